Source: an optimization exercise on an open RTL-to-GDS flow (aim: small area). Production flows keep margins and buffers that such runs may drop.
RTL that was checked went through simulation tests only; none was proved equivalent to the original.
Order is by start time. A run may have started before the one above it ended, and the first run may already hold edits.
Not every run is shown, and edits may drop behaviour that the tests do not exercise.
No functional check of the RTL was part of runs 6 to 8.
No activity file was given, so power comes from the tool's default toggle rates.

## flow/design.v

```verilog
`timescale 1ns / 1ps
module clock_div  #(
	parameter int COUNT_VAL = 1)(
    input logic clock,
    input logic reset,
    output logic div_clock,
    output logic tick
    );
logic [$clog2(COUNT_VAL):0] count;
localparam COUNT_VAL_n = COUNT_VAL / 2;
assign tick = (count == COUNT_VAL_n - 1) && (div_clock == 1'b0);
always_ff @(posedge clock or posedge reset)
    begin
        if(reset) begin
           count <= 'b0;
           div_clock <= 'b0;
         end
         else if (count == COUNT_VAL_n -1) begin
           count <= 'b0;
           div_clock <= ~div_clock;
         end
         else begin
           count <= count +1;
           div_clock <= div_clock; 
         end
    end
endmodule
`timescale 1ns / 1ps
module vga_controller #( 
    parameter h_actv_pixel = 640,
    parameter h_sync_pulse = 96,
    parameter h_back_porch = 48,
    parameter h_front_porch = 16,
    parameter h_sync_pol = 0,
    parameter v_actv_pixel = 480,
    parameter v_sync_pulse = 2,
    parameter v_back_porch = 33,
    parameter v_front_porch = 10,
    parameter v_sync_pol = 0    
)(
    input logic clk,    
    input logic ce,     
    input logic reset,  
    output logic h_sync,  
    output logic v_sync,  
    output logic [11:0] h_counter_out,  
    output logic [11:0] v_counter_out,  
    output logic disp_enable   
    );
    localparam v_tot_pixel = v_sync_pulse + v_back_porch + v_actv_pixel + v_front_porch;
    localparam h_tot_pixel = h_sync_pulse + h_back_porch + h_actv_pixel + h_front_porch;
    localparam beg_of_v_sync = v_actv_pixel + v_front_porch ;
    localparam end_of_v_sync = v_sync_pulse + v_actv_pixel + v_front_porch -1 ;
    localparam beg_of_h_sync = h_actv_pixel + h_front_porch ;
    localparam end_of_h_sync = h_sync_pulse + h_actv_pixel + h_front_porch -1 ;
    logic [11:0]  v_counter;
    logic [11:0]  h_counter;
    always_ff @(posedge clk or  posedge reset )begin
        if (reset)begin     
            v_counter <= 0;  
            h_counter <= 0;
            h_sync <= ~h_sync_pol;
            v_sync <= ~v_sync_pol;
            h_counter_out <= 0;
            v_counter_out <= 0;
        end
        else if (ce) begin
            h_counter_out <= h_counter;
            v_counter_out <= v_counter;
            if (h_counter < (h_tot_pixel-1))begin
                h_counter <= h_counter + 1 ;
            end
            else begin
                h_counter <= 0;
                if (v_counter < (v_tot_pixel -1))
                    v_counter <= v_counter + 1 ;
                else 
                    v_counter <= 0;
            end
            if(h_counter >= beg_of_h_sync && h_counter <= end_of_h_sync)begin
                h_sync <= h_sync_pol; 
            end           
            else begin
                h_sync <= ~h_sync_pol;
            end
            if (v_counter >= beg_of_v_sync && v_counter <= end_of_v_sync)
                v_sync <= v_sync_pol;
            else
                v_sync <= ~v_sync_pol;
        end
    end 
    always_ff @(posedge clk or  posedge reset)begin
        if(reset)begin
            disp_enable <= 0;
        end
        else if (ce) begin
            if ((v_counter <= v_actv_pixel-1) & (h_counter <= h_actv_pixel-1) )
                disp_enable <= 1;
            else 
                disp_enable <= 0; 
            end
    end
endmodule
`timescale 1ns / 1ps
module line_drawer(
    input logic [11:0] nx0,ny0,nx1,ny1,
    input logic  disp_en,
    input logic [11:0] v_cntr,
    input logic [11:0] h_cntr,
    input logic clk,
    input logic ce,
    input logic rst, 
    input logic Vsync,
    output logic [11:0] y, x
    );
    logic [11:0] x0;
    logic [11:0] y0;
    logic [11:0] x1;
    logic [11:0] y1;
    logic [11:0] n,w;
    logic [11:0] w0,n0,w1,n1;
    localparam logic [1:0] set_drawer = 2'd0;
    localparam logic [1:0] loop_drawer = 2'd1;
    localparam logic [1:0] low_high = 2'd2;
    localparam logic [1:0] reset_state = 2'd3;
    logic [1:0] drw_s;  
    logic [11:0] dw,dn;
    int  D;
    localparam int offset_D = 32'hffff;
    logic [11:0] w_cntr;
    logic low_or_high;   
    logic n_dir ; 
    always_ff @(posedge clk or posedge rst)begin
            if(rst)begin
                x0 <= 12'd2;
                y0 <= 12'd7;
                x1 <= 12'd9;
                y1 <= 12'd2;
                w0 <= 'd0;
                n0 <= 'd0;
                w1 <= 'd0;
                n1 <= 'd0;
                n <= 'd0;
                w <= 'd0;
                dw <= 'd0;
                dn <= 'd0;
                D <= 0;
                n_dir <= 1'b0;
                low_or_high <= 1'b0;
                x <= 12'hfff;
                y <= 12'hfff;
                w_cntr <= 'd0;
                drw_s <= low_high;
            end 
            else if (ce) begin
                case(drw_s) 
                    low_high:begin
                                if(x0 >  x1 && y0 > y1 )begin
                                    if((x0 - x1) > (y0 - y1))begin
                                        low_or_high <= 1'b1 ;
                                    end
                                    else begin
                                        low_or_high <= 1'b0 ;
                                    end
                                end
                                else if(x0 >  x1 && y0 < y1 )begin
                                    if((x0 - x1) > (y1 - y0))begin
                                        low_or_high <= 1'b1 ;
                                    end
                                    else begin
                                        low_or_high <= 1'b0 ;
                                    end
                                end
                                else if(x0 <  x1 && y0 > y1 )begin
                                    if((x1 - x0) > (y0 - y1))begin
                                        low_or_high <= 1'b1 ;
                                    end
                                    else begin
                                        low_or_high <= 1'b0 ;
                                    end
                                end
                                else if(x0 <  x1 && y0 < y1 )begin
                                    if((x1 - x0) > (y1 - y0))begin
                                        low_or_high <= 1'b1 ;
                                    end
                                    else begin
                                        low_or_high <= 1'b0 ;
                                    end
                                end 
                                drw_s <= set_drawer;                                                                                            
                            end
                    set_drawer:begin
                                    if(low_or_high == 1'b1)begin  
                                        if(x0 > x1)begin 
                                            {w0, n0, w1, n1} <= {x1,y1,x0,y0}; 
                                            dw <= x0 - x1;
                                            if(y0 > y1) begin
                                                dn <= y0 - y1;
                                                D <= 2*(y0 - y1) - (x0 - x1) + offset_D; 
                                                n_dir <= 1'b0;  
                                            end
                                            else begin
                                                dn <= y1 - y0;
                                                D <= 2*(y1 - y0) - (x0 - x1) + offset_D; 
                                                n_dir <= 1'b0;  
                                            end
                                            n <= y1;
                                            w <= x1; 
                                            w_cntr <= 'd0;
                                            drw_s <= loop_drawer;
                                        end
                                        else begin
                                            {w0, n0, w1, n1} <= {x0,y0,x1,y1}; 
                                            dw <= x1 - x0;
                                            if(y1 > y0) begin
                                                dn <= y1 - y0;
                                                D <= 2*(y1 - y0) - (x1 - x0) + offset_D;
                                                n_dir <= 1'b1;  
                                            end
                                            else begin
                                                dn <= y0 - y1;
                                                D <= 2*(y0 - y1) - (x1 - x0) + offset_D;
                                                n_dir <= 1'b0;  
                                            end
                                            n <= y0;
                                            w <= x0; 
                                            w_cntr <= 'd0;
                                            drw_s <= loop_drawer;
                                        end
                                    end
                                    else begin     
                                        if(y0 > y1)begin 
                                           {w0, n0, w1, n1} <= {y1,x1,y0,x0}; 
                                           dw <= y0 - y1; 
                                           if(x0 > x1) begin
                                               dn <= x0 - x1;
                                               n_dir <= 1'b0;  
                                               D <= 2*(x0 - x1) - (y0 - y1) + offset_D;
                                           end
                                           else begin
                                               dn <= x1 - x0;
                                               n_dir <= 1'b1;  
                                               D <= 2*(x1 - x0) - (y0 - y1) + offset_D;
                                           end
                                           n <= x0;
                                           w <= y1; 
                                           w_cntr <= 'd0;
                                           drw_s <= loop_drawer;
                                        end
                                        else begin  
                                            {w0, n0, w1, n1} <= {y0,x0,y1,x1}; 
                                            dw <= y1 - y0;
                                            if(x0 > x1) begin
                                              dn <= x0 - x1;
                                              n_dir <= 1'b0;  
                                              D <= 2*(x0 - x1) - (y1 - y0) + offset_D;
                                            end
                                            else begin
                                              dn <= x1 - x0;
                                              n_dir <= 1'b1;  
                                              D <= 2*(x1 - x0) - (y1 - y0) + offset_D;
                                            end
                                            n <= x0;
                                            w <= y0; 
                                            w_cntr <= 'd0;
                                            drw_s <= loop_drawer;
                                        end
                                    end
                                end
                    loop_drawer:begin
                                    if(low_or_high == 1'b1)
                                        {x,y} <= {w,n};
                                    else
                                        {x,y} <= {n,w};
                                    if(  (low_or_high == 1'b1) && (h_cntr +1 == w0 + w_cntr) ||    ((low_or_high == 1'b0) && (v_cntr == w0 + w_cntr && h_cntr > n ) ))begin  
                                        w_cntr <= w_cntr + 1;  
                                        w <= w + 1;
                                        if( D > (12'd0 + offset_D) )begin   
                                            if(n_dir == 1'b0)begin 
                                                n <= n - 1;
                                            end
                                            if(n_dir == 1'b1)begin 
                                                n <= n + 1; 
                                            end
                                            D <= D - 2*dw  + 2*dn;
                                        end
                                        else begin
                                        D <= D + 2*dn;
                                        end
                                    end 
                                    if(((low_or_high == 1'b1) && (w_cntr + w0 == w1)) ||    ((low_or_high == 1'b0) && (w_cntr + w0 == w1+1))) begin  
                                        w_cntr <= 'd0; 
                                        n <= n0;
                                        w <= w0;
                                        drw_s <= set_drawer;   
                                    end
                                end
                endcase        
                if(x0 != nx0 || y0 != ny0 || x1 != nx1 || y1 != ny1)begin
                    {x0, y0, x1, y1} <= {nx0, ny0, nx1, ny1};
                    drw_s <= low_high;
                end
            end
        end
endmodule
`timescale 1ns / 1ps
module drawing_line_top(
    input logic clk,
    input logic rst,
    output logic Hsync,
    output logic Vsync,
    output logic [3:0] vgaRed,
    output logic [3:0] vgaGreen,
    output logic [3:0] vgaBlue,
    input logic [11:0] x0,y0,x1,y1,
    output logic disp_en,
    output logic vga_clk,
    output logic [11:0] v_cntr, h_cntr
    );
    logic  vga_clk_buff;
    logic  vga_ce;
    clock_div#(4) vga_clk_mod(.clock(clk), .reset(rst), .div_clock(vga_clk_buff), .tick(vga_ce) ); 
    logic [11:0] v_cntr_buff, h_cntr_buff;
    logic Hsync_buff, Vsync_buff, disp_en_buff;   
    vga_controller#(
         .h_actv_pixel(50), 
         .h_sync_pulse(2),
         .h_back_porch(1),
         .h_front_porch(3),
         .h_sync_pol(0),
         .v_actv_pixel(60),
         .v_sync_pulse(1),
         .v_back_porch(1),
         .v_front_porch(1),
         .v_sync_pol(0)
    ) vgatxt(.clk(clk), .ce(vga_ce), .reset(rst), .h_sync(Hsync_buff), .v_sync(Vsync_buff), .h_counter_out(h_cntr_buff), .v_counter_out(v_cntr_buff), .disp_enable(disp_en_buff));
    logic [11:0] pix_y,pix_x;  
    line_drawer drw1(.nx0(x0), .nx1(x1),.disp_en(disp_en_buff), .rst(rst), .Vsync(Vsync_buff), .ny0(y0), .ny1(y1), .v_cntr(v_cntr_buff), .h_cntr(h_cntr_buff), .clk(clk), .ce(vga_ce), .y(pix_y), .x(pix_x)); 
    logic [3:0] red_r, green_r, blue_r;  
    assign {vgaRed, vgaGreen, vgaBlue} = {red_r, green_r, blue_r}; 
    always_ff @(posedge clk or posedge rst)begin
        if (rst) begin
            {red_r, green_r, blue_r} <= {4'b0 ,4'b0 , 4'b0};
        end
        else if (vga_ce) begin
            if (( (h_cntr_buff == pix_x && v_cntr_buff == pix_y ))&& disp_en_buff == 1'b1 )begin
                {red_r, green_r, blue_r} <= {4'hf,4'b0,4'b0};
            end  
            else if (disp_en_buff == 1'b1) begin
                {red_r, green_r, blue_r} <= {4'b1111,4'b1111,4'b1111};
            end
            else begin
                {red_r, green_r, blue_r} <= {4'b0 ,4'b0 , 4'b0}; 
            end
        end
    end
    assign vga_clk = vga_clk_buff;
    always_ff @(posedge clk or posedge rst)begin
        if (rst) begin
            v_cntr <= 12'd0;
            h_cntr <= 12'd0;
            Vsync <= 1'b1;
            Hsync <= 1'b1;
            disp_en <= 1'b0;
        end
        else if (vga_ce) begin
            v_cntr <= v_cntr_buff;
            h_cntr <= h_cntr_buff;
            Vsync <= Vsync_buff;
            Hsync <= Hsync_buff;
            disp_en <= disp_en_buff;
        end
    end
endmodule
```

## flow/run.sh

```bash
#!/bin/bash
# synth_recipe.tcl (not shown) runs the flow's synth.tcl, then flattens the netlist and writes it again
# the make line also repeats each setting of config.mk as NAME=value (left out here)
make -C /OpenROAD-flow-scripts/flow DESIGN_CONFIG=/design/flow/config.mk WORK_HOME=/design/flow/orfs CLKGATE_MAP_FILE= SYNTH_SCRIPT=/design/flow/synth_recipe.tcl finish
```

## flow/config.mk

```make
export PLATFORM = sky130hd
export DESIGN_NAME = drawing_line_top
export DESIGN_NICKNAME = drawing_line_top
export VERILOG_FILES = /design/flow/design.v
export SDC_FILE = /design/flow/constraint.sdc
export NUM_CORES = 4
export LEC_CHECK = 0
export CAP_MARGIN = 20
export CORE_MARGIN = 2
export CORE_UTILIZATION = 40
export SLEW_MARGIN = 20
```

## flow/constraint.sdc

```tcl
create_clock -name core_clock -period 10.0 [get_ports {clk}]
set_input_delay 2.0000 -clock core_clock [delete_from_list [all_inputs] [get_ports {clk}]]
set_output_delay 2.0000 -clock core_clock [all_outputs]
set_load 0.01 [all_outputs]
```

==> impl_metrics.tcl, run 1 <==
set metrics [dict create \
    grt_max_degree 144 \
    gp_congestion 0.9568 \
    synth_area_per_cell_um2 7.865 \
    drv_slew 0 \
    route.detailed.drc 0 \
    synth_warnings 4 \
    powerDensity_nw_per_um2 172.8 \
    synth_cell_type_count 92 \
    io_pins 90 \
    cts_tree "done" \
    nets 4233 \
    synth_edf_count 0 \
    area_growth_pct 10.52 \
    sw_frac_of_total_pct 42.72 \
    finalSetupViolations 0 \
    outcome "finished clean" \
    grt-ovfl-total 0 \
    root_buffer "clkbuf_16" \
    fmaxAchievable_mhz 167.8 \
    synth_top_area_cell "dfrtp_1" \
    clock_sink_count 288 \
    cts_setup_buffers 0 \
    vias 27220 \
    p_leak_nw 15.31 \
    ys.flop_type "dfrtp_1" \
    dp_slack_ps 3940 \
    tightest_slew_ps 1095 \
    rows 100 \
    ir_drop_v 0.0001098 \
    drtIter0Drc 2173 \
    use_met3_pct 3.032 \
    synth_area_um2 29910 \
    wirelength_mm 98.34 \
    finalSetupTns_ps 0 \
    grt.busiest_layer "met2" \
    worst_slack_ps 4040 \
    placed_cell_area_um2 31660 \
    hold-worst-slack_ps 458.8 \
    die_x_um 277.5 \
    grt_pass1_wl_mm 152.1 \
    yosys-top-cells-area "dfrtp_1 21%, ha_1 15%, nand2_1 6.7%" \
    path_class "flip-flop to flip-flop" \
    netlist_instances 3803 \
    rsz0062_at_grt "false" \
    switchingPower_mw 2.440 \
    cp.required_ps 10420 \
    yosysTopAreaCellShare_pct 21.08 \
    layout_common_cells "528 x nand2_1, 363 x ha_1, 351 x o21ai_0, 321 x nor2_1, 264 x a21oi_1" \
    yosysSeqAreaShare_pct 24.24 \
    async_flop_share_pct 100.0 \
    initial_core_util_pct 40.32 \
    port_buffers 89 \
    cts_made_buffers 38 \
    cts.clk_slew.worst_paths_ps 50 \
    hp-class "flip-flop to flip-flop" \
    cts_resized 0 \
    finalCritPeriodShare_pct 59.60 \
    htree_levels 2 \
    hold_violations 0 \
    ys_ff_latch 288 \
    antenna_found_initial 3 \
    die-area_um2 76980 \
    grt_use_met2_pct 39.54 \
    finalCriticalPeriod_ps 5960 \
    crit_arrival_ps 6380 \
    drive_gt1_share_pct 5.390 \
    gr-usage-met1_pct 35.21 \
    drv_cap 0 \
    clockPowerShare_pct 26.4 \
    internal-power_mw 3.271 \
    slew_headroom_pct 26.46 \
    cts_buffer_depth 3 \
    clk_latency_ps 580 \
    fin_area_um2 33060 \
    vias_per_cell 5.679 \
    dr.pass1.iters 6 \
    crit_path_max_fanout 5 \
    pwr-share-seq_pct 21.5 \
    fp.coreArea_um2 74200 \
    wl_per_cell_um 20.52 \
    finalClockSkew_ps 12.70 \
    comb_power_share_pct 52.0 \
    crit_path_start_kind "flip-flop" \
    grtUsageTotal_pct 25.04 \
    cts.hold.buffers_added 0 \
    drtAntennaViolNets 0 \
    die_h_um 277.5 \
    grt_pass1_vias 25480 \
    cp-end-kind "flip-flop" \
    final_common_cell "nand2_1" \
    hpwl_mm 75.12 \
]
-- layer usage --
layer / wire length, µm / share of wire (%)
met4: 3526 / 3.6
met5: 13 / 0.013
met3: 5971 / 6.1
met2: 43350 / 44
met1: 45470 / 46
-- stage by stage --
stage | utilization (%) | std cells | total power, mW
after floorplan | - | 3803 | 3.373
after global placement | 42.67 | 4721 | 4.156
after detailed placement | 42.67 | 4721 | 4.165
after CTS | 44.54 | 4791 | 5.711
after global routing | 44.55 | 4793 | 6.082
final | 44.55 | 4793 | 5.711
-- registers in the layout (all words and copies together) (netlist names), 3 cells and up --
name and count:
drw1.D 32, drw1.n 12, vgatxt.h_counter_out 12, drw1.x1 12
drw1.w_cntr 12, drw1.w1 12, vgatxt.h_counter 12, drw1.y1 12
drw1.dw 12, drw1.x0 12, drw1.y0 12, drw1.y 12
vgatxt.v_counter_out 12, v_cntr 12, vgatxt.v_counter 12, drw1.dn 12
vga_clk_mod.count 3, h_cntr 12, drw1.x 12, drw1.w 12
drw1.w0 12, drw1.n0 12
-- cell families after synthesis --
family	Yosys count	synth area share, %
XOR/XNOR	336	9.888
AO/OA/AOI/OAI	1072	22.19
flip-flops	288	24.24
buffers and inverters	416	5.542
AND/OR/NAND/NOR	1223	18.35
adder cells (fa/ha/maj)	400	17.37
multiplexers	68	2.422
-- final timing paths --
kind / cells after the start / slack [ps] / from / end
min in group asynchronous: 2 / 1890 / rst / drw1.D[21]
max in group asynchronous: 3 / 6740 / rst / h_cntr[6]
max: 22 / 4040 / drw1.x1[1] / drw1.D[16]
min reg2reg: 2 / 460 / Vsync / Vsync
max reg2reg: 22 / 4040 / drw1.x1[1] / drw1.D[16]
min: 2 / 460 / Vsync / Vsync
-- worst max-delay path, cell delays in order, from the launching register on --
cell	delay, ps
dfrtp_1	440
inv_1	150
ha_1	370
nor2b_1	150
o21ai_0	100
a21boi_0	310
o21ai_0	120
nand2b_1	130
a21oi_1	80
o21bai_1	250
xor2_1	470
inv_1	240
ha_1	350
ha_1	330
o21a_1	140
o41ai_1	810
o21ai_0	310
a22oi_1	260
xor2_1	180
mux2i_1	80
and3_1	210
nor4_1	230
a211oi_1	90
-- synthesized netlist by cell type (14+ instances only) --
cell type  number
o21ai_0       352
buf_2          19
a311oi_1       14
o21a_1         43
inv_1         230
a21o_1         75
nand4_1        57
a21oi_1       264
o21ai_1        21
and3_1         33
o211ai_1       39
a221oi_1       15
nand2_1       530
buf_1          21
a211oi_1       47
nor2b_1        39
xor2_1        151
ha_1          363
nor4_1         36
o31ai_1        14
a31oi_1        39
clkbuf_1      130
mux2_2         15
fa_1           28
and2_1         16
dfrtp_1       252
nor3_1         53
mux2i_1        51
nand2b_1       26
dfstp_2        36
xnor2_1       183
nor2_1        324
nand3_1        54
o21bai_1       27
-- layout make-up --
| class | instances | area (µm²) |
|---|---|---|
| antenna | 2 | 5.005 |
| multi-input combinational | 3099 | 21080 |
| inverter | 230 | 870.8 |
| timing repair buffer | 135 | 1249 |
| sequential | 288 | 7256 |
| fill | 7521 | 41140 |
| tap | 969 | 1212 |
| clock buffer | 52 | 1084 |
| clock inverter | 18 | 302.8 |
-- power groups by stage --
stage	registers [mW]	logic [mW]	clock network, mW
2_1_floorplan	1.21	2.16	0
3_3_place_gp	1.25	2.91	0
3_5_place_dp	1.25	2.91	0
4_1_cts	1.23	2.93	1.55
5_1_grt	1.23	3.26	1.59
6_report	1.23	2.97	1.51
==> inputs of run 2 (changes only) <==
==> flow/design.v (replaced) <==
`timescale 1ns / 1ps
module clock_div (
    input  logic clock,
    input  logic reset,
    output logic div_clock,
    output logic tick
    );
logic half;
assign tick = half & ~div_clock;
always_ff @(posedge clock or posedge reset)
    if (reset) begin
        half      <= 1'b0;
        div_clock <= 1'b0;
    end
    else begin
        half      <= ~half;
        div_clock <= div_clock ^ half;
    end
endmodule
`timescale 1ns / 1ps
module vga_controller (
    input  logic       clk,
    input  logic       ce,
    input  logic       reset,
    output logic [5:0] h2, v2,    
    output logic [5:0] h1, v1,    
    output logic       h_sync, v_sync, disp_en
    );
    logic f1, f2;    
    logic hw;
    assign hw = (h2 == 6'd55);
    assign h1 = f2 ? (hw ? 6'd0 : h2 + 6'd1) : 6'd0;
    assign v1 = f2 ? (hw ? ((v2 == 6'd62) ? 6'd0 : v2 + 6'd1) : v2) : 6'd0;
    always_ff @(posedge clk or posedge reset)
        if (reset) begin
            h2 <= 6'd0;
            v2 <= 6'd0;
            f1 <= 1'b0;
            f2 <= 1'b0;
        end
        else if (ce) begin
            h2 <= h1;
            v2 <= v1;
            f1 <= 1'b1;
            f2 <= f1;
        end
    assign h_sync  = ~(h2 == 6'd53 || h2 == 6'd54);
    assign v_sync  = ~(v2 == 6'd61);
    assign disp_en = f2 & (h2 < 6'd50) & (v2 < 6'd60);
endmodule
`timescale 1ns / 1ps
module line_drawer (
    input  logic [11:0] nx0, ny0, nx1, ny1,
    input  logic [5:0]  h,       
    input  logic [5:0]  v,       
    input  logic        clk,
    input  logic        ce,
    input  logic        rst,
    output logic [5:0]  px, py
    );
    logic [11:0] x0, y0, x1, y1;
    logic        st_set, st_loop;    
    logic        loh;                
    logic [5:0]  w;
    logic [11:0] n;
    logic [12:0] hd;
    logic        pend;               
    logic [12:0] ddx, ddy;
    logic        sx, sy, ex, ey;
    logic [11:0] adx, ady;
    assign ddx = {1'b0, x1} - {1'b0, x0};
    assign ddy = {1'b0, y1} - {1'b0, y0};
    assign sx  = ddx[12];            
    assign sy  = ddy[12];            
    assign ex  = (x0 == x1);
    assign ey  = (y0 == y1);
    assign adx = sx ? -ddx[11:0] : ddx[11:0];
    assign ady = sy ? -ddy[11:0] : ddy[11:0];
    logic [12:0] u;                  
    assign u = {1'b0, ady} - {1'b0, adx};
    logic [11:0] dw, dn, w0, w1, nst;
    logic        ndir, big, ew;
    assign dw   = loh ? adx : ady;
    assign dn   = loh ? ady : adx;
    assign w0   = loh ? (sx ? x1 : x0) : (sy ? y1 : y0);
    assign w1   = loh ? (sx ? x0 : x1) : (sy ? y0 : y1);
    assign ew   = loh ? ex : ey;
    assign nst  = loh ? (sx ? y1 : y0) : x0;
    assign ndir = loh ? (~sx & ~sy & ~ey) : ~sx;
    assign big  = |w0[11:6];
    logic        at_w1, adv, fin, pos;
    assign at_w1 = big ? ew : (w1[11:6] == 6'd0 && w1[5:0] == w);
    assign adv   = ~big & (loh ? ({1'b0, h} + 7'd1 == {1'b0, w})
                               : (v == w && n[11:6] == 6'd0 && h > n[5:0]));
    assign fin   = loh ? at_w1 : pend;
    assign pos   = ~hd[12];
    logic [12:0] opa, opb, hsum;
    logic        cin;
    always_comb begin
        if (st_set) begin
            opa = {1'b0, dn};
            opb = ~{2'b0, dw[11:1]};
            cin = 1'b0;
        end
        else begin
            opa = hd;
            if (pos) begin
                opb = loh ? u : ~u;    
                cin = ~loh;
            end
            else begin
                opb = {1'b0, dn};
                cin = 1'b0;
            end
        end
    end
    assign hsum = opa + opb + {12'd0, cin};
    logic [5:0] wenc, nenc;
    assign wenc = big ? 6'h3f : w;
    assign nenc = (n[11:6] != 6'd0) ? 6'h3f : n[5:0];
    always_ff @(posedge clk or posedge rst)
        if (rst) begin
            x0      <= 12'd2;
            y0      <= 12'd7;
            x1      <= 12'd9;
            y1      <= 12'd2;
            st_set  <= 1'b0;
            st_loop <= 1'b0;
            loh     <= 1'b0;
            px      <= 6'h3f;
            py      <= 6'h3f;
        end
        else if (ce) begin
            {x0, y0, x1, y1} <= {nx0, ny0, nx1, ny1};
            if (~st_set & ~st_loop) begin
                if (~ex & ~ey)
                    loh <= u[12];
                st_set <= 1'b1;
            end
            if (st_set) begin
                st_set  <= 1'b0;
                st_loop <= 1'b1;
            end
            if (st_loop) begin
                px <= loh ? wenc : nenc;
                py <= loh ? nenc : wenc;
                if (fin) begin
                    st_set  <= 1'b1;
                    st_loop <= 1'b0;
                end
            end
            if (x0 != nx0 || y0 != ny0 || x1 != nx1 || y1 != ny1) begin
                st_set  <= 1'b0;
                st_loop <= 1'b0;
            end
        end
    always_ff @(posedge clk)
        if (ce) begin
            if (st_set) begin
                w    <= w0[5:0];
                n    <= nst;
                hd   <= hsum;
                pend <= 1'b0;
            end
            else if (st_loop & adv) begin
                w    <= w + 6'd1;
                pend <= at_w1;
                hd   <= hsum;
                if (pos)
                    n <= ndir ? n + 12'd1 : n - 12'd1;
            end
        end
endmodule
`timescale 1ns / 1ps
module drawing_line_top(
    input logic clk,
    input logic rst,
    output logic Hsync,
    output logic Vsync,
    output logic [3:0] vgaRed,
    output logic [3:0] vgaGreen,
    output logic [3:0] vgaBlue,
    input logic [11:0] x0,y0,x1,y1,
    output logic disp_en,
    output logic vga_clk,
    output logic [11:0] v_cntr, h_cntr
    );
    logic vga_ce;
    clock_div vga_clk_mod(.clock(clk), .reset(rst), .div_clock(vga_clk), .tick(vga_ce));
    logic [5:0] h2, v2, h1, v1;
    vga_controller vgatxt(.clk(clk), .ce(vga_ce), .reset(rst), .h2(h2), .v2(v2), .h1(h1), .v1(v1),
                          .h_sync(Hsync), .v_sync(Vsync), .disp_en(disp_en));
    assign h_cntr = {6'd0, h2};
    assign v_cntr = {6'd0, v2};
    logic [5:0] px, py;
    line_drawer drw1(.nx0(x0), .ny0(y0), .nx1(x1), .ny1(y1), .h(h1), .v(v1),
                     .clk(clk), .ce(vga_ce), .rst(rst), .px(px), .py(py));
    logic hit;
    always_ff @(posedge clk)
        if (vga_ce)
            hit <= (h1 == px) && (v1 == py);
    assign vgaRed   = {4{disp_en}};
    assign vgaGreen = {4{disp_en & ~hit}};
    assign vgaBlue  = {4{disp_en & ~hit}};
endmodule
==> impl_metrics.tcl, run 2 <==
set metrics [dict create \
    initial_core_util_pct 40.64 \
    grt_max_degree 66 \
    die_x_um 166.5 \
    cts_setup_buffers 0 \
    finalCritPeriodShare_pct 64.56 \
    n_fill_cell 2544 \
    cp_slowest_stage_delay_ps 600 \
    n_antenna_cell 0 \
    synth_warnings 4 \
    grt_pass1_vias 8456 \
    synth_edf_count 33 \
    final_common_cell "nand2_1" \
    drv_slew 0 \
    yosysTopAreaCellShare_pct 14.22 \
    wirelength_mm 29.70 \
    cts.hold.buffers_added 0 \
    vias 8831 \
    rows 59 \
    cts_tree "done" \
    critPathSlowestCell "dfstp_2" \
    synthTopCellsByCount "131 x nand2_1, 95 x o21ai_0, 84 x xor2_1" \
    clk_latency_ps 380 \
    hold-worst-slack_ps 472.8 \
    wl_per_cell_um 18.74 \
    synth_cell_type_count 80 \
    largest_reg_flops 13 \
    tightest_slew_ps 802.2 \
    synth_top_area_cell "dfrtp_1" \
    yosys-top-cells-area "dfrtp_1 14%, edfxtp_1 9.4%, ha_1 8.8%" \
    grt_pass1_wl_mm 47.09 \
    port_buffers 77 \
    cts_buffer_depth 2 \
    async_flop_share_pct 70.54 \
    seq_area_um2 2994 \
    powerDensity_nw_per_um2 175.5 \
    hp-class "flip-flop to flip-flop" \
    gp_congestion 0.9101 \
    hold_violations 0 \
    drv_cap 0 \
    cts_resized 0 \
    rsz0062_at_grt "false" \
    finalCriticalPeriod_ps 6456 \
    ys.flop_type "dfrtp_1" \
    htree_levels 3 \
    critical_path_buf_inv_count 3 \
    cp-end-kind "flip-flop" \
    die_h_um 166.5 \
    finalSetupViolations 0 \
    ys_ff_latch 112 \
    outcome "finished clean" \
    fp.coreArea_um2 25980 \
    drive_gt1_share_pct 10.24 \
    finalClockSkew_ps 16.41 \
    crit_arrival_ps 6580 \
    antenna_found_initial 0 \
    crit_path_max_fanout 25 \
    totalPowerFinal_mw 2.072 \
    synth.most_common_cell "nand2_1" \
    p_leak_nw 4.960 \
    area_growth_pct 11.79 \
    top_register "drw1.hd" \
    drtAntennaViolNets 0 \
    grt-ovfl-total 0 \
    slew_headroom_pct 46.06 \
    dr.pass1.iters 6 \
    multi_input_area_um2 6965 \
    fmaxAchievable_mhz 154.9 \
    path_class "flip-flop to flip-flop" \
    die-area_um2 27720 \
    hpwl_mm 23.22 \
    ir_drop_v 0.0001404 \
    nets 1375 \
    crit_top_cell "a21oi_1" \
    cts_made_buffers 9 \
    netlist_instances 1214 \
    crit_path_start_kind "flip-flop" \
    synth_area_per_cell_um2 8.700 \
    layout_common_cells "131 x nand2_1, 95 x o21ai_0, 84 x xor2_1, 77 x nor2_1, 77 x clkdlybuf4s50_1" \
    yosysSeqAreaShare_pct 28.33 \
    synth_area_um2 10560 \
    finalSetupTns_ps 0 \
    drtIter0Drc 601 \
    vias_per_cell 5.572 \
    root_buffer "clkbuf_16" \
    route.detailed.drc 0 \
    cp.required_ps 10130 \
    clock_sink_count 112 \
    cts.clk_slew.worst_paths_ps 90 \
    grtUsageTotal_pct 21.33 \
    dp_slack_ps 3546 \
    worst_slack_ps 3544 \
    path_delay_family "compound AO/OA/AOI/OAI gates" \
    io_pins 90 \
]
run 2: cell count changes after synthesis, sizes merged, moves of 153 or more:
cell,previous run,this run
a21oi,265,64
dfrtp,252,60
ha,363,74
inv,230,77
nand2,531,131
nor2,325,77
o21ai,374,97
run 2: worst paths after layout:
check	slack, ps	from	endpoint	cells past startpoint
min in group asynchronous	2050	rst	drw1.y0[7]	2
max in group asynchronous	6890	rst	drw1.loh	3
min reg2reg	470	vga_clk_mod.half	vga_clk_mod.half	1
min	470	vga_clk_mod.half	vga_clk_mod.half	1
max reg2reg	3540	drw1.y0[0]	drw1.hd[12]	28
max	3540	drw1.y0[0]	drw1.hd[12]	28
run 2: area by class of cell:
class | count | share of cell area (%)
sequential | 112 | 25.36
multi-input combinational | 959 | 59.00
clock buffer | 9 | 1.908
tap | 335 | 3.550
inverter | 77 | 2.459
timing repair buffer | 86 | 7.100
clock inverter | 7 | 0.6253
run 2: power by group:
part | internal [mW] | switching [mW]
logic | 0.502 | 0.626
registers | 0.519 | 0.0398
clock network | 0.178 | 0.208
total | 1.20 | 0.873
run 2: layer usage:
| layer | global-route usage (%) | vias to the layer above | part of all wire [%] |
|---|---|---|---|
| met3 | 3.137 | 43 | 5.5 |
| met4 | 6.522 | 0 | 2.5 |
| met2 | 35.48 | 240 | 48 |
| li1 | - | 4345 | - |
| met1 | 28.76 | 4203 | 45 |
| met5 | 0 | - | 0 |
run 2: logic make-up (layout without fill, tap and decap cells):
group	after synthesis	count (layout)	share of synthesized area, %
adders and majority gates	80	80	9.904
other	1	12	0.03551
xor gates and xnor gates	158	158	14.09
and+or+nand+nor	333	333	14.70
muxes	67	67	6.871
DFF	112	112	28.33
AOI/OAI and AO/OA	309	309	19.69
buffers and inverters	154	179	6.386
run 2: stage by stage:
step / cells / utilization (%) / area [µm²]
2_1_floorplan: 1225 / - / 10600
3_3_place_gp: 1569 / 44.24 / 11490
3_5_place_dp: 1569 / 44.24 / 11490
4_1_cts: 1585 / 45.39 / 11790
5_1_grt: 1585 / 45.44 / 11810
6_report: 1585 / 45.44 / 11810
run 2: worst register-to-register path, delay by kind of cell, from the launching register on:
kind,cells,cell delay (ps)
xor+xnor,2,320
flops,1,600
buf+inv,3,480
simple gates,8,850
fa+ha+maj,4,1700
compound gates,11,2240
==> inputs of run 3 (changes only) <==
==> flow/design.v (replaced) <==
`timescale 1ns / 1ps
module clock_div (
    input  logic clock,
    input  logic reset,
    output logic div_clock,
    output logic tick,
    output logic ph1, ph2, ph3
    );
logic half;
assign tick = half & ~div_clock;
assign ph1  = ~half & div_clock;
assign ph2  = half & div_clock;
assign ph3  = ~half & ~div_clock;
always_ff @(posedge clock or posedge reset)
    if (reset) begin
        half      <= 1'b0;
        div_clock <= 1'b0;
    end
    else begin
        half      <= ~half;
        div_clock <= div_clock ^ half;
    end
endmodule
`timescale 1ns / 1ps
module vga_controller (
    input  logic       clk,
    input  logic       ce,
    input  logic       reset,
    output logic [5:0] h2, v2,    
    output logic [5:0] h1, v1,    
    output logic       h_sync, v_sync, disp_en,
    output logic       started   
    );
    logic [5:0] hc;
    logic       hw, hs;
    assign hw = (hc == 6'd55);
    assign hs = (hc[5:1] == 5'b11111);           
    assign h1 = (hw | (hc == 6'd62)) ? 6'd0 : hc + 6'd1;
    assign v1 = hw ? ((v2 == 6'd62) ? 6'd0 : v2 + 6'd1) : v2;
    assign h2 = hs ? 6'd0 : hc;
    always_ff @(posedge clk or posedge reset)
        if (reset) begin
            hc <= 6'd62;
            v2 <= 6'd0;
        end
        else if (ce) begin
            hc <= (hw | (hc == 6'd63)) ? 6'd0 : hc + 6'd1;
            v2 <= v1;
        end
    assign started = hc != 6'd62;
    assign h_sync  = ~(hc == 6'd53 || hc == 6'd54);
    assign v_sync  = ~(v2 == 6'd61);
    assign disp_en = (hc < 6'd50) & (v2 < 6'd60);
endmodule
`timescale 1ns / 1ps
module line_drawer (
    input  logic [11:0] nx0, ny0, nx1, ny1,
    input  logic [5:0]  h,       
    input  logic [5:0]  v,       
    input  logic        clk,
    input  logic        ce,      
    input  logic        ph1, ph2, ph3,
    input  logic        rst,
    input  logic        started,  
    output logic [5:0]  px, py
    );
    logic [11:0] x0, y0, x1, y1;
    logic        st_set, st_loop;    
    logic        loh;                
    logic [5:0]  w;
    logic [7:0]  n;                  
    logic [13:0] acc;                
    logic [1:0]  mode;               
    logic        pend;               
    logic        chg;
    logic        in_lh;
    assign in_lh = ~st_set & ~st_loop;
    logic        sx, sy, ex, ey;
    assign sx = x0 > x1;
    assign sy = y0 > y1;
    assign ex = x0 == x1;
    assign ey = y0 == y1;
    logic        big;                
    logic        near;               
    logic        lwz;                
    logic [5:0]  lwl;                
    logic        ndir, nlg;
    assign ndir = loh ? (~sx & ~sy) : ~sx;
    assign nlg  = loh ? (sx ^ sy) : sx;
    logic        at_w1, adv, fin, pos;
    assign at_w1 = lwz && lwl == w;
    assign adv   = ~big & (loh ? ({1'b0, h} + 7'd1 == {1'b0, w})
                               : (v == w && near && n[7:6] == 2'd0 && h > n[5:0]));
    assign fin   = loh ? at_w1 : pend;
    assign pos   = ~acc[13];
    logic        aen, bon, axy, lg, sh, inv, cin;
    always_comb begin
        aen = 1'b1; bon = 1'b0; axy = 1'b0; lg = 1'b0; sh = 1'b0; inv = 1'b0; cin = 1'b0;
        if (ce) begin
            if (in_lh) begin                     
                bon = 1'b1; axy = 1'b1;
            end
            else if (st_set) begin               
                aen = 1'b0; bon = 1'b1; axy = ~loh; lg = 1'b1; inv = 1'b1;
            end
            else if (adv & pos) begin            
                bon = 1'b1; axy = ~loh; lg = 1'b1; sh = 1'b1; inv = 1'b1; cin = 1'b1;
            end
        end
        else if (ph1) begin
            if (in_lh) begin                     
                aen = 1'b0; bon = 1'b1; lg = 1'b1;
            end
            else if (mode[1]) begin              
                bon = 1'b1; axy = ~loh; sh = ~mode[0];
            end
        end
        else if (ph2) begin
            if (in_lh) begin                     
                bon = 1'b1; inv = 1'b1; cin = 1'b1;
            end
            else if (mode != 2'd0) begin         
                bon = 1'b1; axy = loh; lg = 1'b1; sh = 1'b1;
            end
        end
        else begin  
            if (in_lh) begin                     
                bon = 1'b1; axy = 1'b1; lg = 1'b1; inv = 1'b1;
            end
            else if (mode != 2'd0) begin         
                bon = 1'b1; axy = loh; sh = 1'b1; inv = 1'b1; cin = 1'b1;
            end
        end
    end
    logic [11:0] pc;
    logic [13:0] opb, sum;
    assign pc  = axy ? ((lg ~^ sy) ? y0 : y1) : ((lg ~^ sx) ? x0 : x1);
    assign opb = (bon ? (sh ? {1'b0, pc, 1'b0} : {2'b0, pc}) : 14'd0) ^ {14{inv}};
    assign sum = (aen ? acc : 14'd0) + opb + {13'd0, cin};
    always_ff @(posedge clk)
        acc <= sum;
    logic [5:0] wenc, nenc;
    assign wenc = big ? 6'h3f : w;
    assign nenc = (near && n[7:6] == 2'd0) ? n[5:0] : 6'h3f;
    always_ff @(posedge clk or posedge rst)
        if (rst) begin
            st_set  <= 1'b0;
            st_loop <= 1'b0;
            loh     <= 1'b0;
            px      <= 6'h3f;
            py      <= 6'h3f;
        end
        else if (ce) begin
            if (in_lh) begin
                if (~started)
                    loh <= 1'b1;
                else if (~ex & ~ey)
                    loh <= ~sum[13];
                st_set <= 1'b1;
            end
            if (st_set) begin
                st_set  <= 1'b0;
                st_loop <= 1'b1;
            end
            if (st_loop) begin
                px <= loh ? wenc : nenc;
                py <= loh ? nenc : wenc;
                if (fin) begin
                    st_set  <= 1'b1;
                    st_loop <= 1'b0;
                end
            end
            if (chg) begin
                st_set  <= 1'b0;
                st_loop <= 1'b0;
            end
        end
    always_ff @(posedge clk)
        if (ce)
            {x0, y0, x1, y1} <= {nx0, ny0, nx1, ny1};
    assign chg = started ? ({x0, y0, x1, y1} != {nx0, ny0, nx1, ny1})
                         : ({nx0, ny0, nx1, ny1} != {12'd2, 12'd7, 12'd9, 12'd2});
    always_ff @(posedge clk)
        if (ce) begin
            mode <= st_set ? 2'd3 : (st_loop & adv) ? (pos ? 2'd2 : 2'd1) : 2'd0;
            if (st_set) begin
                lwz  <= pc[11:6] == 6'd0;
                lwl  <= pc[5:0];
                pend <= 1'b0;
            end
            else if (st_loop & adv) begin
                w    <= w + 6'd1;
                pend <= at_w1;
                if (pos)
                    n <= ndir ? n + 8'd1 : n - 8'd1;
            end
        end
        else if (mode == 2'd3) begin
            if (ph1) begin
                w    <= pc[5:0];
                big  <= pc[11:6] != 6'd0;
            end
            if ((ph2 & nlg) | (ph3 & ~nlg)) begin
                n    <= pc[7:0];
                near <= (pc[11:7] == 5'd0) || (pc[11:6] == 6'h3f);
            end
        end
endmodule
`timescale 1ns / 1ps
module drawing_line_top(
    input logic clk,
    input logic rst,
    output logic Hsync,
    output logic Vsync,
    output logic [3:0] vgaRed,
    output logic [3:0] vgaGreen,
    output logic [3:0] vgaBlue,
    input logic [11:0] x0,y0,x1,y1,
    output logic disp_en,
    output logic vga_clk,
    output logic [11:0] v_cntr, h_cntr
    );
    logic vga_ce, ph1, ph2, ph3;
    clock_div vga_clk_mod(.clock(clk), .reset(rst), .div_clock(vga_clk), .tick(vga_ce),
                          .ph1(ph1), .ph2(ph2), .ph3(ph3));
    logic [5:0] h2, v2, h1, v1;
    logic started;
    vga_controller vgatxt(.clk(clk), .ce(vga_ce), .reset(rst), .h2(h2), .v2(v2), .h1(h1), .v1(v1),
                          .h_sync(Hsync), .v_sync(Vsync), .disp_en(disp_en), .started(started));
    assign h_cntr = {6'd0, h2};
    assign v_cntr = {6'd0, v2};
    logic [5:0] px, py;
    line_drawer drw1(.nx0(x0), .ny0(y0), .nx1(x1), .ny1(y1), .h(h1), .v(v1),
                     .clk(clk), .ce(vga_ce), .ph1(ph1), .ph2(ph2), .ph3(ph3), .rst(rst), .started(started), .px(px), .py(py));
    logic hit;
    always_ff @(posedge clk)
        if (vga_ce)
            hit <= (h1 == px) && (v1 == py);
    assign vgaRed   = {4{disp_en}};
    assign vgaGreen = {4{disp_en & ~hit}};
    assign vgaBlue  = {4{disp_en & ~hit}};
endmodule
==> impl_metrics.tcl, run 3 <==
set metrics [dict create \
    die_x_um 154.7 \
    switchingPower_mw 0.4279 \
    sw_frac_of_total_pct 27.13 \
    drtIter0Drc 490 \
    n_fill_cell 2160 \
    antenna_found_initial 0 \
    cts_tree "done" \
    cts.hold.buffers_added 0 \
    wl_per_cell_um 18.58 \
    vias 7578 \
    crit_path_start_kind "flip-flop" \
    synth_edf_count 75 \
    outcome "finished clean" \
    grt_max_degree 55 \
    synth_area_um2 9080 \
    yosysTopAreaCellShare_pct 24.80 \
    ys_ff_latch 118 \
    cp.required_ps 10350 \
    clk_latency_ps 430 \
    synth.most_common_cell "nor2_1" \
    yosysSeqAreaShare_pct 36.12 \
    ir_drop_v 0.00009171 \
    rows 55 \
    die-area_um2 23920 \
    clockPowerShare_pct 40.6 \
    pwr-share-seq_pct 36.9 \
    grt-ovfl-total 0 \
    cts_made_buffers 17 \
    vias_per_cell 5.698 \
    drtAntennaViolNets 0 \
    drv_cap 0 \
    wirelength_mm 24.71 \
    layout_common_cells "79 x nor2_1, 77 x clkdlybuf4s50_1, 75 x edfxtp_1, 66 x inv_1, 65 x xnor2_1" \
    crit_arrival_ps 8240 \
    final_common_cell "nor2_1" \
    place_inst 1298 \
    gp_congestion 0.9174 \
    initial_core_util_pct 40.47 \
    crit_top_cell "a21oi_1" \
    tightest_slew_ps 1040 \
    cts_setup_buffers 0 \
    io_pins 90 \
    route.detailed.drc 0 \
    cts_buffer_depth 2 \
    rsz0062_at_grt "false" \
    synth_warnings 4 \
    hp-class "flip-flop to flip-flop" \
    largest_reg_flops 14 \
    port_buffers 77 \
    dr.pass1.iters 5 \
    top_register "drw1.acc" \
    hpwl_mm 18.32 \
    grt_pass1_vias 7217 \
    grtUsageTotal_pct 20.95 \
    fp.coreArea_um2 22430 \
    comb_power_share_pct 22.6 \
    synth_top_area_cell "edfxtp_1" \
    path_class "flip-flop to flip-flop" \
    ys.flop_type "edfxtp_1" \
    n_antenna_cell 0 \
    cts_resized 0 \
    synth_area_per_cell_um2 9.218 \
    clock_sink_count 118 \
    instances_no_fill 1330 \
    finalClockSkew_ps 11.67 \
    grt_pass1_wl_mm 39.05 \
    die_h_um 154.7 \
    root_buffer "clkbuf_16" \
    hold-worst-slack_ps 492.9 \
    worst_slack_ps 2105 \
    path_delay_family "compound AO/OA/AOI/OAI gates" \
    slew_headroom_pct 30.43 \
    internal-power_mw 1.149 \
    totalPowerFinal_mw 1.577 \
    finalCritPeriodShare_pct 78.95 \
    critPathSlowestCell "mux2i_1" \
    netlist_instances 985 \
    drv_slew 0 \
    nets 1142 \
    critical_path_buf_inv_count 1 \
    yosys-top-cells-area "edfxtp_1 25%, ha_1 7.9%, xnor2_1 6.3%" \
    synthTopCellsByCount "79 x nor2_1, 75 x edfxtp_1, 66 x inv_1" \
    dp_slack_ps 2321 \
    hold_violations 0 \
    async_flop_share_pct 24.58 \
    htree_levels 4 \
    crit_path_max_fanout 12 \
    finalCriticalPeriod_ps 7895 \
    area_growth_pct 16.26 \
    fmaxAchievable_mhz 126.7 \
    cp_slowest_stage_delay_ps 710 \
    placed_cell_area_um2 9942 \
    final_util_pct 47.06 \
    fin_area_um2 10560 \
    drive_gt1_share_pct 8.038 \
    finalSetupTns_ps 0 \
    cts.clk_slew.worst_paths_ps 60 \
    finalSetupViolations 0 \
    p_leak_nw 4.269 \
    cp-end-kind "flip-flop" \
    synth_cell_type_count 83 \
    powerDensity_nw_per_um2 149.4 \
]
run 3: worst paths after layout:
path	from	to	slack, ps	cells past startpoint
worst min register to register	drw1.py[4]	drw1.py[4]	490	2
worst min-delay path	drw1.py[4]	drw1.py[4]	490	2
max in group asynchronous	rst	drw1.px[5]	7670	3
min in group asynchronous	rst	vgatxt.v2[2]	1980	3
worst max-delay path	vgatxt.hc[1]	drw1.acc[12]	2100	30
worst max register to register	vgatxt.hc[1]	drw1.acc[12]	2100	30
run 3: layout make-up:
class,count,area (µm²),area share [%]
multi-input combinational,745,5261,49.84
sequential,118,3279,31.07
timing repair buffer,82,808.3,7.657
clock buffer,20,436.7,4.137
tap,285,356.6,3.378
inverter,68,255.2,2.418
clock inverter,12,158.9,1.505
run 3: cell families (layout without fill, tap and decap cells):
logic type / after synthesis / in the layout / synth area share (%)
AOI/OAI and AO/OA: 264 / 264 / 19.31
adders and majority gates: 60 / 60 / 8.516
buffers and inverters: 133 / 182 / 6.807
xor gates and xnor gates: 91 / 91 / 8.985
DFF: 118 / 118 / 36.12
and+or+nand+nor: 289 / 289 / 16.80
other: 1 / 12 / 0.04130
muxes: 29 / 29 / 3.431
run 3: worst register-to-register path: cells and delay by family (launching register included):
| family | cells | cell delay, ps |
|---|---|---|
| AO/OA/AOI/OAI | 11 | 2520 |
| AND/OR/NAND/NOR | 11 | 2440 |
| adder cells (fa/ha/maj) | 3 | 1070 |
| multiplexers | 1 | 710 |
| flip-flops | 1 | 630 |
| XOR/XNOR | 3 | 380 |
| buffers and inverters | 1 | 60 |
run 3: metal layers:
metal  up-vias  part of all wire, %  track usage (%)
met2       222                   47            34.40
met1      3630                   45            27.23
met4         0                  3.4            9.127
li1       3675                    -                -
met5         -                    0                0
met3        51                  4.5            3.614
run 3: power by group through the flow:
stage                     clock [mW]  sequential, mW  combinational, mW
after floorplan                    0           0.582              0.275
after global routing           0.671           0.586              0.399
final                          0.640           0.582              0.356
after CTS                      0.651           0.581              0.357
after detailed placement           0           0.591              0.353
after global placement             0           0.590              0.347
==> inputs of run 4 (changes only) <==
==> flow/flow/run.sh (new file) <==
#!/bin/bash
# Standard layout, with the smallest buffer on the ports.
export BUFFER_PORTS_ARGS="-buffer_cell sky130_fd_sc_hd__buf_1"
cat standard.sh > standard_copy.log
bash standard.sh > standard.log 2>&1
==> flow/standard.sh (new file) <==
#!/bin/bash
# synth_recipe.tcl (not shown) runs the flow's synth.tcl, then flattens the netlist and writes it again
# the make line also repeats each setting of config.mk as NAME=value (left out here)
make -C /OpenROAD-flow-scripts/flow DESIGN_CONFIG=/design/flow/config.mk WORK_HOME=/design/flow/orfs CLKGATE_MAP_FILE= SYNTH_SCRIPT=/design/flow/synth_recipe.tcl "${@:-finish}"
removed: flow/run.sh
==> impl_metrics.tcl, run 4 <==
set metrics [dict create \
    ir_drop_v 0.0001092 \
    r2r_cells 30 \
    crit_path_start_kind "flip-flop" \
    min_to "drw1.py[5]" \
    p_leak_nw 4.072 \
    finalSetupViolations 0 \
    n_antenna_cell 0 \
    grt_pass1_wl_mm 38.21 \
    drive_gt1_share_pct 8.206 \
    synth_top_area_cell "edfxtp_1" \
    grtUsageTotal_pct 20.44 \
    wirelength_mm 24.05 \
    synth.most_common_cell "nor2_1" \
    clock_sink_count 118 \
    drtIter0Drc 468 \
    hold-worst-slack_ps 488.5 \
    slew_headroom_pct 30.93 \
    yosysSeqAreaShare_pct 36.12 \
    dp_slack_ps 2436 \
    synth_edf_count 75 \
    netlist_instances 985 \
    antenna_found_initial 0 \
    pwr-share-seq_pct 37.2 \
    hpwl_mm 18.02 \
    yosysTopAreaCellShare_pct 24.80 \
    synth_cell_type_count 83 \
    clk_latency_ps 430 \
    root_buffer "clkbuf_16" \
    path_class "flip-flop to flip-flop" \
    synth_area_per_cell_um2 9.218 \
    largest_reg_flops 14 \
    top_register "drw1.acc" \
    cts_made_buffers 17 \
    final_util_pct 44.96 \
    synthTopCellsByCount "79 x nor2_1, 75 x edfxtp_1, 66 x inv_1" \
    cts_buffer_depth 2 \
    cts.clk_slew.worst_paths_ps 60 \
    port_buffers 77 \
    tightest_slew_ps 1034 \
    initial_core_util_pct 40.47 \
    synth_area_um2 9080 \
    cts_tree "done" \
    htree_levels 4 \
    internal-power_mw 1.133 \
    io_pins 90 \
    crit_top_cell "a21oi_1" \
    worst_slack_ps 2275 \
    crit_arrival_ps 8080 \
    powerDensity_nw_per_um2 154.5 \
    reg2reg_slack_ps 2280 \
    finalSetupTns_ps 0 \
    comb_power_share_pct 21.8 \
    vias_per_cell 5.563 \
    drtAntennaViolNets 0 \
    die_x_um 154.7 \
    final_common_cell "nor2_1" \
    outcome "finished clean" \
    die_h_um 154.7 \
    hp-class "flip-flop to flip-flop" \
    hold_violations 0 \
    cp.required_ps 10350 \
    sw_frac_of_total_pct 27.25 \
    finalCriticalPeriod_ps 7725 \
    gp_congestion 0.8912 \
    fp.coreArea_um2 22430 \
    grt_max_degree 57 \
    hp-start "drw1.py[5]" \
    async_flop_share_pct 24.58 \
    cp-startpoint "vgatxt.hc[1]" \
    hold_depth 2 \
    die-area_um2 23920 \
    cts_setup_buffers 0 \
    route.detailed.drc 0 \
    finalClockSkew_ps 8.366 \
    yosys-top-cells-area "edfxtp_1 25%, ha_1 7.9%, xnor2_1 6.3%" \
    cp-end-kind "flip-flop" \
    cts.hold.buffers_added 0 \
    drv_slew 0 \
    ys_ff_latch 118 \
    finalCritPeriodShare_pct 77.25 \
    rows 55 \
    n_fill_cell 2203 \
    crit_path_max_fanout 12 \
    dr.pass1.iters 5 \
    synth_warnings 4 \
    fmaxAchievable_mhz 129.5 \
    grt-ovfl-total 0 \
    grt_pass1_vias 6901 \
    cp_slowest_stage_delay_ps 740 \
    area_growth_pct 11.08 \
    worstReg2RegEnd "drw1.acc[12]" \
    rsz0062_at_grt "false" \
    totalPowerFinal_mw 1.558 \
    vias 7416 \
    ys.flop_type "edfxtp_1" \
    nets 1145 \
    reg2reg_from "vgatxt.hc[1]" \
    wl_per_cell_um 18.04 \
    cts_resized 0 \
    layout_common_cells "79 x nor2_1, 77 x buf_1, 75 x edfxtp_1, 66 x inv_1, 65 x xnor2_1" \
    clockPowerShare_pct 41.0 \
    drv_cap 0 \
    switchingPower_mw 0.4245 \
    critPathSlowestCell "mux2i_1" \
]
## run 4: cell count changes in the layout (fill, tap and decap cells not counted), moves of 3 or more
cell,previous run,this run
clkdlybuf4s50_1,77,0
buf_1,0,77
clkinv_2,7,3
clkbuf_8,0,3
buf_4,5,8
## run 4: how the worst max path moves through the flow
stage | to | slack (ps)
3_5_place_dp | drw1.acc[12] | 2440
3_3_place_gp | drw1.acc[12] | 2650
2_1_floorplan | drw1.acc[12] | 3520
6_report | drw1.acc[12] | 2280
5_1_grt | drw1.acc[12] | 1620
4_1_cts | drw1.acc[12] | 2380
## run 4: layer usage
layer	global-route usage, %	vias to the layer above	wire length, µm
met5	0	-	0
met4	6.658	0	514
met3	3.642	36	1101
met2	33.61	199	11420
met1	27.33	3501	11010
li1	-	3680	-
## run 4: through the flow
step	cell area, µm²	std cells
after floorplan	9121	996
after global placement	9483	1301
after detailed placement	9483	1301
after CTS	10090	1333
after global routing	10090	1333
final	10090	1333
## run 4: final cells by class
class                      instances  area, µm²  area share [%]
sequential                       118       3279           32.51
clock inverter                     9      125.1           1.241
inverter                          68      255.2           2.531
timing repair buffer              85      349.1           3.461
multi-input combinational        745       5243           51.98
clock buffer                      23      478.0           4.739
tap                              285      356.6           3.536
## run 4: cell families after synthesis
group | Yosys count | share of synthesized area, %
and+or+nand+nor | 289 | 16.80
AOI/OAI and AO/OA | 264 | 19.31
buffers and inverters | 133 | 6.807
DFF | 118 | 36.12
xor gates and xnor gates | 91 | 8.985
adders and majority gates | 60 | 8.516
muxes | 29 | 3.431
other | 1 | 0.04130
## run 4: power groups by stage
stage,Clock [mW],Sequential [mW],Combinational (mW)
after global placement,0,0.590,0.334
final,0.638,0.580,0.340
after global routing,0.670,0.583,0.386
after CTS,0.648,0.581,0.341
after detailed placement,0,0.590,0.337
after floorplan,0,0.582,0.275
## run 4: critical path: cells and delay by family, from the launching register on
family	cells	cell delay, ps
AOI/OAI and AO/OA	11	2490
xor gates and xnor gates	3	390
adders and majority gates	3	1020
buffers and inverters	1	60
DFF	1	620
muxes	1	740
and+or+nand+nor	11	2340
==> inputs of run 5 (changes only) <==
==> flow/run.sh (new file) <==
#!/bin/bash
# synth_recipe.tcl (not shown) runs the flow's synth.tcl, then flattens the netlist and writes it again
# the make line also repeats each setting of config.mk as NAME=value (left out here)
make -C /OpenROAD-flow-scripts/flow DESIGN_CONFIG=/design/flow/config.mk WORK_HOME=/design/flow/orfs CLKGATE_MAP_FILE= SYNTH_SCRIPT=/design/flow/synth_recipe.tcl finish
--- a/flow/config.mk
+++ b/flow/config.mk
@@ -9,3 +9,4 @@
 export CORE_MARGIN = 2
-export CORE_UTILIZATION = 40
+export CORE_UTILIZATION = 60
+export CTS_BUF_LIST = sky130_fd_sc_hd__clkbuf_4
 export SLEW_MARGIN = 20
removed: flow/flow/run.sh
removed: flow/standard.sh
==> impl_metrics.tcl, run 5 <==
set metrics [dict create \
    port_buffers 77 \
    final_util_pct 68.92 \
    cts.hold.buffers_added 0 \
    layout_common_cells "79 x nor2_1, 77 x clkdlybuf4s50_1, 75 x edfxtp_1, 66 x inv_1, 65 x xnor2_1" \
    fin_area_um2 10090 \
    ys.flop_type "edfxtp_1" \
    grt-ovfl-total 0 \
    clk_latency_ps 550 \
    nets 1142 \
    synth_area_um2 9080 \
    synth_edf_count 75 \
    final_common_cell "nor2_1" \
    n_antenna_cell 0 \
    met1_length_mm 9.881 \
    crit_top_cell "a21o_1" \
    reg2reg_slack_ps 2260 \
    reg2reg_from "vgatxt.hc[1]" \
    crit_arrival_ps 8150 \
    grt_pass1_vias 7044 \
    async_flop_share_pct 24.58 \
    r2r_cells 28 \
    vias 7590 \
    drtIter0Drc 573 \
    finalCritPeriodShare_pct 77.41 \
    instances_no_fill 1228 \
    synthTopCellsByCount "79 x nor2_1, 75 x edfxtp_1, 66 x inv_1" \
    powerDensity_nw_per_um2 126.1 \
    hold_violations 0 \
    yosys-top-cells-area "edfxtp_1 25%, ha_1 7.9%, xnor2_1 6.3%" \
    drive_gt1_share_pct 8.238 \
    ys_ff_latch 118 \
    rows 44 \
    sw_frac_of_total_pct 30.66 \
    path_class "flip-flop to flip-flop" \
    cp.required_ps 10410 \
    wl_per_cell_um 18.45 \
    p_leak_nw 4.107 \
    synth_area_per_cell_um2 9.218 \
    rsz0062_at_grt "false" \
    clock_sink_count 118 \
    wirelength_mm 22.66 \
    io_pins 90 \
    synth_cell_type_count 83 \
    netlist_instances 985 \
    cts.clk_slew.worst_paths_ps 110 \
    slew_headroom_pct 29.50 \
    finalCriticalPeriod_ps 7741 \
    fmaxAchievable_mhz 129.2 \
    route.detailed.drc 0 \
    drv_slew 0 \
    die_x_um 127.0 \
    hp-start "drw1.py[3]" \
    hold-worst-slack_ps 498.9 \
    multi_input_area_um2 5249 \
    vias_per_cell 6.181 \
    area_growth_pct 11.15 \
    grt_max_degree 82 \
    finalClockSkew_ps 24.73 \
    largest_reg_flops 14 \
    crit_path_max_fanout 12 \
    cts_buffer_depth 2 \
    cts_made_buffers 17 \
    placed_cell_area_um2 9816 \
    drv_cap 0 \
    finalSetupViolations 0 \
    dr_wl_met3_mm 1.119 \
    antenna_found_initial 0 \
    switchingPower_mw 0.3903 \
    place_inst 1197 \
    cp-end-kind "flip-flop" \
    wl_met2_mm 10.87 \
    cts_resized 0 \
    outcome "finished clean" \
    die_h_um 127.0 \
    min_to "drw1.py[3]" \
    cts_setup_buffers 0 \
    initial_core_util_pct 62.00 \
    critPathSlowestCell "mux2i_1" \
    clockPowerShare_pct 26.9 \
    die-area_um2 16130 \
    pwr-share-seq_pct 45.6 \
    comb_power_share_pct 27.5 \
    top_register "drw1.acc" \
    finalSetupTns_ps 0 \
    yosysSeqAreaShare_pct 36.12 \
    dr.pass1.iters 8 \
    synth_warnings 4 \
    htree_levels 4 \
    synth.most_common_cell "nor2_1" \
    hpwl_mm 17.11 \
    worstReg2RegEnd "drw1.loh" \
    drtAntennaViolNets 0 \
    hold_depth 2 \
    topRoutingLayerUsed "met4" \
    root_buffer "clkbuf_4" \
    internal-power_mw 0.8828 \
    gp_congestion 0.9509 \
    hp-class "flip-flop to flip-flop" \
    grt_pass1_wl_mm 36.60 \
    tightest_slew_ps 1055 \
    crit_path_start_kind "flip-flop" \
    ir_drop_v 0.0001481 \
    grtUsageTotal_pct 28.57 \
    n_fill_cell 1161 \
    yosysTopAreaCellShare_pct 24.80 \
    cp_slowest_stage_delay_ps 750 \
    synth_top_area_cell "edfxtp_1" \
    cts_tree "done" \
    seq_area_um2 3279 \
    fp.coreArea_um2 14640 \
]
==> run 5: cell counts after synthesis <==
Identical to the previous run, type by type.
==> run 5: metal layers <==
| layer | track usage, % | vias to the layer above |
|---|---|---|
| met1 | 37.60 | 3574 |
| li1 | - | 3688 |
| met5 | 0 | - |
| met3 | 4.941 | 59 |
| met4 | 12.54 | 0 |
| met2 | 46.65 | 269 |
==> run 5: logic make-up after synthesis <==
kind of cell | synth area share [%]
multiplexers | 3.431
other | 0.04130
buffers and inverters | 6.807
flip-flops | 36.12
XOR/XNOR | 8.985
adder cells (fa/ha/maj) | 8.516
AND/OR/NAND/NOR | 16.80
AO/OA/AOI/OAI | 19.31
==> run 5: worst max-delay path by stage <==
stage               slack, ps            to                   from  depth (start not counted)
floorplan                3520  drw1.acc[12]  vga_clk_mod.div_clock                         28
global placement         2650  drw1.acc[12]           vgatxt.hc[1]                         30
detailed placement       2450  drw1.acc[12]           vgatxt.hc[1]                         30
CTS                      2390      drw1.loh           vgatxt.hc[1]                         28
global route             1510      drw1.loh           vgatxt.hc[1]                         28
finish                   2260      drw1.loh           vgatxt.hc[1]                         28
==> run 5: area by class of cell <==
cell class                      instances  area share, %
Timing Repair Buffer                   82          8.009
Inverter                               68          2.529
Clock inverter                         13          1.339
Sequential cell                       118          32.49
Tap cell                              184          2.281
Multi-Input combinational cell        745          52.01
Clock buffer                           18          1.339
==> run 5: power groups by stage <==
stage	Sequential (mW)	Combinational (mW)	Clock (mW)
after floorplan	0.582	0.275	0
after global placement	0.589	0.341	0
after detailed placement	0.591	0.347	0
after CTS	0.580	0.350	0.350
after global routing	0.583	0.400	0.371
final	0.580	0.350	0.343
==> run 5: worst max-delay path, delay by kind of cell, from the launching register on <==
| family | cells | cell delay (ps) |
|---|---|---|
| fa+ha+maj | 2 | 680 |
| xor+xnor | 3 | 550 |
| simple gates | 9 | 2240 |
| flops | 1 | 630 |
| mux | 1 | 750 |
| compound gates | 13 | 2770 |
==> run 5: metrics by stage <==
| step | total power [mW] | setup WS (ps) |
|---|---|---|
| 2_1_floorplan | 0.8565 | 3520 |
| 3_3_place_gp | 0.9306 | 2652 |
| 3_5_place_dp | 0.9380 | 2447 |
| 4_1_cts | 1.281 | 2389 |
| 5_1_grt | 1.354 | 1512 |
| 6_report | 1.273 | 2259 |
==> inputs of run 6 (changes only) <==
--- a/flow/design.v
+++ b/flow/design.v
@@ -82,5 +82,2 @@
     assign ey = y0 == y1;
-    logic        big;                
-    logic        near;               
-    logic        lwz;                
     logic [5:0]  lwl;                
@@ -90,5 +87,5 @@
     logic        at_w1, adv, fin, pos;
-    assign at_w1 = lwz && lwl == w;
-    assign adv   = ~big & (loh ? ({1'b0, h} + 7'd1 == {1'b0, w})
-                               : (v == w && near && n[7:6] == 2'd0 && h > n[5:0]));
+    assign at_w1 = lwl == w;
+    assign adv   = loh ? ({1'b0, h} + 7'd1 == {1'b0, w})
+                       : (v == w && n[7:6] == 2'd0 && h > n[5:0]);
     assign fin   = loh ? at_w1 : pend;
@@ -142,4 +139,4 @@
     logic [5:0] wenc, nenc;
-    assign wenc = big ? 6'h3f : w;
-    assign nenc = (near && n[7:6] == 2'd0) ? n[5:0] : 6'h3f;
+    assign wenc = w;
+    assign nenc = (n[7:6] == 2'd0) ? n[5:0] : 6'h3f;
     always_ff @(posedge clk or posedge rst)
@@ -186,4 +183,3 @@
             if (st_set) begin
-                lwz  <= pc[11:6] == 6'd0;
-                lwl  <= pc[5:0];
+                lwl  <= (pc[11:6] == 6'd0) ? pc[5:0] : 6'h3f;
                 pend <= 1'b0;
@@ -199,8 +195,6 @@
             if (ph1) begin
-                w    <= pc[5:0];
-                big  <= pc[11:6] != 6'd0;
+                w    <= (pc[11:6] == 6'd0) ? pc[5:0] : 6'h3f;
             end
             if ((ph2 & nlg) | (ph3 & ~nlg)) begin
-                n    <= pc[7:0];
-                near <= (pc[11:7] == 5'd0) || (pc[11:6] == 6'h3f);
+                n    <= ((pc[11:7] == 5'd0) || (pc[11:6] == 6'h3f)) ? pc[7:0] : 8'd128;
             end
==> flow/flow/run.sh (new file) <==
#!/bin/bash
# Standard layout, with the smallest buffer on the ports.
export BUFFER_PORTS_ARGS="-buffer_cell sky130_fd_sc_hd__buf_1"
bash standard.sh > standard.log 2>&1
==> flow/standard.sh (new file) <==
#!/bin/bash
# synth_recipe.tcl (not shown) runs the flow's synth.tcl, then flattens the netlist and writes it again
# the make line also repeats each setting of config.mk as NAME=value (left out here)
make -C /OpenROAD-flow-scripts/flow DESIGN_CONFIG=/design/flow/config.mk WORK_HOME=/design/flow/orfs CLKGATE_MAP_FILE= SYNTH_SCRIPT=/design/flow/synth_recipe.tcl "${@:-finish}"
--- a/flow/config.mk
+++ b/flow/config.mk
@@ -10,3 +10,3 @@
 export CORE_UTILIZATION = 60
-export CTS_BUF_LIST = sky130_fd_sc_hd__clkbuf_4
+export CTS_BUF_LIST = sky130_fd_sc_hd__clkbuf_8
 export SLEW_MARGIN = 20
removed: flow/run.sh
==> impl_metrics.tcl, run 6 <==
set metrics [dict create \
    outcome "finished clean" \
    clockPowerShare_pct 30.6 \
    dr.pass1.iters 6 \
    fmaxAchievable_mhz 127.4 \
    final_common_cell "nor2_1" \
    hold_violations 0 \
    path_class "flip-flop to flip-flop" \
    slew_headroom_pct 30.92 \
    ys_ff_latch 115 \
    grt-ovfl-total 0 \
    root_buffer "clkbuf_8" \
    critPathSlowestCell "o41a_1" \
    critical_path_buf_inv_count 0 \
    internal-power_mw 0.9123 \
    cp_slowest_stage_delay_ps 650 \
    cts_made_buffers 17 \
    sw_frac_of_total_pct 32.63 \
    wirelength_mm 24.00 \
    crit_top_cell "o21ai_0" \
    initial_core_util_pct 61.10 \
    cts.hold.buffers_added 0 \
    top_register "drw1.acc" \
    reg2reg_slack_ps 2150 \
    wl_per_cell_um 18.75 \
    synth_cell_type_count 95 \
    drv_cap 0 \
    synth_warnings 4 \
    async_flop_share_pct 25.22 \
    nets 1188 \
    vias_per_cell 6.174 \
    n_antenna_cell 0 \
    drv_slew 0 \
    io_pins 90 \
    die-area_um2 16430 \
    cp-startpoint "vgatxt.hc[1]" \
    netlist_instances 1034 \
    ys.flop_type "edfxtp_1" \
    yosys-top-cells-area "edfxtp_1 23%, ha_1 7.6%, xnor2_1 5.7%" \
    cp-end-kind "flip-flop" \
    synth_area_um2 9254 \
    yosysSeqAreaShare_pct 34.46 \
    crit_cells 29 \
    clk_latency_ps 460 \
    drive_gt1_share_pct 8.150 \
    r2r_cells 29 \
    cts.clk_slew.worst_paths_ps 80 \
    clock_sink_count 115 \
    synth_edf_count 72 \
    crit_end "drw1.loh" \
    comb_power_share_pct 26.9 \
    pwr-share-seq_pct 42.5 \
    crit_path_max_fanout 18 \
    layout_common_cells "82 x nor2_1, 77 x buf_1, 73 x inv_1, 72 x edfxtp_1, 71 x a21oi_1" \
    htree_levels 4 \
    rsz0062_at_grt "false" \
    place_inst 1248 \
    cts_buffer_depth 2 \
    switchingPower_mw 0.4420 \
    finalClockSkew_ps 12.56 \
    instances_no_fill 1280 \
    crit_path_start_kind "flip-flop" \
    n_fill_cell 1317 \
    grtUsageTotal_pct 29.64 \
    grt_pass1_wl_mm 37.75 \
    antenna_found_initial 0 \
    yosysTopAreaCellShare_pct 23.36 \
    synth_top_area_cell "edfxtp_1" \
    port_buffers 77 \
    powerDensity_nw_per_um2 137.0 \
    rows 45 \
    finalCritPeriodShare_pct 78.47 \
    die_h_um 128.2 \
    grt_max_degree 46 \
    largest_reg_flops 14 \
    synth_area_per_cell_um2 8.950 \
    ir_drop_v 0.0001363 \
    finalCriticalPeriod_ps 7847 \
    hp-class "flip-flop to flip-flop" \
    p_leak_nw 3.832 \
    reg2reg_from "vgatxt.hc[1]" \
    worstReg2RegEnd "drw1.loh" \
    gp_congestion 0.9579 \
    finalSetupViolations 0 \
    cp.required_ps 10340 \
    cts_tree "done" \
    drtIter0Drc 782 \
    finalSetupTns_ps 0 \
    path_delay_family "compound AO/OA/AOI/OAI gates" \
    area_growth_pct 6.801 \
    vias 7903 \
    cts_setup_buffers 0 \
    drtAntennaViolNets 0 \
    synthTopCellsByCount "82 x nor2_1, 73 x inv_1, 72 x edfxtp_1" \
    tightest_slew_ps 1029 \
    cts_resized 0 \
    route.detailed.drc 0 \
    crit_arrival_ps 8190 \
    fp.coreArea_um2 15150 \
    grt_pass1_vias 7166 \
    die_x_um 128.2 \
    hpwl_mm 18.05 \
    synth.most_common_cell "nor2_1" \
]
## run 6: cell types whose count changed after synthesis, sizes merged, moves of 7 or more
cell   before  now
a21oi      50   72
nand4      16   35
a21o       32   14
o22ai      24   12
nand3      21   31
mux2i      22   15
nand2      57   64
## run 6: logic make-up (layout without fill, tap and decap cells)
group           count (synthesis)  count (layout)  share of synthesized area [%]
compound gates                280             280                          20.13
buf+inv                       144             191                          7.139
simple gates                  330             330                          19.46
mux                            23              23                          2.772
flops                         115             115                          34.46
xor+xnor                       81              81                          7.666
fa+ha+maj                      60              60                          8.329
other cells                     1              12                        0.04052
## run 6: final cells by class
| type | instances | area (µm²) | area share, % |
|---|---|---|---|
| repair buffers | 85 | 349.1 | 3.532 |
| flip-flops and latches | 115 | 3189 | 32.27 |
| clock buffers | 17 | 234.0 | 2.367 |
| multi-input cells | 786 | 5464 | 55.29 |
| inverters | 74 | 277.8 | 2.810 |
| clock inverters | 15 | 133.9 | 1.355 |
| well taps | 188 | 235.2 | 2.380 |
## run 6: worst min path at each step
stage | slack (ps) | end | depth (start not counted) | startpoint
2_1_floorplan | 460 | drw1.py[0] | 2 | drw1.py[0]
3_3_place_gp | 480 | drw1.py[0] | 2 | drw1.py[0]
3_5_place_dp | 480 | drw1.py[0] | 2 | drw1.py[0]
4_1_cts | 490 | drw1.py[0] | 2 | drw1.py[0]
5_1_grt | 510 | drw1.py[0] | 2 | drw1.py[0]
6_report | 490 | drw1.py[0] | 2 | drw1.py[0]
## run 6: metal layers
metal | track usage (%) | vias up | part of all wire, %
met2 | 48.62 | 252 | 47
met5 | 0 | - | 0
met4 | 9.632 | 0 | 2.1
li1 | - | 3890 | -
met1 | 39.96 | 3726 | 46
met3 | 5.050 | 35 | 5.1
## run 6: worst min-delay path: cells and delay by family (launching register included)
family / cells / cell delay, ps
AOI/OAI and AO/OA: 1 / 60
DFF: 1 / 380
and+or+nand+nor: 1 / 40
## run 6: through the flow
stage	hold slack, ps	instance area (µm²)	total power, mW	utilization [%]	setup WS [ps]
after floorplan	463.7	9295	0.8637	-	3277
after global placement	476.5	9509	0.9395	62.78	2551
after detailed placement	477.7	9509	0.9447	62.78	2293
after CTS	488.3	9877	1.360	65.21	2268
after global routing	511.4	9883	1.429	65.25	1317
final	487.1	9883	1.354	65.25	2153
## run 6: power by group through the flow
| stage | Sequential, mW | Clock [mW] | Combinational (mW) |
|---|---|---|---|
| finish | 0.576 | 0.414 | 0.365 |
| global route | 0.578 | 0.439 | 0.412 |
| CTS | 0.575 | 0.421 | 0.363 |
| detailed placement | 0.585 | 0 | 0.360 |
| global placement | 0.584 | 0 | 0.355 |
| floorplan | 0.569 | 0 | 0.294 |
==> inputs of run 7 (changes only) <==
--- a/flow/config.mk
+++ b/flow/config.mk
@@ -10,3 +10,3 @@
 export CORE_UTILIZATION = 60
-export CTS_BUF_LIST = sky130_fd_sc_hd__clkbuf_8
+export CTS_BUF_LIST = sky130_fd_sc_hd__clkbuf_4
 export SLEW_MARGIN = 20
==> impl_metrics.tcl, run 7 <==
set metrics [dict create \
    vias_per_cell 6.166 \
    layout_common_cells "82 x nor2_1, 77 x buf_1, 73 x inv_1, 72 x edfxtp_1, 71 x a21oi_1" \
    reg2reg_from "vgatxt.hc[1]" \
    hold_violations 0 \
    grt_pass1_vias 7160 \
    wl_per_cell_um 18.64 \
    port_buffers 77 \
    initial_core_util_pct 61.10 \
    crit_top_cell "o21ai_0" \
    synth_area_per_cell_um2 8.950 \
    drv_cap 0 \
    grt-ovfl-total 0 \
    hold-worst-slack_ps 492.7 \
    synth_edf_count 72 \
    cp_slowest_stage_delay_ps 650 \
    async_flop_share_pct 25.22 \
    hp-start "drw1.py[0]" \
    cts_buffer_depth 2 \
    route.detailed.drc 0 \
    gp_congestion 0.9579 \
    grt_max_degree 46 \
    io_pins 90 \
    drtIter0Drc 873 \
    fmaxAchievable_mhz 127.3 \
    reg2reg_slack_ps 2140 \
    top_register "drw1.acc" \
    die_x_um 128.2 \
    finalSetupViolations 0 \
    slew_headroom_pct 30.20 \
    synth_area_um2 9254 \
    path_delay_family "compound AO/OA/AOI/OAI gates" \
    wirelength_mm 23.86 \
    path_class "flip-flop to flip-flop" \
    crit_path_start_kind "flip-flop" \
    tightest_slew_ps 1040 \
    die-area_um2 16430 \
    crit_arrival_ps 8300 \
    drv_slew 0 \
    cts.clk_slew.worst_paths_ps 120 \
    rows 45 \
    rsz0062_at_grt "false" \
    n_antenna_cell 0 \
    p_leak_nw 3.788 \
    finalCriticalPeriod_ps 7857 \
    synth_top_area_cell "edfxtp_1" \
    drive_gt1_share_pct 8.150 \
    dr.pass1.iters 5 \
    critPathSlowestCell "o41a_1" \
    area_growth_pct 5.652 \
    powerDensity_nw_per_um2 129.7 \
    ir_drop_v 0.0001396 \
    cp.required_ps 10440 \
    root_buffer "clkbuf_4" \
    ys_ff_latch 115 \
    finalCritPeriodShare_pct 78.57 \
    largest_reg_flops 14 \
    cts_tree "done" \
    netlist_instances 1034 \
    cts.hold.buffers_added 0 \
    cts_resized 0 \
    grtUsageTotal_pct 29.58 \
    vias 7893 \
    yosys-top-cells-area "edfxtp_1 23%, ha_1 7.6%, xnor2_1 5.7%" \
    synth_warnings 4 \
    clock_sink_count 115 \
    finalClockSkew_ps 22.45 \
    final_common_cell "nor2_1" \
    finalSetupTns_ps 0 \
    outcome "finished clean" \
    hpwl_mm 18.05 \
    cts_setup_buffers 0 \
    worstReg2RegEnd "drw1.loh" \
    antenna_found_initial 0 \
    synth.most_common_cell "nor2_1" \
    critical_path_buf_inv_count 0 \
    yosysSeqAreaShare_pct 34.46 \
    final_util_pct 64.55 \
    grt_pass1_wl_mm 37.66 \
    yosysTopAreaCellShare_pct 23.36 \
    fp.coreArea_um2 15150 \
    clk_latency_ps 550 \
    nets 1188 \
    hold_depth 2 \
    ys.flop_type "edfxtp_1" \
    synth_cell_type_count 95 \
    hp-class "flip-flop to flip-flop" \
    die_h_um 128.2 \
    drtAntennaViolNets 0 \
    htree_levels 4 \
    min_to "drw1.py[0]" \
    n_fill_cell 1329 \
    r2r_cells 29 \
    synthTopCellsByCount "82 x nor2_1, 73 x inv_1, 72 x edfxtp_1" \
    cp-end-kind "flip-flop" \
    cts_made_buffers 17 \
    crit_path_max_fanout 18 \
]
## run 7: cell counts after synthesis
Identical to the previous run, type by type.
## run 7: cell type report
type,count,area [µm²],area share (%)
multi-input cells,786,5464,55.89
flip-flops and latches,115,3189,32.62
clock inverters,15,133.9,1.369
inverters,74,277.8,2.841
repair buffers,85,349.1,3.571
well taps,188,235.2,2.406
clock buffers,17,127.6,1.305
## run 7: worst max path at each step
stage,start,to,slack (ps),cells after the start
CTS,vgatxt.hc[1],drw1.loh,2260,29
global placement,vgatxt.hc[1],drw1.loh,2550,29
finish,vgatxt.hc[1],drw1.loh,2140,29
global route,vgatxt.hc[1],drw1.loh,1300,29
detailed placement,vgatxt.hc[1],drw1.loh,2290,29
floorplan,vgatxt.hc[0],drw1.loh,3280,32
## run 7: cells by family after synthesis
logic type | after synthesis | synth area share (%)
simple gates | 330 | 19.46
other cells | 1 | 0.04052
fa+ha+maj | 60 | 8.329
compound gates | 280 | 20.13
xor+xnor | 81 | 7.666
buf+inv | 144 | 7.139
flops | 115 | 34.46
mux | 23 | 2.772
## run 7: metrics by stage
| stage | instance area (µm²) | worst slack, ps | cells | power, mW |
|---|---|---|---|---|
| after floorplan | 9295 | 3277 | 1045 | 0.8637 |
| after global placement | 9509 | 2551 | 1248 | 0.9395 |
| after detailed placement | 9509 | 2293 | 1248 | 0.9447 |
| after CTS | 9771 | 2262 | 1280 | 1.271 |
| after global routing | 9777 | 1304 | 1280 | 1.342 |
| final | 9777 | 2143 | 1280 | 1.268 |
## run 7: tightest hold or removal path: cells and delay by family, from the launching register on
kind	cells	cell delay, ps
flip-flops	1	390
AND/OR/NAND/NOR	1	40
AO/OA/AOI/OAI	1	60
## run 7: report_power, final
group | total, mW | switching [mW] | internal (mW)
Clock | 0.328 | 0.203 | 0.125
Sequential | 0.576 | 0.0268 | 0.549
Combinational | 0.365 | 0.199 | 0.166
## run 7: per-layer routing
layer	track usage [%]	share of wire [%]
met1	39.99	46
met2	48.15	47
met3	5.634	5.0
met5	0	0
met4	9.179	2.0
==> inputs of run 8 (changes only) <==
--- a/flow/design.v
+++ b/flow/design.v
@@ -77,11 +77,8 @@
     assign in_lh = ~st_set & ~st_loop;
-    logic        sx, sy, ex, ey;
+    logic        sx, ex, sy, ey;
     assign sx = x0 > x1;
-    assign sy = y0 > y1;
     assign ex = x0 == x1;
-    assign ey = y0 == y1;
     logic [5:0]  lwl;                
-    logic        ndir, nlg;
+    logic        ndir;
     assign ndir = loh ? (~sx & ~sy) : ~sx;
-    assign nlg  = loh ? (sx ^ sy) : sx;
     logic        at_w1, adv, fin, pos;
@@ -92,44 +89,44 @@
     assign pos   = ~acc[13];
-    logic        aen, bon, axy, lg, sh, inv, cin;
+    logic [11:0] pc;
+    logic        isx, lg, syu, wrole;
+    assign pc    = ce ? x0 : ph1 ? y1 : ph2 ? y0 : x1;
+    assign isx   = ce | ph3;
+    assign syu   = (in_lh & ph3) ? acc[13] : sy;    
+    assign lg    = ce ? sx : ph3 ? ~sx : ph2 ? syu : ~syu;   
+    assign wrole = isx == loh;                      
+    logic        aen, bon, sh, inv, cin;
+    logic        ini, stp, sgn;
     always_comb begin
-        aen = 1'b1; bon = 1'b0; axy = 1'b0; lg = 1'b0; sh = 1'b0; inv = 1'b0; cin = 1'b0;
+        ini = 1'b0; stp = 1'b0; sgn = 1'b0;
         if (ce) begin
-            if (in_lh) begin                     
-                bon = 1'b1; axy = 1'b1;
-            end
-            else if (st_set) begin               
-                aen = 1'b0; bon = 1'b1; axy = ~loh; lg = 1'b1; inv = 1'b1;
-            end
-            else if (adv & pos) begin            
-                bon = 1'b1; axy = ~loh; lg = 1'b1; sh = 1'b1; inv = 1'b1; cin = 1'b1;
-            end
-        end
-        else if (ph1) begin
-            if (in_lh) begin                     
-                aen = 1'b0; bon = 1'b1; lg = 1'b1;
-            end
-            else if (mode[1]) begin              
-                bon = 1'b1; axy = ~loh; sh = ~mode[0];
-            end
-        end
-        else if (ph2) begin
-            if (in_lh) begin                     
-                bon = 1'b1; inv = 1'b1; cin = 1'b1;
-            end
-            else if (mode != 2'd0) begin         
-                bon = 1'b1; axy = loh; lg = 1'b1; sh = 1'b1;
-            end
-        end
-        else begin  
-            if (in_lh) begin                     
-                bon = 1'b1; axy = 1'b1; lg = 1'b1; inv = 1'b1;
-            end
-            else if (mode != 2'd0) begin         
-                bon = 1'b1; axy = loh; sh = 1'b1; inv = 1'b1; cin = 1'b1;
-            end
-        end
-    end
-    logic [11:0] pc;
+            ini = st_set;
+            stp = st_loop & adv;
+            sgn = pos;
+        end
+        else begin
+            ini = mode == 2'd3;
+            stp = mode == 2'd2 || mode == 2'd1;
+            sgn = mode == 2'd2;
+        end
+        aen = 1'b1; bon = 1'b0; sh = 1'b0; inv = 1'b0; cin = 1'b0;
+        if (in_lh) begin
+            bon = 1'b1;
+            if (ph1)
+                aen = 1'b0;
+            else if (ph2) begin
+                inv = 1'b1; cin = 1'b1;
+            end
+            else begin
+                inv = lg ^ syu; cin = ~lg & ~syu;
+            end
+        end
+        else if (ini | stp) begin
+            aen = ~(ce & ini);
+            bon = ~(stp & ~sgn & wrole);
+            sh  = stp | ~wrole;
+            inv = wrole ? lg : ~lg;
+            cin = inv & ~(ini & wrole);
+        end
+    end
     logic [13:0] opb, sum;
-    assign pc  = axy ? ((lg ~^ sy) ? y0 : y1) : ((lg ~^ sx) ? x0 : x1);
     assign opb = (bon ? (sh ? {1'b0, pc, 1'b0} : {2'b0, pc}) : 14'd0) ^ {14{inv}};
@@ -138,2 +135,6 @@
         acc <= sum;
+    logic        cap_w, cap_l, cap_n;
+    assign cap_w = ini & wrole & ~lg;
+    assign cap_l = ini & wrole & lg;
+    assign cap_n = ini & (ce ? ~loh : ph1 ? (loh & sx) : ph2 ? (loh & ~sx) : 1'b0);
     logic [5:0] wenc, nenc;
@@ -146,2 +147,3 @@
             loh     <= 1'b0;
+            sy      <= 1'b1;
             px      <= 6'h3f;
@@ -149,3 +151,6 @@
         end
-        else if (ce) begin
+        else begin
+          if (in_lh & ph3 & started)
+            sy <= acc[13];
+          if (ce) begin
             if (in_lh) begin
@@ -154,3 +159,3 @@
                 else if (~ex & ~ey)
-                    loh <= ~sum[13];
+                    loh <= sum[13] ^ sy;
                 st_set <= 1'b1;
@@ -173,2 +178,3 @@
             end
+          end
         end
@@ -179,9 +185,7 @@
                          : ({nx0, ny0, nx1, ny1} != {12'd2, 12'd7, 12'd9, 12'd2});
-    always_ff @(posedge clk)
+    always_ff @(posedge clk) begin
         if (ce) begin
             mode <= st_set ? 2'd3 : (st_loop & adv) ? (pos ? 2'd2 : 2'd1) : 2'd0;
-            if (st_set) begin
-                lwl  <= (pc[11:6] == 6'd0) ? pc[5:0] : 6'h3f;
+            if (st_set)
                 pend <= 1'b0;
-            end
             else if (st_loop & adv) begin
@@ -193,10 +197,11 @@
         end
-        else if (mode == 2'd3) begin
-            if (ph1) begin
-                w    <= (pc[11:6] == 6'd0) ? pc[5:0] : 6'h3f;
-            end
-            if ((ph2 & nlg) | (ph3 & ~nlg)) begin
-                n    <= ((pc[11:7] == 5'd0) || (pc[11:6] == 6'h3f)) ? pc[7:0] : 8'd128;
-            end
-        end
+        if (in_lh & ph3)
+            ey <= acc == 14'd0;
+        if (cap_w)
+            w   <= (pc[11:6] == 6'd0) ? pc[5:0] : 6'h3f;
+        if (cap_l)
+            lwl <= (pc[11:6] == 6'd0) ? pc[5:0] : 6'h3f;
+        if (cap_n)
+            n   <= ((pc[11:7] == 5'd0) || (pc[11:6] == 6'h3f)) ? pc[7:0] : 8'd128;
+    end
 endmodule
--- a/flow/config.mk
+++ b/flow/config.mk
@@ -10,3 +10,3 @@
 export CORE_UTILIZATION = 60
-export CTS_BUF_LIST = sky130_fd_sc_hd__clkbuf_4
+export CTS_BUF_LIST = sky130_fd_sc_hd__clkbuf_8
 export SLEW_MARGIN = 20
==> impl_metrics.tcl, run 8 <==
set metrics [dict create \
    outcome "finished clean" \
    top_register "drw1.acc" \
    synth_edf_count 73 \
    finalClockSkew_ps 8.018 \
    internal-power_mw 0.9028 \
    cts_setup_buffers 0 \
    cp-end-kind "flip-flop" \
    place_inst 1196 \
    hold-worst-slack_ps 490.1 \
    crit_top_cell "ha_1" \
    die_x_um 125.2 \
    root_buffer "clkbuf_8" \
    worst_slack_ps 3445 \
    cts.clk_slew.worst_paths_ps 80 \
    cts_buffer_depth 2 \
    cts_made_buffers 17 \
    fmaxAchievable_mhz 152.6 \
    grtUsageTotal_pct 28.12 \
    cts.hold.buffers_added 0 \
    wl_per_cell_um 17.67 \
    cts_resized 0 \
    ys_ff_latch 117 \
    drtAntennaViolNets 0 \
    io_pins 90 \
    final_util_pct 65.61 \
    crit_path_max_fanout 11 \
    clockPowerShare_pct 34.2 \
    vias 7375 \
    critical_path_buf_inv_count 1 \
    grt_max_degree 69 \
    dr.pass1.iters 6 \
    synth.most_common_cell "nor2_1" \
    netlist_instances 986 \
    hp-class "flip-flop to flip-flop" \
    finalSetupTns_ps 0 \
    nets 1131 \
    p_leak_nw 3.681 \
    tightest_slew_ps 1033 \
    synth_area_um2 8807 \
    crit_path_start_kind "flip-flop" \
    slew_headroom_pct 30.48 \
    final_common_cell "nor2_1" \
    synth_warnings 4 \
    hold_violations 0 \
    area_growth_pct 7.458 \
    drtIter0Drc 606 \
    rows 44 \
    cp_slowest_stage_delay_ps 610 \
    crit_arrival_ps 6900 \
    drv_cap 0 \
    path_class "flip-flop to flip-flop" \
    vias_per_cell 6.006 \
    yosysTopAreaCellShare_pct 24.89 \
    die-area_um2 15660 \
    fp.coreArea_um2 14420 \
    antenna_found_initial 0 \
    clock_sink_count 117 \
    htree_levels 4 \
    initial_core_util_pct 61.06 \
    dp_slack_ps 3502 \
    finalCritPeriodShare_pct 65.55 \
    grt_pass1_vias 6908 \
    comb_power_share_pct 22.5 \
    n_antenna_cell 0 \
    finalCriticalPeriod_ps 6555 \
    pwr-share-seq_pct 43.3 \
    synth_top_area_cell "edfxtp_1" \
    finalSetupViolations 0 \
    rsz0062_at_grt "false" \
    wirelength_mm 21.70 \
    largest_reg_flops 14 \
    cp.required_ps 10340 \
    port_buffers 77 \
    synth_area_per_cell_um2 8.932 \
    switchingPower_mw 0.4035 \
    sw_frac_of_total_pct 30.89 \
    powerDensity_nw_per_um2 138.0 \
    instances_no_fill 1228 \
    drv_slew 0 \
    cts_tree "done" \
    yosys-top-cells-area "edfxtp_1 25%, ha_1 6.7%, xnor2_1 5.7%" \
    critPathSlowestCell "o21ai_1" \
    ir_drop_v 0.0001086 \
    gp_congestion 0.8845 \
    n_fill_cell 1233 \
    synthTopCellsByCount "104 x nor2_1, 80 x nand2_1, 73 x edfxtp_1" \
    drive_gt1_share_pct 7.471 \
    grt_pass1_wl_mm 35.16 \
    clk_latency_ps 460 \
    hpwl_mm 15.91 \
    layout_common_cells "103 x nor2_1, 80 x nand2_1, 77 x buf_1, 73 x edfxtp_1, 65 x a21oi_1" \
    path_delay_family "compound AO/OA/AOI/OAI gates" \
    die_h_um 125.2 \
    grt-ovfl-total 0 \
    yosysSeqAreaShare_pct 36.85 \
    async_flop_share_pct 25.64 \
    ys.flop_type "edfxtp_1" \
    synth_cell_type_count 78 \
    route.detailed.drc 0 \
]
==> run 8: final timing paths <==
| kind | depth (start not counted) | from | to | slack (ps) |
|---|---|---|---|---|
| max in group asynchronous | 3 | rst | drw1.py[2] | 8060 |
| max | 25 | vgatxt.hc[1] | drw1.loh | 3450 |
| min in group asynchronous | 3 | rst | vga_clk_mod.half | 1600 |
| min | 2 | drw1.py[1] | drw1.py[1] | 490 |
| min reg2reg | 2 | drw1.py[1] | drw1.py[1] | 490 |
| max reg2reg | 25 | vgatxt.hc[1] | drw1.loh | 3450 |
==> run 8: area by class of cell <==
class	instances	area, µm²	area share [%]
tap	184	230.2	2.433
timing repair buffer	83	334.1	3.530
inverter	56	210.2	2.221
clock inverter	15	156.4	1.653
sequential	117	3246	34.29
clock buffer	17	234.0	2.472
multi-input combinational	756	5054	53.40
==> run 8: layer usage <==
layer  wire length [µm]  GRT usage, %
met1               9975         37.40
met2              10230         46.07
met3                875         4.878
met4                614         10.98
met5                  0             0
==> run 8: cells by family after synthesis <==
| logic type | count (synthesis) | share of synthesized area, % |
|---|---|---|
| AOI/OAI and AO/OA | 253 | 18.64 |
| other | 1 | 0.04258 |
| muxes | 23 | 2.713 |
| and+or+nand+nor | 323 | 18.24 |
| xor gates and xnor gates | 95 | 9.689 |
| adders and majority gates | 50 | 7.359 |
| DFF | 117 | 36.85 |
| buffers and inverters | 124 | 6.464 |
==> run 8: power by group through the flow <==
stage,Clock [mW],Combinational [mW],Sequential (mW)
after CTS,0.452,0.293,0.565
after floorplan,0,0.248,0.563
after detailed placement,0,0.291,0.575
after global routing,0.471,0.331,0.568
final,0.446,0.294,0.566
after global placement,0,0.289,0.575
==> run 8: tightest hold or removal path, stage by stage, from the launching register on <==
cell,delay (ps)
dfstp_2,380
nand2_1,40
o21ai_0,60
==> run 8: metrics by stage <==
step / power (mW) / cell area, µm²
2_1_floorplan: 0.8103 / 8848
3_3_place_gp: 0.8645 / 9074
3_5_place_dp: 0.8659 / 9074
4_1_cts: 1.310 / 9464
5_1_grt: 1.370 / 9464
6_report: 1.306 / 9464
==> inputs of run 9 (changes only) <==
--- a/flow/design.v
+++ b/flow/design.v
@@ -148,4 +148,3 @@
             sy      <= 1'b1;
-            px      <= 6'h3f;
-            py      <= 6'h3f;
+            py[5:2] <= 4'hf;                 
         end
@@ -167,4 +166,3 @@
             if (st_loop) begin
-                px <= loh ? wenc : nenc;
-                py <= loh ? nenc : wenc;
+                py[5:2] <= loh ? nenc[5:2] : wenc[5:2];
                 if (fin) begin
@@ -186,2 +184,6 @@
     always_ff @(posedge clk) begin
+        if (ce & st_loop) begin
+            px      <= loh ? wenc : nenc;
+            py[1:0] <= loh ? nenc[1:0] : wenc[1:0];
+        end
         if (ce) begin
==> impl_metrics.tcl, run 9 <==
set metrics [dict create \
    drtAntennaViolNets 0 \
    n_fill_cell 1203 \
    cts_resized 0 \
    path_class "flip-flop to flip-flop" \
    grt-ovfl-total 0 \
    finalCriticalPeriod_ps 7466 \
    cp_slowest_stage_delay_ps 630 \
    tightest_slew_ps 875.3 \
    grt_pass1_wl_mm 36.78 \
    hpwl_mm 16.52 \
    htree_levels 4 \
    hp-class "flip-flop to flip-flop" \
    wirelength_mm 22.26 \
    yosys-top-cells-area "edfxtp_1 28%, ha_1 6.7%, xnor2_1 6.7%" \
    placed_cell_area_um2 9035 \
    finalClockSkew_ps 11.35 \
    yosysTopAreaCellShare_pct 27.74 \
    die_h_um 124.9 \
    finalCritPeriodShare_pct 74.66 \
    cts.clk_slew.worst_paths_ps 80 \
    outcome "finished clean" \
    synth.most_common_cell "edfxtp_1" \
    gp_congestion 0.9141 \
    synth_area_per_cell_um2 9.126 \
    synth_cell_type_count 78 \
    ys.flop_type "edfxtp_1" \
    cts_tree "done" \
    cts_setup_buffers 0 \
    fmaxAchievable_mhz 133.9 \
    n_antenna_cell 0 \
    grtUsageTotal_pct 29.26 \
    ys_ff_latch 117 \
    crit_path_start_kind "flip-flop" \
    netlist_instances 961 \
    vias_per_cell 6.106 \
    cp.required_ps 10330 \
    grt_max_degree 80 \
    drtIter0Drc 606 \
    hold_violations 0 \
    antenna_found_initial 0 \
    finalSetupTns_ps 0 \
    grt_pass1_vias 7168 \
    synth_top_area_cell "edfxtp_1" \
    drv_slew 0 \
    initial_core_util_pct 60.80 \
    nets 1108 \
    io_pins 90 \
    rows 44 \
    area_growth_pct 7.690 \
    clk_latency_ps 450 \
    instances_no_fill 1205 \
    port_buffers 77 \
    async_flop_share_pct 18.80 \
    cts.hold.buffers_added 0 \
    ir_drop_v 0.0001288 \
    dp_slack_ps 2702 \
    crit_arrival_ps 7800 \
    layout_common_cells "81 x edfxtp_1, 77 x buf_1, 76 x nand2_1, 73 x nor2_1, 67 x xnor2_1" \
    route.detailed.drc 0 \
    synthTopCellsByCount "81 x edfxtp_1, 76 x nand2_1, 74 x nor2_1" \
    drv_cap 0 \
    die-area_um2 15600 \
    wl_per_cell_um 18.47 \
    synth_edf_count 81 \
    path_delay_family "compound AO/OA/AOI/OAI gates" \
    yosysSeqAreaShare_pct 37.35 \
    fp.coreArea_um2 14420 \
    synth_area_um2 8770 \
    place_inst 1172 \
    powerDensity_nw_per_um2 140.5 \
    final_common_cell "edfxtp_1" \
    crit_path_max_fanout 12 \
    cts_buffer_depth 2 \
    rsz0062_at_grt "false" \
    critPathSlowestCell "a21oi_1" \
    critical_path_buf_inv_count 1 \
    dr.pass1.iters 7 \
    die_x_um 124.9 \
    cts_made_buffers 17 \
    drive_gt1_share_pct 6.758 \
    top_register "drw1.acc" \
    vias 7358 \
    p_leak_nw 3.691 \
    slew_headroom_pct 41.65 \
    root_buffer "clkbuf_8" \
    final_util_pct 65.48 \
    fin_area_um2 9444 \
    clock_sink_count 117 \
    finalSetupViolations 0 \
    largest_reg_flops 14 \
    cp-end-kind "flip-flop" \
    synth_warnings 4 \
    worst_slack_ps 2534 \
]
## run 9: path summary, 6_finish.rpt
check | start | end | slack, ps | depth (start not counted)
setup / recovery | vgatxt.hc[1] | drw1.loh | 2530 | 27
hold / removal | drw1.py[2] | drw1.py[2] | 490 | 2
setup reg to reg | vgatxt.hc[1] | drw1.loh | 2530 | 27
hold reg to reg | drw1.py[2] | drw1.py[2] | 490 | 2
max in group asynchronous | rst | drw1.sy | 8000 | 3
min in group asynchronous | rst | vgatxt.hc[0] | 1500 | 2
## run 9: area by class of cell
cell class,count,area [µm²],area share [%]
multi-input combinational,721,4932,52.23
timing repair buffer,87,384.1,4.067
inverter,64,240.2,2.544
tap,184,230.2,2.438
sequential,117,3276,34.68
clock buffer,17,234.0,2.477
clock inverter,15,147.6,1.563
## run 9: logic make-up (layout without fill, tap and decap cells)
group,Yosys count,count (layout),share of synthesized area (%)
flops,117,117,37.35
simple gates,294,294,17.05
other cells,1,12,0.04276
mux,22,22,2.540
xor+xnor,95,95,9.730
compound gates,248,248,18.85
fa+ha+maj,50,50,7.390
buf+inv,134,183,7.048
## run 9: power by group
part           leakage, nW  switching [mW]  internal, mW
Combinational         2.32           0.166         0.141
Sequential            1.17          0.0267         0.555
Clock                0.201           0.199         0.239
Total                 3.69           0.392         0.935
## run 9: worst reg2reg max path, delay by kind of cell (launching register included)
family                     cells  cell delay [ps]
AOI/OAI and AO/OA             14             3830
buffers and inverters          1               80
DFF                            1              610
and+or+nand+nor                5              930
xor gates and xnor gates       4              930
adders and majority gates      3              950
## run 9: through the flow
stage	total power [mW]	hold WS, ps
floorplan	0.8300	463.7
global placement	0.8825	483.9
detailed placement	0.8934	480.5
CTS	1.331	491.0
global route	1.398	509.0
finish	1.327	490.0
## run 9: metal layers
layer / wire length (µm) / vias up / global-route usage (%)
met2: 10870 / 249 / 49.76
met4: 620 / 0 / 10.33
met1: 9493 / 3507 / 37.30
li1: - / 3555 / -
met3: 1274 / 47 / 5.756
met5: 0 / - / 0
==> inputs of run 10 (changes only) <==
--- a/flow/config.mk
+++ b/flow/config.mk
@@ -11,2 +11,4 @@
 export CTS_BUF_LIST = sky130_fd_sc_hd__clkbuf_8
+export CTS_CLUSTER_DIAMETER = 100
+export CTS_CLUSTER_SIZE = 30
 export SLEW_MARGIN = 20
==> impl_metrics.tcl, run 10 <==
set metrics [dict create \
    cts_setup_buffers 0 \
    cts_made_buffers 17 \
    cts_buffer_depth 2 \
    clk_latency_ps 450 \
    pwr-share-seq_pct 43.9 \
    wl_per_cell_um 18.47 \
    ys_ff_latch 117 \
    cts_resized 0 \
    antenna_found_initial 0 \
    top_register "drw1.acc" \
    grt_pass1_wl_mm 36.78 \
    finalCritPeriodShare_pct 74.66 \
    ir_drop_v 0.0001288 \
    port_buffers 77 \
    initial_core_util_pct 60.80 \
    fmaxAchievable_mhz 133.9 \
    gp_congestion 0.9141 \
    synthTopCellsByCount "81 x edfxtp_1, 76 x nand2_1, 74 x nor2_1" \
    synth_edf_count 81 \
    largest_reg_flops 14 \
    die_x_um 124.9 \
    slew_headroom_pct 41.65 \
    grt_pass1_vias 7168 \
    rows 44 \
    die_h_um 124.9 \
    drive_gt1_share_pct 6.758 \
    crit_path_start_kind "flip-flop" \
    powerDensity_nw_per_um2 140.5 \
    switchingPower_mw 0.3918 \
    cts.hold.buffers_added 0 \
    synth_cell_type_count 78 \
    cts.clk_slew.worst_paths_ps 80 \
    htree_levels 4 \
    grtUsageTotal_pct 29.26 \
    grt-ovfl-total 0 \
    cp.required_ps 10330 \
    drtAntennaViolNets 0 \
    synth_area_um2 8770 \
    dp_slack_ps 2702 \
    finalClockSkew_ps 11.35 \
    synth_top_area_cell "edfxtp_1" \
    comb_power_share_pct 23.1 \
    die-area_um2 15600 \
    final_common_cell "edfxtp_1" \
    layout_common_cells "81 x edfxtp_1, 77 x buf_1, 76 x nand2_1, 73 x nor2_1, 67 x xnor2_1" \
    drv_cap 0 \
    grt_max_degree 80 \
    io_pins 90 \
    crit_arrival_ps 7800 \
    nets 1108 \
    vias 7358 \
    synth_area_per_cell_um2 9.126 \
    path_class "flip-flop to flip-flop" \
    internal-power_mw 0.9350 \
    route.detailed.drc 0 \
    hpwl_mm 16.52 \
    cts_tree "done" \
    root_buffer "clkbuf_8" \
    sw_frac_of_total_pct 29.53 \
    yosysSeqAreaShare_pct 37.35 \
    worst_slack_ps 2534 \
    finalSetupTns_ps 0 \
    vias_per_cell 6.106 \
    yosysTopAreaCellShare_pct 27.74 \
    dr.pass1.iters 7 \
    hp-class "flip-flop to flip-flop" \
    wirelength_mm 22.26 \
    drv_slew 0 \
    hold_violations 0 \
    p_leak_nw 3.691 \
    clock_sink_count 117 \
    area_growth_pct 7.690 \
    async_flop_share_pct 18.80 \
    tightest_slew_ps 875.3 \
    ys.flop_type "edfxtp_1" \
    outcome "finished clean" \
    fp.coreArea_um2 14420 \
    final_util_pct 65.48 \
    drtIter0Drc 606 \
    cp-end-kind "flip-flop" \
    crit_path_max_fanout 12 \
    synth_warnings 4 \
    n_antenna_cell 0 \
    synth.most_common_cell "edfxtp_1" \
    finalCriticalPeriod_ps 7466 \
    rsz0062_at_grt "false" \
    yosys-top-cells-area "edfxtp_1 28%, ha_1 6.7%, xnor2_1 6.7%" \
    clockPowerShare_pct 33.0 \
    finalSetupViolations 0 \
    netlist_instances 961 \
]
## run 10: cell counts after synthesis
No cell type changed its count.
## run 10: cell type report
class                   instances  area (µm²)
clock buffers                  17       234.0
well taps                     184       230.2
inverters                      64       240.2
clock inverters                15       147.6
flip-flops and latches        117        3276
multi-input cells             721        4932
fillers                      1203        4980
repair buffers                 87       384.1
## run 10: cells by family (layout without fill, tap and decap cells)
family	Yosys count	after routing	synth area share [%]
fa+ha+maj	50	50	7.390
simple gates	294	294	17.05
other cells	1	12	0.04276
buf+inv	134	183	7.048
compound gates	248	248	18.85
xor+xnor	95	95	9.730
mux	22	22	2.540
flops	117	117	37.35
## run 10: final timing paths
check / slack (ps) / startpoint / depth (start not counted) / endpoint
max in group asynchronous: 8000 / rst / 3 / drw1.sy
setup / recovery: 2530 / vgatxt.hc[1] / 27 / drw1.loh
hold reg to reg: 490 / drw1.py[2] / 2 / drw1.py[2]
hold / removal: 490 / drw1.py[2] / 2 / drw1.py[2]
setup reg to reg: 2530 / vgatxt.hc[1] / 27 / drw1.loh
min in group asynchronous: 1500 / rst / 2 / vgatxt.hc[0]
## run 10: worst max-delay path, stage by stage (launching register included)
cell	delay (ps)
dfstp_2	610
ha_1	450
nand2b_4	110
a21oi_1	620
or2_1	240
inv_1	80
ha_1	200
xor2_1	160
xnor2_1	150
nor3_1	130
nand4_1	130
o32ai_2	330
o2111ai_2	250
o21a_2	230
a21oi_1	630
a22oi_1	200
xnor2_1	300
ha_1	300
a21o_1	180
a21o_1	200
a21oi_1	140
o21bai_1	100
a21o_1	200
a41o_1	250
nor4_1	320
o41a_1	300
xnor3_1	320
o22a_1	200
## run 10: per-layer routing
layer	global-route usage [%]	vias up	wire length [µm]
li1	-	3555	-
met2	49.76	249	10870
met4	10.33	0	620
met5	0	-	0
met3	5.756	47	1274
met1	37.30	3507	9493
## run 10: power groups by stage
stage | logic [mW] | registers, mW | clock network, mW
floorplan | 0.256 | 0.574 | 0
global route | 0.349 | 0.585 | 0.465
detailed placement | 0.302 | 0.592 | 0
finish | 0.307 | 0.582 | 0.438
CTS | 0.304 | 0.581 | 0.445
global placement | 0.292 | 0.591 | 0
## run 10: per-stage QoR
step                      instance area (µm²)  hold slack [ps]  std cells  power [mW]
after global placement                   9027            483.9       1171      0.8825
after floorplan                          8811            463.7        972      0.8300
after global routing                     9444            509.0       1205       1.398
final                                    9444            490.0       1205       1.327
after CTS                                9417            491.0       1204       1.331
after detailed placement                 9035            480.5       1172      0.8934
==> inputs of run 11 (changes only) <==
--- a/flow/config.mk
+++ b/flow/config.mk
@@ -7,3 +7,3 @@
 export LEC_CHECK = 0
-export CAP_MARGIN = 20
+export CAP_MARGIN = 0
 export CORE_MARGIN = 2
@@ -11,4 +11,2 @@
 export CTS_BUF_LIST = sky130_fd_sc_hd__clkbuf_8
-export CTS_CLUSTER_DIAMETER = 100
-export CTS_CLUSTER_SIZE = 30
-export SLEW_MARGIN = 20
+export SLEW_MARGIN = 0
==> impl_metrics.tcl, run 11 <==
set metrics [dict create \
    outcome "finished clean" \
    grt_use_met2_pct 49.60 \
    synth_top_family_by_area "compound AO/OA/AOI/OAI gates" \
    synthAdderAreaFrac_pct 7.390 \
    port_buffers 77 \
    hold_violations 0 \
    crit_path_start_kind "flip-flop" \
    synth_cell_type_count 78 \
    fmaxAchievable_mhz 133.9 \
    layout_common_cells "81 x edfxtp_1, 77 x buf_1, 76 x nand2_1, 73 x nor2_1" \
    cp_slowest_stage_delay_ps 640 \
    synthTopCellsByCount "81 x edfxtp_1, 76 x nand2_1, 74 x nor2_1" \
    synth_top_area_cell "edfxtp_1" \
    grt_pass1_wl_mm 36.26 \
    finalCritPeriodShare_pct 74.66 \
    cp-end-kind "flip-flop" \
    drv_cap 0 \
    final_common_cell "edfxtp_1" \
    fp.coreArea_um2 14420 \
    route.detailed.drc 0 \
    critPathSlowestCell "a21oi_1" \
    cts_buffer_depth 2 \
    critical_path_buf_inv_count 1 \
    grt-ovfl-total 0 \
    synth_edf_count 81 \
    synth.most_common_cell "edfxtp_1" \
    drtIter0Drc 550 \
    yosys-top-cells-area "edfxtp_1 28%, ha_1 6.7%, xnor2_1 6.7%" \
    path_delay_family "compound AO/OA/AOI/OAI gates" \
    synth_area_um2 8770 \
    synth_warnings 4 \
    ys_ff_latch 117 \
    finalSetupViolations 0 \
    cts_setup_buffers 0 \
    cts_tree "done" \
    synth_area_per_cell_um2 9.126 \
    grtUsageTotal_pct 28.75 \
    gr-usage-met1_pct 36.77 \
    n_fill_cell 1185 \
    yosysTopAreaCellShare_pct 27.74 \
    cp.required_ps 10330 \
    cts_made_buffers 17 \
    dr.pass1.iters 5 \
    p_leak_nw 3.663 \
    drive_gt1_share_pct 6.575 \
    vias 7373 \
    grt_pass1_vias 7175 \
    die_h_um 124.9 \
    async_flop_share_pct 18.80 \
    antenna_found_initial 0 \
    rows 44 \
    wirelength_mm 22.13 \
    sw_frac_of_total_pct 29.97 \
    slew_headroom_pct 21.86 \
    top_register "drw1.acc" \
    initial_core_util_pct 60.80 \
    pwr-share-seq_pct 44.9 \
    finalSetupTns_ps 0 \
    powerDensity_nw_per_um2 138.2 \
    place_inst 1171 \
    cts_resized 0 \
    ys.flop_type "edfxtp_1" \
    finalCriticalPeriod_ps 7466 \
    n_antenna_cell 0 \
    use_met3_pct 4.639 \
    htree_levels 4 \
    wl_per_cell_um 18.40 \
    grt_max_degree 80 \
    synth_compound_gate_area_share_pct 18.85 \
    grt.busiest_layer "met2" \
    largest_reg_flops 14 \
    tightest_slew_ps 1163 \
    cts.clk_slew.worst_paths_ps 70 \
    yosys.area_share.simple_pct 17.05 \
    comb_power_share_pct 23.4 \
    ir_drop_v 0.0001225 \
    area_growth_pct 7.034 \
    synth_mux_area_share_pct 2.540 \
    clk_latency_ps 440 \
    hpwl_mm 16.52 \
    clockPowerShare_pct 31.7 \
    yosysSeqAreaShare_pct 37.35 \
    switchingPower_mw 0.3888 \
    instances_no_fill 1203 \
    nets 1106 \
    die-area_um2 15600 \
    hp-class "flip-flop to flip-flop" \
    clock_sink_count 117 \
    gp_congestion 0.9141 \
    root_buffer "clkbuf_8" \
    rsz0062_at_grt "false" \
    internal-power_mw 0.9087 \
    crit_path_max_fanout 12 \
    finalClockSkew_ps 13.52 \
    drtAntennaViolNets 0 \
    io_pins 90 \
    yosys.area_share.xor_xnor_pct 9.730 \
    netlist_instances 961 \
    crit_arrival_ps 7790 \
    vias_per_cell 6.129 \
    path_class "flip-flop to flip-flop" \
    drv_slew 0 \
    cts.hold.buffers_added 0 \
    die_x_um 124.9 \
]
-- run 11: changes by cell type in the layout (fill, tap and decap cells not counted) --
cell	previous run	this run
buf_16	1	0
buf_4	9	8
bufinv_16	3	2
clkinv_1	3	2
clkinvlp_4	2	3
inv_1	66	67
-- run 11: logic make-up (layout without fill, tap and decap cells) --
family                     count (synthesis)  after routing
AOI/OAI and AO/OA                        248            248
xor gates and xnor gates                  95             95
adders and majority gates                 50             50
buffers and inverters                    134            181
DFF                                      117            117
muxes                                     22             22
other                                      1             12
and+or+nand+nor                          294            294
-- run 11: layout make-up --
| class | instances | area [µm²] | share of cell area [%] |
|---|---|---|---|
| Inverter | 64 | 240.2 | 2.559 |
| Sequential cell | 117 | 3276 | 34.90 |
| Clock inverter | 15 | 125.1 | 1.333 |
| Multi-Input combinational cell | 721 | 4932 | 52.55 |
| Clock buffer | 17 | 234.0 | 2.493 |
| Timing Repair Buffer | 85 | 349.1 | 3.719 |
| Tap cell | 184 | 230.2 | 2.453 |
-- run 11: worst paths after layout --
kind,slack (ps),cells past startpoint,to,startpoint
min reg2reg,490,2,drw1.py[2],drw1.py[2]
max in group asynchronous,7630,2,drw1.st_loop,rst
min,490,2,drw1.py[2],drw1.py[2]
max reg2reg,2530,27,drw1.loh,vgatxt.hc[1]
min in group asynchronous,1760,2,vgatxt.v2[0],rst
max,2530,27,drw1.loh,vgatxt.hc[1]
-- run 11: per-stage QoR --
step                      power (mW)  util, %  setup WS, ps  area, µm²  hold slack, ps
after floorplan               0.8300        -          3511       8811           463.7
after detailed placement      0.8933    62.59          2693       9027           480.3
after global placement        0.8825    62.59          2983       9027           483.9
after global routing           1.371    65.08          2014       9387           506.4
after CTS                      1.304    65.08          2641       9387           490.6
final                          1.298    65.08          2534       9387           491.8
-- run 11: power groups by stage --
| stage | logic (mW) | registers (mW) | clock network [mW] |
|---|---|---|---|
| finish | 0.303 | 0.582 | 0.412 |
| global placement | 0.292 | 0.591 | 0 |
| floorplan | 0.256 | 0.574 | 0 |
| CTS | 0.304 | 0.582 | 0.419 |
| detailed placement | 0.301 | 0.592 | 0 |
| global route | 0.344 | 0.585 | 0.441 |
-- run 11: metal layers --
| metal | vias to the layer above | wire length (µm) |
|---|---|---|
| li1 | 3551 | - |
| met1 | 3523 | 9606 |
| met2 | 261 | 10910 |
| met3 | 38 | 1111 |
| met4 | 0 | 505 |
| met5 | - | 0 |
-- run 11: tightest hold or removal path, stage by stage (launching register included) --
cell and delay (ps):
dfstp_2 380, nand2_1 50, o21ai_0 70
==> inputs of run 12 (changes only) <==
==> flow/flow/run.sh (replaced) <==
#!/bin/bash
# Standard layout, with the smallest buffer on the ports and no dummy clock loads.
export BUFFER_PORTS_ARGS="-buffer_cell sky130_fd_sc_hd__buf_1"
export CTS_ARGS="-sink_clustering_enable -repair_clock_nets -buf_list sky130_fd_sc_hd__clkbuf_8 -dont_use_dummy_load"
bash standard.sh > standard.log 2>&1
--- a/flow/config.mk
+++ b/flow/config.mk
@@ -7,3 +7,3 @@
 export LEC_CHECK = 0
-export CAP_MARGIN = 0
+export CAP_MARGIN = 20
 export CORE_MARGIN = 2
@@ -11,2 +11,2 @@
 export CTS_BUF_LIST = sky130_fd_sc_hd__clkbuf_8
-export SLEW_MARGIN = 0
+export SLEW_MARGIN = 20
==> impl_metrics.tcl, run 12 <==
set metrics [dict create \
    worstReg2RegEnd "drw1.loh" \
    outcome "finished clean" \
    drv_slew 0 \
    cts.hold.buffers_added 0 \
    reg2reg_from "vgatxt.hc[1]" \
    r2r_cells 27 \
    synth_edf_count 81 \
    rows 44 \
    synthTopCellsByCount "81 x edfxtp_1, 76 x nand2_1, 74 x nor2_1" \
    clk_latency_ps 440 \
    place_inst 1172 \
    path_delay_family "compound AO/OA/AOI/OAI gates" \
    port_buffers 77 \
    die_x_um 124.9 \
    io_pins 90 \
    drtIter0Drc 546 \
    wl_per_cell_um 18.66 \
    crit_arrival_ps 7770 \
    min_to "drw1.py[2]" \
    hold_depth 2 \
    hold_violations 0 \
    path_class "flip-flop to flip-flop" \
    fin_area_um2 9296 \
    synth_area_um2 8770 \
    n_fill_cell 1215 \
    grtUsageTotal_pct 29.05 \
    drv_cap 0 \
    hp-class "flip-flop to flip-flop" \
    hp-start "drw1.py[2]" \
    crit_path_start_kind "flip-flop" \
    final_util_pct 64.45 \
    synth_cell_type_count 78 \
    synth.most_common_cell "edfxtp_1" \
    drtAntennaViolNets 0 \
    slew_headroom_pct 40.70 \
    ys.flop_type "edfxtp_1" \
    cp_slowest_stage_delay_ps 620 \
    grt_pass1_wl_mm 36.50 \
    instances_no_fill 1190 \
    antenna_found_initial 0 \
    async_flop_share_pct 18.80 \
    vias_per_cell 6.166 \
    grt-ovfl-total 0 \
    finalCritPeriodShare_pct 74.47 \
    cp-end-kind "flip-flop" \
    vias 7338 \
    finalSetupTns_ps 0 \
    cts_setup_buffers 0 \
    cts_buffer_depth 2 \
    root_buffer "clkbuf_8" \
    ys_ff_latch 117 \
    critical_path_buf_inv_count 1 \
    cts_tree "done" \
    layout_common_cells "81 x edfxtp_1, 77 x buf_1, 76 x nand2_1, 73 x nor2_1, 67 x xnor2_1" \
    drive_gt1_share_pct 5.964 \
    p_leak_nw 3.612 \
    finalSetupViolations 0 \
    cp.required_ps 10320 \
    yosysTopAreaCellShare_pct 27.74 \
    netlist_instances 961 \
    gp_congestion 0.9141 \
    grt_max_degree 80 \
    n_antenna_cell 0 \
    dr.pass1.iters 5 \
    synth_warnings 4 \
    cts_made_buffers 17 \
    hpwl_mm 16.52 \
    synth_area_per_cell_um2 9.126 \
    die_h_um 124.9 \
    initial_core_util_pct 60.80 \
    ir_drop_v 0.0001285 \
    cts_resized 0 \
    reg2reg_slack_ps 2550 \
    fp.coreArea_um2 14420 \
    powerDensity_nw_per_um2 130.0 \
    cts.clk_slew.worst_paths_ps 70 \
    grt_pass1_vias 7124 \
    top_register "drw1.acc" \
    final_common_cell "edfxtp_1" \
    crit_path_max_fanout 12 \
    tightest_slew_ps 889.5 \
    wirelength_mm 22.21 \
    nets 1108 \
    route.detailed.drc 0 \
    yosysSeqAreaShare_pct 37.35 \
    htree_levels 4 \
    yosys-top-cells-area "edfxtp_1 28%, ha_1 6.7%, xnor2_1 6.7%" \
    clock_sink_count 117 \
    placed_cell_area_um2 9035 \
    largest_reg_flops 14 \
    critPathSlowestCell "a21oi_1" \
    finalClockSkew_ps 25.98 \
    fmaxAchievable_mhz 134.3 \
    die-area_um2 15600 \
    rsz0062_at_grt "false" \
    finalCriticalPeriod_ps 7447 \
    synth_top_area_cell "edfxtp_1" \
    area_growth_pct 6.007 \
]
## run 12: cells by family (layout without fill, tap and decap cells)
| family | count (synthesis) | count (layout) | share of synthesized area, % |
|---|---|---|---|
| muxes | 22 | 22 | 2.540 |
| and+or+nand+nor | 294 | 294 | 17.05 |
| AOI/OAI and AO/OA | 248 | 248 | 18.85 |
| buffers and inverters | 134 | 168 | 7.048 |
| other | 1 | 12 | 0.04276 |
| xor gates and xnor gates | 95 | 95 | 9.730 |
| DFF | 117 | 117 | 37.35 |
| adders and majority gates | 50 | 50 | 7.390 |
## run 12: layout make-up
cell class	count	area [µm²]	area share (%)
Multi-Input combinational cell	721	4932	53.06
Sequential cell	117	3276	35.24
Timing Repair Buffer	87	384.1	4.132
Inverter	64	240.2	2.584
Clock buffer	17	234.0	2.517
Tap cell	184	230.2	2.476
## run 12: per-layer routing
metal  up-vias  share of wire [%]  global-route usage, %
met5         -                  0                      0
met2       246                 49                  49.76
met3        32                5.6                  5.584
li1       3539                  -                      -
met4         0                2.2                  9.542
met1      3521                 43                  37.11
## run 12: tightest hold or removal path, cell delays in order, from the launching register on
cell and delay, ps:
dfstp_2 370, nand2_1 40, o21ai_0 70
## run 12: worst max path at each step
stage | start | endpoint | depth (start not counted)
3_5_place_dp | vgatxt.hc[1] | drw1.loh | 26
3_3_place_gp | vgatxt.hc[1] | drw1.loh | 26
4_1_cts | vgatxt.hc[1] | drw1.loh | 27
2_1_floorplan | vga_clk_mod.div_clock | drw1.loh | 26
5_1_grt | vgatxt.hc[1] | drw1.loh | 27
6_report | vgatxt.hc[1] | drw1.loh | 27
## run 12: metrics by stage
stage | worst slack (ps) | power (mW) | hold slack (ps)
2_1_floorplan | 3511 | 0.8300 | 463.7
3_3_place_gp | 2983 | 0.8825 | 483.9
3_5_place_dp | 2702 | 0.8934 | 480.5
4_1_cts | 2637 | 1.213 | 490.1
5_1_grt | 1971 | 1.278 | 507.9
6_report | 2553 | 1.209 | 488.4
## run 12: power by group
| part | total (mW) | switching (mW) | leakage [nW] | internal (mW) |
|---|---|---|---|---|
| Clock | 0.318 | 0.169 | 0.122 | 0.149 |
| Combinational | 0.308 | 0.166 | 2.32 | 0.141 |
| Sequential | 0.583 | 0.0270 | 1.17 | 0.556 |
| Total | 1.21 | 0.363 | 3.61 | 0.846 |
==> inputs of run 13 (changes only) <==
--- a/flow/config.mk
+++ b/flow/config.mk
@@ -7,3 +7,3 @@
 export LEC_CHECK = 0
-export CAP_MARGIN = 20
+export CAP_MARGIN = 0
 export CORE_MARGIN = 2
@@ -11,2 +11,2 @@
 export CTS_BUF_LIST = sky130_fd_sc_hd__clkbuf_8
-export SLEW_MARGIN = 20
+export SLEW_MARGIN = 0
==> impl_metrics.tcl, run 13 <==
set metrics [dict create \
    outcome "finished clean" \
    die-area_um2 15600 \
    gp_congestion 0.9141 \
    vias_per_cell 6.140 \
    yosys-top-cells-area "edfxtp_1 28%, ha_1 6.7%, xnor2_1 6.7%" \
    initial_core_util_pct 60.80 \
    critical_path_buf_inv_count 1 \
    reg2reg_from "vgatxt.hc[1]" \
    place_inst 1171 \
    synthTopCellsByCount "81 x edfxtp_1, 76 x nand2_1, 74 x nor2_1" \
    drtIter0Drc 531 \
    cts_tree "done" \
    netlist_instances 961 \
    yosysTopAreaCellShare_pct 27.74 \
    synth.most_common_cell "edfxtp_1" \
    yosys.area_share.simple_pct 17.05 \
    antenna_found_initial 0 \
    clk_latency_ps 440 \
    top_register "drw1.acc" \
    cp-startpoint "vgatxt.hc[1]" \
    tightest_slew_ps 1225 \
    drtAntennaViolNets 0 \
    hp-class "flip-flop to flip-flop" \
    die_h_um 124.9 \
    rows 44 \
    seq_area_um2 3276 \
    instances_no_fill 1188 \
    yosys.area_share.xor_xnor_pct 9.730 \
    grt_pass1_vias 7175 \
    cts_made_buffers 17 \
    grt-ovfl-total 0 \
    multi_input_area_um2 4932 \
    fp.coreArea_um2 14420 \
    area_growth_pct 5.607 \
    cts.clk_slew.worst_paths_ps 70 \
    cts_setup_buffers 0 \
    critPathSlowestCell "a21oi_1" \
    finalCriticalPeriod_ps 7448 \
    path_class "flip-flop to flip-flop" \
    synth_top_family_by_area "compound AO/OA/AOI/OAI gates" \
    wirelength_mm 21.98 \
    hp-start "drw1.py[2]" \
    nets 1106 \
    drive_gt1_share_pct 5.777 \
    p_leak_nw 3.594 \
    die_x_um 124.9 \
    grtUsageTotal_pct 28.63 \
    powerDensity_nw_per_um2 130.1 \
    hpwl_mm 16.52 \
    cp_slowest_stage_delay_ps 650 \
    wl_per_cell_um 18.50 \
    htree_levels 4 \
    root_buffer "clkbuf_8" \
    vias 7294 \
    cp-end-kind "flip-flop" \
    cts.hold.buffers_added 0 \
    finalSetupViolations 0 \
    layout_common_cells "81 x edfxtp_1, 77 x buf_1, 76 x nand2_1, 73 x nor2_1, 67 x xnor2_1" \
    route.detailed.drc 0 \
    ys_ff_latch 117 \
    clock_sink_count 117 \
    synth_warnings 4 \
    slew_headroom_pct 17.73 \
    dr.pass1.iters 5 \
    finalCritPeriodShare_pct 74.48 \
    hold_violations 0 \
    synth_mux_area_share_pct 2.540 \
    async_flop_share_pct 18.80 \
    grt_pass1_wl_mm 35.99 \
    rsz0062_at_grt "false" \
    drv_slew 0 \
    ir_drop_v 0.0001198 \
    crit_arrival_ps 7770 \
    drv_cap 0 \
    synth_cell_type_count 78 \
    final_common_cell "edfxtp_1" \
    n_fill_cell 1204 \
    cts_buffer_depth 2 \
    cts_resized 0 \
    largest_reg_flops 14 \
    crit_path_max_fanout 12 \
    grt_max_degree 80 \
    crit_path_start_kind "flip-flop" \
    n_antenna_cell 0 \
    synth_area_per_cell_um2 9.126 \
    io_pins 90 \
    synth_area_um2 8770 \
    synth_compound_gate_area_share_pct 18.85 \
    synth_top_area_cell "edfxtp_1" \
    path_delay_family "compound AO/OA/AOI/OAI gates" \
    finalSetupTns_ps 0 \
    finalClockSkew_ps 22.72 \
    synthAdderAreaFrac_pct 7.390 \
    synth_edf_count 81 \
    cp.required_ps 10320 \
    ys.flop_type "edfxtp_1" \
    yosysSeqAreaShare_pct 37.35 \
    fmaxAchievable_mhz 134.3 \
    port_buffers 77 \
]
run 13: cell types whose count changed in the layout (fill, tap and decap cells not counted):
cell	previous run	this run
buf_4	9	8
buf_16	1	0
run 13: logic make-up after synthesis:
family          after synthesis
flops                       117
mux                          22
compound gates              248
fa+ha+maj                    50
buf+inv                     134
simple gates                294
other cells                   1
xor+xnor                     95
run 13: cell type report:
cell class / count / share of cell area, %
Inverter: 64 / 2.594
Timing Repair Buffer: 85 / 3.769
Tap cell: 184 / 2.486
Sequential cell: 117 / 35.37
Clock buffer: 17 / 2.526
Multi-Input combinational cell: 721 / 53.26
run 13: final timing paths:
kind | endpoint | cells past startpoint | slack (ps)
worst max-delay path | drw1.loh | 27 | 2550
worst min-delay path | drw1.py[2] | 2 | 490
worst max register to register | drw1.loh | 27 | 2550
worst min register to register | drw1.py[2] | 2 | 490
max in group asynchronous | drw1.st_loop | 2 | 7600
min in group asynchronous | vgatxt.v2[1] | 2 | 1770
run 13: power breakdown:
part | leakage (nW) | switching [mW] | internal [mW]
clock | 0.122 | 0.169 | 0.149
sequential | 1.17 | 0.0271 | 0.556
combinational | 2.31 | 0.164 | 0.140
total | 3.59 | 0.360 | 0.845
run 13: metrics by stage:
stage          power, mW  setup slack [ps]  hold slack [ps]  util (%)  area, µm²
2_1_floorplan     0.8300              3511            463.7         -       8811
3_3_place_gp      0.8825              2983            483.9     62.59       9027
3_5_place_dp      0.8933              2693            480.3     62.59       9027
4_1_cts            1.210              2650            490.0     64.21       9261
5_1_grt            1.272              2020            505.4     64.21       9261
6_report           1.205              2552            490.7     64.21       9261
run 13: worst min-delay path, stage by stage (launching register included):
cell	delay, ps
dfstp_2	380
nand2_1	50
o21ai_0	70
run 13: per-layer routing:
| metal | routed length (µm) | GRT usage [%] | vias up |
|---|---|---|---|
| li1 | - | - | 3545 |
| met1 | 9588 | 36.35 | 3484 |
| met2 | 10820 | 49.60 | 223 |
| met3 | 1063 | 4.983 | 42 |
| met4 | 514 | 9.608 | 0 |
| met5 | 0 | 0 | - |
==> inputs of run 14 (changes only) <==
==> flow/flow/run.sh (replaced) <==
#!/bin/bash
# Standard layout, with the smallest buffer on the ports and no dummy clock loads.
export BUFFER_PORTS_ARGS="-buffer_cell sky130_fd_sc_hd__buf_1"
export CTS_ARGS="-sink_clustering_enable -repair_clock_nets -buf_list sky130_fd_sc_hd__clkbuf_8 -dont_use_dummy_load -sink_clustering_size 30 -sink_clustering_max_diameter 100 -sink_buffer_max_cap_derate 1.0"
bash standard.sh > standard.log 2>&1
==> impl_metrics.tcl, run 14 <==
set metrics [dict create \
    synth_area_per_cell_um2 9.126 \
    p_leak_nw 3.594 \
    slew_headroom_pct 17.73 \
    grt_max_degree 80 \
    place_inst 1171 \
    drtAntennaViolNets 0 \
    rsz0062_at_grt "false" \
    top_register "drw1.acc" \
    gp_congestion 0.9141 \
    initial_core_util_pct 60.80 \
    port_buffers 77 \
    ys.flop_type "edfxtp_1" \
    cts.hold.buffers_added 0 \
    hold_violations 0 \
    synthTopCellsByCount "81 x edfxtp_1, 76 x nand2_1, 74 x nor2_1" \
    netlist_instances 961 \
    synth_area_um2 8770 \
    path_class "flip-flop to flip-flop" \
    n_fill_cell 1204 \
    cts_resized 0 \
    fin_area_um2 9261 \
    dr.pass1.iters 5 \
    synth.most_common_cell "edfxtp_1" \
    cp.required_ps 10320 \
    hp-class "flip-flop to flip-flop" \
    critical_path_buf_inv_count 1 \
    ys_ff_latch 117 \
    clk_latency_ps 440 \
    critPathSlowestCell "a21oi_1" \
    hpwl_mm 16.52 \
    crit_arrival_ps 7770 \
    vias_per_cell 6.140 \
    n_antenna_cell 0 \
    worstReg2RegEnd "drw1.loh" \
    placed_cell_area_um2 9027 \
    wl_per_cell_um 18.50 \
    yosysSeqAreaShare_pct 37.35 \
    synth_edf_count 81 \
    totalPowerFinal_mw 1.205 \
    r2r_cells 27 \
    tightest_slew_ps 1225 \
    cts_buffer_depth 2 \
    cts.clk_slew.worst_paths_ps 70 \
    drive_gt1_share_pct 5.777 \
    grtUsageTotal_pct 28.63 \
    htree_levels 4 \
    nets 1106 \
    io_pins 90 \
    cp-end-kind "flip-flop" \
    root_buffer "clkbuf_8" \
    synth_warnings 4 \
    powerDensity_nw_per_um2 130.1 \
    async_flop_share_pct 18.80 \
    die-area_um2 15600 \
    grt_pass1_wl_mm 35.99 \
    hp-start "drw1.py[2]" \
    layout_common_cells "81 x edfxtp_1, 77 x buf_1, 76 x nand2_1, 73 x nor2_1, 67 x xnor2_1" \
    cp_slowest_stage_delay_ps 650 \
    die_h_um 124.9 \
    drv_slew 0 \
    area_growth_pct 5.607 \
    outcome "finished clean" \
    clock_sink_count 117 \
    crit_path_start_kind "flip-flop" \
    finalCritPeriodShare_pct 74.48 \
    hold_depth 2 \
    vias 7294 \
    antenna_found_initial 0 \
    finalSetupViolations 0 \
    cts_made_buffers 17 \
    route.detailed.drc 0 \
    hold-worst-slack_ps 490.7 \
    yosys-top-cells-area "edfxtp_1 28%, ha_1 6.7%, xnor2_1 6.7%" \
    drv_cap 0 \
    die_x_um 124.9 \
    synth_top_area_cell "edfxtp_1" \
    wirelength_mm 21.98 \
    finalClockSkew_ps 22.72 \
    rows 44 \
    min_to "drw1.py[2]" \
    grt-ovfl-total 0 \
    cts_tree "done" \
    final_common_cell "edfxtp_1" \
    fmaxAchievable_mhz 134.3 \
    fp.coreArea_um2 14420 \
    cts_setup_buffers 0 \
    path_delay_family "compound AO/OA/AOI/OAI gates" \
    synth_cell_type_count 78 \
    instances_no_fill 1188 \
    largest_reg_flops 14 \
    reg2reg_from "vgatxt.hc[1]" \
    reg2reg_slack_ps 2550 \
    grt_pass1_vias 7175 \
    yosysTopAreaCellShare_pct 27.74 \
    ir_drop_v 0.0001198 \
    finalSetupTns_ps 0 \
    drtIter0Drc 531 \
    finalCriticalPeriod_ps 7448 \
    crit_path_max_fanout 12 \
]
==> run 14: cell counts after synthesis <==
No cell type changed its count.
==> run 14: final cells by class <==
class / count / area, µm² / share of cell area, %
clock buffer: 17 / 234.0 / 2.526
inverter: 64 / 240.2 / 2.594
multi-input combinational: 721 / 4932 / 53.26
sequential: 117 / 3276 / 35.37
tap: 184 / 230.2 / 2.486
timing repair buffer: 85 / 349.1 / 3.769
==> run 14: per-layer routing <==
metal  up-vias  wire [µm]  track usage, %
met2       223      10820           49.60
met3        42       1063           4.983
met1      3484       9588           36.35
met5         -          0               0
li1       3545          -               -
met4         0        514           9.608
==> run 14: where the power goes <==
| part | switching, mW | internal (mW) |
|---|---|---|
| sequential | 0.0271 | 0.556 |
| clock | 0.169 | 0.149 |
| combinational | 0.164 | 0.140 |
| total | 0.360 | 0.845 |
==> run 14: kinds of logic (layout without fill, tap and decap cells) <==
kind of cell / Yosys count / count (layout) / share of synthesized area (%)
AO/OA/AOI/OAI: 248 / 248 / 18.85
flip-flops: 117 / 117 / 37.35
buffers and inverters: 134 / 166 / 7.048
multiplexers: 22 / 22 / 2.540
adder cells (fa/ha/maj): 50 / 50 / 7.390
AND/OR/NAND/NOR: 294 / 294 / 17.05
other: 1 / 12 / 0.04276
XOR/XNOR: 95 / 95 / 9.730
==> run 14: metrics by stage <==
stage	setup WS [ps]	util [%]
finish	2552	64.21
global route	2020	64.21
CTS	2650	64.21
detailed placement	2693	62.59
global placement	2983	62.59
floorplan	3511	-
==> run 14: how the worst max path moves through the flow <==
| stage | start | end | slack (ps) | depth (start not counted) |
|---|---|---|---|---|
| 2_1_floorplan | vga_clk_mod.div_clock | drw1.loh | 3510 | 26 |
| 3_3_place_gp | vgatxt.hc[1] | drw1.loh | 2980 | 26 |
| 3_5_place_dp | vgatxt.hc[1] | drw1.loh | 2690 | 26 |
| 4_1_cts | vgatxt.hc[1] | drw1.loh | 2650 | 27 |
| 5_1_grt | vgatxt.hc[1] | drw1.loh | 2020 | 27 |
| 6_report | vgatxt.hc[1] | drw1.loh | 2550 | 27 |
==> run 14: tightest hold or removal path, stage by stage (launching register included) <==
cell and delay [ps]:
dfstp_2 380, nand2_1 50, o21ai_0 70
==> inputs of run 15 (changes only) <==
==> flow/flow/run.sh (replaced) <==
#!/bin/bash
# Standard layout, with the smallest buffer on the ports, small clock leaf buffers and no dummy clock loads.
export BUFFER_PORTS_ARGS="-buffer_cell sky130_fd_sc_hd__buf_1"
export CTS_ARGS="-sink_clustering_enable -repair_clock_nets -buf_list sky130_fd_sc_hd__clkbuf_8 -sink_clustering_buffer sky130_fd_sc_hd__clkbuf_4 -dont_use_dummy_load"
bash standard.sh > standard.log 2>&1
--- a/flow/config.mk
+++ b/flow/config.mk
@@ -10,3 +10,2 @@
 export CORE_UTILIZATION = 60
-export CTS_BUF_LIST = sky130_fd_sc_hd__clkbuf_8
 export SLEW_MARGIN = 0
==> impl_metrics.tcl, run 15 <==
set metrics [dict create \
    cts_made_buffers 17 \
    n_antenna_cell 0 \
    fp.coreArea_um2 14420 \
    placed_cell_area_um2 9027 \
    synth_top_area_cell "edfxtp_1" \
    powerDensity_nw_per_um2 130.1 \
    multi_input_area_um2 4932 \
    fmaxAchievable_mhz 134.3 \
    hp-class "flip-flop to flip-flop" \
    yosysSeqAreaShare_pct 37.35 \
    cp_slowest_stage_delay_ps 650 \
    hpwl_mm 16.52 \
    synth_edf_count 81 \
    area_growth_pct 5.607 \
    fin_area_um2 9261 \
    finalCritPeriodShare_pct 74.48 \
    top_register "drw1.acc" \
    r2r_cells 27 \
    cts_setup_buffers 0 \
    drtIter0Drc 531 \
    antenna_found_initial 0 \
    outcome "finished clean" \
    ys.flop_type "edfxtp_1" \
    hold_depth 2 \
    htree_levels 4 \
    path_delay_family "compound AO/OA/AOI/OAI gates" \
    drtAntennaViolNets 0 \
    wirelength_mm 21.98 \
    wl_per_cell_um 18.50 \
    die-area_um2 15600 \
    drv_cap 0 \
    grt_use_met2_pct 49.60 \
    largest_reg_flops 14 \
    crit_path_max_fanout 12 \
    cp.required_ps 10320 \
    drive_gt1_share_pct 5.777 \
    ys_ff_latch 117 \
    final_util_pct 64.21 \
    synth_cell_type_count 78 \
    path_class "flip-flop to flip-flop" \
    synth_warnings 4 \
    cts.hold.buffers_added 0 \
    grt_pass1_wl_mm 35.99 \
    vias 7294 \
    use_met3_pct 4.983 \
    clk_latency_ps 440 \
    seq_area_um2 3276 \
    cts.clk_slew.worst_paths_ps 70 \
    rows 44 \
    finalCriticalPeriod_ps 7448 \
    grt_max_degree 80 \
    cts_resized 0 \
    ir_drop_v 0.0001198 \
    route.detailed.drc 0 \
    crit_path_start_kind "flip-flop" \
    synth_area_um2 8770 \
    dr.pass1.iters 5 \
    netlist_instances 961 \
    synth_area_per_cell_um2 9.126 \
    clock_sink_count 117 \
    gr-usage-met1_pct 36.35 \
    root_buffer "clkbuf_8" \
    nets 1106 \
    grt-ovfl-total 0 \
    io_pins 90 \
    async_flop_share_pct 18.80 \
    finalSetupTns_ps 0 \
    cts_tree "done" \
    yosysTopAreaCellShare_pct 27.74 \
    cts_buffer_depth 2 \
    initial_core_util_pct 60.80 \
    slew_headroom_pct 17.73 \
    rsz0062_at_grt "false" \
    n_fill_cell 1204 \
    cp-end-kind "flip-flop" \
    p_leak_nw 3.594 \
    yosys-top-cells-area "edfxtp_1 28%, ha_1 6.7%, xnor2_1 6.7%" \
    synth.most_common_cell "edfxtp_1" \
    grt_pass1_vias 7175 \
    layout_common_cells "81 x edfxtp_1, 77 x buf_1, 76 x nand2_1, 73 x nor2_1, 67 x xnor2_1" \
    critPathSlowestCell "a21oi_1" \
    final_common_cell "edfxtp_1" \
    finalSetupViolations 0 \
    port_buffers 77 \
    finalClockSkew_ps 22.72 \
    grtUsageTotal_pct 28.63 \
    critical_path_buf_inv_count 1 \
    drv_slew 0 \
    die_x_um 124.9 \
    hold_violations 0 \
    vias_per_cell 6.140 \
    tightest_slew_ps 1225 \
    synthTopCellsByCount "81 x edfxtp_1, 76 x nand2_1, 74 x nor2_1" \
    gp_congestion 0.9141 \
    crit_arrival_ps 7770 \
    grt.busiest_layer "met2" \
    crit_cells 27 \
    die_h_um 124.9 \
]
==> run 15: cell counts after synthesis <==
Identical to the previous run, type by type.
==> run 15: layer usage <==
layer	vias to the layer above	routed length [µm]	part of all wire (%)
li1	3545	-	-
met1	3484	9588	44
met2	223	10820	49
met3	42	1063	4.8
met4	0	514	2.3
met5	-	0	0
==> run 15: layout make-up <==
cell class	instances	share of cell area, %
well taps	184	2.486
multi-input cells	721	53.26
inverters	64	2.594
repair buffers	85	3.769
clock buffers	17	2.526
flip-flops and latches	117	35.37
==> run 15: metrics by stage <==
stage / worst slack, ps / hold WS [ps] / std cells / power [mW]
detailed placement: 2693 / 480.3 / 1171 / 0.8933
floorplan: 3511 / 463.7 / 972 / 0.8300
global route: 2020 / 505.4 / 1188 / 1.272
finish: 2552 / 490.7 / 1188 / 1.205
global placement: 2983 / 483.9 / 1171 / 0.8825
CTS: 2650 / 490.0 / 1188 / 1.210
==> run 15: power breakdown <==
| part | internal (mW) | switching (mW) |
|---|---|---|
| logic | 0.140 | 0.164 |
| clock network | 0.149 | 0.169 |
| registers | 0.556 | 0.0271 |
| total | 0.845 | 0.360 |
==> run 15: final timing paths <==
kind	startpoint	endpoint	slack [ps]
min in group asynchronous	rst	vgatxt.v2[1]	1770
setup reg to reg	vgatxt.hc[1]	drw1.loh	2550
hold / removal	drw1.py[2]	drw1.py[2]	490
hold reg to reg	drw1.py[2]	drw1.py[2]	490
max in group asynchronous	rst	drw1.st_loop	7600
setup / recovery	vgatxt.hc[1]	drw1.loh	2550
==> run 15: cell families after synthesis <==
| kind of cell | Yosys count | share of synthesized area [%] |
|---|---|---|
| other | 1 | 0.04276 |
| buffers and inverters | 134 | 7.048 |
| AOI/OAI and AO/OA | 248 | 18.85 |
| xor gates and xnor gates | 95 | 9.730 |
| adders and majority gates | 50 | 7.390 |
| muxes | 22 | 2.540 |
| and+or+nand+nor | 294 | 17.05 |
| DFF | 117 | 37.35 |
==> run 15: worst register-to-register path, cell delays in order, from the launching register on <==
cell       delay [ps]
dfstp_2           600
ha_1              430
nand2b_4          110
a21oi_1           620
or2_1             240
inv_1              80
ha_1              200
xor2_1            160
xnor2_1           150
nor3_1            130
nand4_1           130
o32ai_2           330
o2111ai_2         250
o21a_2            230
a21oi_1           650
a22oi_1           220
xnor2_1           310
ha_1              290
a21o_1            180
a21o_1            200
a21oi_1           140
o21bai_1          100
a21o_1            200
a41o_1            250
nor4_1            310
o41a_1            300
xnor3_1           320
o22a_1            200
==> inputs of run 16 (changes only) <==
==> flow/flow/run.sh (replaced) <==
#!/bin/bash
# Standard layout, with the smallest buffer on the ports, small clock leaf buffers and no dummy clock loads.
export BUFFER_PORTS_ARGS="-buffer_cell sky130_fd_sc_hd__buf_1"
export CTS_ARGS="-sink_clustering_enable -repair_clock_nets -buf_list sky130_fd_sc_hd__clkbuf_4 -root_buf sky130_fd_sc_hd__clkbuf_8 -dont_use_dummy_load"
bash standard.sh > standard.log 2>&1
==> impl_metrics.tcl, run 16 <==
set metrics [dict create \
    outcome "finished clean" \
    final_common_cell "edfxtp_1" \
    slew_headroom_pct 20.31 \
    path_delay_family "compound AO/OA/AOI/OAI gates" \
    hp-class "flip-flop to flip-flop" \
    hold_depth 2 \
    pwr-share-seq_pct 51.6 \
    synth_cell_type_count 78 \
    critPathSlowestCell "a21oi_1" \
    cts_resized 0 \
    tightest_slew_ps 1186 \
    drtAntennaViolNets 0 \
    hold_violations 0 \
    internal-power_mw 0.7782 \
    die-area_um2 15600 \
    cp-end-kind "flip-flop" \
    hpwl_mm 16.52 \
    finalSetupTns_ps 0 \
    finalCriticalPeriod_ps 7444 \
    async_flop_share_pct 18.80 \
    seq_area_um2 3276 \
    clockPowerShare_pct 21.5 \
    yosysTopAreaCellShare_pct 27.74 \
    switchingPower_mw 0.3493 \
    yosys-top-cells-area "edfxtp_1 28%, ha_1 6.7%, xnor2_1 6.7%" \
    area_growth_pct 4.466 \
    place_inst 1171 \
    grt_pass1_wl_mm 36.06 \
    cp.required_ps 10310 \
    ys_ff_latch 117 \
    cts_tree "done" \
    largest_reg_flops 14 \
    synthTopCellsByCount "81 x edfxtp_1, 76 x nand2_1, 74 x nor2_1" \
    ir_drop_v 0.0001119 \
    grt-ovfl-total 0 \
    antenna_found_initial 0 \
    grt_max_degree 80 \
    drv_slew 0 \
    crit_cells 27 \
    synth_top_area_cell "edfxtp_1" \
    synth_area_um2 8770 \
    drive_gt1_share_pct 5.777 \
    hold-worst-slack_ps 493.9 \
    dr.pass1.iters 8 \
    dr_wl_met3_mm 1.178 \
    synth.most_common_cell "edfxtp_1" \
    synth_warnings 4 \
    synth_edf_count 81 \
    cts.clk_slew.worst_paths_ps 100 \
    fmaxAchievable_mhz 134.3 \
    drv_cap 0 \
    finalSetupViolations 0 \
    fin_area_um2 9161 \
    die_h_um 124.9 \
    powerDensity_nw_per_um2 123.1 \
    htree_levels 4 \
    wl_per_cell_um 18.51 \
    critical_path_buf_inv_count 1 \
    finalClockSkew_ps 40.91 \
    p_leak_nw 3.553 \
    cts.hold.buffers_added 0 \
    sw_frac_of_total_pct 30.98 \
    rsz0062_at_grt "false" \
    ys.flop_type "edfxtp_1" \
    drtIter0Drc 601 \
    crit_arrival_ps 7750 \
    netlist_instances 961 \
    cts_setup_buffers 0 \
    finalCritPeriodShare_pct 74.44 \
    cts_buffer_depth 2 \
    comb_power_share_pct 26.9 \
    root_buffer "clkbuf_8" \
    instances_no_fill 1188 \
    rows 44 \
    vias_per_cell 6.136 \
    multi_input_area_um2 4932 \
    placed_cell_area_um2 9027 \
    crit_path_start_kind "flip-flop" \
    final_util_pct 63.51 \
    clk_latency_ps 430 \
    n_fill_cell 1219 \
    layout_common_cells "81 x edfxtp_1, 77 x buf_1, 76 x nand2_1, 73 x nor2_1, 67 x xnor2_1" \
    gp_congestion 0.9141 \
    vias 7289 \
    fp.coreArea_um2 14420 \
    initial_core_util_pct 60.80 \
    topRoutingLayerUsed "met4" \
    top_register "drw1.acc" \
    yosysSeqAreaShare_pct 37.35 \
    met1_length_mm 9.465 \
    port_buffers 77 \
    wl_met2_mm 10.89 \
    crit_path_max_fanout 12 \
    cp_slowest_stage_delay_ps 650 \
    path_class "flip-flop to flip-flop" \
    cts_made_buffers 17 \
    wirelength_mm 21.99 \
    route.detailed.drc 0 \
    grt_pass1_vias 7187 \
    clock_sink_count 117 \
    synth_area_per_cell_um2 9.126 \
    n_antenna_cell 0 \
    grtUsageTotal_pct 28.71 \
    io_pins 90 \
    r2r_cells 27 \
    nets 1106 \
    die_x_um 124.9 \
]
-- run 16: cell counts after synthesis --
Identical to the previous run, type by type.
-- run 16: per-layer routing --
metal / global-route usage, % / up-vias
met5: 0 / -
met4: 10.07 / 0
met3: 4.854 / 37
met2: 49.69 / 248
met1: 36.41 / 3467
li1: - / 3537
-- run 16: worst register-to-register path, cell delays in order, from the launching register on --
cell	delay [ps]
dfstp_2	610
ha_1	430
nand2b_4	110
a21oi_1	620
or2_1	240
inv_1	80
ha_1	200
xor2_1	160
xnor2_1	150
nor3_1	130
nand4_1	130
o32ai_2	330
o2111ai_2	250
o21a_2	230
a21oi_1	650
a22oi_1	220
xnor2_1	310
ha_1	290
a21o_1	180
a21o_1	200
a21oi_1	140
o21bai_1	100
a21o_1	200
a41o_1	250
nor4_1	310
o41a_1	300
xnor3_1	320
o22a_1	200
-- run 16: area by class of cell --
| cell class | count | share of cell area, % |
|---|---|---|
| Tap cell | 184 | 2.513 |
| Clock buffer | 17 | 1.461 |
| Sequential cell | 117 | 35.76 |
| Timing Repair Buffer | 85 | 3.810 |
| Multi-Input combinational cell | 721 | 53.84 |
| Inverter | 64 | 2.622 |
-- run 16: per-stage QoR --
| stage | total power [mW] | setup slack [ps] |
|---|---|---|
| after detailed placement | 0.8933 | 2693 |
| after global placement | 0.8825 | 2983 |
| final | 1.128 | 2556 |
| after CTS | 1.133 | 2644 |
| after floorplan | 0.8300 | 3511 |
| after global routing | 1.195 | 2021 |
-- run 16: logic make-up after synthesis --
| group | after synthesis | share of synthesized area, % |
|---|---|---|
| adders and majority gates | 50 | 7.390 |
| and+or+nand+nor | 294 | 17.05 |
| other | 1 | 0.04276 |
| muxes | 22 | 2.540 |
| DFF | 117 | 37.35 |
| buffers and inverters | 134 | 7.048 |
| xor gates and xnor gates | 95 | 9.730 |
| AOI/OAI and AO/OA | 248 | 18.85 |
-- run 16: power by group through the flow --
stage	logic (mW)	registers [mW]	clock network (mW)
after global routing	0.345	0.585	0.266
final	0.304	0.582	0.242
after floorplan	0.256	0.574	0
after detailed placement	0.301	0.592	0
after CTS	0.304	0.581	0.248
after global placement	0.292	0.591	0
-- run 16: path summary, 6_finish.rpt --
check / start / end / slack [ps]
min in group asynchronous: rst / vgatxt.v2[1] / 1780
worst min-delay path: drw1.py[2] / drw1.py[2] / 490
max in group asynchronous: rst / drw1.st_loop / 7600
worst min register to register: drw1.py[2] / drw1.py[2] / 490
worst max-delay path: vgatxt.hc[1] / drw1.loh / 2560
worst max register to register: vgatxt.hc[1] / drw1.loh / 2560
==> inputs of run 17 (changes only) <==
==> flow/flow/run.sh (replaced) <==
#!/bin/bash
# Standard layout, with the smallest buffer on the ports, small clock leaf buffers and no dummy clock loads.
export BUFFER_PORTS_ARGS="-buffer_cell sky130_fd_sc_hd__buf_1"
export CTS_ARGS="-sink_clustering_enable -repair_clock_nets -buf_list sky130_fd_sc_hd__clkbuf_4 -root_buf sky130_fd_sc_hd__clkbuf_8 -dont_use_dummy_load -sink_buffer_max_cap_derate 0.6"
bash standard.sh > standard.log 2>&1
==> impl_metrics.tcl, run 17 <==
set metrics [dict create \
    cts_tree "done" \
    gp_congestion 0.9141 \
    critPathSlowestCell "a21oi_1" \
    synth_area_per_cell_um2 9.126 \
    finalCritPeriodShare_pct 74.44 \
    initial_core_util_pct 60.80 \
    placed_cell_area_um2 9027 \
    cts_setup_buffers 0 \
    p_leak_nw 3.553 \
    yosysTopAreaCellShare_pct 27.74 \
    drv_cap 0 \
    synth_cell_type_count 78 \
    synth_warnings 4 \
    crit_path_max_fanout 12 \
    cts_resized 0 \
    fin_area_um2 9161 \
    powerDensity_nw_per_um2 123.1 \
    root_buffer "clkbuf_8" \
    io_pins 90 \
    grtUsageTotal_pct 28.71 \
    synth_top_family_by_area "compound AO/OA/AOI/OAI gates" \
    antenna_found_initial 0 \
    drtIter0Drc 601 \
    grt_pass1_wl_mm 36.06 \
    finalClockSkew_ps 40.91 \
    yosys-top-cells-area "edfxtp_1 28%, ha_1 6.7%, xnor2_1 6.7%" \
    die_h_um 124.9 \
    ys.flop_type "edfxtp_1" \
    finalSetupTns_ps 0 \
    hold_violations 0 \
    fmaxAchievable_mhz 134.3 \
    grt_max_degree 80 \
    cp_slowest_stage_delay_ps 650 \
    yosys.area_share.simple_pct 17.05 \
    n_fill_cell 1219 \
    largest_reg_flops 14 \
    finalCriticalPeriod_ps 7444 \
    async_flop_share_pct 18.80 \
    drtAntennaViolNets 0 \
    clock_sink_count 117 \
    nets 1106 \
    clk_latency_ps 430 \
    synth.most_common_cell "edfxtp_1" \
    r2r_cells 27 \
    cts_made_buffers 17 \
    port_buffers 77 \
    synthAdderAreaFrac_pct 7.390 \
    area_growth_pct 4.466 \
    layout_common_cells "81 x edfxtp_1, 77 x buf_1, 76 x nand2_1, 73 x nor2_1, 67 x xnor2_1" \
    slew_headroom_pct 20.31 \
    outcome "finished clean" \
    grt_pass1_vias 7187 \
    synthTopCellsByCount "81 x edfxtp_1, 76 x nand2_1, 74 x nor2_1" \
    crit_path_start_kind "flip-flop" \
    vias 7289 \
    ir_drop_v 0.0001119 \
    hp-class "flip-flop to flip-flop" \
    synth_compound_gate_area_share_pct 18.85 \
    hpwl_mm 16.52 \
    final_util_pct 63.51 \
    vias_per_cell 6.136 \
    tightest_slew_ps 1186 \
    cts.hold.buffers_added 0 \
    route.detailed.drc 0 \
    synth_edf_count 81 \
    htree_levels 4 \
    rsz0062_at_grt "false" \
    totalPowerFinal_mw 1.128 \
    die_x_um 124.9 \
    fp.coreArea_um2 14420 \
    synth_area_um2 8770 \
    rows 44 \
    crit_arrival_ps 7750 \
    top_register "drw1.acc" \
    finalSetupViolations 0 \
    cp.required_ps 10310 \
    hold_depth 2 \
    yosysSeqAreaShare_pct 37.35 \
    n_antenna_cell 0 \
    final_common_cell "edfxtp_1" \
    drive_gt1_share_pct 5.777 \
    synth_top_area_cell "edfxtp_1" \
    synth_mux_area_share_pct 2.540 \
    cts_buffer_depth 2 \
    wl_per_cell_um 18.51 \
    cp-end-kind "flip-flop" \
    die-area_um2 15600 \
    yosys.area_share.xor_xnor_pct 9.730 \
    wirelength_mm 21.99 \
    grt-ovfl-total 0 \
    netlist_instances 961 \
    drv_slew 0 \
    cts.clk_slew.worst_paths_ps 100 \
    ys_ff_latch 117 \
    dr.pass1.iters 8 \
    path_class "flip-flop to flip-flop" \
]
## run 17: per-stage QoR
stage / hold WS, ps / instances / setup WS (ps)
3_3_place_gp: 483.9 / 1171 / 2983
4_1_cts: 494.7 / 1188 / 2644
6_report: 493.9 / 1188 / 2556
5_1_grt: 511.6 / 1188 / 2021
2_1_floorplan: 463.7 / 972 / 3511
3_5_place_dp: 480.3 / 1171 / 2693
## run 17: layer usage
metal | wire length (µm) | global-route usage, % | up-vias
met5 | 0 | 0 | -
met1 | 9465 | 36.41 | 3467
met2 | 10890 | 49.69 | 248
li1 | - | - | 3537
met4 | 459 | 10.07 | 0
met3 | 1178 | 4.854 | 37
## run 17: kinds of logic after synthesis
logic type,Yosys count
compound gates,248
xor+xnor,95
fa+ha+maj,50
buf+inv,134
flops,117
mux,22
other cells,1
simple gates,294
## run 17: path summary, 6_finish.rpt
kind | slack [ps] | from | end
min in group asynchronous | 1780 | rst | vgatxt.v2[1]
setup reg to reg | 2560 | vgatxt.hc[1] | drw1.loh
hold / removal | 490 | drw1.py[2] | drw1.py[2]
setup / recovery | 2560 | vgatxt.hc[1] | drw1.loh
max in group asynchronous | 7600 | rst | drw1.st_loop
hold reg to reg | 490 | drw1.py[2] | drw1.py[2]
## run 17: area by class of cell
type	count	area, µm²	area share, %
clock buffer	17	133.9	1.461
sequential	117	3276	35.76
timing repair buffer	85	349.1	3.810
tap	184	230.2	2.513
inverter	64	240.2	2.622
multi-input combinational	721	4932	53.84
## run 17: critical path, delay by kind of cell (launching register included)
| family | cells | cell delay (ps) |
|---|---|---|
| XOR/XNOR | 4 | 940 |
| adder cells (fa/ha/maj) | 3 | 920 |
| flip-flops | 1 | 610 |
| buffers and inverters | 1 | 80 |
| AND/OR/NAND/NOR | 5 | 920 |
| AO/OA/AOI/OAI | 14 | 3850 |
## run 17: report_power, final
group          internal [mW]  switching, mW  leakage [nW]  total (mW)
Combinational          0.140          0.164          2.31       0.304
Clock                 0.0833          0.159        0.0808       0.242
Sequential             0.555         0.0268          1.17       0.582
Total                  0.778          0.349          3.55        1.13
==> inputs of run 18 (changes only) <==
==> flow/flow/run.sh (replaced) <==
#!/bin/bash
# Standard layout, with the smallest buffer on the ports, small clock leaf buffers and no dummy clock loads.
export BUFFER_PORTS_ARGS="-buffer_cell sky130_fd_sc_hd__buf_1"
export CTS_ARGS="-sink_clustering_enable -repair_clock_nets -buf_list sky130_fd_sc_hd__clkbuf_4 -root_buf sky130_fd_sc_hd__clkbuf_8 -dont_use_dummy_load"
bash standard.sh > standard.log 2>&1
--- a/flow/config.mk
+++ b/flow/config.mk
@@ -7,2 +7,3 @@
 export LEC_CHECK = 0
+export ABC_CLOCK_PERIOD_IN_PS = 100000
 export CAP_MARGIN = 0
==> impl_metrics.tcl, run 18 <==
set metrics [dict create \
    n_antenna_cell 0 \
    cp-end-kind "flip-flop" \
    htree_levels 4 \
    ys.flop_type "edfxtp_1" \
    drtIter0Drc 601 \
    port_buffers 77 \
    layout_common_cells "81 x edfxtp_1, 77 x buf_1, 76 x nand2_1, 73 x nor2_1, 67 x xnor2_1" \
    wirelength_mm 21.99 \
    cts_setup_buffers 0 \
    grt_pass1_wl_mm 36.06 \
    topRoutingLayerUsed "met4" \
    dr.pass1.iters 8 \
    drive_gt1_share_pct 5.777 \
    finalClockSkew_ps 40.91 \
    yosys-top-cells-area "edfxtp_1 28%, ha_1 6.7%, xnor2_1 6.7%" \
    drtAntennaViolNets 0 \
    synth_area_per_cell_um2 9.126 \
    slew_headroom_pct 20.31 \
    synth_edf_count 81 \
    crit_path_start_kind "flip-flop" \
    worst_slack_ps 2556 \
    outcome "finished clean" \
    path_class "flip-flop to flip-flop" \
    cp.required_ps 10310 \
    vias 7289 \
    p_leak_nw 3.553 \
    rows 44 \
    antenna_found_initial 0 \
    largest_reg_flops 14 \
    die_x_um 124.9 \
    met1_length_mm 9.465 \
    finalCriticalPeriod_ps 7444 \
    cts_tree "done" \
    rsz0062_at_grt "false" \
    grtUsageTotal_pct 28.71 \
    ys_ff_latch 117 \
    cts.hold.buffers_added 0 \
    n_fill_cell 1219 \
    instances_no_fill 1188 \
    wl_met2_mm 10.89 \
    hpwl_mm 16.52 \
    root_buffer "clkbuf_8" \
    dp_slack_ps 2693 \
    clk_latency_ps 430 \
    top_register "drw1.acc" \
    crit_path_max_fanout 12 \
    tightest_slew_ps 1186 \
    final_util_pct 63.51 \
    fmaxAchievable_mhz 134.3 \
    final_common_cell "edfxtp_1" \
    vias_per_cell 6.136 \
    wl_per_cell_um 18.51 \
    die_h_um 124.9 \
    synth_top_area_cell "edfxtp_1" \
    netlist_instances 961 \
    gp_congestion 0.9141 \
    synth.most_common_cell "edfxtp_1" \
    dr_wl_met3_mm 1.178 \
    grt_pass1_vias 7187 \
    grt-ovfl-total 0 \
    finalCritPeriodShare_pct 74.44 \
    hp-class "flip-flop to flip-flop" \
    cts_made_buffers 17 \
    hold_violations 0 \
    nets 1106 \
    io_pins 90 \
    cts.clk_slew.worst_paths_ps 100 \
    async_flop_share_pct 18.80 \
    area_growth_pct 4.466 \
    powerDensity_nw_per_um2 123.1 \
    finalSetupViolations 0 \
    synth_area_um2 8770 \
    place_inst 1171 \
    synth_warnings 4 \
    finalSetupTns_ps 0 \
    clock_sink_count 117 \
    fp.coreArea_um2 14420 \
    crit_arrival_ps 7750 \
    synthTopCellsByCount "81 x edfxtp_1, 76 x nand2_1, 74 x nor2_1" \
    grt_max_degree 80 \
    drv_slew 0 \
    initial_core_util_pct 60.80 \
    route.detailed.drc 0 \
    cts_buffer_depth 2 \
    yosysSeqAreaShare_pct 37.35 \
    drv_cap 0 \
    synth_cell_type_count 78 \
    yosysTopAreaCellShare_pct 27.74 \
    die-area_um2 15600 \
    ir_drop_v 0.0001119 \
    cts_resized 0 \
]
-- run 18: cell counts after synthesis --
Identical to the previous run, type by type.
-- run 18: report_power, final --
group          internal, mW  switching, mW  total, mW  leakage (nW)
Clock                0.0833          0.159      0.242        0.0808
Combinational         0.140          0.164      0.304          2.31
Sequential            0.555         0.0268      0.582          1.17
Total                 0.778          0.349       1.13          3.55
-- run 18: metrics by stage --
stage	instance area [µm²]	power, mW	hold WS, ps
CTS	9161	1.133	494.7
finish	9161	1.128	493.9
global route	9161	1.195	511.6
global placement	9027	0.8825	483.9
detailed placement	9027	0.8933	480.3
floorplan	8811	0.8300	463.7
-- run 18: metal layers --
layer | track usage, % | vias up
li1 | - | 3537
met1 | 36.41 | 3467
met2 | 49.69 | 248
met3 | 4.854 | 37
met4 | 10.07 | 0
met5 | 0 | -
-- run 18: final timing paths --
check,slack (ps),endpoint,start,cells after the start
setup reg to reg,2560,drw1.loh,vgatxt.hc[1],27
hold / removal,490,drw1.py[2],drw1.py[2],2
max in group asynchronous,7600,drw1.st_loop,rst,2
min in group asynchronous,1780,vgatxt.v2[1],rst,2
setup / recovery,2560,drw1.loh,vgatxt.hc[1],27
hold reg to reg,490,drw1.py[2],drw1.py[2],2
-- run 18: kinds of logic (layout without fill, tap and decap cells) --
group	count (synthesis)	in the layout	share of synthesized area (%)
AOI/OAI and AO/OA	248	248	18.85
buffers and inverters	134	166	7.048
muxes	22	22	2.540
adders and majority gates	50	50	7.390
xor gates and xnor gates	95	95	9.730
other	1	12	0.04276
DFF	117	117	37.35
and+or+nand+nor	294	294	17.05
-- run 18: final cells by class --
type / instances / area, µm² / share of cell area [%]
Multi-Input combinational cell: 721 / 4932 / 53.84
Sequential cell: 117 / 3276 / 35.76
Timing Repair Buffer: 85 / 349.1 / 3.810
Inverter: 64 / 240.2 / 2.622
Tap cell: 184 / 230.2 / 2.513
Clock buffer: 17 / 133.9 / 1.461
-- run 18: worst max-delay path, cell delays in order (launching register included) --
cell and delay (ps):
dfstp_2 610, ha_1 430, nand2b_4 110, a21oi_1 620, or2_1 240, inv_1 80, ha_1 200, xor2_1 160
xnor2_1 150, nor3_1 130, nand4_1 130, o32ai_2 330, o2111ai_2 250, o21a_2 230, a21oi_1 650, a22oi_1 210
xnor2_1 310, ha_1 290, a21o_1 180, a21o_1 190, a21oi_1 140, o21bai_1 100, a21o_1 200, a41o_1 250
nor4_1 310, o41a_1 300, xnor3_1 320, o22a_1 200
==> inputs of run 19 (changes only) <==
--- a/flow/config.mk
+++ b/flow/config.mk
@@ -7,3 +7,3 @@
 export LEC_CHECK = 0
-export ABC_CLOCK_PERIOD_IN_PS = 100000
+export ABC_AREA = 1
 export CAP_MARGIN = 0
==> impl_metrics.tcl, run 19 <==
set metrics [dict create \
    crit_path_start_kind "flip-flop" \
    rsz0062_at_grt "false" \
    cts_resized 0 \
    reg2reg_slack_ps 4300 \
    comb_power_share_pct 25.2 \
    final_common_cell "nand2_1" \
    cts.hold.buffers_added 0 \
    vias 7515 \
    powerDensity_nw_per_um2 122.9 \
    ir_drop_v 0.00009865 \
    cp_slowest_stage_delay_ps 540 \
    cts_made_buffers 17 \
    place_inst 1320 \
    hold-worst-slack_ps 491.3 \
    nets 1255 \
    hp-class "flip-flop to flip-flop" \
    synth_area_um2 8827 \
    htree_levels 4 \
    finalClockSkew_ps 42.13 \
    yosys-top-cells-area "edfxtp_1 28%, nand2_1 10%, ha_1 6.7%" \
    grt_pass1_vias 7100 \
    p_leak_nw 4.187 \
    antenna_found_initial 0 \
    initial_core_util_pct 60.97 \
    route.detailed.drc 0 \
    outcome "finished clean" \
    yosysSeqAreaShare_pct 37.11 \
    grtUsageTotal_pct 28.55 \
    port_buffers 77 \
    hpwl_mm 16.49 \
    multi_input_area_um2 4741 \
    synthTopCellsByCount "242 x nand2_1, 119 x inv_1, 82 x nor2_1" \
    dr.pass1.iters 5 \
    grt_max_degree 47 \
    path_class "flip-flop to flip-flop" \
    finalSetupViolations 0 \
    drtAntennaViolNets 0 \
    finalSetupTns_ps 0 \
    largest_reg_flops 14 \
    n_antenna_cell 0 \
    slew_headroom_pct 30.32 \
    synth.most_common_cell "nand2_1" \
    drtIter0Drc 771 \
    clock_sink_count 117 \
    tightest_slew_ps 1034 \
    ys.flop_type "edfxtp_1" \
    die_h_um 125.3 \
    io_pins 90 \
    clk_latency_ps 430 \
    ys_ff_latch 117 \
    sw_frac_of_total_pct 32.60 \
    vias_per_cell 5.621 \
    synth_area_per_cell_um2 8.032 \
    rows 44 \
    cts_setup_buffers 0 \
    finalCriticalPeriod_ps 5699 \
    drv_slew 0 \
    crit_arrival_ps 6030 \
    synth_cell_type_count 61 \
    drv_cap 0 \
    top_register "drw1.acc" \
    fp.coreArea_um2 14480 \
    critical_path_buf_inv_count 5 \
    path_delay_family "simple AND/OR/NAND/NOR gates" \
    clockPowerShare_pct 21.7 \
    yosysTopAreaCellShare_pct 27.55 \
    die-area_um2 15700 \
    drive_gt1_share_pct 9.454 \
    synth_edf_count 81 \
    instances_no_fill 1337 \
    grt_pass1_wl_mm 35.46 \
    root_buffer "clkbuf_8" \
    grt-ovfl-total 0 \
    critPathSlowestCell "nor2_4" \
    cts_tree "done" \
    cts_buffer_depth 2 \
    gp_congestion 0.9098 \
    cp-end-kind "flip-flop" \
    layout_common_cells "242 x nand2_1, 119 x inv_1, 82 x nor2_1, 81 x edfxtp_1, 77 x buf_1" \
    internal-power_mw 0.7616 \
    pwr-share-seq_pct 53.1 \
    crit_top_cell "nand3_1" \
    n_fill_cell 1317 \
    wirelength_mm 21.67 \
    hold_violations 0 \
    cts.clk_slew.worst_paths_ps 120 \
    seq_area_um2 3276 \
    switchingPower_mw 0.3683 \
    synth_warnings 4 \
    netlist_instances 1099 \
    synth_top_area_cell "edfxtp_1" \
    fmaxAchievable_mhz 175.5 \
    area_growth_pct 4.181 \
    wl_per_cell_um 16.20 \
    async_flop_share_pct 18.80 \
    die_x_um 125.3 \
    crit_path_max_fanout 26 \
    cp.required_ps 10330 \
    finalCritPeriodShare_pct 56.99 \
]
## run 19: layout make-up
type,instances,share of cell area [%]
clock buffers,17,1.456
inverters,131,5.401
multi-input cells,807,51.55
flip-flops and latches,117,35.62
well taps,184,2.503
repair buffers,81,3.469
## run 19: through the flow
stage               cell area [µm²]  utilization [%]  total power, mW  worst slack [ps]
finish                         9196            63.52            1.130              4301
detailed placement             9062            62.59           0.8917              4388
floorplan                      8869                -           0.8283              4614
CTS                            9196            63.52            1.132              4313
global route                   9196            63.52            1.198              3616
global placement               9062            62.59           0.8870              4467
## run 19: path summary, 6_finish.rpt
| kind | from | to | cells past startpoint |
|---|---|---|---|
| worst max-delay path | vgatxt.hc[0] | drw1.acc[12] | 37 |
| worst min-delay path | drw1.py[3] | drw1.py[3] | 2 |
| worst max register to register | vgatxt.hc[0] | drw1.acc[12] | 37 |
| worst min register to register | drw1.py[3] | drw1.py[3] | 2 |
| max in group asynchronous | rst | vga_clk_mod.half | 2 |
| min in group asynchronous | rst | vgatxt.hc[0] | 2 |
## run 19: metal layers
metal,part of all wire (%),GRT usage [%]
met5,0,0
met4,3.6,12.35
met3,4.9,4.835
met2,47,47.15
met1,44,37.22
## run 19: logic make-up after synthesis
family                   synth area share (%)
AO/OA/AOI/OAI                           11.52
flip-flops                              37.11
XOR/XNOR                                6.449
adder cells (fa/ha/maj)                 7.342
AND/OR/NAND/NOR                         27.74
other                                 0.04248
buffers and inverters                   9.794
## run 19: worst register-to-register path, delay by kind of cell (launching register included)
kind	cells	cell delay (ps)
buffers and inverters	5	450
and+or+nand+nor	19	2410
AOI/OAI and AO/OA	7	900
adders and majority gates	4	1070
xor gates and xnor gates	2	300
DFF	1	480
## run 19: power groups by stage
stage	Clock [mW]	Combinational (mW)	Sequential [mW]
2_1_floorplan	0	0.246	0.583
3_3_place_gp	0	0.278	0.609
3_5_place_dp	0	0.282	0.609
4_1_cts	0.249	0.284	0.599
5_1_grt	0.268	0.325	0.605
6_report	0.246	0.285	0.600
==> inputs of run 20 (changes only) <==
--- a/flow/config.mk
+++ b/flow/config.mk
@@ -7,3 +7,2 @@
 export LEC_CHECK = 0
-export ABC_AREA = 1
 export CAP_MARGIN = 0
@@ -11,2 +10,3 @@
 export CORE_UTILIZATION = 60
+export PLACE_DENSITY = 0.8
 export SLEW_MARGIN = 0
==> impl_metrics.tcl, run 20 <==
set metrics [dict create \
    outcome "finished clean" \
    rows 44 \
    synth_mux_area_share_pct 2.540 \
    cp-end-kind "flip-flop" \
    synth_warnings 4 \
    yosysTopAreaCellShare_pct 27.74 \
    async_flop_share_pct 18.80 \
    synth_compound_gate_area_share_pct 18.85 \
    synth_top_family_by_area "compound AO/OA/AOI/OAI gates" \
    yosys.area_share.xor_xnor_pct 9.730 \
    cts_tree "done" \
    root_buffer "clkbuf_8" \
    yosys.area_share.simple_pct 17.05 \
    grt_use_met2_pct 44.33 \
    antenna_found_initial 0 \
    synth.most_common_cell "edfxtp_1" \
    grtUsageTotal_pct 27.59 \
    die_x_um 124.9 \
    synthAdderAreaFrac_pct 7.390 \
    cts_buffer_depth 2 \
    path_class "flip-flop to flip-flop" \
    wirelength_mm 20.79 \
    synthTopCellsByCount "81 x edfxtp_1, 76 x nand2_1, 74 x nor2_1" \
    finalCriticalPeriod_ps 7284 \
    ir_drop_v 0.0001445 \
    hold_violations 0 \
    area_growth_pct 4.380 \
    dr.pass1.iters 6 \
    drtAntennaViolNets 0 \
    route.detailed.drc 0 \
    clk_latency_ps 420 \
    synth_area_um2 8770 \
    final_common_cell "edfxtp_1" \
    finalCritPeriodShare_pct 72.84 \
    use_met3_pct 6.100 \
    drtIter0Drc 582 \
    fmaxAchievable_mhz 137.3 \
    cp.required_ps 10290 \
    grt_pass1_vias 7023 \
    die-area_um2 15600 \
    hp-class "flip-flop to flip-flop" \
    fp.coreArea_um2 14420 \
    ys_ff_latch 117 \
    vias_per_cell 6.141 \
    drive_gt1_share_pct 5.683 \
    synth_top_area_cell "edfxtp_1" \
    die_h_um 124.9 \
    synth_area_per_cell_um2 9.126 \
    r2r_cells 27 \
    netlist_instances 961 \
    synth_edf_count 81 \
    drv_slew 0 \
    ys.flop_type "edfxtp_1" \
    hpwl_mm 15.46 \
    hold_depth 2 \
    cts_made_buffers 17 \
    powerDensity_nw_per_um2 122.7 \
    layout_common_cells "81 x edfxtp_1, 77 x buf_1, 76 x nand2_1, 73 x nor2_1, 67 x xnor2_1" \
    grt.busiest_layer "met2" \
    yosysSeqAreaShare_pct 37.35 \
    cts_resized 0 \
    top_register "drw1.acc" \
    cts_setup_buffers 0 \
    initial_core_util_pct 60.80 \
    grt_max_degree 67 \
    reg2reg_slack_ps 2720 \
    drv_cap 0 \
    clock_sink_count 117 \
    vias 7289 \
    tightest_slew_ps 1250 \
    crit_arrival_ps 7570 \
    finalSetupViolations 0 \
    crit_path_start_kind "flip-flop" \
    n_antenna_cell 0 \
    finalClockSkew_ps 32.56 \
    finalSetupTns_ps 0 \
    gr-usage-met1_pct 36.22 \
    synth_cell_type_count 78 \
    p_leak_nw 3.547 \
    grt-ovfl-total 0 \
    port_buffers 77 \
    final_util_pct 63.46 \
    crit_path_max_fanout 12 \
    cts.clk_slew.worst_paths_ps 100 \
    yosys-top-cells-area "edfxtp_1 28%, ha_1 6.7%, xnor2_1 6.7%" \
    cts.hold.buffers_added 0 \
    gp_congestion 0.9419 \
    io_pins 90 \
    htree_levels 4 \
    largest_reg_flops 14 \
    wl_per_cell_um 17.51 \
    slew_headroom_pct 16.00 \
    rsz0062_at_grt "false" \
    nets 1105 \
    grt_pass1_wl_mm 34.76 \
]
## run 20: changes by cell type after synthesis, moves of 16 or more
| cell | change |
|---|---|
| o21ai_0 | -20 |
| nand2_1 | -166 |
| nand4_1 | -16 |
| mux2i_1 | +20 |
| a31oi_1 | +26 |
| nand2_2 | -21 |
| inv_1 | -56 |
| xnor2_1 | +37 |
| nand3_1 | -38 |
## run 20: final timing paths
check                             start            to
max in group asynchronous           rst      drw1.loh
max reg2reg                vgatxt.hc[1]      drw1.loh
min reg2reg                  drw1.py[5]    drw1.py[5]
min in group asynchronous           rst  vgatxt.v2[5]
max                        vgatxt.hc[1]      drw1.loh
min                          drw1.py[5]    drw1.py[5]
## run 20: cell type report
class,count,area [µm²]
Timing Repair Buffer,84,341.6
Multi-Input combinational cell,721,4932
Fill cell,1239,5270
Inverter,64,240.2
Tap cell,184,230.2
Clock buffer,17,133.9
Sequential cell,117,3276
## run 20: routing by layer
| layer | vias up | part of all wire [%] | wire length (µm) |
|---|---|---|---|
| li1 | 3537 | - | - |
| met5 | - | 0 | 0 |
| met3 | 57 | 6.9 | 1429 |
| met4 | 0 | 3.7 | 771 |
| met2 | 273 | 46 | 9608 |
| met1 | 3422 | 43 | 8980 |
## run 20: worst max-delay path: stages, from the launching register on
cell and delay, ps:
dfstp_2 610, ha_1 440, nand2b_4 110, a21oi_1 590
or2_1 240, inv_1 80, ha_1 210, xor2_1 150
xnor2_1 140, nor3_1 140, nand4_1 130, o32ai_2 350
o2111ai_2 240, o21a_2 220, a21oi_1 600, a22oi_1 180
xnor2_1 300, ha_1 280, a21o_1 170, a21o_1 190
a21oi_1 140, o21bai_1 100, a21o_1 210, a41o_1 260
nor4_1 290, o41a_1 280, xnor3_1 310, o22a_1 200
## run 20: power by group
part	total (mW)	internal [mW]	switching, mW
registers	0.579	0.555	0.0238
logic	0.310	0.140	0.170
clock network	0.234	0.0832	0.151
total	1.12	0.778	0.345
## run 20: kinds of logic (layout without fill, tap and decap cells)
kind of cell / after synthesis / in the layout
AND/OR/NAND/NOR: 294 / 294
AO/OA/AOI/OAI: 248 / 248
buffers and inverters: 134 / 165
flip-flops: 117 / 117
XOR/XNOR: 95 / 95
adder cells (fa/ha/maj): 50 / 50
multiplexers: 22 / 22
other: 1 / 12
## run 20: metrics by stage
stage | hold slack (ps) | cell area (µm²) | setup slack, ps | power [mW] | std cells
final | 499.9 | 9154 | 2717 | 1.123 | 1187
after global routing | 544.5 | 9154 | 2061 | 1.190 | 1187
after CTS | 497.4 | 9154 | 2718 | 1.128 | 1187
after detailed placement | 483.1 | 9020 | 2770 | 0.8965 | 1170
after global placement | 472.2 | 9020 | 2981 | 0.8833 | 1170
after floorplan | 463.7 | 8811 | 3511 | 0.8300 | 972
==> inputs of run 21 (changes only) <==
--- a/flow/config.mk
+++ b/flow/config.mk
@@ -9,4 +9,3 @@
 export CORE_MARGIN = 2
-export CORE_UTILIZATION = 60
-export PLACE_DENSITY = 0.8
+export CORE_UTILIZATION = 75
 export SLEW_MARGIN = 0
==> impl_metrics.tcl, run 21 <==
set metrics [dict create \
    grt_pass1_vias 7288 \
    layout_common_cells "81 x edfxtp_1, 77 x buf_1, 76 x nand2_1, 73 x nor2_1, 67 x xnor2_1" \
    cts_made_buffers 17 \
    die-area_um2 12570 \
    die_h_um 112.1 \
    totalPowerFinal_mw 1.128 \
    drtAntennaViolNets 0 \
    n_fill_cell 788 \
    synth_warnings 4 \
    synth_top_family_by_area "compound AO/OA/AOI/OAI gates" \
    dr.pass1.iters 6 \
    netlist_instances 961 \
    yosysTopAreaCellShare_pct 27.74 \
    final_util_pct 79.63 \
    crit_path_max_fanout 12 \
    die_x_um 112.1 \
    antenna_found_initial 0 \
    synth_top_area_cell "edfxtp_1" \
    grtUsageTotal_pct 34.91 \
    synth_edf_count 81 \
    outcome "finished clean" \
    n_antenna_cell 0 \
    wl_per_cell_um 18.93 \
    initial_core_util_pct 76.80 \
    htree_levels 4 \
    cts.hold.buffers_added 0 \
    dp_slack_ps 2759 \
    finalSetupViolations 0 \
    clock_sink_count 117 \
    cts_resized 0 \
    ys.flop_type "edfxtp_1" \
    cts_setup_buffers 0 \
    drtIter0Drc 805 \
    root_buffer "clkbuf_8" \
    vias_per_cell 6.633 \
    yosys.area_share.simple_pct 17.05 \
    wirelength_mm 21.66 \
    grt_max_degree 64 \
    hpwl_mm 16.01 \
    synth.most_common_cell "edfxtp_1" \
    cts_tree "done" \
    nets 1103 \
    slew_headroom_pct 22.17 \
    synth_cell_type_count 78 \
    ys_ff_latch 117 \
    cp-end-kind "flip-flop" \
    powerDensity_nw_per_um2 124.1 \
    synthTopCellsByCount "81 x edfxtp_1, 76 x nand2_1, 74 x nor2_1" \
    grt_pass1_wl_mm 35.30 \
    cts_buffer_depth 2 \
    synth_area_um2 8770 \
    drv_cap 0 \
    top_register "drw1.acc" \
    instances_no_fill 1144 \
    tightest_slew_ps 1158 \
    hold_violations 0 \
    finalCritPeriodShare_pct 74.14 \
    yosys-top-cells-area "edfxtp_1 28%, ha_1 6.7%, xnor2_1 6.7%" \
    hold-worst-slack_ps 486.0 \
    clk_latency_ps 420 \
    port_buffers 77 \
    fin_area_um2 9092 \
    finalClockSkew_ps 43.35 \
    ir_drop_v 0.0001570 \
    finalSetupTns_ps 0 \
    hp-class "flip-flop to flip-flop" \
    grt-ovfl-total 0 \
    yosysSeqAreaShare_pct 37.35 \
    async_flop_share_pct 18.80 \
    largest_reg_flops 14 \
    gp_congestion 0.9213 \
    reg2reg_slack_ps 2590 \
    rows 39 \
    crit_arrival_ps 7720 \
    route.detailed.drc 0 \
    area_growth_pct 3.681 \
    synthAdderAreaFrac_pct 7.390 \
    synth_mux_area_share_pct 2.540 \
    synth_compound_gate_area_share_pct 18.85 \
    placed_cell_area_um2 8954 \
    synth_area_per_cell_um2 9.126 \
    io_pins 90 \
    vias 7588 \
    final_common_cell "edfxtp_1" \
    crit_path_start_kind "flip-flop" \
    path_class "flip-flop to flip-flop" \
    drv_slew 0 \
    drive_gt1_share_pct 5.594 \
    rsz0062_at_grt "false" \
    fmaxAchievable_mhz 134.9 \
    fp.coreArea_um2 11420 \
    cts.clk_slew.worst_paths_ps 100 \
    worst_slack_ps 2586 \
    place_inst 1127 \
    p_leak_nw 3.540 \
    cp.required_ps 10310 \
    yosys.area_share.xor_xnor_pct 9.730 \
    finalCriticalPeriod_ps 7414 \
]
==> run 21: cell count changes in the layout (fill, tap and decap cells not counted) <==
cell | before | now
buf_4 | 7 | 5
a21boi_0 | 2 | 1
a21boi_1 | 0 | 1
o31ai_1 | 12 | 11
o31ai_2 | 0 | 1
==> run 21: critical path, stage by stage (launching register included) <==
cell and delay, ps:
dfstp_2 610, ha_1 430, nand2b_4 120, a21oi_1 620, or2_1 240, inv_1 80
ha_1 290, xor2_1 160, nor3_1 180, nand4_1 130, o32ai_2 340, o2111ai_2 240
o21a_2 240, a21oi_1 640, a22oi_1 180, xnor2_1 300, ha_1 290, a21o_1 180
a21o_1 190, a21oi_1 150, o21bai_1 110, a21o_1 210, a41o_1 250, nor4_1 270
o41a_1 280, xnor3_1 340, o22a_1 200
==> run 21: layout make-up <==
cell class	count	area (µm²)	area share, %
Clock buffer	17	133.9	1.472
Inverter	64	240.2	2.642
Multi-Input combinational cell	721	4937	54.30
Sequential cell	117	3276	36.03
Tap cell	143	178.9	1.968
Timing Repair Buffer	82	326.6	3.592
==> run 21: path summary, 6_finish.rpt <==
check,from,to,cells after the start
setup / recovery,vgatxt.hc[1],drw1.loh,26
hold / removal,drw1.py[3],drw1.py[3],2
setup reg to reg,vgatxt.hc[1],drw1.loh,26
hold reg to reg,drw1.py[3],drw1.py[3],2
max in group asynchronous,rst,drw1.st_loop,2
min in group asynchronous,rst,vgatxt.hc[0],2
==> run 21: logic make-up (layout without fill, tap and decap cells) <==
kind of cell	count (synthesis)	after routing
other	1	12
and+or+nand+nor	294	294
buffers and inverters	134	163
xor gates and xnor gates	95	95
adders and majority gates	50	50
muxes	22	22
AOI/OAI and AO/OA	248	248
DFF	117	117
==> run 21: metal layers <==
layer | wire length (µm) | global-route usage [%] | share of wire (%)
met1 | 8531 | 43.69 | 39
met2 | 10470 | 59.12 | 48
met3 | 1748 | 5.616 | 8.1
met4 | 908 | 17.24 | 4.2
met5 | 0 | 0 | 0
==> run 21: power by group <==
group	internal (mW)	leakage [nW]	switching [mW]
combinational	0.141	2.29	0.162
clock	0.0832	0.0808	0.156
sequential	0.555	1.17	0.0313
total	0.779	3.54	0.349
==> inputs of run 22 (changes only) <==
--- a/flow/design.v
+++ b/flow/design.v
@@ -66,3 +66,3 @@
     );
-    logic [11:0] x0, y0, x1, y1;
+    logic [11:0] r0, r1, r2, r3;
     logic        st_set, st_loop;    
@@ -78,4 +78,2 @@
     logic        sx, ex, sy, ey;
-    assign sx = x0 > x1;
-    assign ex = x0 == x1;
     logic [5:0]  lwl;                
@@ -91,3 +89,3 @@
     logic        isx, lg, syu, wrole;
-    assign pc    = ce ? x0 : ph1 ? y1 : ph2 ? y0 : x1;
+    assign pc    = r0;
     assign isx   = ce | ph3;
@@ -178,6 +176,13 @@
         end
-    always_ff @(posedge clk)
+    always_ff @(posedge clk) begin
         if (ce)
-            {x0, y0, x1, y1} <= {nx0, ny0, nx1, ny1};
-    assign chg = started ? ({x0, y0, x1, y1} != {nx0, ny0, nx1, ny1})
+            {r0, r1, r2, r3} <= {ny1, ny0, nx1, nx0};
+        else
+            {r0, r1, r2, r3} <= {r1, r2, r3, r0};
+        if (ph1) begin
+            sx <= r3 > r2;
+            ex <= r3 == r2;
+        end
+    end
+    assign chg = started ? ({r0, r2, r3, r1} != {nx0, ny0, nx1, ny1})
                          : ({nx0, ny0, nx1, ny1} != {12'd2, 12'd7, 12'd9, 12'd2});
==> impl_metrics.tcl, run 22 <==
set metrics [dict create \
    outcome "finished clean" \
    io_pins 90 \
    synth_cell_type_count 78 \
    area_growth_pct 3.587 \
    cts.clk_slew.worst_paths_ps 90 \
    powerDensity_nw_per_um2 128.0 \
    synth_area_um2 8756 \
    vias 7687 \
    pwr-share-seq_pct 49.5 \
    drv_cap 0 \
    tightest_slew_ps 1003 \
    layout_common_cells "93 x nor2_1, 93 x nand2_1, 77 x buf_1, 69 x xnor2_1, 68 x o21ai_0" \
    cts.hold.buffers_added 0 \
    cts_buffer_depth 2 \
    yosys-top-cells-area "dfxtp_1 14%, edfxtp_1 12%, xnor2_1 6.9%" \
    ys.flop_type "dfxtp_1" \
    synth_top_area_cell "dfxtp_1" \
    cp-end-kind "flip-flop" \
    grt_pass1_vias 7196 \
    largest_reg_flops 14 \
    initial_core_util_pct 76.68 \
    nets 1155 \
    die_h_um 112.1 \
    sw_frac_of_total_pct 32.50 \
    topRoutingLayerUsed "met4" \
    path_class "flip-flop to flip-flop" \
    synth_warnings 4 \
    cp.required_ps 10290 \
    synth_area_per_cell_um2 8.669 \
    crit_path_start_kind "flip-flop" \
    met1_length_mm 8.780 \
    finalSetupViolations 0 \
    grtUsageTotal_pct 34.35 \
    drtIter0Drc 856 \
    root_buffer "clkbuf_8" \
    antenna_found_initial 0 \
    hpwl_mm 15.76 \
    instances_no_fill 1196 \
    grt_max_degree 89 \
    synth_edf_count 35 \
    cts_tree "done" \
    rows 39 \
    cts_made_buffers 17 \
    switchingPower_mw 0.3773 \
    hp-class "flip-flop to flip-flop" \
    n_antenna_cell 0 \
    route.detailed.drc 0 \
    dr.pass1.iters 5 \
    wl_per_cell_um 17.75 \
    wirelength_mm 21.23 \
    cts_resized 0 \
    fin_area_um2 9070 \
    crit_arrival_ps 6860 \
    clockPowerShare_pct 20.6 \
    finalClockSkew_ps 36.41 \
    crit_path_max_fanout 11 \
    slew_headroom_pct 33.11 \
    htree_levels 4 \
    ir_drop_v 0.0001909 \
    gp_congestion 0.9881 \
    finalSetupTns_ps 0 \
    clk_latency_ps 420 \
    yosysTopAreaCellShare_pct 14.18 \
    drv_slew 0 \
    port_buffers 77 \
    wl_met2_mm 10.25 \
    p_leak_nw 3.540 \
    finalCriticalPeriod_ps 6571 \
    die_x_um 112.1 \
    fp.coreArea_um2 11420 \
    cp_slowest_stage_delay_ps 580 \
    grt-ovfl-total 0 \
    drive_gt1_share_pct 8.167 \
    clock_sink_count 119 \
    placed_cell_area_um2 8936 \
    hold_violations 0 \
    vias_per_cell 6.427 \
    rsz0062_at_grt "false" \
    yosysSeqAreaShare_pct 32.61 \
    top_register "drw1.acc" \
    die-area_um2 12560 \
    ys_ff_latch 119 \
    netlist_instances 1010 \
    cts_setup_buffers 0 \
    internal-power_mw 0.7836 \
    hold-worst-slack_ps 487.2 \
    totalPowerFinal_mw 1.161 \
    n_fill_cell 826 \
    synthTopCellsByCount "93 x nand2_1, 93 x nor2_1, 69 x xnor2_1" \
    grt_pass1_wl_mm 34.98 \
    fmaxAchievable_mhz 152.2 \
    async_flop_share_pct 18.49 \
    critPathSlowestCell "a21oi_1" \
    place_inst 1179 \
    comb_power_share_pct 29.9 \
    dr_wl_met3_mm 1.435 \
    finalCritPeriodShare_pct 65.71 \
    drtAntennaViolNets 0 \
]
## run 22: final cells by class
class	count	area [µm²]	share of cell area [%]
multi-input cells	784	5384	59.36
well taps	143	178.9	1.973
flip-flops and latches	119	2855	31.48
clock buffers	17	133.9	1.476
repair buffers	82	326.6	3.600
inverters	51	191.4	2.111
## run 22: layer usage
| metal | track usage, % | vias to the layer above |
|---|---|---|
| met3 | 6.533 | 63 |
| met4 | 14.72 | 0 |
| met1 | 43.92 | 3565 |
| met5 | 0 | - |
| met2 | 57.41 | 356 |
| li1 | - | 3703 |
## run 22: logic make-up after synthesis
logic type,share of synthesized area (%)
other cells,0.04283
fa+ha+maj,7.402
buf+inv,6.516
mux,7.788
compound gates,17.31
flops,32.61
simple gates,19.43
xor+xnor,8.903
## run 22: per-stage QoR
step           worst slack (ps)  util [%]
2_1_floorplan              4202         -
3_3_place_gp               3806     78.26
3_5_place_dp               3597     78.26
4_1_cts                    3554     79.43
5_1_grt                    2809     79.43
6_report                   3429     79.43
## run 22: critical path, delay by kind of cell, from the launching register on
kind	cells	cell delay, ps
mux	1	300
flops	1	510
fa+ha+maj	3	800
compound gates	11	2820
buf+inv	1	150
simple gates	9	1600
xor+xnor	1	280
## run 22: final timing paths
path                            depth (start not counted)         start                to  slack [ps]
worst max register to register                         26  vgatxt.hc[0]          drw1.loh        3430
min in group asynchronous                               2           rst  vga_clk_mod.half        1750
worst min register to register                          2    drw1.py[2]        drw1.py[2]         490
worst min-delay path                                    2    drw1.py[2]        drw1.py[2]         490
max in group asynchronous                               2           rst      vgatxt.v2[4]        7640
worst max-delay path                                   26  vgatxt.hc[0]          drw1.loh        3430
## run 22: power by group through the flow
stage	Combinational [mW]	Clock, mW	Sequential [mW]
3_3_place_gp	0.332	0	0.583
2_1_floorplan	0.281	0	0.569
6_report	0.347	0.239	0.575
5_1_grt	0.387	0.258	0.580
3_5_place_dp	0.339	0	0.586
4_1_cts	0.344	0.240	0.574
==> inputs of run 23 (changes only) <==
--- a/flow/design.v
+++ b/flow/design.v
@@ -78,3 +78,3 @@
     logic        sx, ex, sy, ey;
-    logic [5:0]  lwl;                
+    logic        weq;                
     logic        ndir;
@@ -82,3 +82,5 @@
     logic        at_w1, adv, fin, pos;
-    assign at_w1 = lwl == w;
+    logic        cmpw, atl;
+    assign cmpw  = (pc[11:6] == 6'd0) && (pc[5:0] == w);
+    assign at_w1 = (ce & atl) ? cmpw : weq;
     assign adv   = loh ? ({1'b0, h} + 7'd1 == {1'b0, w})
@@ -133,5 +135,5 @@
         acc <= sum;
-    logic        cap_w, cap_l, cap_n;
+    logic        cap_w, cap_n;
+    assign atl   = wrole & lg;                      
     assign cap_w = ini & wrole & ~lg;
-    assign cap_l = ini & wrole & lg;
     assign cap_n = ini & (ce ? ~loh : ph1 ? (loh & sx) : ph2 ? (loh & ~sx) : 1'b0);
@@ -208,4 +210,6 @@
             w   <= (pc[11:6] == 6'd0) ? pc[5:0] : 6'h3f;
-        if (cap_l)
-            lwl <= (pc[11:6] == 6'd0) ? pc[5:0] : 6'h3f;
+        if (ini)
+            weq <= loh ? ex : ey;
+        else if (~ce & atl)
+            weq <= cmpw;
         if (cap_n)
==> impl_metrics.tcl, run 23 <==
set metrics [dict create \
    clockPowerShare_pct 21.0 \
    finalCritPeriodShare_pct 68.44 \
    clk_latency_ps 420 \
    dr.pass1.iters 5 \
    area_growth_pct 3.407 \
    totalPowerFinal_mw 1.133 \
    final_common_cell "nand2_1" \
    finalSetupTns_ps 0 \
    final_util_pct 79.86 \
    finalCriticalPeriod_ps 6844 \
    htree_levels 4 \
    yosys-top-cells-area "dfxtp_1 15%, edfxtp_1 11%, xnor2_1 8.0%" \
    comb_power_share_pct 30.2 \
    yosysSeqAreaShare_pct 32.03 \
    port_buffers 77 \
    p_leak_nw 3.538 \
    finalSetupViolations 0 \
    die_x_um 110.1 \
    fin_area_um2 8733 \
    async_flop_share_pct 19.30 \
    fp.coreArea_um2 10940 \
    cts_resized 0 \
    cts_tree "done" \
    use_met3_pct 7.290 \
    pwr-share-seq_pct 48.8 \
    drive_gt1_share_pct 7.692 \
    hp-class "flip-flop to flip-flop" \
    nets 1130 \
    ir_drop_v 0.0002163 \
    path_class "flip-flop to flip-flop" \
    cp-end-kind "flip-flop" \
    grt.busiest_layer "met2" \
    grt_max_degree 93 \
    yosysTopAreaCellShare_pct 14.70 \
    rsz0062_at_grt "false" \
    drtAntennaViolNets 0 \
    ys_ff_latch 114 \
    crit_path_start_kind "flip-flop" \
    grt_pass1_wl_mm 32.59 \
    sw_frac_of_total_pct 32.10 \
    outcome "finished clean" \
    netlist_instances 996 \
    crit_path_max_fanout 13 \
    n_fill_cell 778 \
    cp.required_ps 10330 \
    route.detailed.drc 0 \
    wirelength_mm 20.58 \
    cts.clk_slew.worst_paths_ps 90 \
    synthTopCellsByCount "86 x nand2_1, 78 x nor2_1, 77 x xnor2_1" \
    die_h_um 110.1 \
    drv_cap 0 \
    cts_buffer_depth 2 \
    layout_common_cells "86 x nand2_1, 78 x nor2_1, 77 x xnor2_1, 77 x buf_1, 73 x o21ai_0" \
    cts_made_buffers 17 \
    io_pins 90 \
    fmaxAchievable_mhz 146.1 \
    wl_per_cell_um 17.63 \
    drv_slew 0 \
    gp_congestion 0.9699 \
    grt_pass1_vias 6745 \
    synth_warnings 4 \
    internal-power_mw 0.7692 \
    synth.most_common_cell "nand2_1" \
    placed_cell_area_um2 8600 \
    synth_area_per_cell_um2 8.480 \
    cts_setup_buffers 0 \
    largest_reg_flops 14 \
    gr-usage-met1_pct 43.40 \
    ys.flop_type "dfxtp_1" \
    top_register "drw1.acc" \
    crit_arrival_ps 7170 \
    rows 38 \
    clock_sink_count 114 \
    initial_core_util_pct 77.23 \
    hpwl_mm 15.26 \
    grtUsageTotal_pct 34.76 \
    grt_use_met2_pct 58.46 \
    hold_violations 0 \
    vias 7389 \
    synth_cell_type_count 71 \
    synth_edf_count 30 \
    switchingPower_mw 0.3637 \
    antenna_found_initial 0 \
    powerDensity_nw_per_um2 129.7 \
    hold-worst-slack_ps 474.8 \
    drtIter0Drc 793 \
    grt-ovfl-total 0 \
    vias_per_cell 6.332 \
    slew_headroom_pct 33.69 \
    n_antenna_cell 0 \
    tightest_slew_ps 994.6 \
    critPathSlowestCell "dfstp_2" \
    synth_area_um2 8446 \
    finalClockSkew_ps 41.77 \
    synth_top_area_cell "dfxtp_1" \
    cp_slowest_stage_delay_ps 650 \
    cts.hold.buffers_added 0 \
    root_buffer "clkbuf_8" \
    die-area_um2 12130 \
]
==> run 23: changes by cell type after synthesis, sizes merged, moves of 4 or more <==
cell,before,now
clkbuf,28,43
mux2,41,37
o32ai,13,17
a31oi,26,31
o2111ai,7,1
o21a,3,9
xnor2,69,77
nor2,94,78
inv,51,57
nand2,93,86
o21ai,69,75
nand3,30,23
edfxtp,35,30
xor2,20,16
==> run 23: path summary, 6_finish.rpt <==
path	start	endpoint	slack [ps]	cells after the start
worst min register to register	drw1.r1[8]	drw1.r0[8]	470	2
worst max register to register	vgatxt.hc[1]	drw1.loh	3160	27
min in group asynchronous	rst	vgatxt.v2[5]	1740	2
max in group asynchronous	rst	vgatxt.v2[4]	7690	2
worst min-delay path	drw1.r1[8]	drw1.r0[8]	470	2
worst max-delay path	vgatxt.hc[1]	drw1.loh	3160	27
==> run 23: kinds of logic (layout without fill, tap and decap cells) <==
logic type	after synthesis	in the layout	share of synthesized area [%]
xor+xnor	94	94	9.926
flops	114	114	32.03
buf+inv	138	158	7.422
other cells	1	12	0.04440
compound gates	232	232	17.42
simple gates	308	308	17.91
mux	57	57	7.304
fa+ha+maj	52	52	7.941
==> run 23: cell type report <==
class                      instances  area (µm²)  area share, %
multi-input combinational        755        5167          59.17
sequential                       114        2705          30.97
timing repair buffer              83       334.1          3.825
inverter                          58       217.7          2.493
tap                              140       175.2          2.006
clock buffer                      17       133.9          1.533
==> run 23: through the flow <==
| stage | worst slack (ps) | std cells |
|---|---|---|
| 5_1_grt | 2569 | 1167 |
| 3_3_place_gp | 3699 | 1150 |
| 2_1_floorplan | 4217 | 1007 |
| 6_report | 3156 | 1167 |
| 4_1_cts | 3288 | 1167 |
| 3_5_place_dp | 3444 | 1150 |
==> run 23: worst max-delay path, delay by kind of cell, from the launching register on <==
kind,cells,cell delay (ps)
and+or+nand+nor,8,1680
xor gates and xnor gates,4,760
muxes,2,460
DFF,1,650
AOI/OAI and AO/OA,10,2250
adders and majority gates,3,970
==> run 23: power groups by stage <==
stage          logic (mW)  registers, mW  clock network (mW)
6_report            0.342          0.553               0.238
5_1_grt             0.387          0.556               0.255
4_1_cts             0.342          0.552               0.236
3_5_place_dp        0.339          0.562                   0
3_3_place_gp        0.332          0.561                   0
2_1_floorplan       0.281          0.547                   0
==> run 23: layer usage <==
| layer | vias up | wire length, µm |
|---|---|---|
| met5 | - | 0 |
| met4 | 0 | 559 |
| met3 | 59 | 1419 |
| met2 | 317 | 10020 |
| met1 | 3443 | 8583 |
| li1 | 3570 | - |
==> inputs of run 24 (changes only) <==
--- a/flow/design.v
+++ b/flow/design.v
@@ -76,2 +76,3 @@
     logic        in_lh;
+    logic [11:0] pc;                 
     assign in_lh = ~st_set & ~st_loop;
@@ -82,3 +83,3 @@
     logic        at_w1, adv, fin, pos;
-    logic        cmpw, atl;
+    logic        cmpw, atl;          
     assign cmpw  = (pc[11:6] == 6'd0) && (pc[5:0] == w);
@@ -89,3 +90,2 @@
     assign pos   = ~acc[13];
-    logic [11:0] pc;
     logic        isx, lg, syu, wrole;
@@ -136,3 +136,3 @@
     logic        cap_w, cap_n;
-    assign atl   = wrole & lg;                      
+    assign atl   = wrole & lg;
     assign cap_w = ini & wrole & ~lg;
@@ -140,2 +140,5 @@
     logic [5:0] wenc, nenc;
+    logic [3:0] pyh;
+    logic [1:0] pyl;
+    assign py = {pyh, pyl};
     assign wenc = w;
@@ -148,3 +151,3 @@
             sy      <= 1'b1;
-            py[5:2] <= 4'hf;                 
+            pyh     <= 4'hf;                 
         end
@@ -166,3 +169,3 @@
             if (st_loop) begin
-                py[5:2] <= loh ? nenc[5:2] : wenc[5:2];
+                pyh     <= loh ? nenc[5:2] : wenc[5:2];
                 if (fin) begin
@@ -193,3 +196,3 @@
             px      <= loh ? wenc : nenc;
-            py[1:0] <= loh ? nenc[1:0] : wenc[1:0];
+            pyl     <= loh ? nenc[1:0] : wenc[1:0];
         end
==> impl_metrics.tcl, run 24 <==
set metrics [dict create \
    synth_edf_count 30 \
    ys_ff_latch 114 \
    netlist_instances 1022 \
    vias_per_cell 6.362 \
    cts_setup_buffers 0 \
    path_delay_family "compound AO/OA/AOI/OAI gates" \
    ys.flop_type "dfxtp_1" \
    finalSetupTns_ps 0 \
    io_pins 90 \
    n_antenna_cell 0 \
    hpwl_mm 15.09 \
    synth_cell_type_count 81 \
    p_leak_nw 3.659 \
    cts_resized 0 \
    cp-startpoint "vgatxt.hc[0]" \
    yosysTopAreaCellShare_pct 14.28 \
    cts.hold.buffers_added 0 \
    hold-worst-slack_ps 487.7 \
    finalClockSkew_ps 26.87 \
    synth_compound_gate_area_share_pct 19.88 \
    crit_path_start_kind "flip-flop" \
    port_buffers 77 \
    cp-end-kind "flip-flop" \
    htree_levels 4 \
    root_buffer "clkbuf_8" \
    yosysSeqAreaShare_pct 31.13 \
    hp-class "flip-flop to flip-flop" \
    nets 1152 \
    drv_cap 0 \
    critical_path_buf_inv_count 0 \
    slew_headroom_pct 23.70 \
    synthTopCellsByCount "95 x nand2_1, 79 x o21ai_0, 69 x inv_1" \
    die_h_um 111.6 \
    cp_slowest_stage_delay_ps 770 \
    largest_reg_flops 14 \
    dp_slack_ps 2103 \
    finalSetupViolations 0 \
    reg2reg_from "vgatxt.hc[0]" \
    yosys.area_share.xor_xnor_pct 9.084 \
    route.detailed.drc 0 \
    area_growth_pct 2.692 \
    grt_pass1_vias 7015 \
    drtAntennaViolNets 0 \
    yosys.area_share.simple_pct 17.00 \
    final_common_cell "nand2_1" \
    top_register "drw1.acc" \
    grt_pass1_wl_mm 33.82 \
    dr.pass1.iters 5 \
    cp.required_ps 10300 \
    drtIter0Drc 579 \
    grt-ovfl-total 0 \
    synth_top_family_by_area "compound AO/OA/AOI/OAI gates" \
    async_flop_share_pct 19.30 \
    crit_path_max_fanout 14 \
    powerDensity_nw_per_um2 125.5 \
    yosys-top-cells-area "dfxtp_1 14%, edfxtp_1 10%, ha_1 6.9%" \
    hold_violations 0 \
    die_x_um 111.6 \
    grt_max_degree 97 \
    crit_arrival_ps 8300 \
    tightest_slew_ps 1132 \
    antenna_found_initial 0 \
    initial_core_util_pct 76.44 \
    wirelength_mm 20.53 \
    ir_drop_v 0.0002185 \
    die-area_um2 12460 \
    synth_warnings 4 \
    cts_tree "done" \
    cts.clk_slew.worst_paths_ps 90 \
    cts_made_buffers 17 \
    wl_per_cell_um 17.22 \
    synth_mux_area_share_pct 6.997 \
    path_class "flip-flop to flip-flop" \
    layout_common_cells "95 x nand2_1, 79 x o21ai_0, 77 x buf_1, 69 x inv_1, 68 x nor2_1" \
    drive_gt1_share_pct 10.10 \
    finalCriticalPeriod_ps 8004 \
    drv_slew 0 \
    synth.most_common_cell "nand2_1" \
    hp-start "drw1.r1[3]" \
    outcome "finished clean" \
    grtUsageTotal_pct 33.64 \
    worst_slack_ps 1996 \
    critPathSlowestCell "mux2i_2" \
    finalCritPeriodShare_pct 80.04 \
    synth_area_um2 8691 \
    clk_latency_ps 420 \
    gp_congestion 0.9060 \
    cts_buffer_depth 2 \
    fp.coreArea_um2 11370 \
    synth_area_per_cell_um2 8.504 \
    vias 7583 \
    final_util_pct 78.50 \
    rows 39 \
    synth_top_area_cell "dfxtp_1" \
    clock_sink_count 114 \
    synthAdderAreaFrac_pct 7.601 \
    rsz0062_at_grt "false" \
    fmaxAchievable_mhz 124.9 \
]
[run 24: cell types whose count changed in the layout (fill, tap and decap cells not counted), sizes merged, moves of 6 or more]
cell	change
nor2	-10
nand4	-7
a31oi	-10
xor2	+12
mux2i	-11
xnor2	-20
mux2	+8
inv	+12
o21ai	+15
a21oi	+10
nand2	+10
nor4	+6
[run 24: kinds of logic after synthesis]
group | count (synthesis)
other | 1
adders and majority gates | 51
and+or+nand+nor | 299
muxes | 54
DFF | 114
buffers and inverters | 152
xor gates and xnor gates | 86
AOI/OAI and AO/OA | 265
[run 24: layout make-up]
cell class	count	area, µm²
clock buffer	17	133.9
fill	860	2445
inverter	69	259.0
multi-input combinational	767	5321
sequential	114	2705
tap	143	178.9
timing repair buffer	82	326.6
[run 24: power breakdown]
part	switching, mW	leakage [nW]	internal (mW)
clock	0.146	0.0808	0.0830
combinational	0.171	2.53	0.165
sequential	0.0365	1.05	0.518
total	0.354	3.66	0.767
[run 24: worst min-delay path, stage by stage, from the launching register on]
cell and delay [ps]:
dfxtp_1 300, inv_1 70, o21ai_0 70
[run 24: stage by stage]
step                instances  instance area (µm²)  power [mW]
floorplan                1033                 8732      0.8257
global placement         1175                 8791      0.8860
detailed placement       1175                 8791      0.8945
CTS                      1192                 8925       1.124
global route             1192                 8925       1.189
finish                   1192                 8925       1.120
[run 24: path summary, 6_finish.rpt]
check                                        endpoint  slack [ps]  depth (start not counted)
worst max-delay path                         drw1.loh        2000                         26
worst min-delay path                       drw1.r0[3]         490                          2
worst max register to register               drw1.loh        2000                         26
worst min register to register             drw1.r0[3]         490                          2
max in group asynchronous       vga_clk_mod.div_clock        7600                          2
min in group asynchronous                vgatxt.v2[0]        1780                          2
[run 24: metal layers]
layer / share of wire, % / track usage (%) / up-vias
met2: 47 / 55.39 / 325
met4: 2.9 / 15.06 / 0
met1: 43 / 43.65 / 3542
met3: 7.1 / 5.770 / 54
met5: 0 / 0 / -
li1: - / - / 3662

==> re-timing with driven ports <==
No port has a modelled driver above. Below, the same layouts with a new extraction and two added sets of constraints. Step 1, drivers: a clkbuf_16 drives clk and a buf_2 each remaining input, both assumed. Step 2 times the ports against the registers' clock, not the clock port: input delays grow and output delays shrink by t, the midpoint of the rising clock arrivals with the driver on. Three values: ideal, step 1, step 2; two values: the first two.
run	t (ns)	setup WS [ns]	worst setup path after step 2	latest minus earliest clock arrival (ns)	worst slew at a driven data input, ns
run 1	0.631	4.040 / 4.040 / 4.040	register to register	0.012 / 0.013	0.09
run 2	0.418	3.544 / 3.544 / 3.544	register to register	0.016 / 0.016	0.05
run 3	0.470	2.105 / 2.105 / 2.105	register to register	0.013 / 0.013	0.03
run 4	0.470	2.275 / 2.275 / 2.275	register to register	0.008 / 0.009	0.03
run 5	0.579	2.259 / 2.259 / 2.259	register to register	0.024 / 0.025	0.04
run 6	0.488	2.153 / 2.153 / 2.153	register to register	0.013 / 0.012	0.05
run 7	0.577	2.143 / 2.143 / 2.143	register to register	0.022 / 0.023	0.05
run 8	0.491	3.445 / 3.445 / 3.445	register to register	0.008 / 0.008	0.05
run 9	0.481	2.534 / 2.534 / 2.534	register to register	0.012 / 0.011	0.03
run 10	0.481	2.534 / 2.534 / 2.534	register to register	0.012 / 0.011	0.03
run 11	0.475	2.534 / 2.534 / 2.534	register to register	0.013 / 0.013	0.04
run 12	0.466	2.553 / 2.553 / 2.553	register to register	0.026 / 0.026	0.04
run 13	0.468	2.552 / 2.552 / 2.552	register to register	0.023 / 0.023	0.04
run 14	0.468	2.552 / 2.552 / 2.552	register to register	0.023 / 0.023	0.04
run 15	0.468	2.552 / 2.552 / 2.552	register to register	0.023 / 0.023	0.04
run 16	0.445	2.556 / 2.556 / 2.556	register to register	0.040 / 0.041	0.04
run 17	0.445	2.556 / 2.556 / 2.556	register to register	0.040 / 0.041	0.04
run 18	0.445	2.556 / 2.556 / 2.556	register to register	0.040 / 0.041	0.04
run 19	0.451	4.301 / 4.301 / 4.301	register to register	0.042 / 0.042	0.03
run 20	0.446	2.716 / 2.716 / 2.716	register to register	0.033 / 0.033	0.04
run 21	0.441	2.586 / 2.586 / 2.586	register to register	0.044 / 0.044	0.05
run 22	0.439	3.429 / 3.429 / 3.429	register to register	0.043 / 0.043	0.05
run 23	0.435	3.156 / 3.156 / 3.156	register to register	0.042 / 0.042	0.06
run 24	0.445	1.996 / 1.996 / 1.996	register to register	0.027 / 0.027	0.04
After both steps every run listed still meets setup and hold.
